What follows belongs to an exercise in optimizing a design on an open flow for small area; a production flow would make more cautious choices. At most, simulation tests tie the RTL to the original design; equivalence was not proved. Runs are listed by start time; runs that overlapped did not see each other's results, and the first one shown may already differ from the original design. Not every run is shown, and edits may drop behaviour that the tests do not exercise. The RTL of run 1 was laid out without a check of its function.

==> design.v <==
`timescale 1ns/1ns
module RX(input clk, input rst, input [51:0]in, input run, input [1:0]cr, input [1:0]mod, output out, output valid);
wire run1, run2, run3;
wire [17:0]x0_demapped, x1_demapped;
wire [1:0]x_deinterleaved;
wire x_decoded, ready;
demapper_pr rx_demapper(.x_in(in), .run(run), .mod(mod), .valid(run1), .x0_demapped(x0_demapped), .x1_demapped(x1_demapped));
deinterleaver rx_deinterleaver(.clk(clk), .rst(rst), .mod(mod), .x0(x0_demapped), .x1(x1_demapped), .run(run1), .x_deinterleaved(x_deinterleaved), .valid(run2));
decoder rx_decoder(.x(x_deinterleaved), .clk(clk), .rst(rst), .run(run2), .valid(run3), .x_decoded(x_decoded));
scrambler rx_descrambler(.x(x_decoded), .initialState(7'd127), .run(run3), .clk(clk), .reset(rst), .x_scrambled(out), .valid(valid), .rdy(ready));
endmodule
`timescale 1ns/1ns
module scrambler(input x, input [6:0] initialState, input run, 
		input clk, input reset, output reg x_scrambled
		, output reg valid, output rdy);
	parameter seed_init = 1'b0, ready = 1'b1;
	wire valid_run, internal_xor;
	reg [6:0] scramblerInitBits;
	reg State;
	assign rdy = State;  
	assign valid_run = run & rdy;  
	assign internal_xor = scramblerInitBits[6] ^ scramblerInitBits[3];
	always @(posedge clk, negedge reset) begin
		if(~reset) begin
			State <= 1'b0;  
			scramblerInitBits[6:0] <= 7'd0;
			x_scrambled <= 1'b0;
			valid <= 1'b0;
		end
		else begin
			valid <= valid_run;  
			if(State == seed_init) begin
				State <= ready;
				scramblerInitBits[6:0] <= initialState[6:0];
				x_scrambled <= x_scrambled;
			end
			else begin   
				State <= State;
				if(valid_run) begin
					scramblerInitBits[6:1] <= scramblerInitBits[5:0]; 
					scramblerInitBits[0] <= internal_xor;
					x_scrambled <= x ^ internal_xor;
				end
				else begin  
					scramblerInitBits[6:0] <= scramblerInitBits[6:0];
					x_scrambled <= x_scrambled;
				end
			end
		end
	end
endmodule
`timescale 1ns/1ns
module demapper_pr(input [51:0]x_in, input run, input [1:0]mod, output valid, output reg [17:0]x0_demapped, output reg [17:0]x1_demapped);  
wire [5:0]subc0, subc1, subc2, subc3, subc4, subc5;
assign valid = run;
always @ (*) begin
	if(mod == 2'd0) begin  
		x0_demapped = {15'd0, subc2[0], subc1[0], subc0[0]};
		x1_demapped = {15'd0, subc5[0], subc4[0], subc3[0]};
	end
	else if(mod == 2'd1) begin  
		x0_demapped = {12'd0, subc2[1:0], subc1[1:0], subc0[1:0]};
		x1_demapped = {12'd0, subc5[1:0], subc4[1:0], subc3[1:0]};
	end
	else if(mod == 2'd2) begin  
		x0_demapped = {6'd0, subc2[3:0], subc1[3:0], subc0[3:0]};
		x1_demapped = {6'd0, subc5[3:0], subc4[3:0], subc3[3:0]};
	end
	else begin  
		x0_demapped = {subc2[5:0], subc1[5:0], subc0[5:0]};
		x1_demapped = {subc5[5:0], subc4[5:0], subc3[5:0]};
	end
end
demapper demap0(.x(x_in[7:0]), .mod(mod), .x_demapped(subc0));
demapper demap1(.x(x_in[15:8]), .mod(mod), .x_demapped(subc1));
demapper demap2(.x(x_in[23:16]), .mod(mod), .x_demapped(subc2));
demapper demap3(.x(x_in[31:24]), .mod(mod), .x_demapped(subc3));
demapper demap4(.x(x_in[39:32]), .mod(mod), .x_demapped(subc4));
demapper demap5(.x(x_in[47:40]), .mod(mod), .x_demapped(subc5));
endmodule
`timescale 1ns/1ns
module demapper(input [7:0]x, input [1:0]mod, output reg [5:0]x_demapped);
always @ (*) begin
	if(mod == 2'd0) begin  
		x_demapped = (x[7] == 1'b0) ? 6'd1 : 6'd0;
	end
	else if(mod == 2'd1) begin  
		x_demapped[5:2] = 4'd0;
		x_demapped[1] = (x[3] == 1'b0) ? 1'b1 : 1'b0;
		x_demapped[0] = (x[7] == 1'b0) ? 1'b1 : 1'b0;
	end
	else if(mod == 2'd2) begin  
		x_demapped[1:0] = (x[7:4] == 4'h1) ? 2'b11:(x[7:4] == 4'h9) ? 2'b10:(x[7:4] == 4'h3) ? 2'b01: 2'b00;
		x_demapped[3:2] = (x[3:0] == 4'h1) ? 2'b11:(x[3:0] == 4'h9) ? 2'b10:(x[3:0] == 4'h3) ? 2'b01: 2'b00;
		x_demapped[5:4] = 2'd0;
	end
	else begin  
		x_demapped[2:0] = (x[7:4] == 4'h1) ? 3'b011:(x[7:4] == 4'h3) ? 3'b111:(x[7:4] == 4'h5) ? 3'b101:(x[7:4] == 4'h7) ? 3'b001:(x[7:4] == 4'h9) ? 3'b010:(x[7:4] == 4'hb) ? 3'b110:(x[7:4] == 4'hd) ? 3'b100: 3'b000;
		x_demapped[5:3] = (x[3:0] == 4'h1) ? 3'b011:(x[3:0] == 4'h3) ? 3'b111:(x[3:0] == 4'h5) ? 3'b101:(x[3:0] == 4'h7) ? 3'b001:(x[3:0] == 4'h9) ? 3'b010:(x[3:0] == 4'hb) ? 3'b110:(x[3:0] == 4'hd) ? 3'b100: 3'b000;
	end
end
endmodule
`timescale 1ns/1ns
module deinterleaver(input clk, input rst, input [1:0]mod, input [17:0]x0, input [17:0]x1, input run, output [1:0]x_deinterleaved, output valid);
parameter s9 = 4'd8,s1 = 4'd0,s2 = 4'd1,s3 = 4'd2,s4 = 4'd3,s5 = 4'd4,s6 = 4'd5,s7 = 4'd6,s8 = 4'd7;
reg [135:0]evens, odds;
reg [3:0]s;
wire [17:0]inter2_evens, inter2_odds;
wire count_run, gozero;
reg [135:0]new_evens, new_odds;
reg [1:0]inter_mod_even, inter_mod_odd;
reg [3:0]new_s;
assign count_run = (s == s9) ? 1'b1 : 1'b0;
assign valid = run || count_run;
assign x_deinterleaved[1] = (run == 1'b1) ? inter2_evens[0] : evens[135];
assign x_deinterleaved[0] = (run == 1'b1) ? inter2_odds[0] : odds[135];
always @ (*) begin
	if(s == s9) begin
		new_s = (gozero == 1'b1) ? s1 : s;
	end
	else if(s == s1) begin
		new_s = (run == 1'b1) ? s2 : s;
	end
	else if(s == s2) begin
		new_s = (run == 1'b1) ? s3 : s;
	end
	else if(s == s3) begin
		new_s = (run == 1'b1) ? s4 : s;
	end
	else if(s == s4) begin
		new_s = (run == 1'b1) ? s5 : s;
	end
	else if(s == s5) begin
		new_s = (run == 1'b1) ? s6 : s;
	end
	else if(s == s6) begin
		new_s = (run == 1'b1) ? s7 : s;
	end
	else if(s == s7) begin
		new_s = (run == 1'b1) ? s8 : s;
	end
	else begin
		new_s = (run == 1'b1) ? s9 : s;
	end
end
always @ (*) begin
	if((run == 1'b1) && (count_run == 1'b0)) begin
		new_evens = {evens[134:128],inter2_evens[1],evens[126:120],inter2_evens[2],evens[118:112],inter2_evens[3],evens[110:104],inter2_evens[4],evens[102:96],inter2_evens[5],evens[94:88],inter2_evens[6],evens[86:80],inter2_evens[7],evens[78:72],inter2_evens[8],evens[70:64],inter2_evens[9],evens[62:56],inter2_evens[10],evens[54:48],inter2_evens[11],evens[46:40],inter2_evens[12],evens[38:32],inter2_evens[13],evens[30:24],inter2_evens[14],evens[22:16],inter2_evens[15],evens[14:8],inter2_evens[16],evens[6:0],inter2_evens[17]};
		new_odds = {odds[134:128],inter2_odds[1],odds[126:120],inter2_odds[2],odds[118:112],inter2_odds[3],odds[110:104],inter2_odds[4],odds[102:96],inter2_odds[5],odds[94:88],inter2_odds[6],odds[86:80],inter2_odds[7],odds[78:72],inter2_odds[8],odds[70:64],inter2_odds[9],odds[62:56],inter2_odds[10],odds[54:48],inter2_odds[11],odds[46:40],inter2_odds[12],odds[38:32],inter2_odds[13],odds[30:24],inter2_odds[14],odds[22:16],inter2_odds[15],odds[14:8],inter2_odds[16],odds[6:0],inter2_odds[17]};
	end
	else if((run == 1'b0) && (count_run == 1'b1)) begin
		new_evens = {evens[134:0],inter2_evens[17]};
		new_odds = {odds[134:0],inter2_odds[17]};
	end
	else begin
		new_evens = evens[135:0];
		new_odds = odds[135:0];
	end
end
always @ (*) begin
	if((mod == 2'd0) || (mod == 2'd1)) begin
		inter_mod_even = 2'd0;
		inter_mod_odd = 2'd0;
	end
	else if(mod == 2'd2) begin
		inter_mod_even = 2'd0;
		inter_mod_odd = 2'd1;
	end
	else begin
		if((s == s9) || (s == s1)) begin
			inter_mod_even = 2'd0;
			inter_mod_odd = 2'd3;
		end
		else if(s == s2) begin
			inter_mod_even = 2'd2;
			inter_mod_odd = 2'd0;
		end
		else if(s == s3) begin
			inter_mod_even = 2'd3;
			inter_mod_odd = 2'd2;
		end
		else if(s == s4) begin
			inter_mod_even = 2'd0;
			inter_mod_odd = 2'd3;
		end
		else if(s == s5) begin
			inter_mod_even = 2'd2;
			inter_mod_odd = 2'd0;
		end
		else if(s == s6) begin
			inter_mod_even = 2'd3;
			inter_mod_odd = 2'd2;
		end
		else if(s == s7) begin
			inter_mod_even = 2'd0;
			inter_mod_odd = 2'd3;
		end
		else begin
			inter_mod_even = 2'd2;
			inter_mod_odd = 2'd0;
		end
	end
end
interleave2_even inter2_even(.inter_mod(inter_mod_even), .in(x0), .out(inter2_evens));
interleave2_odd inter2_odd(.inter_mod(inter_mod_odd), .in(x1), .out(inter2_odds));
counter8 counter(.clk(clk), .rst(rst), .run(count_run), .mod(mod), .gozero(gozero));
always @ (posedge clk, negedge rst) begin
	if(~rst) begin
		s <= 2'd0;
		evens <= 136'd0;
		odds <= 136'd0;
	end
	else begin
		s <= new_s;
		evens <= new_evens;
		odds <= new_odds;
	end
end
endmodule
`timescale 1ns/1ns
module interleave2_even(input [1:0]inter_mod, input [17:0]in, output reg [17:0]out);
always @ (*) begin
	if(inter_mod == 2'd3) begin  
		out[5:0] = {in[3], in[5], in[4], in[0], in[2], in[1]};
		out[11:6] = {in[9], in[11], in[10], in[6], in[8], in[7]};
		out[17:12] = {in[15], in[17], in[16], in[12], in[14], in[13]};
	end
	else if(inter_mod == 2'd2) begin  
		out[5:0] = {in[4], in[3], in[5], in[1], in[0], in[2]};
		out[11:6] = {in[10], in[9], in[11], in[7], in[6], in[8]};
		out[17:12] = {in[16], in[15], in[17], in[13], in[12], in[14]};
	end
	else begin  
		out[5:0] = {in[5], in[4], in[3], in[2], in[1], in[0]};
		out[11:6] = {in[11], in[10], in[9], in[8], in[7], in[6]};
		out[17:12] = {in[17], in[16], in[15], in[14], in[13], in[12]};
	end
end
endmodule
`timescale 1ns/1ns
module interleave2_odd(input [1:0]inter_mod, input [17:0]in, output reg [17:0]out);
always @ (*) begin
	if(inter_mod == 2'd3) begin  
		out[5:0] = {in[3], in[5], in[4], in[0], in[2], in[1]};
		out[11:6] = {in[9], in[11], in[10], in[6], in[8], in[7]};
		out[17:12] = {in[15], in[17], in[16], in[12], in[14], in[13]};
	end
	else if(inter_mod == 2'd2) begin  
		out[5:0] = {in[4], in[3], in[5], in[1], in[0], in[2]};
		out[11:6] = {in[10], in[9], in[11], in[7], in[6], in[8]};
		out[17:12] = {in[16], in[15], in[17], in[13], in[12], in[14]};
	end
	else if(inter_mod == 2'd1) begin  
		out[5:0] = {in[4], in[5], in[2], in[3], in[0], in[1]};
		out[11:6] = {in[10], in[11], in[8], in[9], in[6], in[7]};
		out[17:12] = {in[17], in[16], in[15], in[14], in[13], in[12]};  
	end
	else begin  
		out[5:0] = {in[5], in[4], in[3], in[2], in[1], in[0]};
		out[11:6] = {in[11], in[10], in[9], in[8], in[7], in[6]};
		out[17:12] = {in[17], in[16], in[15], in[14], in[13], in[12]};
	end
end
endmodule
`timescale 1ns/1ns
module counter8(input clk, input rst, input run, input [1:0]mod, output gozero);
reg [7:0]count;
wire [7:0]count_end;
assign count_end = (mod == 2'd0) ? 8'd15 : (mod == 2'd1) ? 8'd39 : (mod == 2'd2) ? 8'd87 : 8'd135;
assign gozero = (count == count_end)? 1'b1 : 1'b0;
always @(posedge clk, negedge rst) begin
	if(~rst) begin
		count <= 8'd0;
	end
	else if((run == 1'b1) && (gozero == 1'b1)) begin
		count <= 8'd0;
	end
	else if((run == 1'b1) && (gozero == 1'b0)) begin
		count <= count + 1'b1;
	end
	else begin
		count <= count;
	end
end
endmodule
`timescale 1ns/1ns
module decoder (input [1:0]x, input clk, input rst, input run, output reg valid, output x_decoded);
parameter err_len = 4; 
reg [err_len*64-1:0]errors;
reg [63:0]path_mem[11:0][1:0];
reg [5:0]mpn0;  
reg [21:0]mpn;
reg [23:0]out_reg;
reg go_back, cb_go_back, cb_start, run1;
wire [err_len*64-1:0]err_add_in;
wire [err_len*64-1:0]err_0_in;
wire [err_len*64-1:0]err_1_in;
wire [err_len*64-1:0]new_errors;
wire [err_len*64-1:0]min_out;
wire [err_len*64-1:0]min8_in;
wire [63:0]mem_out[1:0];
wire [3*8-1:0]min_idx;
wire [err_len*8-1:0]inner_min;
wire [2:0]min_idx_left;
wire [63:0]start_state;
wire [63:0]discarded_bits;
wire [5:0]start_state_num;
wire [4:0]memptr;
wire [4:0]cb_memptr;
wire start, zero, gozero, gozero1, min_en, bit1, bit2, to_out, new_go_back, new_cb_go_back, new_valid, gozero2, new_cb_start, new_run1;
wire [4:0]count;
wire [3:0]count1;
wire [21:0]new_mpn;
wire [21:0]state_select;
wire [23:0]out_pack;
wire [23:0]new_out_reg;
wire [5:0]new_mpn0;
reg [2:0]min_idx_right;
wire count1_8;
assign min8_in = (min_en == 1'b1) ? min_out: {(err_len*64){1'b1}};  
assign start_state_num = {min_idx_left , min_idx_right};
assign start = zero;
assign memptr = (go_back == 1'b0) ? count : (5'd23 - count);
assign cb_memptr = (cb_go_back == 1'b1) ? count1 : (5'd11 - count1);
assign state_select = (cb_start == 1'b1) ? {16'd0, mpn0[5:0]} : mpn[21:0];
assign new_mpn = {state_select[19:0], bit1, bit2};
assign out_pack = {mpn, bit1, bit2};
assign new_out_reg = ({to_out,valid} == 2'b00) ? out_reg : ({to_out,valid} == 2'b01) ? {1'b0,out_reg[23:1]} : out_pack;
assign new_errors = (run) ? min_out : errors;
assign new_mpn0 = (min_en == 1'b1) ? start_state_num :  mpn0;
assign min_en = gozero & run;
assign mem_out[0] = path_mem[cb_memptr][0];
assign mem_out[1] = path_mem[cb_memptr][1];
assign bit1 = (cb_go_back == 1'b1) ? mem_out[0][state_select[5:0]] : mem_out[1][state_select[5:0]];
assign bit2 = (cb_go_back == 1'b1) ? mem_out[1][{state_select[4:0],bit1}] : mem_out[0][{state_select[4:0],bit1}];
assign new_go_back = (min_en == 1'b1) ? ~go_back : go_back;
assign new_cb_go_back = (gozero1 == 1'b1) ? ~cb_go_back : cb_go_back;
assign new_valid = ({to_out,gozero2} == 2'b10) ? 1'b1 : ({to_out,gozero2} == 2'b11) ? 1'b1 : ({to_out,gozero2} == 2'b01) ? 1'b0 : valid;
assign new_cb_start = min_en;
assign new_run1 = ({min_en,gozero1} == 2'b10) ? 1'b1 : ({min_en,gozero1} == 2'b01) ? 1'b0 : run1;
assign to_out = count1_8;
assign run2 = valid;
assign x_decoded = out_reg[0];
always @(*) begin
	if(min_idx_left == 3'd0) begin
		min_idx_right = min_idx[2:0];
	end
	else if(min_idx_left == 3'd1) begin
		min_idx_right = min_idx[5:3];
	end
	else if(min_idx_left == 3'd2) begin
		min_idx_right = min_idx[8:6];
	end
	else if(min_idx_left == 3'd3) begin
		min_idx_right = min_idx[11:9];
	end
	else if(min_idx_left == 3'd4) begin
		min_idx_right = min_idx[14:12];
	end
	else if(min_idx_left == 3'd5) begin
		min_idx_right = min_idx[17:15];
	end
	else if(min_idx_left == 3'd6) begin
		min_idx_right = min_idx[20:18];
	end
	else begin
		min_idx_right = min_idx[23:21];
	end
end
generate
	genvar i;
	for(i=0;i<64;i=i+1) begin : err_add_instantiate
		assign err_add_in[(i+1)*err_len-1:i*err_len] = ({start,start_state[i]} == 2'b11) ? {err_len{1'b0}} : ({start,start_state[i]} == 2'b10) ? {err_len{1'b1}} : errors[(i+1)*err_len-1:i*err_len];
		assign start_state[i] = (mpn0[5:0] == i) ? 1'b1 : 1'b0;
	end
	for(i=0;i<32;i=i+1) begin : min_first_half_instantiate
		min_error #(.m(err_len-1)) min_err0(.error_0_out(err_0_in[(2*i+1)*err_len-1:2*i*err_len]), .error_1_out(err_0_in[(2*i+2)*err_len-1:(2*i+1)*err_len]), .error_min(min_out[(i+1)*err_len-1:i*err_len]), .out_bit(discarded_bits[i]));
	end
	for(i=32;i<64;i=i+1) begin : min_second_half_instantiate
		min_error #(.m(err_len-1)) min_err1(.error_0_out(err_1_in[(2*(i-32)+1)*err_len-1:2*(i-32)*err_len]), .error_1_out(err_1_in[(2*(i-32)+2)*err_len-1:(2*(i-32)+1)*err_len]), .error_min(min_out[(i+1)*err_len-1:i*err_len]), .out_bit(discarded_bits[i]));
	end
	for(i=0;i<8;i=i+1) begin : min8_instantiate
		min8 #(.m(err_len-1)) min8_err(.in0(min8_in[(8*i+1)*err_len-1:8*i*err_len]), .in1(min8_in[(8*i+2)*err_len-1:(8*i+1)*err_len]), .in2(min8_in[(8*i+3)*err_len-1:(8*i+2)*err_len]), .in3(min8_in[(8*i+4)*err_len-1:(8*i+3)*err_len]), .in4(min8_in[(8*i+5)*err_len-1:(8*i+4)*err_len]), .in5(min8_in[(8*i+6)*err_len-1:(8*i+5)*err_len]), .in6(min8_in[(8*i+7)*err_len-1:(8*i+6)*err_len]), .in7(min8_in[(8*i+8)*err_len-1:(8*i+7)*err_len]), .min_index(min_idx[3*(i+1)-1:3*i]), .in_min(inner_min[(i+1)*err_len-1:i*err_len]));
	end
endgenerate
min8_index #(.m(err_len-1)) last_min8(.in0(inner_min[err_len-1:0]), .in1(inner_min[2*err_len-1:err_len]), .in2(inner_min[3*err_len-1:2*err_len]), .in3(inner_min[4*err_len-1:3*err_len]), .in4(inner_min[5*err_len-1:4*err_len]), .in5(inner_min[6*err_len-1:5*err_len]), .in6(inner_min[7*err_len-1:6*err_len]), .in7(inner_min[8*err_len-1:7*err_len]), .min_index(min_idx_left));
counter0_23 counter(.clk(clk), .rst(rst), .run(run), .count(count), .zero(zero), .gozero(gozero));
counter1_12 counter1(.clk(clk), .rst(rst), .run(run1), .count(count1), .count_8(count1_8), .gozero(gozero1));
counter2_23 counter2(.clk(clk), .rst(rst), .run(run2), .gozero(gozero2));
always @(posedge clk, negedge rst) begin
	if(~rst) begin
		errors <= 'd0;
		mpn0 <= 6'd0;
		go_back <= 1'b0;
		cb_go_back <= 1'b0;
		cb_start <= 1'b0;
		run1 <= 1'b0;
		valid <= 1'b0;
		out_reg <= 24'd0;
	end
	else begin
		valid <= new_valid;
		errors <= new_errors;
		path_mem[memptr[4:1]][memptr[0]] <= (run == 1'b1) ? discarded_bits : path_mem[memptr[4:1]][memptr[0]];
		mpn0 <= new_mpn0;
		mpn <= new_mpn;
		out_reg <= new_out_reg;
		go_back <= new_go_back;
		cb_go_back <= new_cb_go_back;
		cb_start <= new_cb_start;
		run1 <= new_run1;
	end
end
error_adder #(.m(err_len-1)) err_add0(.error(err_add_in[1*err_len-1:0*err_len]), .a(x), .error_0_in(err_0_in[1*err_len-1:0*err_len]), .error_1_in(err_1_in[1*err_len-1:0*err_len]));
error_adder3 #(.m(err_len-1)) err_add1(.error(err_add_in[2*err_len-1:1*err_len]), .a(x), .error_0_in(err_0_in[2*err_len-1:1*err_len]), .error_1_in(err_1_in[2*err_len-1:1*err_len]));
error_adder2 #(.m(err_len-1)) err_add2(.error(err_add_in[3*err_len-1:2*err_len]), .a(x), .error_0_in(err_0_in[3*err_len-1:2*err_len]), .error_1_in(err_1_in[3*err_len-1:2*err_len]));
error_adder1 #(.m(err_len-1)) err_add3(.error(err_add_in[4*err_len-1:3*err_len]), .a(x), .error_0_in(err_0_in[4*err_len-1:3*err_len]), .error_1_in(err_1_in[4*err_len-1:3*err_len]));
error_adder #(.m(err_len-1)) err_add4(.error(err_add_in[5*err_len-1:4*err_len]), .a(x), .error_0_in(err_0_in[5*err_len-1:4*err_len]), .error_1_in(err_1_in[5*err_len-1:4*err_len]));
error_adder3 #(.m(err_len-1)) err_add5(.error(err_add_in[6*err_len-1:5*err_len]), .a(x), .error_0_in(err_0_in[6*err_len-1:5*err_len]), .error_1_in(err_1_in[6*err_len-1:5*err_len]));
error_adder2 #(.m(err_len-1)) err_add6(.error(err_add_in[7*err_len-1:6*err_len]), .a(x), .error_0_in(err_0_in[7*err_len-1:6*err_len]), .error_1_in(err_1_in[7*err_len-1:6*err_len]));
error_adder1 #(.m(err_len-1)) err_add7(.error(err_add_in[8*err_len-1:7*err_len]), .a(x), .error_0_in(err_0_in[8*err_len-1:7*err_len]), .error_1_in(err_1_in[8*err_len-1:7*err_len]));
error_adder3 #(.m(err_len-1)) err_add8(.error(err_add_in[9*err_len-1:8*err_len]), .a(x), .error_0_in(err_0_in[9*err_len-1:8*err_len]), .error_1_in(err_1_in[9*err_len-1:8*err_len]));
error_adder #(.m(err_len-1)) err_add9(.error(err_add_in[10*err_len-1:9*err_len]), .a(x), .error_0_in(err_0_in[10*err_len-1:9*err_len]), .error_1_in(err_1_in[10*err_len-1:9*err_len]));
error_adder1 #(.m(err_len-1)) err_add10(.error(err_add_in[11*err_len-1:10*err_len]), .a(x), .error_0_in(err_0_in[11*err_len-1:10*err_len]), .error_1_in(err_1_in[11*err_len-1:10*err_len]));
error_adder2 #(.m(err_len-1)) err_add11(.error(err_add_in[12*err_len-1:11*err_len]), .a(x), .error_0_in(err_0_in[12*err_len-1:11*err_len]), .error_1_in(err_1_in[12*err_len-1:11*err_len]));
error_adder3 #(.m(err_len-1)) err_add12(.error(err_add_in[13*err_len-1:12*err_len]), .a(x), .error_0_in(err_0_in[13*err_len-1:12*err_len]), .error_1_in(err_1_in[13*err_len-1:12*err_len]));
error_adder #(.m(err_len-1)) err_add13(.error(err_add_in[14*err_len-1:13*err_len]), .a(x), .error_0_in(err_0_in[14*err_len-1:13*err_len]), .error_1_in(err_1_in[14*err_len-1:13*err_len]));
error_adder1 #(.m(err_len-1)) err_add14(.error(err_add_in[15*err_len-1:14*err_len]), .a(x), .error_0_in(err_0_in[15*err_len-1:14*err_len]), .error_1_in(err_1_in[15*err_len-1:14*err_len]));
error_adder2 #(.m(err_len-1)) err_add15(.error(err_add_in[16*err_len-1:15*err_len]), .a(x), .error_0_in(err_0_in[16*err_len-1:15*err_len]), .error_1_in(err_1_in[16*err_len-1:15*err_len]));
error_adder3 #(.m(err_len-1)) err_add16(.error(err_add_in[17*err_len-1:16*err_len]), .a(x), .error_0_in(err_0_in[17*err_len-1:16*err_len]), .error_1_in(err_1_in[17*err_len-1:16*err_len]));
error_adder #(.m(err_len-1)) err_add17(.error(err_add_in[18*err_len-1:17*err_len]), .a(x), .error_0_in(err_0_in[18*err_len-1:17*err_len]), .error_1_in(err_1_in[18*err_len-1:17*err_len]));
error_adder1 #(.m(err_len-1)) err_add18(.error(err_add_in[19*err_len-1:18*err_len]), .a(x), .error_0_in(err_0_in[19*err_len-1:18*err_len]), .error_1_in(err_1_in[19*err_len-1:18*err_len]));
error_adder2 #(.m(err_len-1)) err_add19(.error(err_add_in[20*err_len-1:19*err_len]), .a(x), .error_0_in(err_0_in[20*err_len-1:19*err_len]), .error_1_in(err_1_in[20*err_len-1:19*err_len]));
error_adder3 #(.m(err_len-1)) err_add20(.error(err_add_in[21*err_len-1:20*err_len]), .a(x), .error_0_in(err_0_in[21*err_len-1:20*err_len]), .error_1_in(err_1_in[21*err_len-1:20*err_len]));
error_adder #(.m(err_len-1)) err_add21(.error(err_add_in[22*err_len-1:21*err_len]), .a(x), .error_0_in(err_0_in[22*err_len-1:21*err_len]), .error_1_in(err_1_in[22*err_len-1:21*err_len]));
error_adder1 #(.m(err_len-1)) err_add22(.error(err_add_in[23*err_len-1:22*err_len]), .a(x), .error_0_in(err_0_in[23*err_len-1:22*err_len]), .error_1_in(err_1_in[23*err_len-1:22*err_len]));
error_adder2 #(.m(err_len-1)) err_add23(.error(err_add_in[24*err_len-1:23*err_len]), .a(x), .error_0_in(err_0_in[24*err_len-1:23*err_len]), .error_1_in(err_1_in[24*err_len-1:23*err_len]));
error_adder #(.m(err_len-1)) err_add24(.error(err_add_in[25*err_len-1:24*err_len]), .a(x), .error_0_in(err_0_in[25*err_len-1:24*err_len]), .error_1_in(err_1_in[25*err_len-1:24*err_len]));
error_adder3 #(.m(err_len-1)) err_add25(.error(err_add_in[26*err_len-1:25*err_len]), .a(x), .error_0_in(err_0_in[26*err_len-1:25*err_len]), .error_1_in(err_1_in[26*err_len-1:25*err_len]));
error_adder2 #(.m(err_len-1)) err_add26(.error(err_add_in[27*err_len-1:26*err_len]), .a(x), .error_0_in(err_0_in[27*err_len-1:26*err_len]), .error_1_in(err_1_in[27*err_len-1:26*err_len]));
error_adder1 #(.m(err_len-1)) err_add27(.error(err_add_in[28*err_len-1:27*err_len]), .a(x), .error_0_in(err_0_in[28*err_len-1:27*err_len]), .error_1_in(err_1_in[28*err_len-1:27*err_len]));
error_adder #(.m(err_len-1)) err_add28(.error(err_add_in[29*err_len-1:28*err_len]), .a(x), .error_0_in(err_0_in[29*err_len-1:28*err_len]), .error_1_in(err_1_in[29*err_len-1:28*err_len]));
error_adder3 #(.m(err_len-1)) err_add29(.error(err_add_in[30*err_len-1:29*err_len]), .a(x), .error_0_in(err_0_in[30*err_len-1:29*err_len]), .error_1_in(err_1_in[30*err_len-1:29*err_len]));
error_adder2 #(.m(err_len-1)) err_add30(.error(err_add_in[31*err_len-1:30*err_len]), .a(x), .error_0_in(err_0_in[31*err_len-1:30*err_len]), .error_1_in(err_1_in[31*err_len-1:30*err_len]));
error_adder1 #(.m(err_len-1)) err_add31(.error(err_add_in[32*err_len-1:31*err_len]), .a(x), .error_0_in(err_0_in[32*err_len-1:31*err_len]), .error_1_in(err_1_in[32*err_len-1:31*err_len]));
error_adder1 #(.m(err_len-1)) err_add32(.error(err_add_in[33*err_len-1:32*err_len]), .a(x), .error_0_in(err_0_in[33*err_len-1:32*err_len]), .error_1_in(err_1_in[33*err_len-1:32*err_len]));
error_adder2 #(.m(err_len-1)) err_add33(.error(err_add_in[34*err_len-1:33*err_len]), .a(x), .error_0_in(err_0_in[34*err_len-1:33*err_len]), .error_1_in(err_1_in[34*err_len-1:33*err_len]));
error_adder3 #(.m(err_len-1)) err_add34(.error(err_add_in[35*err_len-1:34*err_len]), .a(x), .error_0_in(err_0_in[35*err_len-1:34*err_len]), .error_1_in(err_1_in[35*err_len-1:34*err_len]));
error_adder #(.m(err_len-1)) err_add35(.error(err_add_in[36*err_len-1:35*err_len]), .a(x), .error_0_in(err_0_in[36*err_len-1:35*err_len]), .error_1_in(err_1_in[36*err_len-1:35*err_len]));
error_adder1 #(.m(err_len-1)) err_add36(.error(err_add_in[37*err_len-1:36*err_len]), .a(x), .error_0_in(err_0_in[37*err_len-1:36*err_len]), .error_1_in(err_1_in[37*err_len-1:36*err_len]));
error_adder2 #(.m(err_len-1)) err_add37(.error(err_add_in[38*err_len-1:37*err_len]), .a(x), .error_0_in(err_0_in[38*err_len-1:37*err_len]), .error_1_in(err_1_in[38*err_len-1:37*err_len]));
error_adder3 #(.m(err_len-1)) err_add38(.error(err_add_in[39*err_len-1:38*err_len]), .a(x), .error_0_in(err_0_in[39*err_len-1:38*err_len]), .error_1_in(err_1_in[39*err_len-1:38*err_len]));
error_adder #(.m(err_len-1)) err_add39(.error(err_add_in[40*err_len-1:39*err_len]), .a(x), .error_0_in(err_0_in[40*err_len-1:39*err_len]), .error_1_in(err_1_in[40*err_len-1:39*err_len]));
error_adder2 #(.m(err_len-1)) err_add40(.error(err_add_in[41*err_len-1:40*err_len]), .a(x), .error_0_in(err_0_in[41*err_len-1:40*err_len]), .error_1_in(err_1_in[41*err_len-1:40*err_len]));
error_adder1 #(.m(err_len-1)) err_add41(.error(err_add_in[42*err_len-1:41*err_len]), .a(x), .error_0_in(err_0_in[42*err_len-1:41*err_len]), .error_1_in(err_1_in[42*err_len-1:41*err_len]));
error_adder #(.m(err_len-1)) err_add42(.error(err_add_in[43*err_len-1:42*err_len]), .a(x), .error_0_in(err_0_in[43*err_len-1:42*err_len]), .error_1_in(err_1_in[43*err_len-1:42*err_len]));
error_adder3 #(.m(err_len-1)) err_add43(.error(err_add_in[44*err_len-1:43*err_len]), .a(x), .error_0_in(err_0_in[44*err_len-1:43*err_len]), .error_1_in(err_1_in[44*err_len-1:43*err_len]));
error_adder2 #(.m(err_len-1)) err_add44(.error(err_add_in[45*err_len-1:44*err_len]), .a(x), .error_0_in(err_0_in[45*err_len-1:44*err_len]), .error_1_in(err_1_in[45*err_len-1:44*err_len]));
error_adder1 #(.m(err_len-1)) err_add45(.error(err_add_in[46*err_len-1:45*err_len]), .a(x), .error_0_in(err_0_in[46*err_len-1:45*err_len]), .error_1_in(err_1_in[46*err_len-1:45*err_len]));
error_adder #(.m(err_len-1)) err_add46(.error(err_add_in[47*err_len-1:46*err_len]), .a(x), .error_0_in(err_0_in[47*err_len-1:46*err_len]), .error_1_in(err_1_in[47*err_len-1:46*err_len]));
error_adder3 #(.m(err_len-1)) err_add47(.error(err_add_in[48*err_len-1:47*err_len]), .a(x), .error_0_in(err_0_in[48*err_len-1:47*err_len]), .error_1_in(err_1_in[48*err_len-1:47*err_len]));
error_adder2 #(.m(err_len-1)) err_add48(.error(err_add_in[49*err_len-1:48*err_len]), .a(x), .error_0_in(err_0_in[49*err_len-1:48*err_len]), .error_1_in(err_1_in[49*err_len-1:48*err_len]));
error_adder1 #(.m(err_len-1)) err_add49(.error(err_add_in[50*err_len-1:49*err_len]), .a(x), .error_0_in(err_0_in[50*err_len-1:49*err_len]), .error_1_in(err_1_in[50*err_len-1:49*err_len]));
error_adder #(.m(err_len-1)) err_add50(.error(err_add_in[51*err_len-1:50*err_len]), .a(x), .error_0_in(err_0_in[51*err_len-1:50*err_len]), .error_1_in(err_1_in[51*err_len-1:50*err_len]));
error_adder3 #(.m(err_len-1)) err_add51(.error(err_add_in[52*err_len-1:51*err_len]), .a(x), .error_0_in(err_0_in[52*err_len-1:51*err_len]), .error_1_in(err_1_in[52*err_len-1:51*err_len]));
error_adder2 #(.m(err_len-1)) err_add52(.error(err_add_in[53*err_len-1:52*err_len]), .a(x), .error_0_in(err_0_in[53*err_len-1:52*err_len]), .error_1_in(err_1_in[53*err_len-1:52*err_len]));
error_adder1 #(.m(err_len-1)) err_add53(.error(err_add_in[54*err_len-1:53*err_len]), .a(x), .error_0_in(err_0_in[54*err_len-1:53*err_len]), .error_1_in(err_1_in[54*err_len-1:53*err_len]));
error_adder #(.m(err_len-1)) err_add54(.error(err_add_in[55*err_len-1:54*err_len]), .a(x), .error_0_in(err_0_in[55*err_len-1:54*err_len]), .error_1_in(err_1_in[55*err_len-1:54*err_len]));
error_adder3 #(.m(err_len-1)) err_add55(.error(err_add_in[56*err_len-1:55*err_len]), .a(x), .error_0_in(err_0_in[56*err_len-1:55*err_len]), .error_1_in(err_1_in[56*err_len-1:55*err_len]));
error_adder1 #(.m(err_len-1)) err_add56(.error(err_add_in[57*err_len-1:56*err_len]), .a(x), .error_0_in(err_0_in[57*err_len-1:56*err_len]), .error_1_in(err_1_in[57*err_len-1:56*err_len]));
error_adder2 #(.m(err_len-1)) err_add57(.error(err_add_in[58*err_len-1:57*err_len]), .a(x), .error_0_in(err_0_in[58*err_len-1:57*err_len]), .error_1_in(err_1_in[58*err_len-1:57*err_len]));
error_adder3 #(.m(err_len-1)) err_add58(.error(err_add_in[59*err_len-1:58*err_len]), .a(x), .error_0_in(err_0_in[59*err_len-1:58*err_len]), .error_1_in(err_1_in[59*err_len-1:58*err_len]));
error_adder #(.m(err_len-1)) err_add59(.error(err_add_in[60*err_len-1:59*err_len]), .a(x), .error_0_in(err_0_in[60*err_len-1:59*err_len]), .error_1_in(err_1_in[60*err_len-1:59*err_len]));
error_adder1 #(.m(err_len-1)) err_add60(.error(err_add_in[61*err_len-1:60*err_len]), .a(x), .error_0_in(err_0_in[61*err_len-1:60*err_len]), .error_1_in(err_1_in[61*err_len-1:60*err_len]));
error_adder2 #(.m(err_len-1)) err_add61(.error(err_add_in[62*err_len-1:61*err_len]), .a(x), .error_0_in(err_0_in[62*err_len-1:61*err_len]), .error_1_in(err_1_in[62*err_len-1:61*err_len]));
error_adder3 #(.m(err_len-1)) err_add62(.error(err_add_in[63*err_len-1:62*err_len]), .a(x), .error_0_in(err_0_in[63*err_len-1:62*err_len]), .error_1_in(err_1_in[63*err_len-1:62*err_len]));
error_adder #(.m(err_len-1)) err_add63(.error(err_add_in[64*err_len-1:63*err_len]), .a(x), .error_0_in(err_0_in[64*err_len-1:63*err_len]), .error_1_in(err_1_in[64*err_len-1:63*err_len]));
endmodule
`timescale 1ns/1ns
module counter0_23(input clk, input rst, input run, output reg [4:0]count, output zero, output gozero);
assign gozero = (count == 5'd23)? 1'b1 : 1'b0;
assign zero = (count == 5'd0)? 1'b1 : 1'b0;
always @(posedge clk, negedge rst) begin
	if(~rst) begin
		count <= 5'd0;
	end
	else if((run == 1'b1) && (gozero == 1'b1)) begin
		count <= 5'd0;
	end
	else if((run == 1'b1) && (gozero == 1'b0)) begin
		count <= count + 1'b1;
	end
	else begin
		count <= count;
	end
end
endmodule
`timescale 1ns/1ns
module counter1_12(input clk, input rst, input run, output reg [3:0]count, output count_8, output gozero);
assign gozero = (count == 4'd11)? 1'b1 : 1'b0;
assign count_8 = (count == 4'd8)? 1'b1 : 1'b0;
always @(posedge clk, negedge rst) begin
	if(~rst) begin
		count <= 4'd0;
	end
	else if((run == 1'b1) && (gozero == 1'b1)) begin
		count <= 4'd0;
	end
	else if((run == 1'b1) && (gozero == 1'b0)) begin
		count <= count + 1'b1;
	end
	else begin
		count <= count;
	end
end
endmodule
`timescale 1ns/1ns
module counter2_23(input clk, input rst, input run, output gozero);
reg [4:0]count;
assign gozero = (count == 5'd23)? 1'b1 : 1'b0;
always @(posedge clk, negedge rst) begin
	if(~rst) begin
		count <= 5'd0;
	end
	else if((run == 1'b1) && (gozero == 1'b1)) begin
		count <= 5'd0;
	end
	else if((run == 1'b1) && (gozero == 1'b0)) begin
		count <= count + 1'b1;
	end
	else begin
		count <= count;
	end
end
endmodule
`timescale 1ns/1ns
module error_adder #(parameter m = 6)(input [m:0]error, input [1:0]a, output [m:0]error_0_in, output [m:0]error_1_in);
wire [m:0]error_plus;
wire [1:0] delta;
assign delta = ((a[1:0] == 2'd0) || (a[1:0] == 2'd3)) ? 2'd2 : 2'd1;
assign error_plus = (error[m:1] == {m{1'b1}}) ? {(m+1){1'b1}} : (error[m:0] + delta[1:0]);
assign error_0_in = (a[1:0] == 2'd0)? error : error_plus[m:0];
assign error_1_in = (a[1:0] == 2'd3)? error : error_plus[m:0];
endmodule
`timescale 1ns/1ns
module error_adder1 #(parameter m = 6)(input [m:0]error, input [1:0]a, output [m:0]error_0_in, output [m:0]error_1_in);
wire [m:0]error_plus;
wire [1:0] delta;
assign delta = ((a[1:0] == 2'd1) || (a[1:0] == 2'd2)) ? 2'd2 : 2'd1;
assign error_plus = (error[m:1] == {m{1'b1}}) ? {(m+1){1'b1}} : (error[m:0] + delta[1:0]);
assign error_0_in = (a[1:0] == 2'd1)? error : error_plus[m:0];
assign error_1_in = (a[1:0] == 2'd2)? error : error_plus[m:0];
endmodule
`timescale 1ns/1ns
module error_adder2 #(parameter m = 6)(input [m:0]error, input [1:0]a, output [m:0]error_0_in, output [m:0]error_1_in);
wire [m:0]error_plus;
wire [1:0] delta;
assign delta = ((a[1:0] == 2'd2) || (a[1:0] == 2'd1)) ? 2'd2 : 2'd1;
assign error_plus = (error[m:1] == {m{1'b1}}) ? {(m+1){1'b1}} : (error[m:0] + delta[1:0]);
assign error_0_in = (a[1:0] == 2'd2)? error : error_plus[m:0];
assign error_1_in = (a[1:0] == 2'd1)? error : error_plus[m:0];
endmodule
`timescale 1ns/1ns
module error_adder3 #(parameter m = 6)(input [m:0]error, input [1:0]a, output [m:0]error_0_in, output [m:0]error_1_in);
wire [m:0]error_plus;
wire [1:0] delta;
assign delta = ((a[1:0] == 2'd0) || (a[1:0] == 2'd3)) ? 2'd2 : 2'd1;
assign error_plus = (error[m:1] == {m{1'b1}}) ? {(m+1){1'b1}} : (error[m:0] + delta[1:0]);
assign error_0_in = (a[1:0] == 2'd3)? error : error_plus[m:0];
assign error_1_in = (a[1:0] == 2'd0)? error : error_plus[m:0];
endmodule
`timescale 1ns/1ns
module min8 #(parameter m = 6)(input [m:0]in0, input [m:0]in1, input [m:0]in2, input [m:0]in3, input [m:0]in4, input [m:0]in5, input [m:0]in6, input [m:0]in7, output reg [2:0]min_index, output reg [m:0]in_min);
always @(*) begin
	if((in0 <= in1) && (in0 <= in2) && (in0 <= in3) && (in0 <= in4) && (in0 <= in5) && (in0 <= in6) && (in0 <= in7)) begin
		min_index = 3'd0;
		in_min = in0;
	end
	else if((in1 <= in0) && (in1 <= in2) && (in1 <= in3) && (in1 <= in4) && (in1 <= in5) && (in1 <= in6) && (in1 <= in7)) begin
		min_index = 3'd1;
		in_min = in1;
	end
	else if((in2 <= in0) && (in2 <= in1) && (in2 <= in3) && (in2 <= in4) && (in2 <= in5) && (in2 <= in6) && (in2 <= in7)) begin
		min_index = 3'd2;
		in_min = in2;
	end
	else if((in3 <= in0) && (in3 <= in1) && (in3 <= in2) && (in3 <= in4) && (in3 <= in5) && (in3 <= in6) && (in3 <= in7)) begin
		min_index = 3'd3;
		in_min = in3;
	end
	else if((in4 <= in0) && (in4 <= in1) && (in4 <= in2) && (in4 <= in3) && (in4 <= in5) && (in4 <= in6) && (in4 <= in7)) begin
		min_index = 3'd4;
		in_min = in4;
	end
	else if((in5 <= in0) && (in5 <= in1) && (in5 <= in2) && (in5 <= in3) && (in5 <= in4) && (in5 <= in6) && (in5 <= in7)) begin
		min_index = 3'd5;
		in_min = in5;
	end
	else if((in6 <= in0) && (in6 <= in1) && (in6 <= in2) && (in6 <= in3) && (in6 <= in4) && (in6 <= in5) && (in6 <= in7)) begin
		min_index = 3'd6;
		in_min = in6;
	end
	else begin
		min_index = 3'd7;
		in_min = in7;
	end
end
endmodule
`timescale 1ns/1ns
module min8_index #(parameter m = 6)(input [m:0]in0, input [m:0]in1, input [m:0]in2, input [m:0]in3, input [m:0]in4, input [m:0]in5, input [m:0]in6, input [m:0]in7, output reg [2:0]min_index);
always @(*) begin
	if((in0 <= in1) && (in0 <= in2) && (in0 <= in3) && (in0 <= in4) && (in0 <= in5) && (in0 <= in6) && (in0 <= in7)) begin
		min_index = 3'd0;
	end
	else if((in1 <= in0) && (in1 <= in2) && (in1 <= in3) && (in1 <= in4) && (in1 <= in5) && (in1 <= in6) && (in1 <= in7)) begin
		min_index = 3'd1;
	end
	else if((in2 <= in0) && (in2 <= in1) && (in2 <= in3) && (in2 <= in4) && (in2 <= in5) && (in2 <= in6) && (in2 <= in7)) begin
		min_index = 3'd2;
	end
	else if((in3 <= in0) && (in3 <= in1) && (in3 <= in2) && (in3 <= in4) && (in3 <= in5) && (in3 <= in6) && (in3 <= in7)) begin
		min_index = 3'd3;
	end
	else if((in4 <= in0) && (in4 <= in1) && (in4 <= in2) && (in4 <= in3) && (in4 <= in5) && (in4 <= in6) && (in4 <= in7)) begin
		min_index = 3'd4;
	end
	else if((in5 <= in0) && (in5 <= in1) && (in5 <= in2) && (in5 <= in3) && (in5 <= in4) && (in5 <= in6) && (in5 <= in7)) begin
		min_index = 3'd5;
	end
	else if((in6 <= in0) && (in6 <= in1) && (in6 <= in2) && (in6 <= in3) && (in6 <= in4) && (in6 <= in5) && (in6 <= in7)) begin
		min_index = 3'd6;
	end
	else begin
		min_index = 3'd7;
	end
end
endmodule
`timescale 1ns/1ns
module min_error #(parameter m = 6)(input [m:0]error_0_out, input [m:0]error_1_out, output reg [m:0]error_min, output reg out_bit);
always @(*) begin
	if(error_1_out < error_0_out) begin
		out_bit = 1'b1;
		error_min = error_1_out;
	end
	else begin
		out_bit = 1'b0;
		error_min = error_0_out;
	end
end
endmodule
==> run.sh <==
#!/bin/bash
# synth_recipe.tcl (not shown) runs the flow's synth.tcl, then flattens the netlist and writes it again
# the make line also repeats each setting of config.mk as NAME=value (left out here)
make -C /OpenROAD-flow-scripts/flow DESIGN_CONFIG=/design/flow/config.mk WORK_HOME=/design/flow/orfs CLKGATE_MAP_FILE= SYNTH_SCRIPT=/design/flow/synth_recipe.tcl finish
==> config.mk <==
export PLATFORM = sky130hd
export DESIGN_NAME = RX
export DESIGN_NICKNAME = RX
export VERILOG_FILES = /design/flow/design.v
export SDC_FILE = /design/flow/constraint.sdc
export NUM_CORES = 8
export LEC_CHECK = 0
export CAP_MARGIN = 20
export CORE_MARGIN = 2
export CORE_UTILIZATION = 40
export SLEW_MARGIN = 20
==> constraint.sdc <==
create_clock -name core_clock -period 15.0 [get_ports {clk}]
set_input_delay 3.0000 -clock core_clock [delete_from_list [all_inputs] [get_ports {clk}]]
set_output_delay 3.0000 -clock core_clock [all_outputs]
set_load 0.01 [all_outputs]
==> results of run 1 <==
through the flow:
step | worst slack (ns) | hold slack, ns
2_1_floorplan | 0.0128 | 0.426
3_3_place_gp | -0.0963 | 0.434
3_5_place_dp | -0.0911 | 0.457
4_1_cts | 0.874 | 0.462
5_1_grt | 0.0195 | 0.471
6_report | 0.791 | 0.451
area by class of cell:
class,count,area [um^2],share of cell area
Inverter,664,2510,0.0148
Timing Repair Buffer,1498,12100,0.0715
Tap cell,4794,6000,0.0353
Antenna cell,21,52.6,0.000309
Sequential cell,2157,61800,0.364
Clock buffer,293,6320,0.0372
Clock inverter,146,1670,0.00980
Multi-Input combinational cell,10304,79400,0.467
worst max-delay path: cells and delay by family:
| kind | cells | cell delay [ns] |
|---|---|---|
| mux | 4 | 0.96 |
| simple gates | 14 | 2.44 |
| buf+inv | 9 | 1.90 |
| fa+ha+maj | 6 | 1.85 |
| compound gates | 22 | 4.78 |
placed cells by master (no fill, tap or decap), types with 173 or more instances in the layout:
master,n
edfxtp_1,1558
a22oi_1,612
mux2i_1,606
mux2_2,637
buf_4,1382
nand2b_1,402
nand3_1,173
a21oi_1,779
nand4_1,420
nand2_1,650
o21ai_0,852
nor3_1,282
nor2b_1,330
nor2_1,780
clkbuf_16,239
dfrtp_1,595
inv_1,651
ha_1,1401
a22o_1,209
cells by family (layout without fill, tap and decap cells):
family                     count (synthesis)  in the layout  synth area share
other                                      1             22         0.0000258
DFF                                     2157           2157             0.424
muxes                                   1251           1251            0.0917
buffers and inverters                   1406           2601            0.0378
and+or+nand+nor                         3506           3506             0.125
xor gates and xnor gates                  23             23           0.00138
adders and majority gates               1472           1472             0.130
AOI/OAI and AO/OA                       4051           4051             0.190
path summary, 6_finish.rpt:
path                                                          from                                    end  slack (ns)  cells after the start
setup reg to reg           rx_decoder.counter.count[0]$_DFFE_PN0P_         rx_decoder.mpn0[2]$_DFFE_PN0P_        2.48                     50
hold reg to reg              rx_deinterleaver.odds[69]$_DFFE_PN0P_  rx_deinterleaver.odds[70]$_DFFE_PN0P_        0.45                      1
hold / removal               rx_deinterleaver.odds[69]$_DFFE_PN0P_  rx_deinterleaver.odds[70]$_DFFE_PN0P_        0.45                      1
max in group asynchronous                                      rst     rx_decoder.errors[152]$_DFFE_PN0N_       10.71                      3
min in group asynchronous                                      rst     rx_decoder.errors[211]$_DFFE_PN0N_        2.07                      1
setup / recovery                                            mod[0]         rx_decoder.mpn0[2]$_DFFE_PN0P_        0.79                     55
Yosys cell counts (171+ instances only):
cell type  number  share of area
nor2b_1       332          0.014
nand2_1       652          0.017
a221oi_1      171          0.010
nand4_1       420          0.018
a21oi_1       782          0.027
clkbuf_1      503          0.013
dfrtp_1       599           0.10
a22oi_1       612          0.032
nand2b_1      402          0.017
nand3_1       174         0.0060
mux2_2        639          0.049
edfxtp_1     1558           0.32
nor2_1        811          0.021
o21ai_0       855          0.029
a22o_1        209          0.013
ha_1         1408           0.12
inv_1         656          0.017
nor3_1        287         0.0099
mux2i_1       609          0.042
metal layers:
layer,global-route usage,part of all wire,up-vias
met2,0.483,0.42,9239
met3,0.102,0.13,2626
met4,0.198,0.076,38
met5,0,0.00039,-
met1,0.410,0.37,63156
li1,-,-,55821
==> results.json, run 1 <==
{
  "io_pins": 61,
  "wl_per_cell_um": 31.4,
  "synth-async-reset-ratio": 0.278,
  "ys_ff_latch": 2157,
  "synth_edf_count": 1558,
  "crit_top_cell": "o21ai_0",
  "maxCapViolations": 0,
  "port_buffers": 54,
  "worstSetupStartpointType": "input port",
  "synth_fp_nets": 15398,
  "holdBufCountCts": 0,
  "finalClockSkew_ns": 0.119,
  "grt_max_degree": 170,
  "fin_crit_sh": 0.947,
  "hold_path_class": "reg2reg",
  "drv_slew": 0,
  "h-tree-depth": 4,
  "finalWeightedCongestion": 0.995,
  "nFillCells": 33613,
  "clock_sinks": 2157,
  "finalNonFillerCells": 19877,
  "cts_tree": "done",
  "path_max_fanout": 35,
  "groute.usage.overall": 0.325,
  "cts_made_buffers": 237,
  "ys.flop_type": "edfxtp_1",
  "root_buffer": "clkbuf_16",
  "drt_iter0_drc": 20632,
  "max_slew.worst_pin.slew_ns": 1.29,
  "yosysWarnings": 16,
  "syn_to_final_growth_pct": 16.6,
  "critical_path_class": "in2reg",
  "synth-seq-area-share": 0.424,
  "synth_cell_type_count": 105,
  "antenna_found_initial": 37,
  "vias": 130880,
  "rsz0062_at_grt": "no",
  "initial_utilization": 0.402,
  "maxSlewHeadroom": 0.129,
  "status": "timing/DRC/antenna clean",
  "cp.required_ns": 15.80,
  "post_drt_via_cell_ratio": 6.58,
  "critPathMaxStageDelay_ns": 0.75,
  "syn_area_mm2": 0.146,
  "setup_viol": 0,
  "final_cell_area_mm2": 0.170,
  "slowest_stage": "a211oi_2",
  "wl_mm": 624,
  "drcViolationCount": 0,
  "die_h_um": 607,
  "utilization": 0.469,
  "core_mm2": 0.363,
  "clkTransAtPathRegs_ns": 0.07,
  "synth_cells": 13867,
  "clk_latency_ns": 1.00,
  "crit_arrival_ns": 15.00,
  "overflow": 0,
  "place_area_mm2": 0.162,
  "first_global_vias": 123457,
  "syn_avg_cell_area_um2": 10.5,
  "postCtsResizedCells": 0,
  "die_w_um": 607,
  "post_cts_buffers": 0,
  "critPathCaptureType": "register",
  "ant_nets": 0,
  "drive_above_1_share": 0.183,
  "first_pass_iters": 10,
  "dieArea_mm2": 0.369,
  "layout_min_cycle_time_ns": 14.21,
  "largest_register_ffs": 1536,
  "hold_viol_final": 0,
  "tns_ns": 0,
  "clock_path_buffers": 4,
  "num_rows": 221,
  "fmax_ghz": 0.0704,
  "grt_first_pass_wirelength_mm": 882,
  "fin_nets": 16393,
  "dp.cells": 19415,
  "dp_hpwl_mm": 407
}
Power of run 1 is left out: the tool's default activity adds up to more than one toggle a clock period on the data nets, which glitch-free logic cannot reach.
==> inputs of run 2 (changes only) <==
==> design.v (replaced) <==
`timescale 1ns/1ns
module RX(input clk, input rst, input [51:0]in, input run, input [1:0]cr, input [1:0]mod, output out, output valid);
wire [17:0]x0_demapped, x1_demapped;
wire [1:0]x_deinterleaved;
wire x_decoded, dec_valid;
reg [2:0]widx;      
reg active;         
reg [4:0]step;      
reg [2:0]blk;       
wire last_blk = (mod == 2'd0) ? (blk == 3'd0) : (mod == 2'd1) ? (blk == 3'd1) : (mod == 2'd2) ? (blk == 3'd3) : (blk == 3'd5);
wire blk_end = active & (step == 5'd23);
wire sym_end = blk_end & last_blk;
wire first8 = (blk == 3'd0) & (step[4:3] == 2'b00);
wire drain = active & ~(last_blk & step[4]);
wire buf_shift = run | (active & first8);
reg [1:0]widx3;
always @(*) begin
	case (widx)
		3'd0, 3'd3, 3'd6: widx3 = 2'd0;
		3'd1, 3'd4, 3'd7: widx3 = 2'd1;
		default: widx3 = 2'd2;
	endcase
end
always @(posedge clk, negedge rst) begin
	if (~rst) begin
		widx <= 3'd0;
		active <= 1'b0;
		step <= 5'd0;
		blk <= 3'd0;
	end
	else begin
		if (run)
			widx <= widx + 3'd1;
		if (run & (widx == 3'd7))
			active <= 1'b1;
		else if (sym_end)
			active <= 1'b0;
		if (active) begin
			step <= (step == 5'd23) ? 5'd0 : step + 5'd1;
			if (step == 5'd23)
				blk <= last_blk ? 3'd0 : blk + 3'd1;
		end
	end
end
demapper_pr rx_demapper(.x_in(in), .mod(mod), .x0_demapped(x0_demapped), .x1_demapped(x1_demapped));
deinterleaver rx_deinterleaver(.clk(clk), .mod(mod), .widx3(widx3), .x0(x0_demapped), .x1(x1_demapped),
	.run(run), .drain(drain), .buf_shift(buf_shift), .sel_buf(first8), .x_deinterleaved(x_deinterleaved));
decoder rx_decoder(.clk(clk), .rst(rst), .x(x_deinterleaved), .start(step == 5'd0), .last(blk_end),
	.valid(dec_valid), .x_decoded(x_decoded));
scrambler rx_descrambler(.x(x_decoded), .run(dec_valid), .clk(clk), .reset(rst), .x_scrambled(out), .valid(valid));
endmodule
`timescale 1ns/1ns
module scrambler(input x, input run, input clk, input reset, output reg x_scrambled, output reg valid);
reg [6:0] sb;
wire fb = sb[6] ^ sb[3];
always @(posedge clk)
	x_scrambled <= x ^ fb;
always @(posedge clk, negedge reset) begin
	if (~reset) begin
		sb <= 7'd127;
		valid <= 1'b0;
	end
	else begin
		valid <= run;
		if (run)
			sb <= {sb[5:0], fb};
	end
end
endmodule
`timescale 1ns/1ns
module demapper_pr(input [51:0]x_in, input [1:0]mod, output reg [17:0]x0_demapped, output reg [17:0]x1_demapped);
wire [1:0] q [0:5];
wire [3:0] h [0:5];
wire [5:0] s [0:5];
genvar g;
generate
	for (g = 0; g < 6; g = g + 1) begin : sc
		demapper dm(.x(x_in[8*g+7:8*g]), .d_qpsk(q[g]), .d_16(h[g]), .d_64(s[g]));
	end
endgenerate
integer k;
always @(*) begin
	for (k = 0; k < 18; k = k + 1) begin
		x0_demapped[k] = s[k/6][k%6];
		x1_demapped[k] = s[3+k/6][k%6];
		if (k < 12 && mod != 2'd3) begin
			x0_demapped[k] = h[k/4][k%4];
			x1_demapped[k] = h[3+k/4][k%4];
			if (k < 6 && mod != 2'd2) begin
				x0_demapped[k] = q[k/2][k%2];
				x1_demapped[k] = q[3+k/2][k%2];
				if (k < 3 && mod == 2'd0) begin
					x0_demapped[k] = q[k][0];
					x1_demapped[k] = q[3+k][0];
				end
			end
		end
	end
end
endmodule
`timescale 1ns/1ns
module demapper(input [7:0]x, output [1:0]d_qpsk, output [3:0]d_16, output [5:0]d_64);
function [1:0] qam16;
	input [3:0] n;
	qam16 = (n == 4'h1) ? 2'b11 : (n == 4'h9) ? 2'b10 : (n == 4'h3) ? 2'b01 : 2'b00;
endfunction
function [2:0] qam64;
	input [3:0] n;
	case (n)
		4'h1: qam64 = 3'b011;
		4'h3: qam64 = 3'b111;
		4'h5: qam64 = 3'b101;
		4'h7: qam64 = 3'b001;
		4'h9: qam64 = 3'b010;
		4'hb: qam64 = 3'b110;
		4'hd: qam64 = 3'b100;
		default: qam64 = 3'b000;
	endcase
endfunction
assign d_qpsk = {~x[3], ~x[7]};
assign d_16 = {qam16(x[3:0]), qam16(x[7:4])};
assign d_64 = {qam64(x[3:0]), qam64(x[7:4])};
endmodule
`timescale 1ns/1ns
module deinterleaver(input clk, input [1:0]mod, input [1:0]widx3, input [17:0]x0, input [17:0]x1,
	input run, input drain, input buf_shift, input sel_buf, output [1:0]x_deinterleaved);
reg [135:0]evens, odds;
reg [7:0]buf_e, buf_o;
reg [7:0]dl_e, dl_o;
reg [1:0]inter_mod_even, inter_mod_odd;
wire [17:0]ie, io;
always @(*) begin
	if (mod == 2'd3) begin
		case (widx3)
			2'd0: begin inter_mod_even = 2'd0; inter_mod_odd = 2'd3; end
			2'd1: begin inter_mod_even = 2'd2; inter_mod_odd = 2'd0; end
			default: begin inter_mod_even = 2'd3; inter_mod_odd = 2'd2; end
		endcase
	end
	else begin
		inter_mod_even = 2'd0;
		inter_mod_odd = (mod == 2'd2) ? 2'd1 : 2'd0;
	end
end
interleave2 inter2_even(.inter_mod(inter_mod_even), .in(x0), .out(ie));
interleave2 inter2_odd(.inter_mod(inter_mod_odd), .in(x1), .out(io));
integer j;
always @(posedge clk) begin
	if (run) begin
		for (j = 1; j < 18; j = j + 1) begin
			evens[8*(17-j) +: 8] <= {evens[8*(17-j) +: 7], ie[j]};
			odds[8*(17-j) +: 8] <= {odds[8*(17-j) +: 7], io[j]};
		end
	end
	else if (drain) begin
		evens <= {evens[134:0], ie[17]};
		odds <= {odds[134:0], io[17]};
	end
	if (buf_shift) begin
		buf_e <= {buf_e[6:0], ie[0]};
		buf_o <= {buf_o[6:0], io[0]};
	end
	dl_e <= {dl_e[6:0], evens[135]};
	dl_o <= {dl_o[6:0], odds[135]};
end
assign x_deinterleaved = sel_buf ? {buf_e[7], buf_o[7]} : {dl_e[7], dl_o[7]};
endmodule
`timescale 1ns/1ns
module interleave2(input [1:0]inter_mod, input [17:0]in, output reg [17:0]out);
integer g;
always @(*) begin
	for (g = 0; g < 3; g = g + 1) begin
		case (inter_mod)
			2'd3: out[6*g +: 6] = {in[6*g+3], in[6*g+5], in[6*g+4], in[6*g+0], in[6*g+2], in[6*g+1]};
			2'd2: out[6*g +: 6] = {in[6*g+4], in[6*g+3], in[6*g+5], in[6*g+1], in[6*g+0], in[6*g+2]};
			2'd1: out[6*g +: 6] = (g == 2) ? in[6*g +: 6] : {in[6*g+4], in[6*g+5], in[6*g+2], in[6*g+3], in[6*g+0], in[6*g+1]};
			default: out[6*g +: 6] = in[6*g +: 6];
		endcase
	end
end
endmodule
`timescale 1ns/1ns
module decoder(input clk, input rst, input [1:0]x, input start, input last, output reg valid, output x_decoded);
reg [255:0]metrics;
reg [18*64-1:0]dec_rows;
reg [5:0]mpn0;
reg tb_now;
reg [23:0]out_reg;
reg [4:0]count2;
wire [255:0]nm;
wire [63:0]dec;
wire [5:0]best;
wire [17:0]tb_bits;
acs u_acs(.x(x), .start(start), .start_state(mpn0), .metrics(metrics), .new_metrics(nm), .dec(dec));
argmin64 u_argmin(.m(nm), .idx(best));
traceback u_tb(.rows(dec_rows), .state(mpn0), .bits(tb_bits));
always @(posedge clk) begin
	metrics <= nm;
	dec_rows <= {dec_rows[17*64-1:0], dec};
	out_reg <= tb_now ? {mpn0, tb_bits} : {1'b0, out_reg[23:1]};
end
always @(posedge clk, negedge rst) begin
	if (~rst) begin
		mpn0 <= 6'd0;
		tb_now <= 1'b0;
		valid <= 1'b0;
		count2 <= 5'd0;
	end
	else begin
		if (last)
			mpn0 <= best;
		tb_now <= last;
		if (tb_now)
			valid <= 1'b1;
		else if (count2 == 5'd23)
			valid <= 1'b0;
		if (valid)
			count2 <= (count2 == 5'd23) ? 5'd0 : count2 + 5'd1;
	end
end
assign x_decoded = out_reg[0];
endmodule
module acs(input [1:0]x, input start, input [5:0]start_state, input [255:0]metrics, output reg [255:0]new_metrics, output reg [63:0]dec);
localparam [63:0] C0 = 64'hdd2222dd88777788;  
function [3:0] sat_add;
	input [3:0] e;
	input [1:0] d;
	sat_add = ({1'b0, e} + d > 5'd15) ? 4'd15 : e + d;
endfunction
function [1:0] hd;
	input [1:0] a;
	input [1:0] b;
	hd = (a[1] ^ b[1]) + (a[0] ^ b[0]);
endfunction
reg [3:0] e_in [0:63];
reg [1:0] p, bm0, bm1;
reg [3:0] ca, cb;
integer i;
always @(*) begin
	for (i = 0; i < 64; i = i + 1)
		e_in[i] = start ? ((start_state == i) ? 4'd0 : 4'd15) : metrics[4*i +: 4];
	for (i = 0; i < 32; i = i + 1) begin
		p = C0[2*i +: 2];
		bm0 = hd(x, p);
		bm1 = hd(x, ~p);
		ca = sat_add(e_in[2*i], bm0);
		cb = sat_add(e_in[2*i+1], bm1);
		dec[i] = cb < ca;
		new_metrics[4*i +: 4] = (cb < ca) ? cb : ca;
		ca = sat_add(e_in[2*i], bm1);
		cb = sat_add(e_in[2*i+1], bm0);
		dec[i+32] = cb < ca;
		new_metrics[4*(i+32) +: 4] = (cb < ca) ? cb : ca;
	end
end
endmodule
module argmin64(input [255:0]m, output reg [5:0]idx);
reg [63:0] alive, t;
reg z;
integer n, b;
always @(*) begin
	alive = {64{1'b1}};
	for (b = 3; b >= 0; b = b - 1) begin
		for (n = 0; n < 64; n = n + 1) t[n] = alive[n] & ~m[4*n+b];
		z = |t;
		for (n = 0; n < 64; n = n + 1) alive[n] = alive[n] & (~m[4*n+b] | ~z);
	end
	idx = 6'd0;
	for (n = 63; n >= 0; n = n - 1) if (alive[n]) idx = n;
end
endmodule
module traceback(input [18*64-1:0]rows, input [5:0]state, output reg [17:0]bits);
reg [5:0] st;
integer k;
always @(*) begin
	st = state;
	for (k = 0; k < 18; k = k + 1) begin
		bits[17-k] = rows[64*k + st];
		st = {st[4:0], bits[17-k]};
	end
end
endmodule
==> results.json, run 2 <==
{
  "finalWorstSetupSlack_ns": -4.10,
  "clock_path_buffers": 3,
  "drcViolationCount": 0,
  "yosysMostFrequentCell": "dfxtp_1",
  "wl_per_cell_um": 24.2,
  "post_drt_via_cell_ratio": 5.61,
  "groute.usage.overall": 0.288,
  "crit_start": "rx_decoder.mpn0[0]$_DFFE_PN0P_",
  "r2r_start": "rx_decoder.mpn0[0]$_DFFE_PN0P_",
  "cp.required_ns": 15.73,
  "synth-async-reset-ratio": 0.0186,
  "min_from": "rx_decoder.dec_rows[163]$_DFF_P_",
  "synth_fp_nets": 8883,
  "synth.largest_area_cell": "dfxtp_1",
  "clock_sinks": 1770,
  "post-place-ws_ns": -4.93,
  "largest_register_ffs": 1152,
  "status": "complete, but fails checks",
  "yosysWarnings": 11,
  "holdBufCountCts": 0,
  "synth.top_cells.by_count": "dfxtp_1, nor2_1, a21oi_1",
  "utilization": 0.518,
  "slowest_stage": "or4_4",
  "nFillCells": 18015,
  "grt_first_pass_wirelength_mm": 443,
  "clkTransAtPathRegs_ns": 0.06,
  "port_buffers": 54,
  "grt_max_degree": 89,
  "max_slew.worst_pin.slew_ns": 1.18,
  "syn_area_mm2": 0.0807,
  "cts_made_buffers": 182,
  "drt_iter0_drc": 6972,
  "syn_to_final_growth_pct": 28.4,
  "finalWeightedCongestion": 1.04,
  "io_pins": 61,
  "synth_cell_type_count": 141,
  "ys.flop_type": "dfxtp_1",
  "dieArea_mm2": 0.205,
  "ys_top_cells_by_area": "dfxtp_1, edfxtp_1, ha_1",
  "synth_cells": 8353,
  "critical_path_class": "reg2reg",
  "hold_path_depth": 0,
  "dp_hpwl_mm": 240,
  "tns_ns": -11.85,
  "antenna_found_initial": 19,
  "final_common_cell": "dfxtp_1",
  "num_rows": 164,
  "synth_top_area_share": 0.360,
  "initial_utilization": 0.403,
  "crit_top_cell": "buf_4",
  "root_buffer": "clkbuf_16",
  "setup_viol": 5,
  "fin_crit_sh": 1.27,
  "fin_nets": 10323,
  "cts_tree": "done",
  "layout_min_cycle_time_ns": 19.10,
  "h-tree-depth": 4,
  "final_cell_mix": "dfxtp_1, buf_4, nor2_1",
  "crit_arrival_ns": 19.82,
  "hold_viol_final": 0,
  "synth_edf_count": 288,
  "overflow": 0,
  "fmax_ghz": 0.0524,
  "wl_mm": 306,
  "worstRegToRegCells": 86,
  "first_pass_iters": 6,
  "critPathMaxStageDelay_ns": 0.57,
  "clk_latency_ns": 0.86,
  "die_w_um": 453,
  "place_area_mm2": 0.0947,
  "hold_path_class": "reg2reg",
  "synth-seq-area-share": 0.477,
  "final_cell_area_mm2": 0.104,
  "core_mm2": 0.200,
  "drive_above_1_share": 0.237,
  "first_global_vias": 68050,
  "vias": 70739,
  "finalClockSkew_ns": 0.0764,
  "die_h_um": 453,
  "maxSlewHeadroom": 0.208,
  "drv_slew": 0,
  "path_max_fanout": 17,
  "ant_nets": 0,
  "syn_avg_cell_area_um2": 9.66,
  "rsz0062_at_grt": "yes",
  "ys_ff_latch": 1770,
  "critPathCaptureType": "register",
  "violations": "setup timing",
  "worstSetupStartpointType": "register",
  "maxCapViolations": 0
}
run 2: cell types whose count changed after synthesis, sizes merged, moves of 294 or more:
cell and delta:
mux2 -523, nand2b -319, a22oi -473, nand4 -367
dfxtp +1449, inv -360, dfrtp -573, clkbuf -297
nor2b -294, ha -937, o21ai -439, edfxtp -1270
run 2: repair_timing:
item	in CTS	in global routing
setup endpoints to repair	5	6
buffers inserted	41	46
resized for setup	131	221
cloned	4	5
hold endpoints to repair	0	0
pin swaps	60	82
run 2: cells by family (layout without fill, tap and decap cells):
family,count (synthesis),count (layout),share of synthesized area
AOI/OAI and AO/OA,2189,2189,0.172
xor gates and xnor gates,149,149,0.0162
adders and majority gates,471,471,0.0730
buffers and inverters,671,2268,0.0418
DFF,1770,1770,0.477
muxes,525,525,0.0741
other,0,10,0
and+or+nand+nor,2578,2579,0.145
run 2: layout make-up:
class / count / area [um^2] / share of cell area
multi-input cells: 5913 / 40400 / 0.390
flip-flops and latches: 1770 / 38500 / 0.372
clock buffers: 242 / 5080 / 0.0490
well taps: 2656 / 3320 / 0.0321
repair buffers: 1625 / 13700 / 0.132
diodes: 10 / 25.0 / 0.000242
clock inverters: 100 / 1460 / 0.0141
inverters: 301 / 1130 / 0.0109
run 2: path summary, 6_finish.rpt:
path	endpoint	slack [ns]
min in group asynchronous	rx_descrambler.valid$_DFF_PN0_	2.25
worst max register to register	rx_decoder.out_reg[0]$_DFF_P_	-4.10
worst min-delay path	rx_decoder.dec_rows[227]$_DFF_P_	0.32
max in group asynchronous	rx_decoder.mpn0[0]$_DFFE_PN0P_	12.28
worst min register to register	rx_decoder.dec_rows[227]$_DFF_P_	0.32
worst max-delay path	rx_decoder.out_reg[0]$_DFF_P_	-4.10
run 2: routing by layer:
layer | part of all wire | track usage | up-vias
li1 | - | - | 33054
met1 | 0.42 | 0.370 | 33989
met2 | 0.45 | 0.460 | 2895
met3 | 0.066 | 0.0432 | 787
met4 | 0.065 | 0.169 | 14
met5 | 0.00029 | 0 | -
run 2: per-stage QoR:
step,hold slack [ns],instances
floorplan,0.310,8353
global placement,0.313,12174
detailed placement,0.312,12174
CTS,0.312,12561
global route,0.320,12608
finish,0.320,12617
run 2: worst max-delay path: cells and delay by family (launching register included):
family,cells,cell delay [ns]
compound gates,33,6.74
simple gates,26,6.41
buf+inv,20,3.07
mux,7,2.18
flops,1,0.50
Power of run 2 is left out for the same reason.
==> inputs of run 3 (changes only) <==
--- a/design.v
+++ b/design.v
@@ -270,12 +270,30 @@
 end
 endmodule
 module traceback(input [18*64-1:0]rows, input [5:0]state, output reg [17:0]bits);
+function sel64;
+	input [63:0] r;
+	input [5:0] s;   
+	reg [31:0] l1;
+	reg [15:0] l2;
+	reg [7:0] l3;
+	reg [3:0] l4;
+	reg [1:0] l5;
+	integer j;
+	begin
+		for (j = 0; j < 32; j = j + 1) l1[j] = s[5] ? r[32 + j] : r[j];
+		for (j = 0; j < 16; j = j + 1) l2[j] = s[4] ? l1[16 + j] : l1[j];
+		for (j = 0; j < 8; j = j + 1) l3[j] = s[3] ? l2[8 + j] : l2[j];
+		for (j = 0; j < 4; j = j + 1) l4[j] = s[2] ? l3[4 + j] : l3[j];
+		for (j = 0; j < 2; j = j + 1) l5[j] = s[1] ? l4[2 + j] : l4[j];
+		sel64 = s[0] ? l5[1] : l5[0];
+	end
+endfunction
 reg [5:0] st;
 integer k;
 always @(*) begin
 	st = state;
 	for (k = 0; k < 18; k = k + 1) begin
-		bits[17-k] = rows[64*k + st];
+		bits[17-k] = sel64(rows[64*k +: 64], st);
 		st = {st[4:0], bits[17-k]};
 	end
 end
==> results.json, run 3 <==
{
  "maxCapViolations": 0,
  "drcViolationCount": 0,
  "critPathCaptureType": "register",
  "worstRegToRegCells": 45,
  "worst_hold_slack_ns": 0.291,
  "drive_above_1_share": 0.120,
  "wl_met1_mm": 121,
  "final_cell_mix": "dfxtp_1, nor2_1, a21oi_1",
  "final_cell_area_mm2": 0.0942,
  "place_area_mm2": 0.0878,
  "synth-async-reset-ratio": 0.0186,
  "maxSlewHeadroom": 0.184,
  "nFillCells": 19111,
  "crit_arrival_ns": 14.55,
  "fin_crit_sh": 0.925,
  "crit_top_cell": "buf_4",
  "synth.top_cells.by_count": "dfxtp_1, nor2_1, a21oi_1",
  "post_cts_buffers": 0,
  "clkTransAtPathRegs_ns": 0.06,
  "holdBufCountCts": 0,
  "die_w_um": 459,
  "synth.largest_area_cell": "dfxtp_1",
  "drv_slew": 0,
  "core_mm2": 0.205,
  "first_global_vias": 62445,
  "fmax_ghz": 0.0721,
  "r2r_start": "blk[0]$_DFFE_PN0P_",
  "clk_latency_ns": 0.86,
  "cp.required_ns": 15.68,
  "status": "timing/DRC/antenna clean",
  "overflow": 0,
  "port_buffers": 54,
  "grt_max_degree": 161,
  "hold_viol_final": 0,
  "synth_fp_nets": 8902,
  "syn_avg_cell_area_um2": 9.88,
  "num_rows": 166,
  "ys_ff_latch": 1770,
  "wl_mm": 290,
  "vias": 65446,
  "clock_sinks": 1770,
  "groute.usage.overall": 0.268,
  "critical_path_class": "reg2reg",
  "multi_input_area_mm2": 0.0408,
  "cts_made_buffers": 181,
  "ys_top_cells_by_area": "dfxtp_1, edfxtp_1, ha_1",
  "r2r-end": "rx_decoder.mpn0[0]$_DFFE_PN0P_",
  "drt_iter0_drc": 5477,
  "seqCellArea_mm2": 0.0385,
  "tns_ns": 0,
  "synth_cells": 8372,
  "wl_per_cell_um": 25.4,
  "synth-seq-area-share": 0.465,
  "dp_hpwl_mm": 226,
  "cts_tree": "done",
  "ant_nets": 0,
  "grt_first_pass_wirelength_mm": 419,
  "fin_nets": 9082,
  "largest_register_ffs": 1152,
  "worstSetupStartpointType": "register",
  "path_max_fanout": 34,
  "yosysWarnings": 11,
  "slowest_stage": "o21ai_0",
  "rsz0062_at_grt": "no",
  "finalWeightedCongestion": 1.04,
  "postCtsResizedCells": 0,
  "initial_utilization": 0.404,
  "dieArea_mm2": 0.210,
  "syn_to_final_growth_pct": 13.9,
  "wl_met2_mm": 132,
  "clock_path_buffers": 3,
  "first_pass_iters": 6,
  "top_layer_used": "met5",
  "die_h_um": 459,
  "antenna_found_initial": 28,
  "final_common_cell": "dfxtp_1",
  "synth_edf_count": 288,
  "io_pins": 61,
  "wl_met3_mm": 17.2,
  "r2r_slack_ns": 1.13,
  "max_slew.worst_pin.slew_ns": 1.21,
  "endpoint": "rx_decoder.mpn0[0]$_DFFE_PN0P_",
  "yosysMostFrequentCell": "dfxtp_1",
  "hold_path_class": "reg2reg",
  "synth_top_area_share": 0.351,
  "root_buffer": "clkbuf_16",
  "ys.flop_type": "dfxtp_1",
  "finalClockSkew_ns": 0.0635,
  "syn_area_mm2": 0.0827,
  "setup_viol": 0,
  "h-tree-depth": 4,
  "post_drt_via_cell_ratio": 5.74,
  "critPathMaxStageDelay_ns": 0.78,
  "synth_cell_type_count": 102,
  "layout_min_cycle_time_ns": 13.87,
  "crit_start": "blk[0]$_DFFE_PN0P_"
}
==> run 3: changes by cell type after synthesis, moves of 96 or more <==
| cell | previous run | this run |
|---|---|---|
| nor2_1 | 1016 | 727 |
| inv_1 | 295 | 528 |
| nor3_1 | 274 | 82 |
| a211oi_1 | 48 | 199 |
| a21oi_1 | 743 | 621 |
| nand2_1 | 693 | 572 |
| o211ai_1 | 21 | 133 |
| mux2_2 | 90 | 186 |
==> run 3: per-stage QoR <==
stage                     setup WS, ns  cells  utilization
after global placement            1.60  11057        0.428
after CTS                         1.41  11394        0.460
after global routing             0.794  11396        0.460
after detailed placement          1.46  11057        0.428
final                             1.13  11403        0.460
after floorplan                   3.98   8372            -
==> run 3: metal layers <==
metal | GRT usage | vias up
li1 | - | 30943
met1 | 0.334 | 31720
met2 | 0.432 | 2145
met3 | 0.0472 | 626
met4 | 0.160 | 12
met5 | 0 | -
==> run 3: cells by family (layout without fill, tap and decap cells) <==
group	count (synthesis)	in the layout	synth area share
muxes	704	704	0.102
adders and majority gates	471	471	0.0712
AOI/OAI and AO/OA	2349	2349	0.188
other	0	9	0
xor gates and xnor gates	150	150	0.0159
buffers and inverters	908	1242	0.0441
and+or+nand+nor	2020	2020	0.114
DFF	1770	1770	0.465
==> run 3: cell type report <==
type,count,share of cell area
clock inverter,76,0.0121
antenna,9,0.000239
tap,2688,0.0357
clock buffer,261,0.0563
sequential,1770,0.409
multi-input combinational,5694,0.433
inverter,530,0.0211
timing repair buffer,375,0.0333
==> run 3: worst min-delay path by stage <==
stage / slack [ns] / start / depth (start not counted) / endpoint
after floorplan: 0.31 / rx_deinterleaver.dl_e[0]$_DFF_P_ / 0 / rx_deinterleaver.dl_e[1]$_DFF_P_
after global placement: 0.31 / rx_deinterleaver.dl_e[4]$_DFF_P_ / 0 / rx_deinterleaver.dl_e[5]$_DFF_P_
after detailed placement: 0.31 / rx_deinterleaver.dl_e[5]$_DFF_P_ / 0 / rx_deinterleaver.dl_e[6]$_DFF_P_
after CTS: 0.29 / rx_deinterleaver.dl_o[1]$_DFF_P_ / 0 / rx_deinterleaver.dl_o[2]$_DFF_P_
after global routing: 0.30 / rx_deinterleaver.dl_o[1]$_DFF_P_ / 0 / rx_deinterleaver.dl_o[2]$_DFF_P_
final: 0.29 / rx_deinterleaver.dl_o[1]$_DFF_P_ / 0 / rx_deinterleaver.dl_o[2]$_DFF_P_
==> run 3: worst max-delay path, delay by kind of cell, from the launching register on <==
family | cells | cell delay, ns
fa+ha+maj | 4 | 1.50
simple gates | 14 | 3.68
compound gates | 13 | 4.28
flops | 1 | 0.42
buf+inv | 12 | 3.01
mux | 1 | 0.52
xor+xnor | 1 | 0.23
Power of run 3 is left out for the same reason.
==> inputs of run 4 (changes only) <==
--- a/design.v
+++ b/design.v
@@ -182,7 +182,7 @@
 `timescale 1ns/1ns
 module decoder(input clk, input rst, input [1:0]x, input start, input last, output reg valid, output x_decoded);
 reg [255:0]metrics;
-reg [18*64-1:0]dec_rows;
+reg [18*49-1:0]dec_rows;
 reg [5:0]mpn0;
 reg tb_now;
 reg [23:0]out_reg;
@@ -191,12 +191,18 @@
 wire [63:0]dec;
 wire [5:0]best;
 wire [17:0]tb_bits;
+wire fam = x[1] ^ x[0];
+reg [15:0]dec_up;
+integer q;
+always @(*)
+	for (q = 0; q < 16; q = q + 1)
+		dec_up[q] = dec[32 + 2*q + (fam ^ (q >= 8))];
 acs u_acs(.x(x), .start(start), .start_state(mpn0), .metrics(metrics), .new_metrics(nm), .dec(dec));
 argmin64 u_argmin(.m(nm), .idx(best));
 traceback u_tb(.rows(dec_rows), .state(mpn0), .bits(tb_bits));
 always @(posedge clk) begin
 	metrics <= nm;
-	dec_rows <= {dec_rows[17*64-1:0], dec};
+	dec_rows <= {dec_rows[17*49-1:0], fam, dec_up, dec[31:0]};
 	out_reg <= tb_now ? {mpn0, tb_bits} : {1'b0, out_reg[23:1]};
 end
 always @(posedge clk, negedge rst) begin
@@ -269,9 +275,9 @@
 	for (n = 63; n >= 0; n = n - 1) if (alive[n]) idx = n;
 end
 endmodule
-module traceback(input [18*64-1:0]rows, input [5:0]state, output reg [17:0]bits);
-function sel64;
-	input [63:0] r;
+module traceback(input [18*49-1:0]rows, input [5:0]state, output reg [17:0]bits);
+function sel49;
+	input [48:0] r;
 	input [5:0] s;   
 	reg [31:0] l1;
 	reg [15:0] l2;
@@ -280,12 +286,13 @@
 	reg [1:0] l5;
 	integer j;
 	begin
-		for (j = 0; j < 32; j = j + 1) l1[j] = s[5] ? r[32 + j] : r[j];
+		for (j = 0; j < 32; j = j + 1)
+			l1[j] = (s[5] && (r[48] == ((j % 2) ^ (j / 16)))) ? r[32 + j / 2] : r[j];
 		for (j = 0; j < 16; j = j + 1) l2[j] = s[4] ? l1[16 + j] : l1[j];
 		for (j = 0; j < 8; j = j + 1) l3[j] = s[3] ? l2[8 + j] : l2[j];
 		for (j = 0; j < 4; j = j + 1) l4[j] = s[2] ? l3[4 + j] : l3[j];
 		for (j = 0; j < 2; j = j + 1) l5[j] = s[1] ? l4[2 + j] : l4[j];
-		sel64 = s[0] ? l5[1] : l5[0];
+		sel49 = s[0] ? l5[1] : l5[0];
 	end
 endfunction
 reg [5:0] st;
@@ -293,7 +300,7 @@
 always @(*) begin
 	st = state;
 	for (k = 0; k < 18; k = k + 1) begin
-		bits[17-k] = sel64(rows[64*k +: 64], st);
+		bits[17-k] = sel49(rows[49*k +: 49], st);
 		st = {st[4:0], bits[17-k]};
 	end
 end
==> results.json, run 4 <==
{
  "grt_first_pass_wirelength_mm": 442,
  "r2r-end": "rx_decoder.mpn0[0]$_DFFE_PN0P_",
  "clkTransAtPathRegs_ns": 0.06,
  "wl_per_cell_um": 27.1,
  "holdBufCountCts": 0,
  "r2r_slack_ns": 1.37,
  "synth_top_area_share": 0.296,
  "endpoint": "rx_decoder.mpn0[0]$_DFFE_PN0P_",
  "drive_above_1_share": 0.114,
  "fin_nets": 9029,
  "maxCapViolations": 0,
  "synth.largest_area_cell": "dfxtp_1",
  "synth_cell_type_count": 122,
  "syn_area_mm2": 0.0797,
  "dp.cells": 10976,
  "hold_path_class": "reg2reg",
  "first_global_vias": 64457,
  "die_w_um": 450,
  "io_pins": 61,
  "crit_arrival_ns": 14.36,
  "ys.flop_type": "dfxtp_1",
  "synth-seq-area-share": 0.415,
  "wl_mm": 305,
  "port_buffers": 54,
  "crit_start": "rx_decoder.mpn0[1]$_DFFE_PN0P_",
  "ys_ff_latch": 1500,
  "status": "timing/DRC/antenna clean",
  "worstSetupStartpointType": "register",
  "yosysMostFrequentCell": "dfxtp_1",
  "fmax_ghz": 0.0734,
  "final_cell_mix": "dfxtp_1, nor2_1, a21oi_1",
  "drcViolationCount": 0,
  "cp.required_ns": 15.73,
  "drt_iter0_drc": 7416,
  "post_drt_via_cell_ratio": 6.04,
  "core_mm2": 0.198,
  "root_buffer": "clkbuf_16",
  "r2r_start": "rx_decoder.mpn0[1]$_DFFE_PN0P_",
  "setup_viol": 0,
  "die_h_um": 450,
  "fin_crit_sh": 0.908,
  "postCtsResizedCells": 0,
  "worstRegToRegCells": 39,
  "ant_nets": 0,
  "worst_hold_slack_ns": 0.313,
  "yosysWarnings": 11,
  "largest_register_ffs": 882,
  "finalWeightedCongestion": 1.04,
  "final_common_cell": "dfxtp_1",
  "path_max_fanout": 43,
  "synth_edf_count": 288,
  "drv_slew": 0,
  "rsz0062_at_grt": "no",
  "synth_cells": 8391,
  "cts_made_buffers": 160,
  "synth-async-reset-ratio": 0.0220,
  "clk_latency_ns": 0.84,
  "syn_avg_cell_area_um2": 9.50,
  "h-tree-depth": 4,
  "hold_viol_final": 0,
  "groute.usage.overall": 0.292,
  "critPathMaxStageDelay_ns": 0.93,
  "synth.top_cells.by_count": "dfxtp_1, nor2_1, a21oi_1",
  "slowest_stage": "dfrtp_2",
  "clock_path_buffers": 3,
  "dieArea_mm2": 0.203,
  "dp_hpwl_mm": 236,
  "tns_ns": 0,
  "grt_max_degree": 176,
  "critPathCaptureType": "register",
  "syn_to_final_growth_pct": 12.9,
  "ys_top_cells_by_area": "dfxtp_1, edfxtp_1, mux2i_1",
  "vias": 68128,
  "antenna_found_initial": 21,
  "post_cts_buffers": 0,
  "cts_tree": "done",
  "critical_path_class": "reg2reg",
  "max_slew.worst_pin.slew_ns": 1.22,
  "clock_sinks": 1500,
  "finalNonFillerCells": 11275,
  "layout_min_cycle_time_ns": 13.63,
  "finalClockSkew_ns": 0.0809,
  "maxSlewHeadroom": 0.180,
  "first_pass_iters": 8,
  "synth_fp_nets": 8921,
  "initial_utilization": 0.403,
  "num_rows": 163,
  "overflow": 0
}
==> run 4: worst max-delay path: cells and delay by family, from the launching register on <==
family          cells  cell delay (ns)
fa+ha+maj           2             0.68
buf+inv             6             1.82
xor+xnor            1             0.20
compound gates     12             4.12
flops               1             0.93
simple gates       18             5.63
==> run 4: metal layers <==
| metal | GRT usage | routed length [um] | up-vias |
|---|---|---|---|
| li1 | - | - | 31228 |
| met1 | 0.387 | 131000 | 33063 |
| met2 | 0.445 | 132000 | 3071 |
| met3 | 0.0504 | 22100 | 764 |
| met4 | 0.172 | 20900 | 2 |
| met5 | 0 | 17 | - |
==> run 4: cells by family (layout without fill, tap and decap cells) <==
kind of cell / after synthesis / after routing / share of synthesized area
AO/OA/AOI/OAI: 2281 / 2281 / 0.193
multiplexers: 835 / 835 / 0.115
flip-flops: 1500 / 1500 / 0.415
buffers and inverters: 820 / 1059 / 0.0425
other: 0 / 5 / 0
adder cells (fa/ha/maj): 471 / 471 / 0.0740
XOR/XNOR: 153 / 153 / 0.0168
AND/OR/NAND/NOR: 2331 / 2331 / 0.144
==> run 4: per-stage QoR <==
step / instance area, um^2 / utilization / setup WS [ns]
after floorplan: 79700 / - / 3.95
after global placement: 84200 / 0.426 / 2.01
after detailed placement: 84200 / 0.426 / 2.00
after CTS: 89900 / 0.455 / 1.88
after global routing: 90000 / 0.455 / 1.23
final: 90000 / 0.455 / 1.37
==> run 4: layout make-up <==
class                      instances  area, um^2
antenna                            5        12.5
clock buffer                     216        4510
clock inverter                    77        1190
fill                           18651      108000
inverter                         436        1640
multi-input combinational       6071       43400
sequential                      1500       33100
tap                             2640        3300
timing repair buffer             330        2810
==> run 4: worst min-delay path by stage <==
stage                     slack (ns)  depth (start not counted)                          endpoint                        startpoint
after floorplan                 0.31                          0  rx_deinterleaver.dl_e[1]$_DFF_P_  rx_deinterleaver.dl_e[0]$_DFF_P_
after global placement          0.31                          0  rx_deinterleaver.dl_o[7]$_DFF_P_  rx_deinterleaver.dl_o[6]$_DFF_P_
after detailed placement        0.31                          0  rx_deinterleaver.dl_e[1]$_DFF_P_  rx_deinterleaver.dl_e[0]$_DFF_P_
after CTS                       0.30                          0   rx_decoder.dec_rows[62]$_DFF_P_   rx_decoder.dec_rows[13]$_DFF_P_
after global routing            0.29                          0   rx_decoder.dec_rows[62]$_DFF_P_   rx_decoder.dec_rows[13]$_DFF_P_
final                           0.31                          0  rx_decoder.dec_rows[211]$_DFF_P_  rx_decoder.dec_rows[162]$_DFF_P_
Power of run 4 is left out for the same reason.
==> inputs of run 5 (changes only) <==
--- a/design.v
+++ b/design.v
@@ -7,6 +7,7 @@
 reg active;         
 reg [4:0]step;      
 reg [2:0]blk;       
+reg at_start;       
 wire last_blk = (mod == 2'd0) ? (blk == 3'd0) : (mod == 2'd1) ? (blk == 3'd1) : (mod == 2'd2) ? (blk == 3'd3) : (blk == 3'd5);
 wire blk_end = active & (step == 5'd23);
 wire sym_end = blk_end & last_blk;
@@ -27,6 +28,7 @@
 		active <= 1'b0;
 		step <= 5'd0;
 		blk <= 3'd0;
+		at_start <= 1'b1;
 	end
 	else begin
 		if (run)
@@ -36,6 +38,7 @@
 		else if (sym_end)
 			active <= 1'b0;
 		if (active) begin
+			at_start <= (step == 5'd23);
 			step <= (step == 5'd23) ? 5'd0 : step + 5'd1;
 			if (step == 5'd23)
 				blk <= last_blk ? 3'd0 : blk + 3'd1;
@@ -45,7 +48,7 @@
 demapper_pr rx_demapper(.x_in(in), .mod(mod), .x0_demapped(x0_demapped), .x1_demapped(x1_demapped));
 deinterleaver rx_deinterleaver(.clk(clk), .mod(mod), .widx3(widx3), .x0(x0_demapped), .x1(x1_demapped),
 	.run(run), .drain(drain), .buf_shift(buf_shift), .sel_buf(first8), .x_deinterleaved(x_deinterleaved));
-decoder rx_decoder(.clk(clk), .rst(rst), .x(x_deinterleaved), .start(step == 5'd0), .last(blk_end),
+decoder rx_decoder(.clk(clk), .rst(rst), .x(x_deinterleaved), .start(at_start), .last(blk_end),
 	.valid(dec_valid), .x_decoded(x_decoded));
 scrambler rx_descrambler(.x(x_decoded), .run(dec_valid), .clk(clk), .reset(rst), .x_scrambled(out), .valid(valid));
 endmodule
@@ -260,20 +263,40 @@
 	end
 end
 endmodule
-module argmin64(input [255:0]m, output reg [5:0]idx);
-reg [63:0] alive, t;
-reg z;
-integer n, b;
+module argmin64(input [255:0]m, output [5:0]idx);
+function [6:0] amin8;   
+	input [31:0] v;
+	reg [7:0] alive, t;
+	reg [3:0] mn;
+	reg [2:0] li;
+	integer n, b;
+	begin
+		alive = 8'hff;
+		for (b = 3; b >= 0; b = b - 1) begin
+			for (n = 0; n < 8; n = n + 1) t[n] = alive[n] & ~v[4*n+b];
+			mn[b] = ~|t;
+			for (n = 0; n < 8; n = n + 1) alive[n] = alive[n] & (~v[4*n+b] | mn[b]);
+		end
+		li = 3'd0;
+		for (n = 7; n >= 0; n = n - 1) if (alive[n]) li = n;
+		amin8 = {mn, li};
+	end
+endfunction
+reg [31:0] gm;
+reg [23:0] gi;
+reg [6:0] r;
+reg [2:0] g;
+integer q;
 always @(*) begin
-	alive = {64{1'b1}};
-	for (b = 3; b >= 0; b = b - 1) begin
-		for (n = 0; n < 64; n = n + 1) t[n] = alive[n] & ~m[4*n+b];
-		z = |t;
-		for (n = 0; n < 64; n = n + 1) alive[n] = alive[n] & (~m[4*n+b] | ~z);
+	for (q = 0; q < 8; q = q + 1) begin
+		r = amin8(m[32*q +: 32]);
+		gm[4*q +: 4] = r[6:3];
+		gi[3*q +: 3] = r[2:0];
 	end
-	idx = 6'd0;
-	for (n = 63; n >= 0; n = n - 1) if (alive[n]) idx = n;
+	r = amin8(gm);
+	g = r[2:0];
 end
+assign idx = {g, gi[3*g +: 3]};
 endmodule
 module traceback(input [18*49-1:0]rows, input [5:0]state, output reg [17:0]bits);
 function sel49;
==> flow/run.sh (new file) <==
#!/bin/bash
# Own flow: the standard layout, with one change to synthesis: the
# combinational logic is mapped by ABC for area (amap) instead of speed, and
# Yosys does not pull out half/full adder cells first. Registers, their names
# and everything from floorplan on are the standard flow's.
set -euo pipefail
here=$(pwd)
sed -E "s#SYNTH_SCRIPT=[^ ]+#SYNTH_SCRIPT=${here}/flow/area_synth.tcl#" standard.sh > area_standard.sh
bash area_standard.sh > flow_make.log 2>&1
==> flow/abc_area_map.script (new file) <==
strash; dc2; dch -f; amap
==> flow/area_synth.tcl (new file) <==
# synth_recipe.tcl with an area-oriented ABC script.
set area_abc_script [file join [file dirname [file normalize [info script]]] abc_area_map.script]
proc synth {args} { yosys synth -nofsm -noshare {*}$args }
proc extract_fa {args} { puts "extract_fa skipped (area flow)" }
proc abc {args} {
  set i [lsearch -exact $args -script]
  if { $i >= 0 } {
    lset args [expr { $i + 1 }] $::area_abc_script
  }
  set i [lsearch -exact $args -D]
  if { $i >= 0 } {
    lset args [expr { $i + 1 }] 12000
  } else {
    lappend args -D 12000
  }
  yosys abc {*}$args
}
source $::env(SCRIPTS_DIR)/synth.tcl
# left out here: clear keep_hierarchy, flatten, clean up, hide names made inside functions, write 1_2_yosys.v
==> standard.sh (new file) <==
#!/bin/bash
# synth_recipe.tcl (not shown) runs the flow's synth.tcl, then flattens the netlist and writes it again
# the make line also repeats each setting of config.mk as NAME=value (left out here)
make -C /OpenROAD-flow-scripts/flow DESIGN_CONFIG=/design/flow/config.mk WORK_HOME=/design/flow/orfs CLKGATE_MAP_FILE= SYNTH_SCRIPT=/design/flow/synth_recipe.tcl "${@:-finish}"
removed: run.sh
==> results.json, run 5 <==
{
  "slowest_stage": "clkinv_1",
  "wl_mm": 205,
  "synth_fp_nets": 6945,
  "ant_nets": 0,
  "die_h_um": 393,
  "synth.largest_area_cell": "dfxtp_1",
  "root_buffer": "clkbuf_16",
  "crit_arrival_ns": 14.83,
  "drcViolationCount": 0,
  "finalWorstSetupSlack_ns": 0.820,
  "synth_top_area_share": 0.390,
  "ys_ff_latch": 1501,
  "initial_utilization": 0.403,
  "port_buffers": 54,
  "synth-seq-area-share": 0.547,
  "overflow": 0,
  "dieArea_mm2": 0.155,
  "fin_crit_sh": 0.945,
  "synth-async-reset-ratio": 0.0227,
  "post-place-ws_ns": 0.529,
  "ys_top_cells_by_area": "dfxtp_1, edfxtp_1, nor2_1",
  "synth_edf_count": 288,
  "critical_path_class": "reg2reg",
  "layout_min_cycle_time_ns": 14.18,
  "syn_area_mm2": 0.0606,
  "first_global_vias": 50565,
  "ys.flop_type": "dfxtp_1",
  "synth.top_cells.by_count": "nor2_1, dfxtp_1, o22ai_1",
  "finalClockSkew_ns": 0.0774,
  "clk_latency_ns": 0.81,
  "finalWeightedCongestion": 0.980,
  "fin_nets": 7250,
  "critPathMaxStageDelay_ns": 0.59,
  "clkTransAtPathRegs_ns": 0.07,
  "hold_path_depth": 0,
  "final_cell_mix": "nor2_1, dfxtp_1, o22ai_1",
  "dp_hpwl_mm": 153,
  "drive_above_1_share": 0.0579,
  "final_cell_area_mm2": 0.0702,
  "status": "timing/DRC/antenna clean",
  "wl_per_cell_um": 22.0,
  "crit_top_cell": "buf_4",
  "r2r_slack_ns": 0.82,
  "place_area_mm2": 0.0648,
  "core_mm2": 0.150,
  "largest_register_ffs": 882,
  "vias": 55125,
  "hold_viol_final": 0,
  "critPathCaptureType": "register",
  "io_pins": 61,
  "synth_cell_type_count": 49,
  "clock_path_buffers": 3,
  "nFillCells": 14283,
  "cts_made_buffers": 153,
  "num_rows": 142,
  "clock_sinks": 1501,
  "r2r-end": "rx_decoder.out_reg[0]$_DFF_P_",
  "syn_avg_cell_area_um2": 8.79,
  "worstRegToRegCells": 51,
  "maxCapViolations": 0,
  "setup_viol": 0,
  "groute.usage.overall": 0.258,
  "drt_iter0_drc": 5663,
  "holdPathEnd": "rx_deinterleaver.dl_e[5]$_DFF_P_",
  "grt_first_pass_wirelength_mm": 307,
  "cts_tree": "done",
  "first_pass_iters": 6,
  "worstSetupStartpointType": "register",
  "syn_to_final_growth_pct": 15.9,
  "worst_hold_slack_ns": 0.327,
  "rsz0062_at_grt": "no",
  "min_from": "rx_deinterleaver.dl_e[4]$_DFF_P_",
  "synth_cells": 6886,
  "hold_path_class": "reg2reg",
  "antenna_found_initial": 12,
  "die_w_um": 393,
  "final_common_cell": "nor2_1",
  "max_slew.worst_pin.slew_ns": 1.18,
  "h-tree-depth": 4,
  "yosysWarnings": 11,
  "grt_max_degree": 82,
  "yosysMostFrequentCell": "nor2_1",
  "post_drt_via_cell_ratio": 5.90,
  "tns_ns": 0,
  "r2r_start": "rx_decoder.mpn0[5]$_DFFE_PN0P_",
  "maxSlewHeadroom": 0.206,
  "cp.required_ns": 15.65,
  "fmax_ghz": 0.0705,
  "drv_slew": 0,
  "path_max_fanout": 36
}
-- run 5: kinds of logic after synthesis --
group	after synthesis	synth area share
AOI/OAI and AO/OA	2386	0.258
and+or+nand+nor	2446	0.161
DFF	1501	0.547
buffers and inverters	553	0.0343
-- run 5: routing by layer --
metal	vias up	GRT usage	share of wire
met5	-	0	0.00028
li1	26186	-	-
met3	493	0.0426	0.065
met1	26219	0.333	0.43
met2	2217	0.418	0.46
met4	10	0.125	0.053
-- run 5: critical path: cells and delay by family, from the launching register on --
kind                   cells  cell delay, ns
buffers and inverters     15            5.47
DFF                        1            0.43
and+or+nand+nor            7            2.05
AOI/OAI and AO/OA         29            5.95
-- run 5: how the worst max path moves through the flow --
stage	slack [ns]	to	from
after floorplan	-2.80	rx_decoder.out_reg[0]$_DFF_P_	rx_decoder.mpn0[5]$_DFFE_PN0P_
after global placement	0.68	rx_decoder.out_reg[0]$_DFF_P_	rx_decoder.mpn0[2]$_DFFE_PN0P_
after detailed placement	0.53	rx_decoder.out_reg[0]$_DFF_P_	rx_decoder.mpn0[2]$_DFFE_PN0P_
after CTS	0.52	rx_decoder.out_reg[0]$_DFF_P_	rx_decoder.mpn0[2]$_DFFE_PN0P_
after global routing	0.05	rx_decoder.out_reg[0]$_DFF_P_	rx_decoder.mpn0[5]$_DFFE_PN0P_
final	0.82	rx_decoder.out_reg[0]$_DFF_P_	rx_decoder.mpn0[5]$_DFFE_PN0P_
-- run 5: area by class of cell --
class / instances / area [um^2] / share of cell area
Sequential cell: 1501 / 33100 / 0.472
Multi-Input combinational cell: 4833 / 25800 / 0.368
Clock buffer: 213 / 4410 / 0.0628
Clock inverter: 69 / 875 / 0.0125
Timing Repair Buffer: 149 / 1260 / 0.0180
Antenna cell: 5 / 12.5 / 0.000178
Tap cell: 2016 / 2520 / 0.0359
Inverter: 553 / 2170 / 0.0309
-- run 5: through the flow --
step | instances | util
global placement | 9046 | 0.432
floorplan | 6886 | -
finish | 9339 | 0.468
detailed placement | 9046 | 0.432
CTS | 9328 | 0.467
global route | 9334 | 0.468
-- run 5: timing repair --
| item | 4_1_cts | 5_1_grt |
|---|---|---|
| endpoints found under the hold margin | 0 | 0 |
| hold buffers | 0 | 0 |
| endpoints found under the setup margin | 0 | 2 |
| buffers inserted | 0 | 5 |
| resized for setup | 0 | 3 |
Power of run 5 is left out for the same reason.
==> inputs of run 6 (changes only) <==
--- a/design.v
+++ b/design.v
@@ -301,21 +301,40 @@
 module traceback(input [18*49-1:0]rows, input [5:0]state, output reg [17:0]bits);
 function sel49;
 	input [48:0] r;
-	input [5:0] s;   
-	reg [31:0] l1;
-	reg [15:0] l2;
-	reg [7:0] l3;
-	reg [3:0] l4;
-	reg [1:0] l5;
+	input [5:0] s;
+	reg [15:0] le, lo, u;
+	reg [7:0] le2, lo2, u2;
+	reg [3:0] le3, lo3, u3;
+	reg [1:0] le4, lo4, u4;
+	reg l0, l1, uu, o0, o1;
 	integer j;
 	begin
-		for (j = 0; j < 32; j = j + 1)
-			l1[j] = (s[5] && (r[48] == ((j % 2) ^ (j / 16)))) ? r[32 + j / 2] : r[j];
-		for (j = 0; j < 16; j = j + 1) l2[j] = s[4] ? l1[16 + j] : l1[j];
-		for (j = 0; j < 8; j = j + 1) l3[j] = s[3] ? l2[8 + j] : l2[j];
-		for (j = 0; j < 4; j = j + 1) l4[j] = s[2] ? l3[4 + j] : l3[j];
-		for (j = 0; j < 2; j = j + 1) l5[j] = s[1] ? l4[2 + j] : l4[j];
-		sel49 = s[0] ? l5[1] : l5[0];
+		for (j = 0; j < 16; j = j + 1) begin
+			le[j] = r[2*j];
+			lo[j] = r[2*j + 1];
+			u[j] = r[32 + j];
+		end
+		for (j = 0; j < 8; j = j + 1) begin
+			le2[j] = s[4] ? le[8 + j] : le[j];
+			lo2[j] = s[4] ? lo[8 + j] : lo[j];
+			u2[j] = s[4] ? u[8 + j] : u[j];
+		end
+		for (j = 0; j < 4; j = j + 1) begin
+			le3[j] = s[3] ? le2[4 + j] : le2[j];
+			lo3[j] = s[3] ? lo2[4 + j] : lo2[j];
+			u3[j] = s[3] ? u2[4 + j] : u2[j];
+		end
+		for (j = 0; j < 2; j = j + 1) begin
+			le4[j] = s[2] ? le3[2 + j] : le3[j];
+			lo4[j] = s[2] ? lo3[2 + j] : lo3[j];
+			u4[j] = s[2] ? u3[2 + j] : u3[j];
+		end
+		l0 = s[1] ? le4[1] : le4[0];
+		l1 = s[1] ? lo4[1] : lo4[0];
+		uu = s[1] ? u4[1] : u4[0];
+		o0 = (s[5] && (s[4] == r[48])) ? uu : l0;
+		o1 = (s[5] && (s[4] != r[48])) ? uu : l1;
+		sel49 = s[0] ? o1 : o0;
 	end
 endfunction
 reg [5:0] st;
==> flow/run.sh (replaced) <==
#!/bin/bash
# Own flow: the standard layout (standard.sh's make command), with
#  - synthesis mapped by ABC for area (flow/area_synth.tcl), and
#  - the extra make variables listed in flow/make_vars.txt (one VAR=value
#    per line), e.g. the clock tree's arguments.
# Registers, their names and types, and every step from floorplan on are the
# standard flow's. make's output goes to flow_make.log; ORFS writes each
# step's log under orfs/logs/.
set -euo pipefail
here=$(pwd)
extra="SYNTH_SCRIPT=${here}/flow/area_synth.tcl"
if [[ -f flow/make_vars.txt ]]; then
  while IFS= read -r line; do
    [[ -z "$line" || "$line" == \#* ]] && continue
    extra="${extra} '${line}'"
  done < flow/make_vars.txt
fi
sed -E "s#SYNTH_SCRIPT=[^ ]+#${extra}#" standard.sh > area_standard.sh
bash area_standard.sh > flow_make.log 2>&1
==> flow/make_vars.txt (new file) <==
CTS_ARGS=-sink_clustering_enable -repair_clock_nets -sink_clustering_size 24 -sink_clustering_max_diameter 100 -dont_use_dummy_load
BUFFER_PORTS_ARGS=-buffer_cell sky130_fd_sc_hd__buf_1
==> results.json, run 6 <==
{
  "dp_hpwl_mm": 135,
  "io_pins": 61,
  "rsz0062_at_grt": "no",
  "root_buffer": "clkbuf_16",
  "ys_top_cells_by_area": "dfxtp_1, edfxtp_1, nor2_1",
  "synth_top_area_share": 0.402,
  "synth_edf_count": 288,
  "worstRegToRegCells": 53,
  "die_h_um": 387,
  "wl_mm": 182,
  "largest_register_ffs": 882,
  "drv_slew": 0,
  "final_common_cell": "nor2_1",
  "min_from": "rx_decoder.dec_rows[529]$_DFF_P_",
  "ant_nets": 0,
  "grt_max_degree": 190,
  "overflow": 0,
  "layout_min_cycle_time_ns": 13.78,
  "seqCellArea_mm2": 0.0331,
  "core_mm2": 0.146,
  "first_global_vias": 46039,
  "vias": 50050,
  "synth.largest_area_cell": "dfxtp_1",
  "port_buffers": 54,
  "worst_hold_slack_ns": 0.295,
  "post_drt_via_cell_ratio": 5.73,
  "syn_avg_cell_area_um2": 8.91,
  "clk_latency_ns": 0.71,
  "worstSetupStartpointType": "register",
  "syn_to_final_growth_pct": 9.93,
  "holdBufCountCts": 0,
  "multi_input_area_mm2": 0.0239,
  "slowest_stage": "dfrtp_1",
  "hold_viol_final": 0,
  "clock_sinks": 1501,
  "num_rows": 140,
  "critPathCaptureType": "register",
  "crit_arrival_ns": 14.38,
  "maxSlewHeadroom": 0.236,
  "ys_ff_latch": 1501,
  "drt_iter0_drc": 4312,
  "maxCapViolations": 0,
  "tns_ns": 0,
  "max_slew.worst_pin.slew_ns": 1.13,
  "status": "timing/DRC/antenna clean",
  "finalNonFillerCells": 8737,
  "dp.cells": 8646,
  "synth_cell_type_count": 48,
  "ys.flop_type": "dfxtp_1",
  "cp.required_ns": 15.60,
  "drive_above_1_share": 0.0362,
  "critPathMaxStageDelay_ns": 0.62,
  "crit_top_cell": "a31oi_4",
  "r2r_start": "rx_decoder.mpn0[3]$_DFFE_PN0P_",
  "clkTransAtPathRegs_ns": 0.09,
  "critical_path_class": "reg2reg",
  "synth-seq-area-share": 0.564,
  "endpoint": "rx_decoder.out_reg[0]$_DFF_P_",
  "path_max_fanout": 56,
  "cts_made_buffers": 75,
  "hold_path_class": "reg2reg",
  "fin_nets": 6879,
  "final_cell_mix": "nor2_1, dfxtp_1, o22ai_1",
  "synth.top_cells.by_count": "nor2_1, dfxtp_1, o22ai_1",
  "h-tree-depth": 3,
  "synth_cells": 6584,
  "drcViolationCount": 0,
  "finalWeightedCongestion": 0.981,
  "crit_start": "rx_decoder.mpn0[3]$_DFFE_PN0P_",
  "dieArea_mm2": 0.150,
  "nFillCells": 14277,
  "initial_utilization": 0.403,
  "cts_tree": "done",
  "synth_fp_nets": 6643,
  "setup_viol": 0,
  "yosysWarnings": 11,
  "antenna_found_initial": 6,
  "first_pass_iters": 6,
  "r2r_slack_ns": 1.22,
  "r2r-end": "rx_decoder.out_reg[0]$_DFF_P_",
  "die_w_um": 387,
  "fmax_ghz": 0.0726,
  "yosysMostFrequentCell": "nor2_1",
  "synth-async-reset-ratio": 0.0227,
  "wl_per_cell_um": 20.8,
  "groute.usage.overall": 0.232,
  "grt_first_pass_wirelength_mm": 271,
  "finalClockSkew_ns": 0.0792,
  "syn_area_mm2": 0.0587,
  "fin_crit_sh": 0.919,
  "clock_path_buffers": 3
}
==> run 6: final cells by class <==
type | instances | area share
Timing Repair Buffer | 156 | 0.0158
Tap cell | 1917 | 0.0372
Antenna cell | 2 | 0.0000776
Multi-Input combinational cell | 4560 | 0.371
Clock buffer | 75 | 0.0291
Sequential cell | 1501 | 0.514
Inverter | 526 | 0.0329
==> run 6: through the flow <==
stage / util / instance area (um^2) / setup WS (ns)
5_1_grt: 0.443 / 64500 / 0.0695
6_report: 0.443 / 64500 / 1.22
2_1_floorplan: - / 59100 / -3.71
3_3_place_gp: 0.429 / 62400 / -0.0598
3_5_place_dp: 0.429 / 62500 / -0.186
4_1_cts: 0.442 / 64400 / 0.314
==> run 6: cells by family after synthesis <==
family | after synthesis | synth area share
compound gates | 2189 | 0.240
buf+inv | 526 | 0.0337
flops | 1501 | 0.564
simple gates | 2368 | 0.161
==> run 6: what timing repair did <==
item                       in CTS  in global routing
resized for setup               1                  2
gates cloned                    2                  1
pin swaps                       3                  5
setup buffers                   2                  9
setup endpoints to repair       1                  2
==> run 6: how the worst min path moves through the flow <==
stage,cells after the start,endpoint
after floorplan,0,rx_deinterleaver.dl_e[1]$_DFF_P_
after global placement,0,rx_deinterleaver.dl_o[5]$_DFF_P_
after detailed placement,0,rx_deinterleaver.dl_e[5]$_DFF_P_
after CTS,0,rx_decoder.dec_rows[578]$_DFF_P_
after global routing,0,rx_decoder.dec_rows[576]$_DFF_P_
final,0,rx_decoder.dec_rows[578]$_DFF_P_
==> run 6: worst max-delay path, delay by kind of cell (launching register included) <==
family | cells | cell delay (ns)
AOI/OAI and AO/OA | 33 | 7.43
buffers and inverters | 12 | 3.43
DFF | 1 | 0.62
and+or+nand+nor | 8 | 2.11
==> run 6: layer usage <==
metal,global-route usage,up-vias,share of wire
met4,0.122,6,0.060
met1,0.297,23605,0.43
met5,0,-,0.00024
li1,-,24543,-
met2,0.385,1542,0.46
met3,0.0258,354,0.051
Power of run 6 is left out for the same reason.
==> inputs of run 7 (changes only) <==
--- a/design.v
+++ b/design.v
@@ -201,7 +201,7 @@
 	for (q = 0; q < 16; q = q + 1)
 		dec_up[q] = dec[32 + 2*q + (fam ^ (q >= 8))];
 acs u_acs(.x(x), .start(start), .start_state(mpn0), .metrics(metrics), .new_metrics(nm), .dec(dec));
-argmin64 u_argmin(.m(nm), .idx(best));
+argmin64 u_argmin(.m(nm), .fam(fam), .idx(best));
 traceback u_tb(.rows(dec_rows), .state(mpn0), .bits(tb_bits));
 always @(posedge clk) begin
 	metrics <= nm;
@@ -263,7 +263,7 @@
 	end
 end
 endmodule
-module argmin64(input [255:0]m, output [5:0]idx);
+module argmin64(input [255:0]m, input fam, output [5:0]idx);
 function [6:0] amin8;   
 	input [31:0] v;
 	reg [7:0] alive, t;
@@ -282,21 +282,48 @@
 		amin8 = {mn, li};
 	end
 endfunction
-reg [31:0] gm;
-reg [23:0] gi;
+function [6:0] amin6;   
+	input [23:0] v;
+	reg [5:0] alive, t;
+	reg [3:0] mn;
+	reg [2:0] li;
+	integer n, b;
+	begin
+		alive = 6'h3f;
+		for (b = 3; b >= 0; b = b - 1) begin
+			for (n = 0; n < 6; n = n + 1) t[n] = alive[n] & ~v[4*n+b];
+			mn[b] = ~|t;
+			for (n = 0; n < 6; n = n + 1) alive[n] = alive[n] & (~v[4*n+b] | mn[b]);
+		end
+		li = 3'd0;
+		for (n = 5; n >= 0; n = n - 1) if (alive[n]) li = n;
+		amin6 = {mn, li};
+	end
+endfunction
+reg [191:0] c;
+reg [23:0] gm;
+reg [17:0] gi;
 reg [6:0] r;
-reg [2:0] g;
+reg [2:0] g, li;
+reg [3:0] kk;
+reg [5:0] id;
 integer q;
 always @(*) begin
-	for (q = 0; q < 8; q = q + 1) begin
-		r = amin8(m[32*q +: 32]);
+	c[127:0] = m[127:0];
+	for (q = 0; q < 16; q = q + 1)
+		c[128 + 4*q +: 4] = m[4*(32 + 2*q + (fam ^ (q >= 8))) +: 4];
+	for (q = 0; q < 6; q = q + 1) begin
+		r = amin8(c[32*q +: 32]);
 		gm[4*q +: 4] = r[6:3];
 		gi[3*q +: 3] = r[2:0];
 	end
-	r = amin8(gm);
+	r = amin6(gm);
 	g = r[2:0];
+	li = gi[3*g +: 3];
+	kk = {g[0], li};
+	id = (g < 3'd4) ? {1'b0, g[1:0], li} : {1'b1, kk, fam ^ kk[3]};
 end
-assign idx = {g, gi[3*g +: 3]};
+assign idx = id;
 endmodule
 module traceback(input [18*49-1:0]rows, input [5:0]state, output reg [17:0]bits);
 function sel49;
==> results.json, run 7 <==
{
  "root_buffer": "clkbuf_16",
  "cts_made_buffers": 76,
  "clock_sinks": 1501,
  "worst_hold_slack_ns": 0.308,
  "first_global_vias": 45029,
  "synth_edf_count": 288,
  "syn_avg_cell_area_um2": 9.12,
  "finalWeightedCongestion": 1.03,
  "groute.usage.overall": 0.229,
  "initial_utilization": 0.404,
  "hold_path_class": "reg2reg",
  "final_cell_area_mm2": 0.0638,
  "layout_min_cycle_time_ns": 14.06,
  "syn_to_final_growth_pct": 9.73,
  "drv_slew": 0,
  "post-place-ws_ns": 0.125,
  "critPathCaptureType": "register",
  "clock_path_buffers": 3,
  "synth_top_area_share": 0.406,
  "grt_max_degree": 166,
  "fin_crit_sh": 0.938,
  "h-tree-depth": 3,
  "ys_ff_latch": 1501,
  "crit_top_cell": "buf_4",
  "fmax_ghz": 0.0711,
  "yosysWarnings": 11,
  "status": "timing/DRC/antenna clean",
  "place_area_mm2": 0.0618,
  "largest_register_ffs": 882,
  "drive_above_1_share": 0.0330,
  "dp_hpwl_mm": 128,
  "holdBufCountCts": 0,
  "synth-seq-area-share": 0.570,
  "finalWorstSetupSlack_ns": 0.936,
  "synth_fp_nets": 6428,
  "multi_input_area_mm2": 0.0237,
  "final_cell_mix": "nor2_1, dfxtp_1, o22ai_1",
  "maxCapViolations": 0,
  "synth_cell_type_count": 51,
  "num_rows": 139,
  "synth-async-reset-ratio": 0.0227,
  "r2r_slack_ns": 0.94,
  "die_w_um": 385,
  "ant_nets": 0,
  "dp.cells": 8392,
  "synth.top_cells.by_count": "nor2_1, dfxtp_1, o22ai_1",
  "nFillCells": 13914,
  "worstSetupStartpointType": "register",
  "hold_viol_final": 0,
  "wl_per_cell_um": 20.8,
  "dieArea_mm2": 0.148,
  "core_mm2": 0.144,
  "finalClockSkew_ns": 0.0871,
  "io_pins": 61,
  "synth.largest_area_cell": "dfxtp_1",
  "die_h_um": 385,
  "port_buffers": 54,
  "ys_top_cells_by_area": "dfxtp_1, edfxtp_1, nor2_1",
  "synth_cells": 6369,
  "syn_area_mm2": 0.0581,
  "final_common_cell": "nor2_1",
  "max_slew.worst_pin.slew_ns": 1.09,
  "critical_path_class": "reg2reg",
  "wl_mm": 176,
  "critPathMaxStageDelay_ns": 0.54,
  "yosysMostFrequentCell": "nor2_1",
  "slowest_stage": "buf_4",
  "drt_iter0_drc": 4380,
  "cts_tree": "done",
  "overflow": 0,
  "grt_first_pass_wirelength_mm": 264,
  "crit_arrival_ns": 14.67,
  "drcViolationCount": 0,
  "vias": 49098,
  "antenna_found_initial": 3,
  "maxSlewHeadroom": 0.274,
  "finalNonFillerCells": 8477,
  "ys.flop_type": "dfxtp_1",
  "clkTransAtPathRegs_ns": 0.09,
  "fin_nets": 6633,
  "seqCellArea_mm2": 0.0331,
  "path_max_fanout": 53,
  "clk_latency_ns": 0.71,
  "cp.required_ns": 15.61,
  "first_pass_iters": 8,
  "post_drt_via_cell_ratio": 5.79,
  "setup_viol": 0
}
run 7: cells by family after synthesis:
family | synth area share
AND/OR/NAND/NOR | 0.155
buffers and inverters | 0.0295
flip-flops | 0.570
AO/OA/AOI/OAI | 0.246
run 7: stage by stage:
| step | utilization | setup TNS (ns) |
|---|---|---|
| CTS | 0.443 | 0 |
| detailed placement | 0.429 | 0 |
| floorplan | - | -23.17 |
| global placement | 0.429 | 0 |
| finish | 0.443 | 0 |
| global route | 0.443 | -0.00622 |
run 7: final timing paths:
kind                                             startpoint                          endpoint  depth (start not counted)
hold / removal             rx_decoder.dec_rows[202]$_DFF_P_  rx_decoder.dec_rows[251]$_DFF_P_                          0
setup reg to reg             rx_decoder.mpn0[3]$_DFFE_PN0P_     rx_decoder.out_reg[0]$_DFF_P_                         49
min in group asynchronous                               rst                blk[1]$_DFFE_PN0P_                          1
max in group asynchronous                               rst    rx_decoder.mpn0[2]$_DFFE_PN0P_                          1
hold reg to reg            rx_decoder.dec_rows[202]$_DFF_P_  rx_decoder.dec_rows[251]$_DFF_P_                          0
setup / recovery             rx_decoder.mpn0[3]$_DFFE_PN0P_     rx_decoder.out_reg[0]$_DFF_P_                         49
run 7: metal layers:
| layer | vias to the layer above | track usage | routed length, um |
|---|---|---|---|
| met5 | - | 0 | 24 |
| met4 | 4 | 0.115 | 9780 |
| met3 | 384 | 0.0301 | 10700 |
| met2 | 1592 | 0.371 | 79500 |
| met1 | 23186 | 0.301 | 76100 |
| li1 | 23932 | - | - |
run 7: worst max-delay path, delay by kind of cell (launching register included):
kind | cells | cell delay (ns)
AOI/OAI and AO/OA | 30 | 8.01
DFF | 1 | 0.52
and+or+nand+nor | 5 | 0.99
buffers and inverters | 14 | 4.27
run 7: cell type report:
cell class,count,area share
sequential,1501,0.519
multi-input combinational,4413,0.371
tap,1903,0.0373
clock buffer,76,0.0298
inverter,457,0.0294
timing repair buffer,125,0.0130
antenna,2,0.0000785
run 7: timing repair:
action | in CTS | in global routing
setup buffers | 0 | 5
gates resized for setup | 0 | 8
endpoints found under the setup margin | 0 | 2
Power of run 7 is left out for the same reason.
==> inputs of run 8 (changes only) <==
--- a/design.v
+++ b/design.v
@@ -151,18 +151,26 @@
 always @(posedge clk) begin
 	if (run) begin
 		for (j = 1; j < 18; j = j + 1) begin
-			evens[8*(17-j) +: 8] <= {evens[8*(17-j) +: 7], ie[j]};
-			odds[8*(17-j) +: 8] <= {odds[8*(17-j) +: 7], io[j]};
+			evens[8*(17-j) +: 7] <= {evens[8*(17-j) +: 6], ie[j]};
+			odds[8*(17-j) +: 7] <= {odds[8*(17-j) +: 6], io[j]};
 		end
 	end
 	else if (drain) begin
-		evens <= {evens[134:0], ie[17]};
-		odds <= {odds[134:0], io[17]};
+		for (j = 1; j < 18; j = j + 1) begin
+			evens[8*(17-j) +: 7] <= {evens[8*(17-j) +: 6], (j == 17) ? ie[17] : evens[8*(17-j) - 1]};
+			odds[8*(17-j) +: 7] <= {odds[8*(17-j) +: 6], (j == 17) ? io[17] : odds[8*(17-j) - 1]};
+		end
+	end
+	for (j = 1; j < 18; j = j + 1) begin
+		evens[8*(17-j) + 7] <= evens[8*(17-j) + 6];
+		odds[8*(17-j) + 7] <= odds[8*(17-j) + 6];
 	end
 	if (buf_shift) begin
-		buf_e <= {buf_e[6:0], ie[0]};
-		buf_o <= {buf_o[6:0], io[0]};
+		buf_e[6:0] <= {buf_e[5:0], ie[0]};
+		buf_o[6:0] <= {buf_o[5:0], io[0]};
 	end
+	buf_e[7] <= buf_e[6];
+	buf_o[7] <= buf_o[6];
 	dl_e <= {dl_e[6:0], evens[135]};
 	dl_o <= {dl_o[6:0], odds[135]};
 end
==> results.json, run 8 <==
{
  "maxSlewHeadroom": 0.241,
  "fin_nets": 6665,
  "drcViolationCount": 0,
  "synth-seq-area-share": 0.568,
  "rsz0062_at_grt": "no",
  "h-tree-depth": 3,
  "cts_tree": "done",
  "overflow": 0,
  "synth_top_area_share": 0.422,
  "final_cell_mix": "nor2_1, dfxtp_1, o22ai_1",
  "dieArea_mm2": 0.147,
  "critical_path_class": "reg2reg",
  "top_layer_used": "met5",
  "maxCapViolations": 0,
  "crit_arrival_ns": 14.45,
  "slowest_stage": "dfrtp_2",
  "wl_met1_mm": 75.1,
  "seqCellArea_mm2": 0.0328,
  "ys_top_cells_by_area": "dfxtp_1, edfxtp_1, nor2_1",
  "clkTransAtPathRegs_ns": 0.09,
  "final_common_cell": "nor2_1",
  "cp.required_ns": 15.58,
  "wl_met2_mm": 80.4,
  "drive_above_1_share": 0.0344,
  "critPathMaxStageDelay_ns": 0.57,
  "synth.top_cells.by_count": "nor2_1, dfxtp_1, o22ai_1",
  "groute.usage.overall": 0.230,
  "setup_viol": 0,
  "clk_latency_ns": 0.69,
  "core_mm2": 0.143,
  "dp_hpwl_mm": 129,
  "drt_iter0_drc": 4404,
  "die_w_um": 384,
  "dp.cells": 8429,
  "post_drt_via_cell_ratio": 5.78,
  "root_buffer": "clkbuf_16",
  "worst_hold_slack_ns": 0.288,
  "syn_area_mm2": 0.0577,
  "wl_met3_mm": 10.4,
  "synth_cells": 6394,
  "io_pins": 61,
  "ant_nets": 0,
  "synth_cell_type_count": 50,
  "path_max_fanout": 50,
  "synth.largest_area_cell": "dfxtp_1",
  "ys.flop_type": "dfxtp_1",
  "holdBufCountCts": 0,
  "cts_made_buffers": 75,
  "first_pass_iters": 7,
  "hold_path_class": "reg2reg",
  "synth-async-reset-ratio": 0.0227,
  "vias": 49214,
  "crit_buf_inv": 13,
  "status": "timing/DRC/antenna clean",
  "nFillCells": 14004,
  "syn_avg_cell_area_um2": 9.02,
  "wl_mm": 176,
  "die_h_um": 384,
  "syn_to_final_growth_pct": 9.79,
  "yosysWarnings": 11,
  "num_rows": 139,
  "antenna_found_initial": 4,
  "fin_crit_sh": 0.925,
  "clock_path_buffers": 3,
  "hold_path_depth": 0,
  "initial_utilization": 0.403,
  "yosysMostFrequentCell": "nor2_1",
  "max_slew.worst_pin.slew_ns": 1.14,
  "worstSetupStartpointType": "register",
  "hold_viol_final": 0,
  "multi_input_area_mm2": 0.0236,
  "wl_per_cell_um": 20.7,
  "crit_top_cell": "a31oi_4",
  "grt_first_pass_wirelength_mm": 265,
  "critPathCaptureType": "register",
  "crit_family": "compound AO/OA/AOI/OAI gates",
  "ys_ff_latch": 1501,
  "cp_num_cells": 52,
  "grt_max_degree": 115,
  "fmax_ghz": 0.0721,
  "clock_sinks": 1501,
  "worstRegToRegCells": 52,
  "finalNonFillerCells": 8510,
  "layout_min_cycle_time_ns": 13.87,
  "largest_register_ffs": 882,
  "finalClockSkew_ns": 0.0851,
  "drv_slew": 0,
  "port_buffers": 54,
  "synth_fp_nets": 6453,
  "first_global_vias": 45424,
  "finalWeightedCongestion": 0.986,
  "synth_edf_count": 252
}
[run 8: path summary, 6_finish.rpt]
path                                                  startpoint                          endpoint  slack (ns)
worst min-delay path            rx_deinterleaver.dl_o[6]$_DFF_P_  rx_deinterleaver.dl_o[7]$_DFF_P_        0.29
max in group asynchronous                                    rst    rx_decoder.mpn0[2]$_DFFE_PN0P_       11.79
worst max-delay path              rx_decoder.mpn0[3]$_DFFE_PN0P_     rx_decoder.out_reg[0]$_DFF_P_        1.13
min in group asynchronous                                    rst    rx_decoder.mpn0[1]$_DFFE_PN0P_        2.49
worst min register to register  rx_deinterleaver.dl_o[6]$_DFF_P_  rx_deinterleaver.dl_o[7]$_DFF_P_        0.29
worst max register to register    rx_decoder.mpn0[3]$_DFFE_PN0P_     rx_decoder.out_reg[0]$_DFF_P_        1.13
[run 8: layer usage]
metal  up-vias  global-route usage
met1     23248               0.298
met2      1584               0.377
met5         -                   0
li1      23960                   -
met4         4               0.113
met3       418              0.0316
[run 8: timing repair]
action	in CTS	in global routing
gates resized for setup	0	3
setup endpoints to repair	0	2
setup buffers	0	2
endpoints found under the hold margin	0	0
[run 8: cell families after synthesis]
| group | after synthesis | share of synthesized area |
|---|---|---|
| buffers and inverters | 454 | 0.0295 |
| AOI/OAI and AO/OA | 2193 | 0.247 |
| and+or+nand+nor | 2244 | 0.156 |
| DFF | 1501 | 0.568 |
| xor gates and xnor gates | 2 | 0.000304 |
[run 8: stage by stage]
step	util	cell area, um^2	setup TNS [ns]	setup WS, ns
floorplan	-	58200	-13.05	-3.32
global placement	0.428	61400	0	0.525
detailed placement	0.429	61400	0	0.364
CTS	0.442	63300	0	0.343
global route	0.442	63300	0	0.185
finish	0.442	63300	0	1.13
[run 8: layout make-up]
| class | instances | share of cell area |
|---|---|---|
| diodes | 3 | 0.000119 |
| clock buffers | 75 | 0.0296 |
| inverters | 454 | 0.0289 |
| multi-input cells | 4440 | 0.373 |
| flip-flops and latches | 1501 | 0.517 |
| well taps | 1903 | 0.0376 |
| repair buffers | 134 | 0.0135 |
Power of run 8 is left out for the same reason.
==> inputs of run 9 (changes only) <==
--- a/design.v
+++ b/design.v
@@ -192,28 +192,30 @@
 endmodule
 `timescale 1ns/1ns
 module decoder(input clk, input rst, input [1:0]x, input start, input last, output reg valid, output x_decoded);
-reg [255:0]metrics;
+reg [127:0]met_lo;       
+reg [63:0]met_hi;        
+reg fam_q;               
 reg [18*49-1:0]dec_rows;
 reg [5:0]mpn0;
 reg tb_now;
 reg [23:0]out_reg;
 reg [4:0]count2;
-wire [255:0]nm;
-wire [63:0]dec;
+wire [127:0]nm_lo;
+wire [63:0]nm_hi;
+wire [31:0]dec_lo;
+wire [15:0]dec_hi;
 wire [5:0]best;
 wire [17:0]tb_bits;
 wire fam = x[1] ^ x[0];
-reg [15:0]dec_up;
-integer q;
-always @(*)
-	for (q = 0; q < 16; q = q + 1)
-		dec_up[q] = dec[32 + 2*q + (fam ^ (q >= 8))];
-acs u_acs(.x(x), .start(start), .start_state(mpn0), .metrics(metrics), .new_metrics(nm), .dec(dec));
-argmin64 u_argmin(.m(nm), .fam(fam), .idx(best));
+acs u_acs(.x(x), .start(start), .start_state(mpn0), .met_lo(met_lo), .met_hi(met_hi), .fam_q(fam_q),
+	.nm_lo(nm_lo), .nm_hi(nm_hi), .dec_lo(dec_lo), .dec_hi(dec_hi));
+argmin64 u_argmin(.m({nm_hi, nm_lo}), .fam(fam), .idx(best));
 traceback u_tb(.rows(dec_rows), .state(mpn0), .bits(tb_bits));
 always @(posedge clk) begin
-	metrics <= nm;
-	dec_rows <= {dec_rows[17*49-1:0], fam, dec_up, dec[31:0]};
+	met_lo <= nm_lo;
+	met_hi <= nm_hi;
+	fam_q <= fam;
+	dec_rows <= {dec_rows[17*49-1:0], fam, dec_hi, dec_lo};
 	out_reg <= tb_now ? {mpn0, tb_bits} : {1'b0, out_reg[23:1]};
 end
 always @(posedge clk, negedge rst) begin
@@ -237,7 +239,8 @@
 end
 assign x_decoded = out_reg[0];
 endmodule
-module acs(input [1:0]x, input start, input [5:0]start_state, input [255:0]metrics, output reg [255:0]new_metrics, output reg [63:0]dec);
+module acs(input [1:0]x, input start, input [5:0]start_state, input [127:0]met_lo, input [63:0]met_hi, input fam_q,
+	output reg [127:0]nm_lo, output reg [63:0]nm_hi, output reg [31:0]dec_lo, output reg [15:0]dec_hi);
 localparam [63:0] C0 = 64'hdd2222dd88777788;  
 function [3:0] sat_add;
 	input [3:0] e;
@@ -249,29 +252,42 @@
 	input [1:0] b;
 	hd = (a[1] ^ b[1]) + (a[0] ^ b[0]);
 endfunction
+wire fam = x[1] ^ x[0];
+reg [3:0] m [0:63];
 reg [3:0] e_in [0:63];
 reg [1:0] p, bm0, bm1;
 reg [3:0] ca, cb;
-integer i;
+integer i, k, t;
 always @(*) begin
+	for (i = 0; i < 32; i = i + 1) begin
+		m[i] = met_lo[4*i +: 4];
+		m[32 + i] = (((i % 2) ^ (i / 16)) == fam_q) ? met_hi[4*(i/2) +: 4] : met_lo[4*i +: 4];
+	end
 	for (i = 0; i < 64; i = i + 1)
-		e_in[i] = start ? ((start_state == i) ? 4'd0 : 4'd15) : metrics[4*i +: 4];
+		e_in[i] = start ? ((start_state == i) ? 4'd0 : 4'd15) : m[i];
 	for (i = 0; i < 32; i = i + 1) begin
 		p = C0[2*i +: 2];
 		bm0 = hd(x, p);
 		bm1 = hd(x, ~p);
 		ca = sat_add(e_in[2*i], bm0);
 		cb = sat_add(e_in[2*i+1], bm1);
-		dec[i] = cb < ca;
-		new_metrics[4*i +: 4] = (cb < ca) ? cb : ca;
+		dec_lo[i] = cb < ca;
+		nm_lo[4*i +: 4] = (cb < ca) ? cb : ca;
+	end
+	for (k = 0; k < 16; k = k + 1) begin
+		t = fam ^ (k >= 8);
+		i = 2*k + t;
+		p = C0[2*i +: 2];
+		bm0 = hd(x, p);
+		bm1 = hd(x, ~p);
 		ca = sat_add(e_in[2*i], bm1);
 		cb = sat_add(e_in[2*i+1], bm0);
-		dec[i+32] = cb < ca;
-		new_metrics[4*(i+32) +: 4] = (cb < ca) ? cb : ca;
+		dec_hi[k] = cb < ca;
+		nm_hi[4*k +: 4] = (cb < ca) ? cb : ca;
 	end
 end
 endmodule
-module argmin64(input [255:0]m, input fam, output [5:0]idx);
+module argmin64(input [191:0]m, input fam, output [5:0]idx);
 function [6:0] amin8;   
 	input [31:0] v;
 	reg [7:0] alive, t;
@@ -317,9 +333,7 @@
 reg [5:0] id;
 integer q;
 always @(*) begin
-	c[127:0] = m[127:0];
-	for (q = 0; q < 16; q = q + 1)
-		c[128 + 4*q +: 4] = m[4*(32 + 2*q + (fam ^ (q >= 8))) +: 4];
+	c = m[191:0];
 	for (q = 0; q < 6; q = q + 1) begin
 		r = amin8(c[32*q +: 32]);
 		gm[4*q +: 4] = r[6:3];
==> results.json, run 9 <==
{
  "grt_first_pass_wirelength_mm": 268,
  "worstSetupStartpointType": "register",
  "maxCapViolations": 0,
  "setup_viol": 0,
  "root_buffer": "clkbuf_16",
  "ys.flop_type": "dfxtp_1",
  "worst_hold_slack_ns": 0.308,
  "port_buffers": 54,
  "slowest_stage": "dfrtp_2",
  "ant_nets": 0,
  "multi_input_area_mm2": 0.0230,
  "cts_tree": "done",
  "crit_top_cell": "a31oi_1",
  "ys_ff_latch": 1437,
  "drcViolationCount": 0,
  "nFillCells": 13611,
  "num_rows": 137,
  "post_drt_via_cell_ratio": 5.82,
  "ys_top_cells_by_area": "dfxtp_1, edfxtp_1, o22ai_1",
  "initial_utilization": 0.403,
  "h-tree-depth": 3,
  "synth.top_cells.by_count": "dfxtp_1, nor2_1, nand2_1",
  "final_cell_mix": "dfxtp_1, nor2_1, nand2_1",
  "yosysWarnings": 12,
  "synth_cell_type_count": 51,
  "crit_arrival_ns": 14.51,
  "grt_max_degree": 130,
  "status": "timing/DRC/antenna clean",
  "max_slew.worst_pin.slew_ns": 1.13,
  "synth_top_area_share": 0.410,
  "syn_to_final_growth_pct": 10.2,
  "layout_min_cycle_time_ns": 13.90,
  "synth_edf_count": 252,
  "yosysMostFrequentCell": "dfxtp_1",
  "finalClockSkew_ns": 0.117,
  "core_mm2": 0.140,
  "fin_nets": 6511,
  "cp.required_ns": 15.61,
  "rsz0062_at_grt": "no",
  "utilization": 0.444,
  "critPathCaptureType": "register",
  "io_pins": 61,
  "first_global_vias": 44356,
  "overflow": 0,
  "synth-seq-area-share": 0.560,
  "drt_iter0_drc": 4350,
  "vias": 48472,
  "first_pass_iters": 7,
  "seqCellArea_mm2": 0.0315,
  "die_w_um": 379,
  "synth_cells": 6223,
  "hold_path_class": "reg2reg",
  "fmax_ghz": 0.0719,
  "cts_made_buffers": 75,
  "critPathMaxStageDelay_ns": 0.60,
  "critical_path_class": "reg2reg",
  "synth_fp_nets": 6282,
  "syn_avg_cell_area_um2": 9.03,
  "synth.largest_area_cell": "dfxtp_1",
  "clk_latency_ns": 0.69,
  "path_max_fanout": 54,
  "drv_slew": 0,
  "antenna_found_initial": 6,
  "wl_per_cell_um": 21.8,
  "dieArea_mm2": 0.143,
  "die_h_um": 379,
  "finalWeightedCongestion": 1.02,
  "synth-async-reset-ratio": 0.0237,
  "wl_mm": 182,
  "clkTransAtPathRegs_ns": 0.09,
  "dp_hpwl_mm": 134,
  "maxSlewHeadroom": 0.238,
  "final_common_cell": "dfxtp_1",
  "fin_crit_sh": 0.927,
  "drive_above_1_share": 0.0378,
  "syn_area_mm2": 0.0562,
  "groute.usage.overall": 0.245,
  "hold_viol_final": 0,
  "n_antenna_cell": 0,
  "largest_register_ffs": 882,
  "clock_sinks": 1437,
  "clock_path_buffers": 3
}
run 9: kinds of logic after synthesis:
logic type,Yosys count,synth area share
xor gates and xnor gates,1,0.000156
buffers and inverters,543,0.0363
and+or+nand+nor,2025,0.145
DFF,1437,0.560
AOI/OAI and AO/OA,2217,0.258
run 9: worst paths after layout:
check	start	end	slack [ns]	depth (start not counted)
setup / recovery	rx_decoder.mpn0[3]$_DFFE_PN0P_	rx_decoder.out_reg[0]$_DFF_P_	1.10	51
max in group asynchronous	rst	rx_decoder.mpn0[3]$_DFFE_PN0P_	11.79	1
hold reg to reg	rx_decoder.dec_rows[519]$_DFF_P_	rx_decoder.dec_rows[568]$_DFF_P_	0.31	0
min in group asynchronous	rst	rx_decoder.mpn0[2]$_DFFE_PN0P_	2.50	1
hold / removal	rx_decoder.dec_rows[519]$_DFF_P_	rx_decoder.dec_rows[568]$_DFF_P_	0.31	0
setup reg to reg	rx_decoder.mpn0[3]$_DFFE_PN0P_	rx_decoder.out_reg[0]$_DFF_P_	1.10	51
run 9: routing by layer:
metal  GRT usage  share of wire
met1       0.318           0.42
met2       0.396           0.45
met3      0.0384          0.068
met4       0.122          0.057
met5           0        0.00032
run 9: worst max-delay path: cells and delay by family (launching register included):
family	cells	cell delay (ns)
buf+inv	12	3.40
flops	1	0.60
simple gates	7	1.91
compound gates	32	7.79
run 9: final cells by class:
type | count | share of cell area
sequential | 1437 | 0.509
multi-input combinational | 4245 | 0.372
tap | 1876 | 0.0379
inverter | 543 | 0.0357
clock buffer | 75 | 0.0303
timing repair buffer | 150 | 0.0154
run 9: what timing repair did:
item	CTS	global route
hold buffers	0	0
setup endpoints to repair	0	2
resized for setup	0	2
buffers inserted	0	0
run 9: through the flow:
stage                     std cells  area, um^2  setup slack, ns  setup TNS, ns
after CTS                      8324       61900            0.237              0
after global routing           8326       61900           0.0169              0
after global placement         8248       60000            0.336              0
after floorplan                6223       56700            -4.73         -23.81
final                          8326       61900             1.10              0
after detailed placement       8249       60000            0.262              0
Power of run 9 is left out for the same reason.
==> inputs of run 10 (changes only) <==
--- a/design.v
+++ b/design.v
@@ -7,7 +7,6 @@
 reg active;         
 reg [4:0]step;      
 reg [2:0]blk;       
-reg at_start;       
 wire last_blk = (mod == 2'd0) ? (blk == 3'd0) : (mod == 2'd1) ? (blk == 3'd1) : (mod == 2'd2) ? (blk == 3'd3) : (blk == 3'd5);
 wire blk_end = active & (step == 5'd23);
 wire sym_end = blk_end & last_blk;
@@ -28,7 +27,6 @@
 		active <= 1'b0;
 		step <= 5'd0;
 		blk <= 3'd0;
-		at_start <= 1'b1;
 	end
 	else begin
 		if (run)
@@ -38,7 +36,6 @@
 		else if (sym_end)
 			active <= 1'b0;
 		if (active) begin
-			at_start <= (step == 5'd23);
 			step <= (step == 5'd23) ? 5'd0 : step + 5'd1;
 			if (step == 5'd23)
 				blk <= last_blk ? 3'd0 : blk + 3'd1;
@@ -48,7 +45,7 @@
 demapper_pr rx_demapper(.x_in(in), .mod(mod), .x0_demapped(x0_demapped), .x1_demapped(x1_demapped));
 deinterleaver rx_deinterleaver(.clk(clk), .mod(mod), .widx3(widx3), .x0(x0_demapped), .x1(x1_demapped),
 	.run(run), .drain(drain), .buf_shift(buf_shift), .sel_buf(first8), .x_deinterleaved(x_deinterleaved));
-decoder rx_decoder(.clk(clk), .rst(rst), .x(x_deinterleaved), .start(at_start), .last(blk_end),
+decoder rx_decoder(.clk(clk), .rst(rst), .x(x_deinterleaved), .active(active), .last(blk_end),
 	.valid(dec_valid), .x_decoded(x_decoded));
 scrambler rx_descrambler(.x(x_decoded), .run(dec_valid), .clk(clk), .reset(rst), .x_scrambled(out), .valid(valid));
 endmodule
@@ -191,7 +188,7 @@
 end
 endmodule
 `timescale 1ns/1ns
-module decoder(input clk, input rst, input [1:0]x, input start, input last, output reg valid, output x_decoded);
+module decoder(input clk, input rst, input [1:0]x, input active, input last, output reg valid, output x_decoded);
 reg [127:0]met_lo;       
 reg [63:0]met_hi;        
 reg fam_q;               
@@ -207,14 +204,25 @@
 wire [5:0]best;
 wire [17:0]tb_bits;
 wire fam = x[1] ^ x[0];
-acs u_acs(.x(x), .start(start), .start_state(mpn0), .met_lo(met_lo), .met_hi(met_hi), .fam_q(fam_q),
+acs u_acs(.x(x), .met_lo(met_lo), .met_hi(met_hi), .fam_q(fam_q),
 	.nm_lo(nm_lo), .nm_hi(nm_hi), .dec_lo(dec_lo), .dec_hi(dec_hi));
+wire restart = last | ~active;
+wire [5:0] b = last ? best : mpn0;
+reg [127:0] init_lo;
+reg [63:0] init_hi;
+integer r;
+always @(*) begin
+	for (r = 0; r < 32; r = r + 1)
+		init_lo[4*r +: 4] = (b == r) ? 4'd0 : 4'd15;
+	for (r = 0; r < 16; r = r + 1)
+		init_hi[4*r +: 4] = (b[5] && (b[4:1] == r)) ? 4'd0 : 4'd15;
+end
 argmin64 u_argmin(.m({nm_hi, nm_lo}), .fam(fam), .idx(best));
 traceback u_tb(.rows(dec_rows), .state(mpn0), .bits(tb_bits));
 always @(posedge clk) begin
-	met_lo <= nm_lo;
-	met_hi <= nm_hi;
-	fam_q <= fam;
+	met_lo <= restart ? init_lo : nm_lo;
+	met_hi <= restart ? init_hi : nm_hi;
+	fam_q <= restart ? (b[0] ^ b[4]) : fam;
 	dec_rows <= {dec_rows[17*49-1:0], fam, dec_hi, dec_lo};
 	out_reg <= tb_now ? {mpn0, tb_bits} : {1'b0, out_reg[23:1]};
 end
@@ -239,7 +247,7 @@
 end
 assign x_decoded = out_reg[0];
 endmodule
-module acs(input [1:0]x, input start, input [5:0]start_state, input [127:0]met_lo, input [63:0]met_hi, input fam_q,
+module acs(input [1:0]x, input [127:0]met_lo, input [63:0]met_hi, input fam_q,
 	output reg [127:0]nm_lo, output reg [63:0]nm_hi, output reg [31:0]dec_lo, output reg [15:0]dec_hi);
 localparam [63:0] C0 = 64'hdd2222dd88777788;  
 function [3:0] sat_add;
@@ -264,7 +272,7 @@
 		m[32 + i] = (((i % 2) ^ (i / 16)) == fam_q) ? met_hi[4*(i/2) +: 4] : met_lo[4*i +: 4];
 	end
 	for (i = 0; i < 64; i = i + 1)
-		e_in[i] = start ? ((start_state == i) ? 4'd0 : 4'd15) : m[i];
+		e_in[i] = m[i];
 	for (i = 0; i < 32; i = i + 1) begin
 		p = C0[2*i +: 2];
 		bm0 = hd(x, p);
@@ -278,8 +286,8 @@
 		t = fam ^ (k >= 8);
 		i = 2*k + t;
 		p = C0[2*i +: 2];
-		bm0 = hd(x, p);
-		bm1 = hd(x, ~p);
+		bm0 = (x == p) ? 2'd0 : 2'd2;
+		bm1 = 2'd2 - bm0;
 		ca = sat_add(e_in[2*i], bm1);
 		cb = sat_add(e_in[2*i+1], bm0);
 		dec_hi[k] = cb < ca;
==> results.json, run 10 <==
{
  "syn_avg_cell_area_um2": 9.33,
  "maxSlewHeadroom": 0.243,
  "clkTransAtPathRegs_ns": 0.09,
  "status": "timing/DRC/antenna clean",
  "place_area_mm2": 0.0597,
  "synth.top_cells.by_count": "dfxtp_1, nor2_1, o22ai_1",
  "rsz0062_at_grt": "no",
  "num_rows": 136,
  "first_pass_iters": 6,
  "drive_above_1_share": 0.0451,
  "final_cell_area_mm2": 0.0616,
  "dp_hpwl_mm": 134,
  "holdPathEnd": "rx_deinterleaver.evens[111]$_DFF_P_",
  "hold_path_depth": 0,
  "h-tree-depth": 3,
  "fin_crit_sh": 0.933,
  "groute.usage.overall": 0.248,
  "yosysWarnings": 12,
  "die_w_um": 377,
  "critPathMaxStageDelay_ns": 0.66,
  "clk_latency_ns": 0.71,
  "crit_start": "rx_decoder.mpn0[2]$_DFF_PN0_",
  "synth-async-reset-ratio": 0.0230,
  "hold_viol_final": 0,
  "largest_register_ffs": 882,
  "antenna_found_initial": 10,
  "synth_top_area_share": 0.414,
  "worstSetupStartpointType": "register",
  "drv_slew": 0,
  "max_slew.worst_pin.slew_ns": 1.12,
  "setup_viol": 0,
  "synth.largest_area_cell": "dfxtp_1",
  "wl_mm": 183,
  "port_buffers": 54,
  "maxCapViolations": 0,
  "ys.flop_type": "dfxtp_1",
  "grt_max_degree": 242,
  "syn_to_final_growth_pct": 10.6,
  "syn_area_mm2": 0.0557,
  "nFillCells": 13298,
  "drcViolationCount": 0,
  "first_global_vias": 44094,
  "path_max_fanout": 55,
  "holdBufCountCts": 0,
  "final_cell_mix": "dfxtp_1, nor2_1, o22ai_1",
  "r2r_slack_ns": 1.00,
  "finalWeightedCongestion": 0.993,
  "crit_arrival_ns": 14.56,
  "synth_cell_type_count": 51,
  "cts_made_buffers": 74,
  "ant_nets": 0,
  "critPathCaptureType": "register",
  "yosysMostFrequentCell": "dfxtp_1",
  "crit_top_cell": "a31oi_4",
  "die_h_um": 377,
  "synth_fp_nets": 6033,
  "post_drt_via_cell_ratio": 6.01,
  "clock_sinks": 1437,
  "root_buffer": "clkbuf_16",
  "min_from": "rx_deinterleaver.evens[110]$_DFFE_PP_",
  "overflow": 0,
  "synth-seq-area-share": 0.565,
  "io_pins": 61,
  "synth_cells": 5974,
  "cts_tree": "done",
  "slowest_stage": "dfrtp_4",
  "finalClockSkew_ns": 0.0944,
  "initial_utilization": 0.404,
  "drt_iter0_drc": 4690,
  "worstRegToRegCells": 53,
  "hold_path_class": "reg2reg",
  "critical_path_class": "reg2reg",
  "synth_edf_count": 252,
  "vias": 48220,
  "cp.required_ns": 15.56,
  "r2r-end": "rx_decoder.out_reg[0]$_DFF_P_",
  "r2r_start": "rx_decoder.mpn0[2]$_DFF_PN0_",
  "core_mm2": 0.138,
  "final_common_cell": "dfxtp_1",
  "fmax_ghz": 0.0714,
  "fin_nets": 6291,
  "layout_min_cycle_time_ns": 14.00,
  "wl_per_cell_um": 22.7,
  "grt_first_pass_wirelength_mm": 270,
  "dieArea_mm2": 0.142,
  "ys_ff_latch": 1437,
  "clock_path_buffers": 3,
  "ys_top_cells_by_area": "dfxtp_1, edfxtp_1, o22ai_1"
}
-- run 10: worst max path at each step --
stage	slack, ns	end
after floorplan	-4.13	rx_decoder.out_reg[0]$_DFF_P_
after global placement	0.49	rx_decoder.out_reg[0]$_DFF_P_
after detailed placement	0.36	rx_decoder.out_reg[0]$_DFF_P_
after CTS	0.39	rx_decoder.out_reg[0]$_DFF_P_
after global routing	0.02	rx_decoder.out_reg[0]$_DFF_P_
final	1.00	rx_decoder.out_reg[0]$_DFF_P_
-- run 10: cells by family after synthesis --
family / count (synthesis) / share of synthesized area
compound gates: 2435 / 0.281
buf+inv: 482 / 0.0325
flops: 1437 / 0.565
simple gates: 1620 / 0.122
-- run 10: per-layer routing --
layer	wire, um	global-route usage	vias to the layer above
li1	-	-	23129
met1	77900	0.327	22987
met2	83300	0.403	1735
met3	11600	0.0316	363
met4	9790	0.118	6
met5	39	0	-
-- run 10: timing repair --
| item | in CTS | in global routing |
|---|---|---|
| endpoints found under the setup margin | 0 | 1 |
| buffers inserted | 0 | 8 |
| resized for setup | 0 | 2 |
| endpoints found under the hold margin | 0 | 0 |
-- run 10: final cells by class --
type	instances	area (um^2)	area share
tap	1794	2240	0.0364
clock buffer	74	1850	0.0301
antenna	5	12.5	0.000203
inverter	482	1970	0.0320
sequential	1437	31500	0.511
multi-input combinational	4055	22800	0.371
timing repair buffer	182	1220	0.0198
-- run 10: critical path, delay by kind of cell (launching register included) --
family,cells,cell delay [ns]
compound gates,31,6.99
buf+inv,15,4.06
flops,1,0.66
simple gates,7,2.01
-- run 10: metrics by stage --
stage	worst slack, ns	utilization	setup TNS [ns]	hold WS, ns	cells
CTS	0.392	0.446	0	0.304	8016
finish	1.00	0.447	0	0.314	8029
global placement	0.493	0.433	0	0.312	7940
floorplan	-4.13	-	-54.69	0.310	5974
detailed placement	0.362	0.433	0	0.314	7942
global route	0.0236	0.447	0	0.318	8024
Power of run 10 is left out for the same reason.
==> inputs of run 11 (changes only) <==
--- a/design.v
+++ b/design.v
@@ -10,9 +10,8 @@
 wire last_blk = (mod == 2'd0) ? (blk == 3'd0) : (mod == 2'd1) ? (blk == 3'd1) : (mod == 2'd2) ? (blk == 3'd3) : (blk == 3'd5);
 wire blk_end = active & (step == 5'd23);
 wire sym_end = blk_end & last_blk;
-wire first8 = (blk == 3'd0) & (step[4:3] == 2'b00);
-wire drain = active & ~(last_blk & step[4]);
-wire buf_shift = run | (active & first8);
+wire tail = active & last_blk & step[4];
+wire drain = active & ~tail;
 reg [1:0]widx3;
 always @(*) begin
 	case (widx)
@@ -43,8 +42,8 @@
 	end
 end
 demapper_pr rx_demapper(.x_in(in), .mod(mod), .x0_demapped(x0_demapped), .x1_demapped(x1_demapped));
-deinterleaver rx_deinterleaver(.clk(clk), .mod(mod), .widx3(widx3), .x0(x0_demapped), .x1(x1_demapped),
-	.run(run), .drain(drain), .buf_shift(buf_shift), .sel_buf(first8), .x_deinterleaved(x_deinterleaved));
+deinterleaver rx_deinterleaver(.clk(clk), .mod(mod), .widx3(widx3), .widx(widx), .x0(x0_demapped), .x1(x1_demapped),
+	.run(run), .drain(drain), .tail(tail), .x_deinterleaved(x_deinterleaved));
 decoder rx_decoder(.clk(clk), .rst(rst), .x(x_deinterleaved), .active(active), .last(blk_end),
 	.valid(dec_valid), .x_decoded(x_decoded));
 scrambler rx_descrambler(.x(x_decoded), .run(dec_valid), .clk(clk), .reset(rst), .x_scrambled(out), .valid(valid));
@@ -122,11 +121,9 @@
 assign d_64 = {qam64(x[3:0]), qam64(x[7:4])};
 endmodule
 `timescale 1ns/1ns
-module deinterleaver(input clk, input [1:0]mod, input [1:0]widx3, input [17:0]x0, input [17:0]x1,
-	input run, input drain, input buf_shift, input sel_buf, output [1:0]x_deinterleaved);
-reg [135:0]evens, odds;
-reg [7:0]buf_e, buf_o;
-reg [7:0]dl_e, dl_o;
+module deinterleaver(input clk, input [1:0]mod, input [1:0]widx3, input [2:0]widx, input [17:0]x0, input [17:0]x1,
+	input run, input drain, input tail, output [1:0]x_deinterleaved);
+reg [143:0]evens, odds;
 reg [1:0]inter_mod_even, inter_mod_odd;
 wire [17:0]ie, io;
 always @(*) begin
@@ -144,34 +141,26 @@
 end
 interleave2 inter2_even(.inter_mod(inter_mod_even), .in(x0), .out(ie));
 interleave2 inter2_odd(.inter_mod(inter_mod_odd), .in(x1), .out(io));
-integer j;
+integer j, i;
 always @(posedge clk) begin
-	if (run) begin
-		for (j = 1; j < 18; j = j + 1) begin
-			evens[8*(17-j) +: 7] <= {evens[8*(17-j) +: 6], ie[j]};
-			odds[8*(17-j) +: 7] <= {odds[8*(17-j) +: 6], io[j]};
-		end
-	end
-	else if (drain) begin
-		for (j = 1; j < 18; j = j + 1) begin
-			evens[8*(17-j) +: 7] <= {evens[8*(17-j) +: 6], (j == 17) ? ie[17] : evens[8*(17-j) - 1]};
-			odds[8*(17-j) +: 7] <= {odds[8*(17-j) +: 6], (j == 17) ? io[17] : odds[8*(17-j) - 1]};
+	for (j = 0; j < 18; j = j + 1) begin
+		for (i = 0; i < 7; i = i + 1) begin
+			if (run || drain || (j == 0 && tail && widx <= i)) begin
+				if (i == 0) begin
+					evens[8*(17-j)] <= run ? ie[j] : (j == 17) ? ie[17] : evens[8*(17-j) - 1];
+					odds[8*(17-j)] <= run ? io[j] : (j == 17) ? io[17] : odds[8*(17-j) - 1];
+				end
+				else begin
+					evens[8*(17-j) + i] <= evens[8*(17-j) + i - 1];
+					odds[8*(17-j) + i] <= odds[8*(17-j) + i - 1];
+				end
+			end
 		end
-	end
-	for (j = 1; j < 18; j = j + 1) begin
 		evens[8*(17-j) + 7] <= evens[8*(17-j) + 6];
 		odds[8*(17-j) + 7] <= odds[8*(17-j) + 6];
 	end
-	if (buf_shift) begin
-		buf_e[6:0] <= {buf_e[5:0], ie[0]};
-		buf_o[6:0] <= {buf_o[5:0], io[0]};
-	end
-	buf_e[7] <= buf_e[6];
-	buf_o[7] <= buf_o[6];
-	dl_e <= {dl_e[6:0], evens[135]};
-	dl_o <= {dl_o[6:0], odds[135]};
 end
-assign x_deinterleaved = sel_buf ? {buf_e[7], buf_o[7]} : {dl_e[7], dl_o[7]};
+assign x_deinterleaved = {evens[143], odds[143]};
 endmodule
 `timescale 1ns/1ns
 module interleave2(input [1:0]inter_mod, input [17:0]in, output reg [17:0]out);
==> results.json, run 11 <==
{
  "status": "timing/DRC/antenna clean",
  "post_drt_via_cell_ratio": 5.93,
  "wl_mm": 175,
  "syn_avg_cell_area_um2": 9.23,
  "grt_max_degree": 180,
  "largest_register_ffs": 882,
  "drive_above_1_share": 0.0375,
  "syn_to_final_growth_pct": 9.97,
  "h-tree-depth": 3,
  "clkTransAtPathRegs_ns": 0.09,
  "yosysWarnings": 12,
  "initial_utilization": 0.403,
  "slowest_stage": "dfrtp_4",
  "drv_slew": 0,
  "rsz0062_at_grt": "no",
  "cts_made_buffers": 72,
  "port_buffers": 54,
  "layout_min_cycle_time_ns": 14.14,
  "clock_path_buffers": 3,
  "synth_cell_type_count": 50,
  "overflow": 0,
  "crit_top_cell": "a31oi_4",
  "r2r_start": "rx_decoder.mpn0[2]$_DFF_PN0_",
  "groute.usage.overall": 0.239,
  "first_pass_iters": 9,
  "synth_fp_nets": 6065,
  "finalClockSkew_ns": 0.0884,
  "ant_nets": 0,
  "finalWeightedCongestion": 0.998,
  "maxCapViolations": 0,
  "final_cell_mix": "dfxtp_1, o22ai_1, nor2_1",
  "worstRegToRegCells": 52,
  "ys_top_cells_by_area": "dfxtp_1, edfxtp_1, o22ai_1",
  "critical_path_class": "reg2reg",
  "final_common_cell": "dfxtp_1",
  "grt_first_pass_wirelength_mm": 262,
  "cp.required_ns": 15.59,
  "synth_top_area_share": 0.410,
  "synth.largest_area_cell": "dfxtp_1",
  "yosysMostFrequentCell": "dfxtp_1",
  "fmax_ghz": 0.0707,
  "dp_hpwl_mm": 127,
  "ys_ff_latch": 1421,
  "vias": 47542,
  "path_max_fanout": 55,
  "hold_path_class": "reg2reg",
  "critPathMaxStageDelay_ns": 0.67,
  "clk_latency_ns": 0.71,
  "hold_path_depth": 0,
  "r2r-end": "rx_decoder.out_reg[0]$_DFF_P_",
  "io_pins": 61,
  "dieArea_mm2": 0.142,
  "synth-async-reset-ratio": 0.0232,
  "first_global_vias": 43589,
  "synth_cells": 6006,
  "r2r_slack_ns": 0.86,
  "crit_arrival_ns": 14.73,
  "root_buffer": "clkbuf_16",
  "tns_ns": 0,
  "maxSlewHeadroom": 0.219,
  "max_slew.worst_pin.slew_ns": 1.17,
  "core_mm2": 0.137,
  "synth.top_cells.by_count": "dfxtp_1, o22ai_1, nor2_1",
  "hold_viol_final": 0,
  "antenna_found_initial": 5,
  "num_rows": 136,
  "worstSetupStartpointType": "register",
  "fin_nets": 6276,
  "die_h_um": 376,
  "holdPathEnd": "rx_decoder.dec_rows[168]$_DFF_P_",
  "fin_crit_sh": 0.942,
  "wl_per_cell_um": 21.8,
  "critPathCaptureType": "register",
  "die_w_um": 376,
  "synth_edf_count": 252,
  "setup_viol": 0,
  "min_from": "rx_decoder.dec_rows[119]$_DFF_P_",
  "drcViolationCount": 0,
  "syn_area_mm2": 0.0554,
  "synth-seq-area-share": 0.562,
  "cts_tree": "done",
  "drt_iter0_drc": 4701,
  "clock_sinks": 1421,
  "ys.flop_type": "dfxtp_1"
}
[run 11: cell count changes after synthesis, sizes merged, moves of 30 or more]
cell / delta
a22oi: -34
clkinv: +145
nand2: -44
nor2: +32
nor2b: -45
nor3: -43
o21a: -30
o21ai: -56
o22ai: +96
[run 11: worst max path at each step]
stage                                       from                             to  cells after the start
global route        rx_decoder.mpn0[2]$_DFF_PN0_  rx_decoder.out_reg[0]$_DFF_P_                     52
floorplan           rx_decoder.mpn0[2]$_DFF_PN0_  rx_decoder.out_reg[0]$_DFF_P_                     48
detailed placement  rx_decoder.mpn0[2]$_DFF_PN0_  rx_decoder.out_reg[0]$_DFF_P_                     52
CTS                 rx_decoder.mpn0[2]$_DFF_PN0_  rx_decoder.out_reg[0]$_DFF_P_                     52
finish              rx_decoder.mpn0[2]$_DFF_PN0_  rx_decoder.out_reg[0]$_DFF_P_                     52
global placement    rx_decoder.mpn0[2]$_DFF_PN0_  rx_decoder.out_reg[0]$_DFF_P_                     52
[run 11: cell type report]
type	count	area, um^2
clock buffer	72	1800
tap	1794	2240
multi-input combinational	3958	22300
timing repair buffer	137	900
inverter	627	2530
antenna	2	5.00
sequential	1421	31200
fill	13300	76500
[run 11: cell families (layout without fill, tap and decap cells)]
logic type      after synthesis  in the layout  synth area share
other cells                   0              2                 0
compound gates             2441           2441             0.283
simple gates               1516           1516             0.113
xor+xnor                      1              1          0.000158
buf+inv                     627            836            0.0425
flops                      1421           1421             0.562
[run 11: worst max-delay path: cells and delay by family (launching register included)]
kind            cells  cell delay, ns
buf+inv            13            4.13
flops               1            0.67
simple gates        9            2.49
compound gates     30            6.60
[run 11: timing repair]
| action | CTS | global route |
|---|---|---|
| hold buffers | 0 | 0 |
| resized for setup | 0 | 8 |
| setup buffers | 0 | 1 |
| endpoints found under the setup margin | 0 | 3 |
[run 11: metal layers]
| layer | global-route usage | wire length, um | vias up |
|---|---|---|---|
| met3 | 0.0339 | 12000 | 397 |
| met2 | 0.372 | 76400 | 1743 |
| met4 | 0.120 | 10200 | 2 |
| met5 | 0 | 16 | - |
| met1 | 0.324 | 76400 | 22374 |
| li1 | - | - | 23026 |
[run 11: stage by stage]
step	utilization	hold WS [ns]	setup WS, ns	cells	instance area [um^2]
4_1_cts	0.443	0.310	0.207	8008	60900
3_3_place_gp	0.429	0.324	0.267	7935	59000
6_report	0.443	0.316	0.864	8011	61000
5_1_grt	0.443	0.311	0.00271	8009	60900
3_5_place_dp	0.430	0.328	0.175	7936	59100
2_1_floorplan	-	0.323	-5.36	6006	55900
Power of run 11 is left out for the same reason.

-- separate check: timing with driven ports --
Ports are ideal in the flow. The routed layouts listed here were re-timed in OpenROAD. Step 1 assumes that a clkbuf_16 drives the clock port and a buf_2 every other input. Step 2 moves the port delays by t, midway between the first and last clock arrival at a register: inputs arrive t later, outputs are due t later. That takes back most of the time a late clock gives input paths. a / b / c = ideal / step 1 / step 2; a / b = the first two.
| run | t, ns | setup WS [ns] | worst hold slack (ns) | pins driven straight from the clock port |
|---|---|---|---|---|
| run 1 | 1.034 | 0.791 / 0.864 / -0.170 | 0.451 / 0.451 / 0.451 | 1 |
| run 2 | 0.909 | -4.097 / -4.097 / -4.097 | 0.320 / 0.320 / 0.320 | 1 |
| run 3 | 0.917 | 1.129 / 1.129 / 1.129 | 0.291 / 0.291 / 0.291 | 1 |
| run 4 | 0.883 | 1.374 / 1.374 / 1.374 | 0.313 / 0.313 / 0.313 | 1 |
| run 5 | 0.843 | 0.820 / 0.820 / 0.820 | 0.327 / 0.327 / 0.327 | 1 |
| run 6 | 0.746 | 1.222 / 1.222 / 1.222 | 0.295 / 0.295 / 0.295 | 1 |
| run 7 | 0.756 | 0.936 / 0.936 / 0.936 | 0.308 / 0.308 / 0.308 | 1 |
| run 8 | 0.733 | 1.130 / 1.130 / 1.130 | 0.288 / 0.288 / 0.288 | 1 |
| run 9 | 0.731 | 1.097 / 1.097 / 1.097 | 0.308 / 0.308 / 0.308 | 1 |
| run 10 | 0.735 | 1.003 / 1.003 / 1.003 | 0.314 / 0.314 / 0.314 | 1 |
| run 11 | 0.750 | 0.864 / 0.864 / 0.864 | 0.316 / 0.316 / 0.316 | 1 |
Met with ideal ports but missed after step 2: setup timing in run 1. For run 1, which loses most, drivers alone change the setup slack by +0.073 ns; drivers and shift together by -0.961 ns.
